Context: an optimization exercise on an open-source flow, tuned for small area and a short achievable clock period. The choices shown serve that exercise and are no tape-out recipe. At most, simulation tests tie the RTL to the original design; equivalence was not proved. Order is by start time. A run may have started before the one above it ended, and the first run may already hold edits. Some runs may be left out. An edit can pass the tests and still lose a function that they never use. For runs 5 to 7, only the layout was checked, not whether the RTL still works. Power is estimated from default activity; no workload was simulated.

==> design.v <==
module RegFile #(parameter WIDTH = 8, DEPTH = 16, ADDR = 4 )
(
input    wire                CLK,
input    wire                RST,
input    wire                WrEn,
input    wire                RdEn,
input    wire   [ADDR-1:0]   Address,
input    wire   [WIDTH-1:0]  WrData,
output   reg    [WIDTH-1:0]  RdData,
output   wire   [WIDTH-1:0]  REG0,
output   wire   [WIDTH-1:0]  REG1,
output   wire   [WIDTH-1:0]  REG2,
output   wire   [WIDTH-1:0]  REG3,
output   wire   [WIDTH-1:0]  REG4,
output   wire   [WIDTH-1:0]  REG5
);
integer I ; 
reg [WIDTH-1:0] regArr [DEPTH-1:0] ;    
always @(posedge CLK or negedge RST)
 begin
   if(!RST)   
    begin
      for (I=0 ; I < DEPTH ; I = I +1)
        begin
          regArr[I] <= 0 ;
        end
     end
   else if (WrEn && !RdEn)  
     begin
      regArr[Address] <= WrData ;
     end
  end
always @(posedge CLK)
 begin
   if (RST && RdEn && !WrEn)  
     begin    
       RdData <= regArr[Address] ;
     end        
  end
assign REG0 = regArr[0] ;
assign REG1 = regArr[1] ;
assign REG2 = regArr[2] ;
assign REG3 = regArr[3] ;
assign REG4 = regArr[4] ;
assign REG5 = regArr[5] ;
endmodule
module FSM_Controller #(parameter WIDTH = 8 , ALU_FUN_WD = 4)(
input    wire                  CLK,
input    wire                  RST,
input    wire                  Enable,
input    wire [WIDTH-1:0]      ALU_Config0,
input    wire [WIDTH-1:0]      ALU_Config1,
input    wire                  UART_Busy,
output   reg  [ALU_FUN_WD-1:0] ALU_FUN,
output   reg                   ALU_Enable,
output   reg                   CLKG_EN
);
parameter   [4:0]      IDLE       = 5'b00000,
                       CHK_ADD    = 5'b00001,
					   CHK_SUB    = 5'b00010,
					   CHK_MULT   = 5'b00011,
					   CHK_DIV    = 5'b00100,
                       CHK_AND    = 5'b00101,
					   CHK_OR     = 5'b00110,
					   CHK_NAND   = 5'b00111,
					   CHK_NOR    = 5'b01000,
					   CHK_XOR    = 5'b01001,					   
					   CHK_XNOR   = 5'b01010,						   
					   CHK_EQ_CMP = 5'b01011,
					   CHK_GR_CMP = 5'b01100,
					   CHK_LS_CMP = 5'b01101,					   
					   CHK_SFT_R  = 5'b01110,
					   CHK_SFT_L  = 5'b01111,
					   CHK_NO_OP  = 5'b10000,
                       WAIT_BUSY_HIGH = 5'b10001,
                       WAIT_BUSY_LOW  = 5'b10010;					   
reg         [4:0]      current_state , 
                       next_state ;
reg         [4:0]      state_flag ;
always @ (posedge CLK or negedge RST)
 begin
  if(!RST)
   begin
    current_state <= IDLE ;
   end
  else
   begin
    current_state <= next_state ;
   end
 end
always @ (*)
 begin
  CLKG_EN = 1'b1 ;  
  ALU_FUN = 'b0000 ;
  ALU_Enable = 1'b0 ;  
  case(current_state)
  IDLE      : begin
               CLKG_EN = 1'b1 ;  
			   ALU_FUN = 'b0000 ;
			   ALU_Enable = 1'b0 ;    
               if(Enable)
			    next_state = CHK_ADD ;
			   else
			    next_state = IDLE ; 			
              end
  CHK_ADD   : begin
               CLKG_EN = 1'b1 ; 
               if(ALU_Config0[0])
			    begin
				 ALU_FUN = 'd0 ;
				 ALU_Enable = 1'b1 ;
			     next_state = WAIT_BUSY_HIGH ;				 
				end
			   else 
                begin
			     ALU_Enable = 1'b0 ;				
			     next_state = CHK_SUB ;               
                end			   
              end
  CHK_SUB   : begin
               CLKG_EN = 1'b1 ; 
               if(ALU_Config0[1])
			    begin
				 ALU_FUN = 'd1 ;
				 ALU_Enable = 1'b1 ;
			     next_state = WAIT_BUSY_HIGH ;				 
				end
			   else 
                begin
			     ALU_Enable = 1'b0 ;	
			     next_state = CHK_MULT ;               
                end						
              end
  CHK_MULT  : begin
              CLKG_EN = 1'b1 ;  
               if(ALU_Config0[2])
			    begin
				 ALU_FUN = 'd2 ;
				 ALU_Enable = 1'b1 ;
			     next_state = WAIT_BUSY_HIGH ;				 
				end
			   else 
                begin
			     ALU_Enable = 1'b0 ;	
			     next_state = CHK_DIV ;               
                end						
              end
  CHK_DIV   : begin
              CLKG_EN = 1'b1 ;  
               if(ALU_Config0[3])
			    begin
				 ALU_FUN = 'd3 ;
				 ALU_Enable = 1'b1 ;
			     next_state = WAIT_BUSY_HIGH ;				 
				end
			   else 
                begin
			     ALU_Enable = 1'b0 ;	
			     next_state = CHK_AND ;               
                end						
              end
  CHK_AND   : begin
              CLKG_EN = 1'b1 ; 
               if(ALU_Config0[4])
			    begin
				 ALU_FUN = 'd4 ;
				 ALU_Enable = 1'b1 ;
			     next_state = WAIT_BUSY_HIGH ;						 
				end
			   else 
                begin
			     ALU_Enable = 1'b0 ;	
			     next_state = CHK_OR ;               
                end						
              end
  CHK_OR    : begin
              CLKG_EN = 1'b1 ; 
               if(ALU_Config0[5])
			    begin
				 ALU_FUN = 'd5 ;
				 ALU_Enable = 1'b1 ;
			     next_state = WAIT_BUSY_HIGH ;					 
				end
			   else 
                begin
			     ALU_Enable = 1'b0 ;	
			     next_state = CHK_NAND ;               
                end						
              end
  CHK_NAND  : begin
              CLKG_EN = 1'b1 ; 
               if(ALU_Config0[6])
			    begin
				 ALU_FUN = 'd6 ;
				 ALU_Enable = 1'b1 ;
			     next_state = WAIT_BUSY_HIGH ;						 
				end
			   else 
                begin
			     ALU_Enable = 1'b0 ;	
			     next_state = CHK_NOR ;               
                end						
              end					   		  
  CHK_NOR  : begin
              CLKG_EN = 1'b1 ;   
               if(ALU_Config0[7])
			    begin
				 ALU_FUN = 'd7 ;
				 ALU_Enable = 1'b1 ;
			     next_state = WAIT_BUSY_HIGH ;						 
				end
			   else 
                begin
			     ALU_Enable = 1'b0 ;	
			     next_state = CHK_XOR ;               
                end						
              end	
  CHK_XOR  : begin
              CLKG_EN = 1'b1 ;  
               if(ALU_Config1[0])
			    begin
				 ALU_FUN = 'd8 ;
				 ALU_Enable = 1'b1 ;
			     next_state = WAIT_BUSY_HIGH ;					 
				end
			   else 
                begin
			     ALU_Enable = 1'b0 ;	
			     next_state = CHK_XNOR ;               
                end						
              end	
  CHK_XNOR  : begin
              CLKG_EN = 1'b1 ;  
               if(ALU_Config1[1])
			    begin
				 ALU_FUN = 'd9 ;
				 ALU_Enable = 1'b1 ;
			     next_state = WAIT_BUSY_HIGH ;					 
				end
			   else 
                begin
			     next_state = CHK_EQ_CMP ;               
                end						
              end	
  CHK_EQ_CMP : begin
               CLKG_EN = 1'b1 ;   
               if(ALU_Config1[2])
			    begin
				 ALU_FUN = 'd10 ;
				 ALU_Enable = 1'b1 ;
			     next_state = WAIT_BUSY_HIGH ;				 
				end
			   else 
                begin
			     ALU_Enable = 1'b0 ;	
			     next_state = CHK_GR_CMP ;               
                end						
              end	
  CHK_GR_CMP : begin
               CLKG_EN = 1'b1 ;    
               if(ALU_Config1[3])
			    begin
				 ALU_FUN = 'd11 ;
				 ALU_Enable = 1'b1 ;
			     next_state = WAIT_BUSY_HIGH ;					 
				end
			   else 
                begin
			     ALU_Enable = 1'b0 ;	
			     next_state = CHK_LS_CMP ;               
                end						
              end	
  CHK_LS_CMP : begin
               CLKG_EN = 1'b1 ; 
               if(ALU_Config1[4])
			    begin
				 ALU_FUN = 'd12 ;
				 ALU_Enable = 1'b1 ;
			     next_state = WAIT_BUSY_HIGH ;					 
				end
			   else 
                begin
			     ALU_Enable = 1'b0 ;	
			     next_state = CHK_SFT_R ;               
                end						
              end
  CHK_SFT_R  : begin
               CLKG_EN = 1'b1 ;  
               if(ALU_Config1[5])
			    begin
				 ALU_FUN = 'd13 ;
				 ALU_Enable = 1'b1 ;
			     next_state = WAIT_BUSY_HIGH ;					 
				end
			   else 
                begin
			     ALU_Enable = 1'b0 ;	
			     next_state = CHK_SFT_L ;               
                end						
              end
  CHK_SFT_L : begin
              CLKG_EN = 1'b1 ;
               if(ALU_Config1[6])
			    begin
				 ALU_FUN = 'd14 ;
				 ALU_Enable = 1'b1 ;
			     next_state = WAIT_BUSY_HIGH ;					 
				end
			   else 
                begin
			     ALU_Enable = 1'b0 ;	
			     next_state = CHK_NO_OP ;               
                end						
              end
  CHK_NO_OP : begin
              CLKG_EN = 1'b1 ;
               if(ALU_Config1[7])
			    begin
				 ALU_FUN = 'd15 ;
				 ALU_Enable = 1'b1 ;
			     next_state = WAIT_BUSY_HIGH ;					 
				end
			   else 
                begin
			     ALU_Enable = 1'b0 ;	
			     next_state = IDLE ;               
                end						
              end
  WAIT_BUSY_HIGH : begin
              CLKG_EN = 1'b1 ;
			  ALU_Enable = 1'b0 ; 
               if(UART_Busy)
			    begin
			     next_state = WAIT_BUSY_LOW ;					 
				end
			   else 
                begin
			     next_state = WAIT_BUSY_HIGH ;	            
                end						
              end			  
  WAIT_BUSY_LOW  : begin
               CLKG_EN = 1'b0 ;
			   ALU_Enable = 1'b0 ;				   
               if(UART_Busy)        
			    begin
			     next_state = WAIT_BUSY_LOW ;				 
				end
			   else 
                begin
				 case(state_flag)
				  5'd0  :  next_state = IDLE ;   
				  5'd1  :  next_state = CHK_SUB ;  
		 		  5'd2  :  next_state = CHK_MULT ;  
		 		  5'd3  :  next_state = CHK_DIV ;  
		 		  5'd4  :  next_state = CHK_AND ;  
		 		  5'd5  :  next_state = CHK_OR ;  
		 		  5'd6  :  next_state = CHK_NAND ;  
				  5'd7  :  next_state = CHK_NOR ;  
				  5'd8  :  next_state = CHK_XOR ;  
				  5'd9  :  next_state = CHK_XNOR ;  
				  5'd10 :  next_state = CHK_EQ_CMP ;  
				  5'd11 :  next_state = CHK_GR_CMP ;  
				  5'd12 :  next_state = CHK_LS_CMP ;  
				  5'd13 :  next_state = CHK_SFT_R ;  
				  5'd14 :  next_state = CHK_SFT_L ; 
				  5'd15 :  next_state = CHK_NO_OP ;  
				  5'd16 :  next_state = IDLE ;   		   
                  default : next_state = IDLE ; 
                 endcase				 
                end						
              end			  
  default   : begin
			   next_state = IDLE ; 
              end	
  endcase                 	   
 end 
always @ (posedge CLK or negedge RST)
begin
 if(!RST)
  begin
   state_flag <= 5'd0 ;  
  end
 else  
  case(current_state)
  IDLE      : begin	
			   state_flag <= 5'd0 ;    
              end
  CHK_ADD   : begin
			   state_flag <= 5'd1 ;     
              end
  CHK_SUB   : begin
			   state_flag <= 5'd2 ;  			
              end
  CHK_MULT  : begin
			  state_flag <= 5'd3 ;    		
              end
  CHK_DIV   : begin
			  state_flag <= 5'd4 ;    				
              end
  CHK_AND   : begin
			  state_flag <= 5'd5 ;    				
              end
  CHK_OR    : begin
			  state_flag <= 5'd6 ;    					
              end
  CHK_NAND  : begin
			  state_flag <= 5'd7 ;    		
              end					   		  
  CHK_NOR  : begin
			  state_flag <= 5'd8 ;    		
              end	
  CHK_XOR  : begin
			  state_flag <= 5'd9 ;    	
              end	
  CHK_XNOR  : begin
			  state_flag <= 5'd10 ;    		
              end	
  CHK_EQ_CMP : begin
			   state_flag <= 5'd11 ;    			
              end	
  CHK_GR_CMP : begin
			   state_flag <= 5'd12 ;    				
              end	
  CHK_LS_CMP : begin
  			   state_flag <= 5'd13 ;  		
              end
  CHK_SFT_R  : begin
  			   state_flag <= 5'd14 ;  	
              end
  CHK_SFT_L : begin
  			  state_flag <= 5'd15 ;  
              end
  CHK_NO_OP : begin
  			  state_flag <= 5'd16 ;  			
              end
  WAIT_BUSY_HIGH : begin				
                   end			  
  WAIT_BUSY_LOW  : begin
                   end
  default   : begin
			   state_flag <= 5'd0 ;   
              end	
  endcase                 	   
 end 
endmodule
module ALU # ( parameter DATA_WIDTH = 8 , 
               parameter FUN_WIDTH = 4
) 
 (
  input wire [DATA_WIDTH-1:0]  A, B,
  input wire [FUN_WIDTH-1:0]   ALU_FUN,
  input wire                   CLK,
  input wire                   RST,
  input wire                   Enable,
  input wire                   CLK_EN,      
  input wire                   TICK,        
  output reg [DATA_WIDTH-1:0]  ALU_OUT,
  output reg                   OUT_VALID
);
  reg   [DATA_WIDTH-1:0]  ALU_OUT_Comb;
  reg                     OUT_VALID_Comb;
always @(posedge CLK or negedge RST)
 begin
  if(!RST)
   begin
    ALU_OUT <= 'b0 ;
    OUT_VALID <= 'b0 ;
   end
  else if(CLK_EN && (Enable || TICK))   
   begin
    ALU_OUT <= ALU_OUT_Comb;
    OUT_VALID <= OUT_VALID_Comb;
   end
 end  
always @(*)
 begin
  if(Enable)
   begin
     OUT_VALID_Comb = 1'b1 ;
     ALU_OUT_Comb = 1'b0 ;
    case (ALU_FUN) 
    4'b0000: begin
               ALU_OUT_Comb = A+B;
              end
    4'b0001: begin
               ALU_OUT_Comb = A-B;
              end
    4'b0010: begin
               ALU_OUT_Comb = A*B;
              end
    4'b0011: begin
               ALU_OUT_Comb = (B == 'b0) ? {DATA_WIDTH{1'b1}} : A/B;   
              end
    4'b0100: begin
               ALU_OUT_Comb = A & B;
              end
    4'b0101: begin
               ALU_OUT_Comb = A | B;
              end
    4'b0110: begin
               ALU_OUT_Comb = ~ (A & B);
              end
    4'b0111: begin
               ALU_OUT_Comb = ~ (A | B);
              end     
    4'b1000: begin
               ALU_OUT_Comb =  (A ^ B);
              end
    4'b1001: begin
               ALU_OUT_Comb = ~ (A ^ B);
              end           
    4'b1010: begin
              if (A==B)
                 ALU_OUT_Comb = 16'b1;
              else
                 ALU_OUT_Comb = 16'b0;
              end
    4'b1011: begin
               if (A>B)
                 ALU_OUT_Comb = 16'b1;
               else
                 ALU_OUT_Comb = 16'b0;
              end 
    4'b1100: begin
               if (A<B)
                 ALU_OUT_Comb = 16'b11;
               else
                 ALU_OUT_Comb = 16'b0;
              end     
    4'b1101: begin
              ALU_OUT_Comb = A>>1;
             end
    4'b1110: begin 
              ALU_OUT_Comb = A<<1;
             end
    default: begin
	       OUT_VALID_Comb = 1'b1 ;
               ALU_OUT_Comb = 16'b0;
             end
    endcase
   end
  else
   begin
    OUT_VALID_Comb = 1'b0 ;
    ALU_OUT_Comb = 16'b0;
   end
 end
endmodule
module ClkDiv #( 
 parameter RATIO_WD = 8 
)
(
 input  wire                   i_ref_clk ,              
 input  wire                   i_rst ,                  
 input  wire                   i_clk_en,                
 input  wire [RATIO_WD-1 : 0] i_div_ratio,             
 output wire                   o_div_tick               
);
reg  [RATIO_WD-2 : 0]  count ;
wire [RATIO_WD-2 :0]   edge_flip_half ;  
wire [RATIO_WD-2 :0]   edge_flip_full ;                                                                        
reg                    div_clk ;
reg                    odd_edge_tog ;               
wire                   flip ;
wire                   is_one ;
wire                   is_zero;
wire                   clk_en;
wire                   is_odd;
always @(posedge i_ref_clk or negedge i_rst)                
 begin : counter_proc
  if(!i_rst)
   begin
    count <= 0 ;
	div_clk <= 0 ;	
    odd_edge_tog <= 1 ;
   end
    else if(clk_en) 
     begin
      if(!is_odd && (count == edge_flip_half))               
       begin
        count <= 0 ;                                         
        div_clk <= ~div_clk ;                                
       end
      else if((is_odd && (count == edge_flip_half) && odd_edge_tog ) || (is_odd && (count == edge_flip_full) && !odd_edge_tog ))   
       begin  
        count <= 0 ;                                         
        div_clk <= ~div_clk ;		                         
        odd_edge_tog <= ~odd_edge_tog ;                      
       end
    else
     count <= count + 1'b1 ;
   end
 end
assign is_odd = i_div_ratio[0] ;
assign edge_flip_half = ((i_div_ratio >> 1) - 1 ) ;
assign edge_flip_full = (i_div_ratio >> 1) ;
assign is_zero = ~|i_div_ratio ;                                
assign is_one  = (i_div_ratio == 1'b1) ;                        
assign clk_en = i_clk_en & !is_one & !is_zero;                  
assign flip = (!is_odd && (count == edge_flip_half)) || (is_odd && (count == edge_flip_half) && odd_edge_tog ) || (is_odd && (count == edge_flip_full) && !odd_edge_tog ) ;
assign o_div_tick = clk_en ? (flip && !div_clk) : 1'b1 ;        
endmodule
module parity_calc # ( parameter WIDTH = 8 )
(
 input   wire                  CLK,
 input   wire                  TICK,
 input   wire                  RST,
 input   wire                  parity_enable,
 input   wire                  parity_type,
 input   wire   [WIDTH-1:0]    DATA,
 input   wire                  Data_Valid,
 output  reg                   parity 
);
reg  [WIDTH-1:0]    DATA_V ;
always @ (posedge CLK or negedge RST)
 begin
  if(!RST)
   begin
    DATA_V <= 'b0 ;
   end
  else if(TICK && Data_Valid)
   begin
    DATA_V <= DATA ;
   end 
 end
always @ (posedge CLK or negedge RST)
 begin
  if(!RST)
   begin
    parity <= 'b0 ;
   end
  else if(TICK)
   begin
    if (parity_enable)
	 begin
	  case(parity_type)
	  1'b0 : begin                 
	          parity <= ^DATA_V  ;      
	         end
	  1'b1 : begin
	          parity <= ~^DATA_V ;      
	         end		
	  endcase       	 
	 end
   end
 end 
endmodule
module Serializer # ( parameter WIDTH = 8 )
(
 input   wire                  CLK,
 input   wire                  TICK,
 input   wire                  RST,
 input   wire   [WIDTH-1:0]    DATA,
 input   wire                  Enable, 
 input   wire                  Data_Valid, 
 output  wire                  ser_out,
 output  wire                  ser_done
);
reg  [WIDTH-1:0]    DATA_V ;
reg  [2:0]          ser_count ;
always @ (posedge CLK or negedge RST)
 begin
  if(!RST)
   begin
    DATA_V <= 'b0 ;
   end
  else if(TICK && Data_Valid)
   begin
    DATA_V <= DATA ;
   end	
  else if(TICK && Enable)
   begin
    DATA_V <= DATA_V >> 1 ;          
   end
 end
always @ (posedge CLK or negedge RST)
 begin
  if(!RST)
   begin
    ser_count <= 'b0 ;
   end
  else if(TICK)
   begin
    if (Enable)
	 begin
      ser_count <= ser_count + 'b1 ;		 
	 end
	else 
	 begin
      ser_count <= 'b0 ;		 
	 end	
   end
 end 
assign ser_done = (ser_count == 'b111) ? 1'b1 : 1'b0 ;
assign ser_out = DATA_V[0] ;
endmodule
module mux  (
 input   wire                  CLK,
 input   wire                  TICK,
 input   wire                  RST,
 input   wire                  IN_0,
 input   wire                  IN_1,
 input   wire                  IN_2,
 input   wire                  IN_3,
 input   wire     [1:0]        SEL,
 output  reg                   OUT 
 );
reg              mux_out ;
always @ (*)
  begin
   case(SEL)
	2'b00 : begin                 
	         mux_out <= IN_0 ;       
	        end
	2'b01 : begin
	         mux_out <= IN_1 ;      
	        end	
	2'b10 : begin
	         mux_out <= IN_2 ;       
	        end	
	2'b11 : begin
	         mux_out <= IN_3 ;      
	        end		
	endcase        	   
  end
always @ (posedge CLK or negedge RST)
 begin
  if(!RST)
   begin
    OUT <= 'b0 ;
   end
  else if(TICK)
   begin
    OUT <= mux_out ;
   end 
 end  
endmodule
module uart_fsm  (
 input   wire                  CLK,
 input   wire                  TICK,
 input   wire                  RST,
 input   wire                  Data_Valid, 
 input   wire                  ser_done, 
 input   wire                  parity_enable, 
 output  reg                   Ser_enable,
 output  reg     [1:0]         mux_sel, 
 output  reg                   busy
);
parameter   [2:0]      IDLE   = 3'b000,
                       start  = 3'b001,
					   data   = 3'b011,
					   parity = 3'b010,
					   stop   = 3'b110 ;
reg         [2:0]      current_state , next_state ;
reg                    busy_c ;
always @ (posedge CLK or negedge RST)
 begin
  if(!RST)
   begin
    current_state <= IDLE ;
   end
  else if(TICK)
   begin
    current_state <= next_state ;
   end
 end
always @ (*)
 begin
  case(current_state)
  IDLE   : begin
            if(Data_Valid)
			 next_state = start ;
			else
			 next_state = IDLE ; 			
           end
  start  : begin
			 next_state = data ;  
           end
  data   : begin
            if(ser_done)
			 begin
			  if(parity_enable)
			   next_state = parity ;
              else
			   next_state = stop ;			  
			 end
			else
			 next_state = data ; 			
           end
  parity : begin
			 next_state = stop ; 
           end
  stop   : begin
			 next_state = IDLE ; 
           end	
  default: begin
			 next_state = IDLE ; 
           end	
  endcase                 	   
 end 
always @ (*)
 begin
  Ser_enable = 1'b0 ;
  case(current_state)
  IDLE   : begin
			Ser_enable = 1'b0 ;
            mux_sel = 2'b11 ;	
            busy_c = 1'b0 ;									
           end
  start  : begin
			Ser_enable = 1'b0 ;  
            busy_c = 1'b1 ;
            mux_sel = 2'b00 ;	
           end
  data   : begin 
			Ser_enable = 1'b1 ;    
            busy_c = 1'b1 ;
            mux_sel = 2'b01 ;	
            if(ser_done)
			 Ser_enable = 1'b0 ;  
			else
 			 Ser_enable = 1'b1 ;              			 
           end
  parity : begin
            busy_c = 1'b1 ;
            mux_sel = 2'b10 ;	
           end
  stop   : begin
            busy_c = 1'b1 ;
            mux_sel = 2'b11 ;			
           end		
  default: begin
            busy_c = 1'b0 ;
			Ser_enable = 1'b0 ;
            mux_sel = 2'b00 ;		
           end	
  endcase         	              
 end 
always @ (posedge CLK or negedge RST)
 begin
  if(!RST)
   begin
    busy <= 1'b0 ;
   end
  else if(TICK)
   begin
    busy <= busy_c ;
   end
 end
endmodule
module UART_TX  (
 input   wire                  CLK,
 input   wire                  TICK,
 input   wire                  RST,
 input   wire     [7:0]        P_DATA,
 input   wire                  Data_Valid,
 input   wire                  parity_enable,
 input   wire                  parity_type, 
 output  wire                  S_DATA,
 output  wire                  busy
 );
wire          seriz_en    , 
              seriz_done  ,
		 	  ser_data    ,
		 	  parity      ;
wire  [1:0]   mux_sel ;
uart_fsm  U0_fsm (
.CLK(CLK),
.TICK(TICK),
.RST(RST),
.Data_Valid(Data_Valid), 
.parity_enable(parity_enable),
.ser_done(seriz_done), 
.Ser_enable(seriz_en),
.mux_sel(mux_sel), 
.busy(busy)
);
Serializer U0_Serializer (
.CLK(CLK),
.TICK(TICK),
.RST(RST),
.DATA(P_DATA),
.Enable(seriz_en), 
.Data_Valid(Data_Valid), 
.ser_out(ser_data),
.ser_done(seriz_done)
);
mux U0_mux (
.CLK(CLK),
.TICK(TICK),
.RST(RST),
.IN_0(1'b0),
.IN_1(ser_data),
.IN_2(parity),
.IN_3(1'b1),
.SEL(mux_sel),
.OUT(S_DATA) 
);
parity_calc U0_parity_calc (
.CLK(CLK),
.TICK(TICK),
.RST(RST),
.parity_enable(parity_enable),
.parity_type(parity_type),
.DATA(P_DATA),
.Data_Valid(Data_Valid), 
.parity(parity)
); 
endmodule
module System_Top #(parameter WIDTH = 8, ADDR = 4 , ALU_FUN_WD = 4) (
input    wire                CONTROL_EN,
input    wire                CLKDIV_EN,
input    wire                CLK,
input    wire                RST,
input    wire                WrEn,
input    wire                RdEn,
input    wire   [ADDR-1:0]   Address,
input    wire   [WIDTH-1:0]  WrData,
output   wire   [WIDTH-1:0]  RdData,
output   wire                SYS_OUT,
output   wire                SYS_VLD
);
wire    [WIDTH-1:0]      ALU_A,
                         ALU_B,
			 ALU_Config0,
			 ALU_Config1,
			 UART_Config,
			 CLKDIV_Config;
wire                     UART_TICK ;
wire 	                 ALU_Enable,
			 CLKG_EN,
			 ALU_VLD ;
wire   [WIDTH-1:0]       ALU_OUT ;
wire   [ALU_FUN_WD-1:0]  ALU_FUN ;
FSM_Controller U0_FSM_Controller (
.CLK(CLK),
.RST(RST),
.Enable(CONTROL_EN),
.ALU_Config0(ALU_Config0),
.ALU_Config1(ALU_Config1),
.UART_Busy(SYS_VLD),
.ALU_Enable(ALU_Enable),
.ALU_FUN(ALU_FUN),
.CLKG_EN(CLKG_EN)
);
RegFile U0_RegFile (
.CLK(CLK),
.RST(RST),
.WrEn(WrEn),
.RdEn(RdEn),
.Address(Address),
.WrData(WrData),
.RdData(RdData),
.REG0(ALU_A),
.REG1(ALU_B),
.REG2(ALU_Config0),
.REG3(ALU_Config1),
.REG4(UART_Config),
.REG5(CLKDIV_Config)
);
ALU U0_ALU (
.CLK(CLK),
.CLK_EN(CLKG_EN),
.TICK(UART_TICK),
.RST(RST),
.A(ALU_A), 
.B(ALU_B),
.Enable(ALU_Enable),
.ALU_FUN(ALU_FUN),
.ALU_OUT(ALU_OUT),
.OUT_VALID(ALU_VLD)
);
UART_TX  U0_UART_TX (
.CLK(CLK),
.TICK(UART_TICK),
.RST(RST),
.P_DATA(ALU_OUT),
.Data_Valid(ALU_VLD),
.parity_enable(UART_Config[0]),
.parity_type(UART_Config[1]), 
.S_DATA(SYS_OUT),
.busy(SYS_VLD)
);
ClkDiv U0_ClkDiv (
.i_ref_clk(CLK),             
.i_rst(RST),               
.i_clk_en(CLKDIV_EN),               
.i_div_ratio(CLKDIV_Config),            
.o_div_tick(UART_TICK)             
);
endmodule
==> run.sh <==
#!/bin/bash
# synth_recipe.tcl (not shown) runs the flow's synth.tcl, then flattens the netlist and writes it again
# the make line also repeats each setting of config.mk as NAME=value (left out here)
make -C /OpenROAD-flow-scripts/flow DESIGN_CONFIG=/design/flow/config.mk WORK_HOME=/design/flow/orfs CLKGATE_MAP_FILE= SYNTH_SCRIPT=/design/flow/synth_recipe.tcl finish
==> config.mk <==
export PLATFORM = sky130hd
export DESIGN_NAME = System_Top
export DESIGN_NICKNAME = System_Top
export VERILOG_FILES = /design/flow/design.v
export SDC_FILE = /design/flow/constraint.sdc
export NUM_CORES = 4
export LEC_CHECK = 0
export CAP_MARGIN = 20
export CORE_MARGIN = 2
export CORE_UTILIZATION = 40
export SLEW_MARGIN = 20
==> constraint.sdc <==
create_clock -name core_clock -period 11.0 [get_ports {CLK}]
set_input_delay 2.2000 -clock core_clock [delete_from_list [all_inputs] [get_ports {CLK}]]
set_output_delay 2.2000 -clock core_clock [all_outputs]
set_load 0.01 [all_outputs]
==> results of run 1 <==
-- layout make-up --
cell class | count | area share (%)
Clock buffer | 17 | 2.86
Clock inverter | 15 | 1.33
Inverter | 77 | 1.94
Multi-Input combinational cell | 1012 | 53.3
Sequential cell | 189 | 32.1
Tap cell | 442 | 3.72
Timing Repair Buffer | 85 | 4.80
-- cells by family (layout without fill, tap and decap cells) --
| family | count (synthesis) | after routing | share of synthesized area, % |
|---|---|---|---|
| fa+ha+maj | 101 | 101 | 10.4 |
| compound gates | 317 | 317 | 16.5 |
| xor+xnor | 53 | 53 | 3.53 |
| buf+inv | 152 | 194 | 5.16 |
| simple gates | 368 | 368 | 13.3 |
| mux | 173 | 173 | 14.8 |
| flops | 189 | 189 | 36.3 |
-- worst max path at each step --
stage                       startpoint                end  cells after the start
6_report       U0_RegFile.regArr[1][4]  U0_ALU.ALU_OUT[0]                     48
4_1_cts        U0_RegFile.regArr[1][4]  U0_ALU.ALU_OUT[0]                     51
3_5_place_dp   U0_RegFile.regArr[1][4]  U0_ALU.ALU_OUT[0]                     49
3_3_place_gp   U0_RegFile.regArr[1][4]  U0_ALU.ALU_OUT[0]                     49
2_1_floorplan  U0_RegFile.regArr[1][4]  U0_ALU.ALU_OUT[0]                     47
5_1_grt        U0_RegFile.regArr[1][4]  U0_ALU.ALU_OUT[0]                     51
-- registers in the layout (all words and copies together) (netlist names), 5 cells and up --
| name | cells |
|---|---|
| U0_RegFile.regArr | 128 |
| U0_ALU.ALU_OUT | 8 |
| U0_RegFile.RdData | 8 |
| U0_UART_TX.U0_Serializer.DATA_V | 8 |
| U0_UART_TX.U0_parity_calc.DATA_V | 8 |
| U0_ClkDiv.count | 7 |
| U0_FSM_Controller.current_state | 5 |
| U0_FSM_Controller.state_flag | 5 |
-- power groups by stage --
stage | combinational (W) | clock (W) | sequential [W]
2_1_floorplan | 0.00163 | 0 | 0.000976
3_3_place_gp | 0.00214 | 0 | 0.00105
3_5_place_dp | 0.00218 | 0 | 0.00106
4_1_cts | 0.00224 | 0.000643 | 0.00105
5_1_grt | 0.00272 | 0.000675 | 0.00108
6_report | 0.00245 | 0.000637 | 0.00105
-- layer usage --
| layer | share of wire [%] | global-route usage (%) |
|---|---|---|
| met1 | 45 | 31.3 |
| met2 | 46 | 36.3 |
| met3 | 7.0 | 4.52 |
| met4 | 2.0 | 6.92 |
| met5 | 0 | 0 |
-- metrics by stage --
stage / std cells / total power [W] / utilization (%)
final: 1837 / 0.00414 / 45.8
after global routing: 1837 / 0.00447 / 45.8
after CTS: 1831 / 0.00394 / 45.2
after detailed placement: 1797 / 0.00324 / 43.1
after global placement: 1797 / 0.00320 / 43.1
after floorplan: 1353 / 0.00261 / -
-- timing repair --
| item | 4_1_cts | 5_1_grt |
|---|---|---|
| setup buffers | 2 | 6 |
| pin swaps | 3 | 13 |
| resized for setup | 10 | 35 |
| endpoints found under the setup margin | 1 | 1 |
-- cell usage in the layout (no fill, tap or decap), drive strengths merged, types with 9 or more instances in the layout --
cell and n:
nand4 9, mux2i 20, a21o 14, xnor2 36, nand2b 13, clkdlybuf4s50 26
ha 86, clkinv 12, a22oi 10, clkbuf 18, o21ai 78, fa 14
xor2 17, inv 80, buf 58, a221oi 15, o22ai 19, nand3 39
dfrtp 180, nor3 43, a22o 11, and3 15, nand2 96, a21oi 61
a211oi 11, mux2 151, o21a 22, nor2 104
==> qor.yml, run 1 <==
status: "complete, no violations"
cp_max_fo: 5
yosysWarnings: 9
setup_ws_ps: 322
vdd_ir_drop_max_uv: 239
synthCells: 1353
yosys_register_bits: 189
start_util_pct: 40.5
endpoint_kind: "flop"
cts_tree: "done"
clockBufferDepth: 2
min_from: "U0_ClkDiv.div_clk"
die_h_um: 185
syn_to_final_growth_pct: 13.1
min_path_type: "flop to flop"
io_pins: 28
holdBufCountCts: 0
multi_input_area_mm2: 0.00792
fp-row-count: 66
r2r-start: "U0_RegFile.regArr[1][4]"
critical_path_buf_inv_count: 3
htree_levels: 4
p_int_w: 0.00240
core_area_mm2: 0.0325
grt_pass1_vias: 10600
r2r_slack_ps: 320
async_reset_ff_share_pct: 95.8
synth_ff_type: "dfrtp_1"
insertion_delay_ps: 450
pwr-share-comb_pct: 59.2
slowest_stage: "or4_4"
antenna_found_initial: 0
fmax_ghz: 0.0936
place_area_mm2: 0.0140
arrival_ps: 10980
synthesis.nets: 1471
switchingPower_w: 0.00174
yosys.cell_types.count: 84
port_buffers: 27
fin_crit_sh_pct: 97.1
grt_setup_unrepaired: "yes"
drive_gt1_share_pct: 21.4
finalSetupTns_ps: 0
slew_headroom_pct: 29.3
min_path_cells: 1
design_area_mm2: 0.0149
skew_ps: 19.6
grt_pass1_wl_um: 60400
maxCapViolCount: 0
cts_made_buffers: 17
path_clk_slew_ps: 80
dp_slack_ps: -316
vias_per_cell: 5.84
power_leakage_nw: 6.55
synth_area_leader_cell: "dfrtp_1"
diodes: 0
synthTopCellsByCount: "dfrtp_1 (180), mux2_2 (151), nor2_1 (104), nand2_1 (96), ha_1 (86)"
seq_area_frac_synth_pct: 36.3
post_drt_wl_per_cell_um: 20.9
powerDensity_mw_per_mm2: 279
crit_family: "compound AO/OA/AOI/OAI gates"
place_congestion: 0.885
finalHoldWorstSlack_ps: 476
synth_area_mm2: 0.0132
grt_usage_pct: 22.8
cpMostUsedCell: "o21a_1"
synth-edff-count: 8
regArea_mm2: 0.00477
dieArea_mm2: 0.0344
nFillCells: 3028
cts.sinks: 189
drc: 0
avgSynthCellArea_um2: 9.72
wirelength_um: 38300
finalSetupViolCount: 0
path_class: "flop to flop"
clock-root-buffer: "clkbuf_16"
gr-total-overflow: 0
vias: 10700
grt_max_degree: 110
worst_pin_slew_ps: 1050
netSwitchingFraction_pct: 42.1
worst_setup_path_start_kind: "flop"
period_needed_ps: 10680
netlist.area_leader.share_pct: 34.2
hold_path_end: "U0_ClkDiv.div_clk"
first_pass_iters: 7
max_stage_delay_ps: 560
synth_most_common_cell: "dfrtp_1"
ant_nets: 0
required_ps: 11300
synth_area_leaders: "dfrtp_1 (34%), mux2_2 (13%), ha_1 (8.2%)"
clock_power_share_pct: 15.4
finalHoldViolations: 0
power_frac_seq_pct: 25.4
hpwlAfterDp_um: 26800
fp.dieW_um: 185
drtIter0Drc: 995
slew_violations: 0
nets: 1500
ff2ff_path_depth: 48
r2r_end: "U0_ALU.ALU_OUT[0]"
==> run 2: changes to the inputs <==
==> design.v (replaced) <==
module System_Top #(parameter WIDTH = 8, ADDR = 4 , ALU_FUN_WD = 4) (
input    wire                CONTROL_EN,
input    wire                CLKDIV_EN,
input    wire                CLK,
input    wire                RST,
input    wire                WrEn,
input    wire                RdEn,
input    wire   [ADDR-1:0]   Address,
input    wire   [WIDTH-1:0]  WrData,
output   reg    [WIDTH-1:0]  RdData,
output   reg                 SYS_OUT,
output   reg                 SYS_VLD
);
reg [7:0] regArr [0:15];
integer I;
always @(posedge CLK or negedge RST)
 begin
  if (!RST)
   begin
    for (I = 0; I < 16; I = I + 1)
      regArr[I] <= 8'd0;
   end
  else if (WrEn && !RdEn)
    regArr[Address] <= WrData;
 end
always @(posedge CLK)
 begin
  if (RST && RdEn && !WrEn)
    RdData <= regArr[Address];
 end
wire [7:0] A     = regArr[0];
wire [7:0] B     = regArr[1];
wire [15:0] CFG  = {regArr[3], regArr[2]};
wire       PAR_EN  = regArr[4][0];
wire       PAR_TYP = regArr[4][1];
wire [7:0] RATIO = regArr[5];
reg  [6:0] dv_count;
reg        div_clk;
reg        odd_tog;
wire       is_odd   = RATIO[0];
wire [6:0] half     = RATIO[7:1];
wire [6:0] half_m1  = half - 7'd1;
wire       ratio_ok = |RATIO[7:1];
wire       dv_en    = CLKDIV_EN & ratio_ok;
wire       flip     = is_odd ? (odd_tog ? (dv_count == half_m1) : (dv_count == half))
                             : (dv_count == half_m1);
always @(posedge CLK or negedge RST)
 begin
  if (!RST)
   begin
    dv_count <= 7'd0;
    div_clk  <= 1'b0;
    odd_tog  <= 1'b1;
   end
  else if (dv_en)
   begin
    if (flip)
     begin
      dv_count <= 7'd0;
      div_clk  <= ~div_clk;
      if (is_odd)
        odd_tog <= ~odd_tog;
     end
    else
      dv_count <= dv_count + 7'd1;
   end
 end
wire tick = ~dv_en | (flip & ~div_clk);
localparam [1:0] C_IDLE = 2'd0, C_CHK = 2'd1, C_WH = 2'd2, C_WL = 2'd3;
reg  [1:0] cphase;
reg  [3:0] op;
wire       alu_en = (cphase == C_CHK) & CFG[op];
always @(posedge CLK or negedge RST)
 begin
  if (!RST)
   begin
    cphase <= C_IDLE;
    op     <= 4'd0;
   end
  else
   case (cphase)
    C_IDLE: if (CONTROL_EN) cphase <= C_CHK;
    C_CHK:  if (CFG[op]) cphase <= C_WH;
            else begin
              op <= op + 4'd1;
              if (op == 4'd15) cphase <= C_IDLE;
            end
    C_WH:   if (SYS_VLD) cphase <= C_WL;
    C_WL:   if (!SYS_VLD) begin
              op <= op + 4'd1;
              cphase <= (op == 4'd15) ? C_IDLE : C_CHK;
            end
   endcase
 end
reg  [7:0] res;
wire [8:0] diff = {1'b0, A} - {1'b0, B};
wire       a_lt = diff[8];
wire       a_eq = (A == B);
wire [7:0] mul_lo = A * B[3:0];
wire [3:0] mul_hi = A[3:0] * B[7:4];
wire       q7 = ({7'd0, A[7]} >= B);
wire [0:0] r7 = q7 ? (A[7] - B[0]) : A[7];
wire [1:0] t6 = {r7, A[6]};
wire       q6 = ({6'd0, t6} >= B);
wire [1:0] r6 = q6 ? (t6 - B[1:0]) : t6;
wire [2:0] t5 = {r6, A[5]};
wire       q5 = ({5'd0, t5} >= B);
wire [2:0] r5 = q5 ? (t5 - B[2:0]) : t5;
wire [3:0] t4 = {r5, A[4]};
wire       q4 = ({4'd0, t4} >= B);
wire [3:0] r4 = q4 ? (t4 - B[3:0]) : t4;
always @(*)
 begin
  case (op)
   4'd0:  res = A + B;
   4'd1:  res = diff[7:0];
   4'd2:  res = mul_lo;
   4'd3:  res = {A[3:0], q7, q6, q5, q4};
   4'd4:  res = A & B;
   4'd5:  res = A | B;
   4'd6:  res = ~(A & B);
   4'd7:  res = ~(A | B);
   4'd8:  res = A ^ B;
   4'd9:  res = ~(A ^ B);
   4'd10: res = {7'd0, a_eq};
   4'd11: res = {7'd0, ~a_lt & ~a_eq};
   4'd12: res = {6'd0, a_lt, a_lt};
   4'd13: res = {1'b0, A[7:1]};
   4'd14: res = {A[6:0], 1'b0};
   default: res = 8'd0;
  endcase
 end
localparam [1:0] S_NONE = 2'd0, S_MUL = 2'd1, S_DIV1 = 2'd2, S_DIV2 = 2'd3;
reg  [1:0] seq;
reg  [7:0] Q;       
reg  [5:0] R;       
reg  [7:0] Bc;      
wire [4:0] t3 = {R[3:0], Q[7]};
wire       q3 = ({3'd0, t3} >= Bc);
wire [4:0] r3 = q3 ? (t3 - Bc[4:0]) : t3;
wire [5:0] t2 = {r3, Q[6]};
wire       q2 = ({2'd0, t2} >= Bc);
wire [5:0] r2 = q2 ? (t2 - Bc[5:0]) : t2;
wire [6:0] t1 = {R[5:0], Q[7]};
wire       q1 = ({1'd0, t1} >= Bc);
wire [6:0] r1 = q1 ? (t1 - Bc[6:0]) : t1;
wire [7:0] t0 = {r1, Q[6]};
wire       q0 = (t0 >= Bc);
reg  [3:0] ust;
reg        valid;
wire       in_data = ust[3];
always @(posedge CLK or negedge RST)
 begin
  if (!RST)
   begin
    valid   <= 1'b0;
    seq     <= S_NONE;
    ust     <= 4'd0;
    SYS_VLD <= 1'b0;
    SYS_OUT <= 1'b0;
   end
  else
   begin
    if (alu_en)
      valid <= 1'b1;
    else if (tick)
      valid <= 1'b0;
    if (alu_en)
      seq <= (op == 4'd2) ? S_MUL : (op == 4'd3) ? S_DIV1 : S_NONE;
    else
      seq <= (seq == S_DIV1) ? S_DIV2 : S_NONE;
    if (tick)
     begin
      SYS_VLD <= (ust != 4'd0);
      case (ust)
       4'd0:    SYS_OUT <= 1'b1;
       4'd1:    SYS_OUT <= 1'b0;
       4'd3:    SYS_OUT <= 1'b1;
       default: SYS_OUT <= Q[0];
      endcase
      case (ust)
       4'd0:    if (valid) ust <= 4'd1;
       4'd1:    ust <= 4'd8;
       4'd2:    ust <= 4'd3;
       4'd3:    ust <= 4'd0;
       4'd15:   ust <= PAR_EN ? 4'd2 : 4'd3;
       default: ust <= ust + 4'd1;
      endcase
     end
   end
 end
always @(posedge CLK)
 begin
  if (alu_en)
   begin
    Q  <= res;
    R  <= {2'd0, (op == 4'd2) ? mul_hi : r4};
    Bc <= B;
   end
  else if (seq == S_MUL)
    Q[7:4] <= Q[7:4] + R[3:0];
  else if (seq == S_DIV1)
   begin
    Q <= {Q[5:0], q3, q2};
    R <= r2;
   end
  else if (seq == S_DIV2)
    Q <= {Q[5:0], q1, q0};
  else if (tick && in_data)
   begin
    if (ust == 4'd15)
      Q[0] <= Q[7] ^ PAR_TYP;
    else
      Q <= {Q[7] ^ Q[0], Q[7:1]};
   end
 end
endmodule
==> qor.yml, run 2 <==
path_class: "flop to flop"  # unchanged
netlist.area_leader.share_pct: 29.5  # was 34.2%
status: "complete, no violations"  # unchanged
switchingPower_w: 0.00142  # was 0.00174 W
io_pins: 28  # unchanged
mostFrequentLayoutCell: "dfrtp_1"  # unchanged
die_h_um: 183  # was 185 µm
slowest_stage: "or4_1"  # was or4_4
htree_levels: 4  # unchanged
r2r-start: "regArr[1][6]"  # was U0_RegFile.regArr[1][4]
seq_area_frac_synth_pct: 36.6  # was 36.3%
yosys_register_bits: 182  # was 189
period_needed_ps: 6030  # was 10680 ps
path_clk_slew_ps: 80  # about the same
largest_reg_flops: 128  # unchanged
r2r_end: "Q[0]"  # was U0_ALU.ALU_OUT[0]
antenna_found_initial: 0  # unchanged
grt_pass1_vias: 9867  # was 10600
dieArea_mm2: 0.0334  # was 0.0344 mm²
min_from: "div_clk"  # was U0_ClkDiv.div_clk
grt_pass1_wl_um: 58100  # was 60400 µm
vdd_ir_drop_max_uv: 139  # was 239 µV
power_leakage_nw: 6.02  # was 6.55 nW
cts_tree: "done"  # unchanged
synth_ff_type: "dfrtp_1"  # unchanged
nFillCells: 3001  # was 3028
finalSetupViolCount: 0  # unchanged
fp-row-count: 65  # was 66
synth_area_leader_cell: "dfrtp_1"  # unchanged
yosys.cell_types.count: 86  # was 84
yosysWarnings: 2  # was 9
drtIter0Drc: 1085  # was 995
post-cts-setup-buffers: 0  # was 2
cts_repair_resize_count: 0  # was 10
synth_area_mm2: 0.0128  # was 0.0132 mm²
first_pass_iters: 5  # was 7
gr-total-overflow: 0  # unchanged
final_cell_mix: "dfrtp_1 (151), mux2_2 (146), nand2_1 (106)"  # was dfrtp_1 (180), mux2_2 (150), nor2_1 (102)
multi_input_area_mm2: 0.00754  # was 0.00792 mm²
avgSynthCellArea_um2: 10.1  # was 9.72 µm²
required_ps: 11180  # was 11300 ps
synth_most_common_cell: "dfrtp_1"  # unchanged
synthCells: 1271  # was 1353
clock_power_share_pct: 19.0  # was 15.4%
post_drt_wl_per_cell_um: 22.3  # was 20.9 µm
power_frac_seq_pct: 32.5  # was 25.4%
vias_per_cell: 6.00  # was 5.84
dp_slack_ps: 5140  # was -316 ps
clockBufferDepth: 2  # unchanged
insertion_delay_ps: 450  # about the same
powerDensity_mw_per_mm2: 242  # was 279 mW/mm²
worst_setup_path_start_kind: "flop"  # unchanged
synthTopCellsByCount: "dfrtp_1 (151), mux2_2 (146), nand2_1 (106), ha_1 (83), nor2_1 (83)"  # was dfrtp_1 (180), mux2_2 (151), nor2_1 (104), nand2_1 (96), ha_1 (86)
grt_usage_pct: 22.7  # was 22.8%
drc: 0  # unchanged
crit_path_start: "regArr[1][6]"  # was U0_RegFile.regArr[1][4]
vias: 10000  # was 10700
drive_gt1_share_pct: 16.5  # was 21.4%
fin_crit_sh_pct: 54.8  # was 97.1%
grt_max_degree: 87  # was 110
p_int_w: 0.00195  # was 0.00240 W
ff2ff_path_depth: 23  # was 48
diodes: 0  # unchanged
synth_area_leaders: "dfrtp_1 (30%), mux2_2 (13%), ha_1 (8.1%)"  # was dfrtp_1 (34%), mux2_2 (13%), ha_1 (8.2%)
min_path_type: "flop to flop"  # unchanged
synth-edff-count: 28  # was 8
endpoint_kind: "flop"  # unchanged
fp.dieW_um: 183  # was 185 µm
worst_pin_slew_ps: 983  # was 1050 ps
start_util_pct: 40.5  # about the same
fmax_ghz: 0.166  # was 0.0936 GHz
place_congestion: 0.917  # was 0.885
cp_cell_sequence: "or4_1 > nor2_1 > nand2_1 > nor3_1 > nor2_1 > a21oi_1 > ha_1 > a21boi_0 > o21ai_0 > a21oi_1 > a21oi_1 > ha_1 > a21oi_1 > nor3_1 > mux2i_1 > ha_1 > a21oi_1 > o21ai_0 > nand2b_1 > nand2b_1 > a21oi_1 > a221oi_1 > o22ai_1"
finalHoldWorstSlack_ps: 491  # was 476 ps
crit_path_end: "Q[0]"  # was U0_ALU.ALU_OUT[0]
hpwlAfterDp_um: 26400  # was 26800 µm
max_stage_delay_ps: 630  # was 560 ps
pwr-share-comb_pct: 48.5  # was 59.2%
netSwitchingFraction_pct: 42.2  # was 42.1%
largest_register: "regArr"  # was U0_RegFile.regArr
arrival_ps: 6220  # was 10980 ps
syn_to_final_growth_pct: 8.81  # was 13.1%
holdBufCountCts: 0  # unchanged
cts_made_buffers: 17  # unchanged
cts.sinks: 182  # was 189
r2r_slack_ps: 4970  # was 320 ps
nets: 1373  # was 1500
setup_ws_ps: 4970  # was 322 ps
regArea_mm2: 0.00469  # was 0.00477 mm²
finalHoldViolations: 0  # unchanged
core_area_mm2: 0.0316  # was 0.0325 mm²
wirelength_um: 37200  # was 38300 µm
slew_headroom_pct: 34.4  # was 29.3%
grt_setup_unrepaired: "no"  # was yes
finalSetupTns_ps: 0  # unchanged
synthesis.nets: 1389  # was 1471
slew_violations: 0  # unchanged
clock-root-buffer: "clkbuf_16"  # unchanged
skew_ps: 14.8  # was 19.6 ps
ant_nets: 0  # unchanged
cp_max_fo: 8  # was 5
async_reset_ff_share_pct: 83.5  # was 95.8%
maxCapViolCount: 0  # unchanged
cpMostUsedCell: "a21oi_1"  # was o21a_1
port_buffers: 27  # unchanged
## run 2: changes by cell type after synthesis, moves of 8 or more
cell,delta
nand2_1,+10
mux2i_1,+16
dfrtp_1,-29
nand3_1,-17
edfxtp_1,+20
inv_1,-11
a31oi_1,+8
and3_1,-12
nor3_1,-27
o21a_1,-11
nor2_1,-21
## run 2: final cells by class
type,count,share of cell area [%]
multi-input cells,952,54.2
flip-flops and latches,182,33.7
repair buffers,36,2.44
well taps,402,3.61
clock inverters,12,0.890
inverters,66,1.78
clock buffers,20,3.43
## run 2: cells by family after synthesis
| group | count (synthesis) | synth area share (%) |
|---|---|---|
| fa+ha+maj | 100 | 10.8 |
| compound gates | 312 | 16.4 |
| buf+inv | 137 | 4.42 |
| xor+xnor | 49 | 3.57 |
| mux | 189 | 17.0 |
| simple gates | 302 | 11.1 |
| flops | 182 | 36.6 |
## run 2: how the worst min path moves through the flow
stage	slack, ps	depth (start not counted)	to
6_report	490	1	div_clk
5_1_grt	500	1	div_clk
4_1_cts	490	1	div_clk
3_5_place_dp	480	1	div_clk
3_3_place_gp	470	1	div_clk
2_1_floorplan	440	1	div_clk
## run 2: through the flow
| stage | instances | total power [W] | util [%] | area [µm²] |
|---|---|---|---|---|
| 6_report | 1670 | 0.00337 | 44.1 | 13900 |
| 5_1_grt | 1670 | 0.00361 | 44.1 | 13900 |
| 4_1_cts | 1670 | 0.00336 | 44.1 | 13900 |
| 3_5_place_dp | 1638 | 0.00272 | 42.2 | 13300 |
| 3_3_place_gp | 1638 | 0.00269 | 42.2 | 13300 |
| 2_1_floorplan | 1271 | 0.00230 | - | 12800 |
## run 2: per-layer routing
metal / up-vias / wire length, µm / track usage [%]
li1: 4602 / - / -
met1: 4982 / 17000 / 31.4
met2: 360 / 17400 / 37.0
met3: 72 / 1750 / 3.02
met4: 0 / 1080 / 7.52
met5: - / 0 / 0
## run 2: worst max-delay path, delay by kind of cell (launching register included)
family | cells | cell delay (ps)
fa+ha+maj | 3 | 950
compound gates | 11 | 1960
simple gates | 8 | 1980
mux | 1 | 410
flops | 1 | 470
## run 2: power by group through the flow
stage	clock network, W	logic, W	registers, W
finish	0.000639	0.00163	0.00110
global placement	0	0.00159	0.00110
CTS	0.000649	0.00162	0.00109
floorplan	0	0.00130	0.00100
global route	0.000676	0.00181	0.00112
detailed placement	0	0.00161	0.00111
==> run 3: changes to the inputs <==
--- a/config.mk
+++ b/config.mk
@@ -5,7 +5,9 @@
 export SDC_FILE = /design/flow/constraint.sdc
 export NUM_CORES = 4
 export LEC_CHECK = 0
+export ABC_CLOCK_PERIOD_IN_PS = 3500
 export CAP_MARGIN = 20
 export CORE_MARGIN = 2
 export CORE_UTILIZATION = 40
+export SETUP_SLACK_MARGIN = 5
 export SLEW_MARGIN = 20
==> qor.yml, run 3 <==
clock_power_share_pct: 18.8  # was 19.0%
worst_pin_slew_ps: 980  # was 983 ps
nFillCells: 2999  # was 3001
slew_violations: 0  # unchanged
min_from: "div_clk"  # unchanged
vias_per_cell: 5.97  # was 6.00
grt_pass1_vias: 9867  # unchanged
fp-row-count: 65  # unchanged
start_util_pct: 40.5  # unchanged
synth_ff_type: "dfrtp_1"  # unchanged
yosys.cell_types.count: 86  # unchanged
skew_ps: 12.6  # was 14.8 ps
syn_to_final_growth_pct: 9.22  # was 8.81%
htree_levels: 4  # unchanged
synth_fa_ha_area_share_pct: 10.8  # unchanged
yosysWarnings: 2  # unchanged
synthesis.nets: 1389  # unchanged
clockBufferDepth: 2  # unchanged
diodes: 0  # unchanged
insertion_delay_ps: 440  # was 450 ps
grt_usage_pct: 22.7  # unchanged
fmax_ghz: 0.181  # was 0.166 GHz
clock-root-buffer: "clkbuf_16"  # unchanged
worst_setup_path_start_kind: "flop"  # unchanged
pwr-share-comb_pct: 48.8  # was 48.5%
status: "complete, no violations"  # unchanged
arrival_ps: 5730  # was 6220 ps
final_cell_mix: "dfrtp_1 (151), mux2_2 (146), nand2_1 (106)"  # unchanged
switchingPower_w: 0.00143  # was 0.00142 W
path_class: "flop to flop"  # unchanged
wirelength_um: 37200  # about the same
synth_most_common_cell: "dfrtp_1"  # unchanged
synth_compound_area_share_pct: 16.4  # unchanged
synthXorXnorAreaFrac_pct: 3.57  # unchanged
design_area_mm2: 0.0140  # was 0.0139 mm²
synth_area_leaders: "dfrtp_1 (30%), mux2_2 (13%), ha_1 (8.1%)"  # unchanged
async_reset_ff_share_pct: 83.5  # unchanged
period_needed_ps: 5540  # was 6030 ps
synthTopCellsByCount: "dfrtp_1 (151), mux2_2 (146), nand2_1 (106), ha_1 (83), nor2_1 (83)"  # unchanged
synth_top_family_by_area: "multiplexers"  # unchanged
synth_area_mm2: 0.0128  # unchanged
nets: 1376  # was 1373
synth-edff-count: 28  # unchanged
ff2ff_path_depth: 23  # unchanged
setup_ws_ps: 5460  # was 4970 ps
largest_reg_flops: 128  # unchanged
p_int_w: 0.00196  # was 0.00195 W
holdBufCountCts: 0  # unchanged
vias: 9990  # was 10000
drc: 0  # unchanged
post_drt_wl_per_cell_um: 22.2  # was 22.3 µm
seq_area_frac_synth_pct: 36.6  # unchanged
vdd_ir_drop_max_uv: 139  # about the same
dieArea_mm2: 0.0334  # unchanged
finalHoldViolations: 0  # unchanged
required_ps: 11190  # was 11180 ps
slew_headroom_pct: 34.6  # was 34.4%
min_path_type: "flop to flop"  # unchanged
place_area_mm2: 0.0133  # unchanged
synthCells: 1271  # unchanged
antenna_found_initial: 0  # unchanged
avgSynthCellArea_um2: 10.1  # unchanged
netSwitchingFraction_pct: 42.2  # about the same
grt_max_degree: 87  # unchanged
r2r-start: "regArr[1][6]"  # unchanged
gr-total-overflow: 0  # unchanged
fp.dieW_um: 183  # unchanged
ant_nets: 0  # unchanged
min_path_cells: 1  # unchanged
place_congestion: 0.917  # unchanged
maxCapViolCount: 0  # unchanged
hold_path_end: "div_clk"  # unchanged
synthMuxAreaShare_pct: 17.0  # unchanged
drtIter0Drc: 1014  # was 1085
grt_setup_unrepaired: "no"  # unchanged
grt_pass1_wl_um: 58100  # unchanged
cp_max_fo: 7  # was 8
largest_register: "regArr"  # unchanged
first_pass_iters: 6  # was 5
cts.sinks: 182  # unchanged
endpoint_kind: "flop"  # unchanged
synthSimpleGateAreaFrac_pct: 11.1  # unchanged
finalSetupViolCount: 0  # unchanged
die_h_um: 183  # unchanged
r2r_end: "Q[0]"  # unchanged
cts_tree: "done"  # unchanged
power_leakage_nw: 6.04  # was 6.02 nW
finalSetupTns_ps: 0  # unchanged
core_area_mm2: 0.0316  # unchanged
netlist.area_leader.share_pct: 29.5  # unchanged
path_clk_slew_ps: 80  # about the same
r2r_slack_ps: 5460  # was 4970 ps
fin_crit_sh_pct: 50.4  # was 54.8%
drive_gt1_share_pct: 17.0  # was 16.5%
io_pins: 28  # unchanged
dp_slack_ps: 5140  # unchanged
mostFrequentLayoutCell: "dfrtp_1"  # unchanged
power_frac_seq_pct: 32.4  # was 32.5%
powerDensity_mw_per_mm2: 243  # was 242 mW/mm²
cts_made_buffers: 17  # unchanged
synth_area_leader_cell: "dfrtp_1"  # unchanged
port_buffers: 27  # unchanged
hpwlAfterDp_um: 26400  # unchanged
yosys_register_bits: 182  # unchanged
-- run 3: changes by cell type in the layout (fill, tap and decap cells not counted), sizes merged --
cell | previous run | this run
buf | 10 | 13
-- run 3: through the flow --
stage,utilization [%],hold slack [ps],total power (W),std cells
4_1_cts,44.1,489,0.00336,1670
2_1_floorplan,-,445,0.00230,1271
6_report,44.3,491,0.00339,1673
5_1_grt,44.3,499,0.00363,1673
3_5_place_dp,42.2,476,0.00272,1638
3_3_place_gp,42.2,467,0.00269,1638
-- run 3: layer usage --
metal	track usage (%)	part of all wire, %	up-vias
met5	0	0	-
met3	3.02	4.7	83
met4	7.52	3.2	0
li1	-	-	4618
met2	37.0	46	349
met1	31.4	46	4940
-- run 3: kinds of logic (layout without fill, tap and decap cells) --
logic type / count (synthesis) / after routing
buffers and inverters: 137 / 137
adder cells (fa/ha/maj): 100 / 100
multiplexers: 189 / 189
XOR/XNOR: 49 / 49
flip-flops: 182 / 182
AO/OA/AOI/OAI: 312 / 312
AND/OR/NAND/NOR: 302 / 302
-- run 3: area by class of cell --
type | instances | area [µm²] | share of cell area (%)
sequential | 182 | 4690 | 33.5
timing repair buffer | 39 | 362 | 2.59
tap | 402 | 503 | 3.60
inverter | 66 | 248 | 1.77
clock inverter | 12 | 124 | 0.887
multi-input combinational | 952 | 7570 | 54.2
clock buffer | 20 | 478 | 3.42
-- run 3: power by group through the flow --
stage | Clock, W | Combinational [W] | Sequential, W
after detailed placement | 0 | 0.00161 | 0.00111
after floorplan | 0 | 0.00130 | 0.00100
after global routing | 0.000676 | 0.00183 | 0.00112
final | 0.000638 | 0.00165 | 0.00110
after global placement | 0 | 0.00159 | 0.00110
after CTS | 0.000649 | 0.00162 | 0.00109
-- run 3: critical path, cell delays in order (launching register included) --
cell and delay (ps):
dfrtp_1 470, or4_4 610, nor2_1 180, nand2_1 120, nor3_1 150, nor2_1 60, a21oi_1 180, inv_1 80
fa_1 420, a21boi_1 200, a31o_2 280, a21oi_1 230, ha_1 240, a21oi_4 90, nor3_4 200, mux2_2 380
ha_1 320, a21oi_1 150, o21ai_0 110, nand2b_1 200, nand2b_1 140, a21oi_1 60, a221oi_1 260, o22ai_1 130
-- run 3: worst max path at each step --
| stage | from | end |
|---|---|---|
| after floorplan | regArr[1][6] | Q[0] |
| after global placement | regArr[1][6] | Q[0] |
| after detailed placement | regArr[1][6] | Q[0] |
| after CTS | regArr[1][6] | Q[0] |
| after global routing | regArr[1][6] | Q[0] |
| final | regArr[1][6] | Q[0] |
-- run 3: repair_timing --
action	CTS	global route
setup buffers	0	3
resized for setup	0	7
setup endpoints to repair	0	5
==> run 4: changes to the inputs <==
==> flow/run.sh (new file) <==
#!/bin/bash
# Standard ORFS layout (standard.sh) with two changes: the adder-extraction step of
# synthesis is skipped (ADDER_MAP_FILE empty, so abc maps the arithmetic), and the timing
# repair aims for extra setup slack.
set -euo pipefail
KNOBS="ADDER_MAP_FILE= SETUP_SLACK_MARGIN=7.3"
bash standard.sh $KNOBS synth > make_synth.log 2>&1
bash standard.sh $KNOBS finish > make_finish.log 2>&1
==> standard.sh (new file) <==
#!/bin/bash
# synth_recipe.tcl (not shown) runs the flow's synth.tcl, then flattens the netlist and writes it again
# the make line also repeats each setting of config.mk as NAME=value (left out here)
make -C /OpenROAD-flow-scripts/flow DESIGN_CONFIG=/design/flow/config.mk WORK_HOME=/design/flow/orfs CLKGATE_MAP_FILE= SYNTH_SCRIPT=/design/flow/synth_recipe.tcl "${@:-finish}"
--- a/config.mk
+++ b/config.mk
@@ -5,9 +5,7 @@
 export SDC_FILE = /design/flow/constraint.sdc
 export NUM_CORES = 4
 export LEC_CHECK = 0
-export ABC_CLOCK_PERIOD_IN_PS = 3500
 export CAP_MARGIN = 20
 export CORE_MARGIN = 2
 export CORE_UTILIZATION = 40
-export SETUP_SLACK_MARGIN = 5
 export SLEW_MARGIN = 20
removed: run.sh
==> qor.yml, run 4 <==
cts_made_buffers: 17  # unchanged
antenna_found_initial: 0  # unchanged
htree_levels: 4  # unchanged
grt.met2_usage_pct: 40.0  # was 37.0%
diodes: 0  # unchanged
busiest_layer: "met2"  # unchanged
dp_slack_ps: 5910  # was 5140 ps
design_area_mm2: 0.0146  # was 0.0140 mm²
fin_crit_sh_pct: 33.5  # was 50.4%
io_pins: 28  # unchanged
synth_top_family_by_area: "compound AO/OA/AOI/OAI gates"  # was multiplexers
synth_ff_type: "dfrtp_1"  # unchanged
yosys_register_bits: 182  # unchanged
synth-edff-count: 28  # unchanged
power_leakage_nw: 5.64  # was 6.04 nW
hold_path_end: "odd_tog"  # was div_clk
drc: 0  # unchanged
r2r_slack_ps: 7410  # was 5460 ps
slowest_stage: "a222oi_1"  # was or4_4
min_path_type: "flop to flop"  # unchanged
clock-root-buffer: "clkbuf_16"  # unchanged
synth_area_mm2: 0.0128  # about the same
seq_area_frac_synth_pct: 36.7  # was 36.6%
cts_tree: "done"  # unchanged
synthSimpleGateAreaFrac_pct: 15.5  # was 11.1%
largest_register: "regArr"  # unchanged
place_congestion: 0.926  # was 0.917
synthTopCellsByCount: "dfrtp_1 (151), nand2_1 (143), mux2_2 (132), nor2_1 (91), a21oi_1 (88)"  # was dfrtp_1 (151), mux2_2 (146), nand2_1 (106), ha_1 (83), nor2_1 (83)
dieArea_mm2: 0.0334  # about the same
path_clk_slew_ps: 80  # about the same
ff2ff_path_depth: 11  # was 23
synth_area_leader_cell: "dfrtp_1"  # unchanged
clockBufferDepth: 2  # unchanged
post_drt_wl_per_cell_um: 22.7  # was 22.2 µm
synthCells: 1412  # was 1271
final_cell_mix: "dfrtp_1 (139), nand2_1 (133), mux2_2 (132)"  # was dfrtp_1 (151), mux2_2 (146), nand2_1 (106)
first_pass_iters: 5  # was 6
crit_path_start: "Address[2]"  # was regArr[1][6]
cts.sinks: 182  # unchanged
endpoint_kind: "flop"  # unchanged
worst_pin_slew_ps: 1030  # was 980 ps
core_area_mm2: 0.0315  # was 0.0316 mm²
min_path_cells: 1  # unchanged
skew_ps: 13.4  # was 12.6 ps
nets: 1420  # was 1376
yosys.cell_types.count: 83  # was 86
mostFrequentLayoutCell: "dfrtp_1"  # unchanged
port_buffers: 27  # unchanged
finalSetupTns_ps: 0  # unchanged
min_from: "odd_tog"  # was div_clk
yosysWarnings: 2  # unchanged
drtIter0Drc: 1253  # was 1014
synth_most_common_cell: "dfrtp_1"  # unchanged
worst_setup_path_start_kind: "primary input"  # was flop
synth_compound_area_share_pct: 20.4  # was 16.4%
vias_per_cell: 6.25  # was 5.97
utilization_pct: 46.3  # was 44.3%
synthXorXnorAreaFrac_pct: 7.01  # was 3.57%
netlist.area_leader.share_pct: 29.6  # was 29.5%
synthMuxAreaShare_pct: 13.9  # was 17.0%
die_h_um: 183  # about the same
avgSynthCellArea_um2: 9.04  # was 10.1 µm²
vdd_ir_drop_max_uv: 98.1  # was 139 µV
max_stage_delay_ps: 350  # was 610 ps
grt_pass1_wl_um: 63800  # was 58100 µm
cp_cell_sequence: "dlygate4sd2_1 > buf_12 > and2_1 > a22o_1 > a32o_1 > a222oi_1 > a21oi_1"  # was or4_4 > nor2_1 > nand2_1 > nor3_1 > nor2_1 > a21oi_1 > inv_1 > fa_1 > a21boi_1 > a31o_2 > a21oi_1 > ha_1 > a21oi_4 > nor3_4 > mux2_2 > ha_1 > a21oi_1 > o21ai_0 > nand2b_1 > nand2b_1 > a21oi_1 > a221oi_1 > o22ai_1
place_area_mm2: 0.0132  # was 0.0133 mm²
synth_fa_ha_area_share_pct: 2.01  # was 10.8%
drive_gt1_share_pct: 23.0  # was 17.0%
gr-total-overflow: 0  # unchanged
maxCapViolCount: 0  # unchanged
powerDensity_mw_per_mm2: 221  # was 243 mW/mm²
wirelength_um: 41200  # was 37200 µm
r2r_end: "R[2]"  # was Q[0]
slew_headroom_pct: 30.9  # was 34.6%
vias: 11300  # was 9990
fp-row-count: 65  # unchanged
grt_use_met1_pct: 33.6  # was 31.4%
syn_to_final_growth_pct: 14.2  # was 9.22%
required_ps: 11180  # was 11190 ps
fp.dieW_um: 183  # about the same
met3_usage_pct: 3.17  # was 3.02%
ant_nets: 0  # unchanged
grt_pass1_vias: 10700  # was 9867
setup_ws_ps: 7310  # was 5460 ps
slew_violations: 0  # unchanged
arrival_ps: 3870  # was 5730 ps
synthesis.nets: 1430  # was 1389
hpwlAfterDp_um: 26800  # was 26400 µm
cp_max_fo: 19  # was 7
r2r-start: "Q[7]"  # was regArr[1][6]
start_util_pct: 40.6  # was 40.5%
period_needed_ps: 3690  # was 5540 ps
largest_reg_flops: 128  # unchanged
finalHoldViolations: 0  # unchanged
fmax_ghz: 0.271  # was 0.181 GHz
path_class: "primary input to flop"  # was flop to flop
grt_setup_unrepaired: "yes"  # was no
async_reset_ff_share_pct: 83.5  # unchanged
synth_area_leaders: "dfrtp_1 (30%), mux2_2 (12%), edfxtp_1 (6.6%)"  # was dfrtp_1 (30%), mux2_2 (13%), ha_1 (8.1%)
status: "complete, no violations"  # unchanged
finalSetupViolCount: 0  # unchanged
grt_usage_pct: 24.5  # was 22.7%
grt_max_degree: 82  # was 87
insertion_delay_ps: 440  # about the same
finalPower_w: 0.00323  # was 0.00339 W
[run 4: final cells by class]
type                       instances  area [µm²]
fill                            2956       16900
multi-input combinational       1080        7760
sequential                       182        4710
timing repair buffer              82         863
tap                              402         503
clock buffer                      17         425
clock inverter                    15         163
inverter                          38         150
timing repair inverter             1        7.51
[run 4: critical path: cells and delay by family]
family          cells  cell delay [ps]
simple gates        1              200
compound gates      4              960
buf+inv             2              490
[run 4: stage by stage]
step,hold WS (ps),instances
2_1_floorplan,423,1412
3_3_place_gp,477,1746
3_5_place_dp,482,1746
4_1_cts,489,1800
5_1_grt,509,1817
6_report,489,1817
[run 4: routing by layer]
layer  vias up  part of all wire, %
met5         -                    0
met4         0                  3.7
met3       105                  5.7
met2       458                   47
met1      5603                   43
li1       5182                    -
[run 4: kinds of logic after synthesis]
group	Yosys count
buf+inv	150
xor+xnor	97
compound gates	387
mux	154
fa+ha+maj	25
simple gates	417
flops	182
[run 4: repair_timing]
action / in CTS / in global routing
resized for setup: 78 / 35
pin swaps: 5 / 6
gates cloned: 4 / 2
hold buffers: 0 / 0
buffers inserted: 18 / 15
endpoints found under the setup margin: 148 / 35
[run 4: power by group]
group          internal [W]  switching, W  total (W)
registers          0.000876      0.000229    0.00111
logic              0.000642      0.000864    0.00151
clock network      0.000305      0.000312   0.000617
[run 4: worst max path at each step]
stage | to | slack (ps) | depth (start not counted)
after global placement | regArr[3][1] | 6030 | 6
after CTS | Q[0] | 7310 | 12
after floorplan | regArr[3][0] | 7260 | 5
after global routing | R[1] | 7270 | 11
after detailed placement | regArr[3][4] | 5910 | 6
final | RdData[6] | 7310 | 7
==> run 5: changes to the inputs <==
--- a/design.v
+++ b/design.v
@@ -93,9 +93,10 @@
    endcase
  end
 reg  [7:0] res;
-wire [8:0] diff = {1'b0, A} - {1'b0, B};
-wire       a_lt = diff[8];
-wire       a_eq = (A == B);
+wire       is_sub = (op != 4'd0);
+wire [8:0] sum    = {1'b0, A} + {1'b0, B ^ {8{is_sub}}} + {8'd0, is_sub};
+wire       a_lt   = ~sum[8];
+wire       a_eq   = (A == B);
 wire [7:0] mul_lo = A * B[3:0];
 wire [3:0] mul_hi = A[3:0] * B[7:4];
 wire       q7 = ({7'd0, A[7]} >= B);
@@ -103,19 +104,13 @@
 wire [1:0] t6 = {r7, A[6]};
 wire       q6 = ({6'd0, t6} >= B);
 wire [1:0] r6 = q6 ? (t6 - B[1:0]) : t6;
-wire [2:0] t5 = {r6, A[5]};
-wire       q5 = ({5'd0, t5} >= B);
-wire [2:0] r5 = q5 ? (t5 - B[2:0]) : t5;
-wire [3:0] t4 = {r5, A[4]};
-wire       q4 = ({4'd0, t4} >= B);
-wire [3:0] r4 = q4 ? (t4 - B[3:0]) : t4;
 always @(*)
  begin
   case (op)
-   4'd0:  res = A + B;
-   4'd1:  res = diff[7:0];
+   4'd0:  res = sum[7:0];
+   4'd1:  res = sum[7:0];
    4'd2:  res = mul_lo;
-   4'd3:  res = {A[3:0], q7, q6, q5, q4};
+   4'd3:  res = {A[5:0], q7, q6};
    4'd4:  res = A & B;
    4'd5:  res = A | B;
    4'd6:  res = ~(A & B);
@@ -130,22 +125,20 @@
    default: res = 8'd0;
   endcase
  end
-localparam [1:0] S_NONE = 2'd0, S_MUL = 2'd1, S_DIV1 = 2'd2, S_DIV2 = 2'd3;
-reg  [1:0] seq;
+localparam [2:0] S_NONE = 3'd0, S_MUL = 3'd1, S_DIV1 = 3'd2, S_DIV2 = 3'd3, S_DIV3 = 3'd4;
+reg  [2:0] seq;
 reg  [7:0] Q;       
-reg  [5:0] R;       
+reg  [6:0] R;       
 reg  [7:0] Bc;      
-wire [4:0] t3 = {R[3:0], Q[7]};
-wire       q3 = ({3'd0, t3} >= Bc);
-wire [4:0] r3 = q3 ? (t3 - Bc[4:0]) : t3;
-wire [5:0] t2 = {r3, Q[6]};
-wire       q2 = ({2'd0, t2} >= Bc);
-wire [5:0] r2 = q2 ? (t2 - Bc[5:0]) : t2;
-wire [6:0] t1 = {R[5:0], Q[7]};
-wire       q1 = ({1'd0, t1} >= Bc);
-wire [6:0] r1 = q1 ? (t1 - Bc[6:0]) : t1;
-wire [7:0] t0 = {r1, Q[6]};
-wire       q0 = (t0 >= Bc);
+wire [7:0] ta = {R, Q[7]};
+wire       qa = (ta >= Bc);
+wire [7:0] da = ta - Bc;
+wire [6:0] ra = qa ? da[6:0] : ta[6:0];
+wire [7:0] tb = {ra, Q[6]};
+wire       qb = (tb >= Bc);
+wire [7:0] db = tb - Bc;
+wire [6:0] rb = qb ? db[6:0] : tb[6:0];
+wire       div_last = (seq == S_DIV3);
 reg  [3:0] ust;
 reg        valid;
 wire       in_data = ust[3];
@@ -168,7 +161,7 @@
     if (alu_en)
       seq <= (op == 4'd2) ? S_MUL : (op == 4'd3) ? S_DIV1 : S_NONE;
     else
-      seq <= (seq == S_DIV1) ? S_DIV2 : S_NONE;
+      seq <= (seq == S_DIV1) ? S_DIV2 : (seq == S_DIV2) ? S_DIV3 : S_NONE;
     if (tick)
      begin
       SYS_VLD <= (ust != 4'd0);
@@ -176,7 +169,7 @@
        4'd0:    SYS_OUT <= 1'b1;
        4'd1:    SYS_OUT <= 1'b0;
        4'd3:    SYS_OUT <= 1'b1;
-       default: SYS_OUT <= Q[0];
+       default: SYS_OUT <= div_last ? qb : Q[0];
       endcase
       case (ust)
        4'd0:    if (valid) ust <= 4'd1;
@@ -194,18 +187,18 @@
   if (alu_en)
    begin
     Q  <= res;
-    R  <= {2'd0, (op == 4'd2) ? mul_hi : r4};
+    R  <= (op == 4'd2) ? {3'd0, mul_hi} : {5'd0, r6};
     Bc <= B;
    end
   else if (seq == S_MUL)
     Q[7:4] <= Q[7:4] + R[3:0];
-  else if (seq == S_DIV1)
-   begin
-    Q <= {Q[5:0], q3, q2};
-    R <= r2;
-   end
-  else if (seq == S_DIV2)
-    Q <= {Q[5:0], q1, q0};
+  else if (seq == S_DIV1 || seq == S_DIV2 || (div_last && !(tick && in_data)))
+   begin
+    Q <= {Q[5:0], qa, qb};
+    R <= rb;
+   end
+  else if (div_last)           
+    Q <= {Q[5] ^ qb, Q[5:0], qa};
   else if (tick && in_data)
    begin
     if (ust == 4'd15)
==> flow/run.sh (replaced) <==
#!/bin/bash
# The standard ORFS layout (standard.sh) with two changes: synthesis skips the
# adder-extraction step (ADDER_MAP_FILE empty, so abc maps the arithmetic), and timing
# repair aims for extra setup slack. Each make run logs to its own file here; ORFS keeps
# every tool's log under orfs/logs.
set -euo pipefail
KNOBS="ADDER_MAP_FILE= SETUP_SLACK_MARGIN=7.3"
bash standard.sh $KNOBS synth > make_synth.log 2>&1
bash standard.sh $KNOBS finish > make_finish.log 2>&1
--- a/config.mk
+++ b/config.mk
@@ -5,6 +5,7 @@
 export SDC_FILE = /design/flow/constraint.sdc
 export NUM_CORES = 4
 export LEC_CHECK = 0
+export ABC_AREA = 1
 export CAP_MARGIN = 20
 export CORE_MARGIN = 2
 export CORE_UTILIZATION = 40
==> qor.yml, run 5 <==
min_from: "valid"  # was odd_tog
place_congestion: 0.939  # was 0.926
critical_path_buf_inv_count: 1  # was 2
endpoint_kind: "output pin"  # was flop
seq_area_frac_synth_pct: 41.9  # was 36.7%
grt_pass1_vias: 9838  # was 10700
yosys_register_bits: 184  # was 182
cp_max_fo: 1  # was 19
synth_most_common_cell: "nand2_1"  # was dfrtp_1
max_stage_delay_ps: 570  # was 350 ps
min_path_cells: 2  # was 1
hpwlAfterDp_um: 23700  # was 26800 µm
dp_cells: 1944  # was 1746
status: "complete, no violations"  # unchanged
largest_reg_flops: 128  # unchanged
power_leakage_nw: 5.85  # was 5.64 nW
period_needed_ps: 3620  # was 3690 ps
fin_crit_sh_pct: 32.9  # was 33.5%
mostFrequentLayoutCell: "nand2_1"  # was dfrtp_1
cts.sinks: 184  # was 182
ff2ff_path_depth: 10  # was 11
final_cell_mix: "nand2_1 (475), o21ai_0 (187), inv_1 (163)"  # was dfrtp_1 (139), nand2_1 (133), mux2_2 (132)
grt_pass1_wl_um: 53700  # was 63800 µm
ant_nets: 0  # unchanged
fp.dieW_um: 173  # was 183 µm
powerDensity_mw_per_mm2: 256  # was 221 mW/mm²
finalSetupTns_ps: 0  # unchanged
io_pins: 28  # unchanged
nFillCells: 2810  # was 2956
netlist.area_leader.share_pct: 33.5  # was 29.6%
slew_violations: 0  # unchanged
grt_usage_pct: 22.4  # was 24.5%
avgSynthCellArea_um2: 7.17  # was 9.04 µm²
synthCells: 1586  # was 1412
worst_setup_path_start_kind: "flop"  # was primary input
cp_cell_sequence: "clkdlybuf4s50_1"  # was dlygate4sd2_1 > buf_12 > and2_1 > a22o_1 > a32o_1 > a222oi_1 > a21oi_1
cts_made_buffers: 17  # unchanged
wirelength_um: 32900  # was 41200 µm
r2r_end: "Q[2]"  # was R[2]
layout.cells.non_filler: 1982  # was 1817
r2r_slack_ps: 7700  # was 7410 ps
synth_area_leader_cell: "dfrtp_1"  # unchanged
crit_path_start: "RdData[1]"  # was Address[2]
synth_area_leaders: "dfrtp_1 (33%), nand2_1 (16%), o21ai_0 (8.5%)"  # was dfrtp_1 (30%), mux2_2 (12%), edfxtp_1 (6.6%)
vdd_ir_drop_max_uv: 118  # was 98.1 µV
largest_register: "regArr"  # unchanged
grt_max_degree: 82  # unchanged
synthTopCellsByCount: "nand2_1 (484), o21ai_0 (192), inv_1 (171), dfrtp_1 (152), nor2_1 (137)"  # was dfrtp_1 (151), nand2_1 (143), mux2_2 (132), nor2_1 (91), a21oi_1 (88)
path_class: "flop to output pin"  # was primary input to flop
core_area_mm2: 0.0279  # was 0.0315 mm²
grt_setup_unrepaired: "yes"  # unchanged
nets: 1609  # was 1420
min_path_type: "flop to flop"  # unchanged
insertion_delay_ps: 450  # was 440 ps
arrival_ps: 1420  # was 3870 ps
htree_levels: 4  # unchanged
diodes: 0  # unchanged
syn_to_final_growth_pct: 11.7  # was 14.2%
synthesis.nets: 1604  # was 1430
skew_ps: 18.2  # was 13.4 ps
clockBufferDepth: 2  # unchanged
start_util_pct: 40.8  # was 40.6%
drtIter0Drc: 968  # was 1253
slew_headroom_pct: 37.9  # was 30.9%
r2r-start: "op[1]"  # was Q[7]
crit_family: "buffers and inverters"  # was compound AO/OA/AOI/OAI gates
maxCapViolCount: 0  # unchanged
fmax_ghz: 0.276  # was 0.271 GHz
hold_path_end: "valid"  # was odd_tog
slowest_stage: "clkdlybuf4s50_1"  # was a222oi_1
synth-edff-count: 31  # was 28
yosys.cell_types.count: 52  # was 83
vias_per_cell: 5.32  # was 6.25
first_pass_iters: 7  # was 5
synth_area_mm2: 0.0114  # was 0.0128 mm²
worst_pin_slew_ps: 930  # was 1030 ps
required_ps: 8800  # was 11180 ps
cts_tree: "done"  # unchanged
clock-root-buffer: "clkbuf_16"  # unchanged
fp-row-count: 61  # was 65
port_buffers: 27  # unchanged
drive_gt1_share_pct: 8.42  # was 23.0%
utilization_pct: 45.6  # was 46.3%
drc: 0  # unchanged
synth_ff_type: "dfrtp_1"  # unchanged
gr-total-overflow: 0  # unchanged
path_clk_slew_ps: 70  # was 80 ps
antenna_found_initial: 0  # unchanged
async_reset_ff_share_pct: 83.2  # was 83.5%
regArea_mm2: 0.00476  # was 0.00471 mm²
yosysWarnings: 2  # unchanged
multi_input_area_mm2: 0.00584  # was 0.00776 mm²
die_h_um: 173  # was 183 µm
vias: 10500  # was 11300
post_drt_wl_per_cell_um: 16.6  # was 22.7 µm
finalHoldViolations: 0  # unchanged
finalSetupViolCount: 0  # unchanged
dieArea_mm2: 0.0298  # was 0.0334 mm²
==> run 5: cell count changes in the layout (fill, tap and decap cells not counted), moves of 36 or more <==
cell,before,now
xnor2_1,64,14
nand3_1,32,82
buf_4,41,5
a21oi_1,87,41
nand2_1,133,475
o21ai_0,79,187
nor2_1,85,122
mux2_2,132,0
inv_1,32,163
==> run 5: repair_timing <==
item,in CTS,in global routing
endpoints found under the setup margin,150,28
buffers inserted,6,0
cloned,0,0
pin swaps,4,1
hold buffers,0,0
resized for setup,43,15
==> run 5: logic make-up (layout without fill, tap and decap cells) <==
kind of cell / count (synthesis) / in the layout / share of synthesized area [%]
and+or+nand+nor: 799 / 799 / 29.9
AOI/OAI and AO/OA: 338 / 338 / 17.3
DFF: 184 / 184 / 41.9
buffers and inverters: 225 / 243 / 7.89
xor gates and xnor gates: 40 / 40 / 3.08
==> run 5: worst max-delay path by stage <==
stage / slack (ps) / end / cells past startpoint
6_report: 7380 / RdData[1] / 1
5_1_grt: 7280 / regArr[14][0] / 6
4_1_cts: 7300 / RdData[5] / 1
3_5_place_dp: 6330 / regArr[13][1] / 5
3_3_place_gp: 6390 / regArr[13][0] / 8
2_1_floorplan: 7520 / RdData[7] / 8
==> run 5: metal layers <==
metal	GRT usage (%)	routed length, µm	share of wire [%]	up-vias
met4	5.80	535	1.6	0
met5	0	0	0	-
li1	-	-	-	5260
met2	34.4	14700	45	274
met1	32.9	15900	48	4977
met3	3.61	1720	5.2	34
==> run 5: layout make-up <==
type                            instances  share of cell area [%]
Multi-Input combinational cell       1177                    46.0
Sequential cell                       184                    37.5
Inverter                              177                    5.28
Tap cell                              378                    3.72
Clock buffer                           17                    3.35
Timing Repair Buffer                   34                    2.61
Clock inverter                         15                    1.58
==> run 5: metrics by stage <==
stage	hold slack [ps]	cell area (µm²)	power [W]	setup slack, ps
after floorplan	420	11400	0.00223	7520
after global placement	461	11900	0.00255	6390
after detailed placement	470	11900	0.00257	6330
after CTS	486	12600	0.00324	7300
after global routing	509	12700	0.00352	7280
final	486	12700	0.00325	7380
==> run 5: power breakdown <==
part	switching (W)	leakage (nW)	total (W)	internal, W
Clock	0.000315	0.304	0.000646	0.000331
Combinational	0.000981	3.29	0.00150	0.000518
Sequential	0.000185	2.25	0.00110	0.000917
Total	0.00148	5.85	0.00325	0.00177
==> run 6: changes to the inputs <==
==> flow/run.sh (replaced) <==
#!/bin/bash
# The standard ORFS layout (standard.sh) with one change: timing
# repair aims for extra setup slack. Each make run logs to its own file here; ORFS keeps
# every tool's log under orfs/logs.
set -euo pipefail
KNOBS="SETUP_SLACK_MARGIN=7.3"
bash standard.sh $KNOBS synth > make_synth.log 2>&1
bash standard.sh $KNOBS finish > make_finish.log 2>&1
==> qor.yml, run 6 <==
cp_cell_sequence: "clkdlybuf4s50_1"  # unchanged
synth-edff-count: 31  # unchanged
avgSynthCellArea_um2: 7.82  # was 7.17 µm²
finalHoldViolations: 0  # unchanged
grt_max_degree: 82  # unchanged
syn_to_final_growth_pct: 13.4  # was 11.7%
nets: 1632  # was 1609
cp_max_fo: 1  # unchanged
start_util_pct: 40.7  # was 40.8%
dieArea_mm2: 0.0308  # was 0.0298 mm²
final_cell_mix: "nand2_1 (426), o21ai_0 (181), inv_1 (172)"  # was nand2_1 (475), o21ai_0 (187), inv_1 (163)
vias: 10300  # was 10500
yosysWarnings: 2  # unchanged
skew_ps: 20.3  # was 18.2 ps
htree_levels: 4  # unchanged
synth_area_mm2: 0.0118  # was 0.0114 mm²
worst_setup_path_start_kind: "flop"  # unchanged
clock-root-buffer: "clkbuf_16"  # unchanged
path_class: "flop to output pin"  # unchanged
endpoint_kind: "output pin"  # unchanged
hpwlAfterDp_um: 24700  # was 23700 µm
vias_per_cell: 5.34  # was 5.32
r2r_slack_ps: 7400  # was 7700 ps
holdBufCountCts: 0  # unchanged
diodes: 0  # unchanged
nFillCells: 2908  # was 2810
dp_cells: 1879  # was 1944
finalSetupTns_ps: 0  # unchanged
min_path_type: "flop to flop"  # unchanged
fmax_ghz: 0.276  # about the same
synth_area_leader_cell: "dfrtp_1"  # unchanged
layout.cells.non_filler: 1927  # was 1982
netlist.area_leader.share_pct: 32.4  # was 33.5%
vdd_ir_drop_max_uv: 149  # was 118 µV
drc: 0  # unchanged
grt_pass1_vias: 9823  # was 9838
grt_setup_unrepaired: "yes"  # unchanged
fin_crit_sh_pct: 32.9  # about the same
max_stage_delay_ps: 580  # was 570 ps
fp.dieW_um: 175  # was 173 µm
critical_path_buf_inv_count: 1  # unchanged
drive_gt1_share_pct: 8.81  # was 8.42%
grt_pass1_wl_um: 55200  # was 53700 µm
cts_tree: "done"  # unchanged
yosys.cell_types.count: 55  # was 52
status: "complete, no violations"  # unchanged
ant_nets: 0  # unchanged
finalSetupViolCount: 0  # unchanged
worst_pin_slew_ps: 958  # was 930 ps
grt_usage_pct: 22.8  # was 22.4%
gr-total-overflow: 0  # unchanged
synthCells: 1503  # was 1586
period_needed_ps: 3620  # about the same
synthesis.nets: 1605  # was 1604
cts_made_buffers: 17  # unchanged
place_congestion: 0.949  # was 0.939
first_pass_iters: 9  # was 7
utilization_pct: 46.2  # was 45.6%
powerDensity_mw_per_mm2: 274  # was 256 mW/mm²
maxCapViolCount: 0  # unchanged
io_pins: 28  # unchanged
slowest_stage: "clkdlybuf4s50_1"  # unchanged
power_leakage_nw: 6.30  # was 5.85 nW
port_buffers: 27  # unchanged
slew_headroom_pct: 35.5  # was 37.9%
arrival_ps: 1420  # about the same
drtIter0Drc: 871  # was 968
fp-row-count: 62  # was 61
largest_register: "regArr"  # unchanged
synthTopCellsByCount: "nand2_1 (435), o21ai_0 (185), inv_1 (183), dfrtp_1 (152), nor2_1 (88)"  # was nand2_1 (484), o21ai_0 (192), inv_1 (171), dfrtp_1 (152), nor2_1 (137)
yosys_register_bits: 184  # unchanged
post_drt_wl_per_cell_um: 17.7  # was 16.6 µm
async_reset_ff_share_pct: 83.2  # unchanged
die_h_um: 175  # was 173 µm
path_clk_slew_ps: 90  # was 70 ps
largest_reg_flops: 128  # unchanged
clockBufferDepth: 2  # unchanged
wirelength_um: 34100  # was 32900 µm
synth_ff_type: "dfrtp_1"  # unchanged
cts.sinks: 184  # unchanged
core_area_mm2: 0.0289  # was 0.0279 mm²
mostFrequentLayoutCell: "nand2_1"  # unchanged
antenna_found_initial: 0  # unchanged
slew_violations: 0  # unchanged
insertion_delay_ps: 460  # was 450 ps
crit_family: "buffers and inverters"  # unchanged
seq_area_frac_synth_pct: 40.5  # was 41.9%
synth_most_common_cell: "nand2_1"  # unchanged
required_ps: 8800  # about the same
synth_area_leaders: "dfrtp_1 (32%), nand2_1 (14%), edfxtp_1 (7.9%)"  # was dfrtp_1 (33%), nand2_1 (16%), o21ai_0 (8.5%)
[run 6: cell type report]
type	count	area [µm²]	share of cell area, %
inverter	193	733	5.50
sequential	184	4770	35.8
clock buffer	17	425	3.19
timing repair inverter	1	7.51	0.0563
tap	384	480	3.61
clock inverter	15	230	1.73
multi-input combinational	1089	6270	47.1
timing repair buffer	44	409	3.07
[run 6: worst paths after layout]
check                              from            to  cells past startpoint
max                           RdData[7]     RdData[7]                      1
min                             div_clk       div_clk                      1
max reg2reg                regArr[0][0]          Q[3]                      9
min reg2reg                     div_clk       div_clk                      1
max in group asynchronous           RST  regArr[6][0]                      2
min in group asynchronous           RST  regArr[0][5]                      1
[run 6: per-layer routing]
| metal | routed length (µm) | up-vias | global-route usage [%] |
|---|---|---|---|
| met5 | 0 | - | 0 |
| met2 | 15500 | 305 | 35.7 |
| met1 | 16300 | 4929 | 33.9 |
| met3 | 1840 | 29 | 2.62 |
| met4 | 396 | 0 | 5.58 |
| li1 | - | 5019 | - |
[run 6: where the power goes]
part	switching, W	internal, W	total [W]
Clock	0.000347	0.000327	0.000674
Sequential	0.000198	0.000924	0.00112
Combinational	0.00112	0.000729	0.00185
Total	0.00167	0.00198	0.00365
[run 6: cell families (layout without fill, tap and decap cells)]
group | after synthesis | after routing | synth area share, %
compound gates | 329 | 329 | 16.1
simple gates | 631 | 631 | 22.6
buf+inv | 230 | 270 | 7.59
fa+ha+maj | 84 | 84 | 9.84
flops | 184 | 184 | 40.5
xor+xnor | 45 | 45 | 3.35
[run 6: timing repair]
item	in CTS	in global routing
resized for setup	17	47
pin swaps	4	10
setup endpoints to repair	16	111
cloned	1	0
setup buffers	0	15
[run 6: metrics by stage]
step / power, W / setup slack [ps] / instance area (µm²) / hold WS [ps]
floorplan: 0.00232 / 7580 / 11800 / 445
global placement: 0.00273 / 6330 / 12400 / 462
detailed placement: 0.00276 / 6420 / 12400 / 466
CTS: 0.00346 / 7180 / 13100 / 480
global route: 0.00396 / 7190 / 13300 / 492
finish: 0.00365 / 7380 / 13300 / 473
==> run 7: changes to the inputs <==
==> flow/run.sh (replaced) <==
#!/bin/bash
# The standard ORFS layout (standard.sh), run with these make settings on top of
# config.mk: ADDER_MAP_FILE= SETUP_SLACK_MARGIN=7.6
# ADDER_MAP_FILE empty skips synthesis's adder-extraction step, so abc maps the arithmetic;
# SETUP_SLACK_MARGIN makes timing repair aim for extra setup slack. Each make run logs to its
# own file here; ORFS keeps every tool's log under orfs/logs.
set -euo pipefail
KNOBS="ADDER_MAP_FILE= SETUP_SLACK_MARGIN=7.6"
bash standard.sh $KNOBS synth > make_synth.log 2>&1
bash standard.sh $KNOBS finish > make_finish.log 2>&1
--- a/config.mk
+++ b/config.mk
@@ -8,5 +8,5 @@
 export ABC_AREA = 1
 export CAP_MARGIN = 20
 export CORE_MARGIN = 2
-export CORE_UTILIZATION = 40
+export CORE_UTILIZATION = 60
 export SLEW_MARGIN = 20
==> qor.yml, run 7 <==
first_pass_iters: 6  # was 9
path_clk_slew_ps: 80  # was 90 ps
cts_made_buffers: 17  # unchanged
slew_headroom_pct: 36.7  # was 35.5%
grt_pass1_wl_um: 52600  # was 55200 µm
die_h_um: 142  # was 175 µm
fp.dieW_um: 142  # was 175 µm
cp_max_fo: 16  # was 1
largest_reg_flops: 128  # unchanged
synth_area_leaders: "dfrtp_1 (33%), nand2_1 (16%), o21ai_0 (8.5%)"  # was dfrtp_1 (32%), nand2_1 (14%), edfxtp_1 (7.9%)
synthCells: 1586  # was 1503
power_leakage_nw: 5.86  # was 6.30 nW
core_area_mm2: 0.0186  # was 0.0289 mm²
synthTopCellsByCount: "nand2_1 (484), o21ai_0 (192), inv_1 (171), dfrtp_1 (152), nor2_1 (137)"  # was nand2_1 (435), o21ai_0 (185), inv_1 (183), dfrtp_1 (152), nor2_1 (88)
synth-edff-count: 31  # unchanged
period_needed_ps: 3420  # was 3620 ps
cts_tree: "done"  # unchanged
finalSetupViolCount: 0  # unchanged
largest_register: "regArr"  # unchanged
crit_family: "buffers and inverters"  # unchanged
htree_levels: 4  # unchanged
regArea_mm2: 0.00476  # was 0.00477 mm²
post_drt_wl_per_cell_um: 17.7  # about the same
grt_max_degree: 99  # was 82
finalSetupTns_ps: 0  # unchanged
synth_area_leader_cell: "dfrtp_1"  # unchanged
seq_area_frac_synth_pct: 41.9  # was 40.5%
antenna_found_initial: 0  # unchanged
critical_path_buf_inv_count: 3  # was 1
synthesis.nets: 1604  # was 1605
hpwlAfterDp_um: 23100  # was 24700 µm
nFillCells: 1637  # was 2908
skew_ps: 11.2  # was 20.3 ps
vias: 10900  # was 10300
worst_pin_slew_ps: 947  # was 958 ps
place_congestion: 0.960  # was 0.949
syn_to_final_growth_pct: 10.8  # was 13.4%
grt_usage_pct: 33.8  # was 22.8%
diodes: 0  # unchanged
grt_pass1_vias: 9997  # was 9823
yosys_register_bits: 184  # unchanged
drtIter0Drc: 1234  # was 871
drc: 0  # unchanged
status: "complete, no violations"  # unchanged
synth_ff_type: "dfrtp_1"  # unchanged
cp_cell_sequence: "clkdlybuf4s50_1 > inv_1 > nor2_1 > buf_4 > nand2_1 > nand2_1 > o21ai_0"  # was clkdlybuf4s50_1
io_pins: 28  # unchanged
endpoint_kind: "flop"  # was output pin
vias_per_cell: 5.91  # was 5.34
min_path_type: "flop to flop"  # unchanged
vdd_ir_drop_max_uv: 126  # was 149 µV
netlist.area_leader.share_pct: 33.5  # was 32.4%
nets: 1616  # was 1632
maxCapViolCount: 0  # unchanged
insertion_delay_ps: 450  # was 460 ps
required_ps: 11300  # was 8800 ps
arrival_ps: 3720  # was 1420 ps
async_reset_ff_share_pct: 83.2  # unchanged
path_class: "primary input to flop"  # was flop to output pin
powerDensity_mw_per_mm2: 259  # was 274 mW/mm²
gr-total-overflow: 0  # unchanged
drive_gt1_share_pct: 10.1  # was 8.81%
holdBufCountCts: 0  # unchanged
multi_input_area_mm2: 0.00591  # was 0.00627 mm²
synth_area_mm2: 0.0114  # was 0.0118 mm²
met3_usage_pct: 7.32  # was 2.62%
max_stage_delay_ps: 500  # was 580 ps
worst_setup_path_start_kind: "primary input"  # was flop
cpMostUsedCell: "nand2_1"
avgSynthCellArea_um2: 7.17  # was 7.82 µm²
yosysWarnings: 2  # unchanged
clock-root-buffer: "clkbuf_16"  # unchanged
wirelength_um: 32600  # was 34100 µm
slowest_stage: "clkdlybuf4s50_1"  # unchanged
clockBufferDepth: 2  # unchanged
port_buffers: 27  # unchanged
grt_setup_unrepaired: "yes"  # unchanged
ant_nets: 0  # unchanged
fp-row-count: 50  # was 62
mostFrequentLayoutCell: "nand2_1"  # unchanged
cts.sinks: 184  # unchanged
fmax_ghz: 0.293  # was 0.276 GHz
yosys.cell_types.count: 52  # was 55
fin_crit_sh_pct: 31.1  # was 32.9%
design_area_mm2: 0.0126  # was 0.0133 mm²
final_cell_mix: "nand2_1 (469), o21ai_0 (191), inv_1 (160)"  # was nand2_1 (426), o21ai_0 (181), inv_1 (172)
grt_use_met1_pct: 48.6  # was 33.9%
busiest_layer: "met2"  # unchanged
finalHoldViolations: 0  # unchanged
slew_violations: 0  # unchanged
dieArea_mm2: 0.0201  # was 0.0308 mm²
start_util_pct: 61.0  # was 40.7%
grt.met2_usage_pct: 51.3  # was 35.7%
finalPower_w: 0.00326  # was 0.00365 W
place_area_mm2: 0.0117  # was 0.0124 mm²
synth_most_common_cell: "nand2_1"  # unchanged
[run 7: cell types whose count changed after synthesis, sizes merged, moves of 9 or more]
cell	delta
inv	-16
nand2	+68
fa	-14
buf	+9
nand3	+41
nor2	+42
ha	-70
[run 7: cell type report]
cell class              count  share of cell area, %
clock inverters            13                   1.21
flip-flops and latches    184                   37.8
inverters                 177                   5.38
multi-input cells        1177                   47.0
well taps                 234                   2.32
clock buffers              19                   3.52
repair inverters            2                 0.0994
repair buffers             39                   2.69
[run 7: final timing paths]
kind	start	to	slack, ps	depth (start not counted)
max in group asynchronous	RST	regArr[15][3]	8150	2
min reg2reg	valid	valid	470	2
max reg2reg	regArr[0][0]	Q[6]	7870	15
min in group asynchronous	RST	dv_count[4]	1670	1
max	WrEn	regArr[10][4]	7580	7
min	valid	valid	470	2
[run 7: metal layers]
layer | part of all wire (%) | vias to the layer above
met5 | 0 | -
met4 | 2.3 | 0
met3 | 8.5 | 69
met2 | 44 | 492
met1 | 45 | 5057
li1 | - | 5289
[run 7: cell families (layout without fill, tap and decap cells)]
| logic type | after synthesis | count (layout) | synth area share, % |
|---|---|---|---|
| buffers and inverters | 225 | 250 | 7.89 |
| AO/OA/AOI/OAI | 338 | 338 | 17.3 |
| XOR/XNOR | 40 | 40 | 3.08 |
| flip-flops | 184 | 184 | 41.9 |
| AND/OR/NAND/NOR | 799 | 799 | 29.9 |
[run 7: what timing repair did]
action	in CTS	in global routing
pin swaps	1	6
cloned	1	1
gates resized for setup	61	33
setup buffers	6	4
setup endpoints to repair	173	153
[run 7: worst register-to-register path: cells and delay by family, from the launching register on]
family | cells | cell delay, ps
AOI/OAI and AO/OA | 2 | 700
and+or+nand+nor | 11 | 1310
DFF | 1 | 570
buffers and inverters | 2 | 310
[run 7: power breakdown]
part	leakage, nW	switching (W)	total, W	internal (W)
logic	3.32	0.00101	0.00153	0.000520
clock network	0.287	0.000298	0.000629	0.000330
registers	2.25	0.000188	0.00111	0.000917
[run 7: stage by stage]
stage / hold WS [ps] / utilization, % / instances / setup WS, ps
5_1_grt: 492 / 67.6 / 1845 / 7470
4_1_cts: 472 / 67.0 / 1840 / 7600
2_1_floorplan: 420 / - / 1586 / 7540
6_report: 473 / 67.6 / 1845 / 7580
3_5_place_dp: 457 / 62.9 / 1801 / 6550
3_3_place_gp: 456 / 62.9 / 1801 / 6620
==> run 8: changes to the inputs <==
--- a/design.v
+++ b/design.v
@@ -66,10 +66,30 @@
    end
  end
 wire tick = ~dv_en | (flip & ~div_clk);
-localparam [1:0] C_IDLE = 2'd0, C_CHK = 2'd1, C_WH = 2'd2, C_WL = 2'd3;
+localparam [1:0] C_IDLE = 2'd0, C_CHK = 2'd1, C_WH = 2'd3, C_WL = 2'd2;
 reg  [1:0] cphase;
 reg  [3:0] op;
 wire       alu_en = (cphase == C_CHK) & CFG[op];
+reg  [1:0] cphase_nx;
+reg        op_inc;
+always @(*)
+ begin
+  cphase_nx = cphase;
+  op_inc    = 1'b0;
+  case (cphase)
+   C_IDLE: if (CONTROL_EN) cphase_nx = C_CHK;
+   C_CHK:  if (CFG[op]) cphase_nx = C_WH;
+           else begin
+             op_inc = 1'b1;
+             if (op == 4'd15) cphase_nx = C_IDLE;
+           end
+   C_WH:   if (SYS_VLD) cphase_nx = C_WL;
+   C_WL:   if (!SYS_VLD) begin
+             op_inc = 1'b1;
+             cphase_nx = (op == 4'd15) ? C_IDLE : C_CHK;
+           end
+  endcase
+ end
 always @(posedge CLK or negedge RST)
  begin
   if (!RST)
@@ -78,27 +98,22 @@
     op     <= 4'd0;
    end
   else
-   case (cphase)
-    C_IDLE: if (CONTROL_EN) cphase <= C_CHK;
-    C_CHK:  if (CFG[op]) cphase <= C_WH;
-            else begin
-              op <= op + 4'd1;
-              if (op == 4'd15) cphase <= C_IDLE;
-            end
-    C_WH:   if (SYS_VLD) cphase <= C_WL;
-    C_WL:   if (!SYS_VLD) begin
-              op <= op + 4'd1;
-              cphase <= (op == 4'd15) ? C_IDLE : C_CHK;
-            end
-   endcase
+   begin
+    cphase[0] <= cphase_nx[0];
+    cphase[1] <= cphase_nx[1];
+    if (op_inc)
+      op <= op + 4'd1;
+   end
  end
 reg  [7:0] res;
-wire       is_sub = (op != 4'd0);
-wire [8:0] sum    = {1'b0, A} + {1'b0, B ^ {8{is_sub}}} + {8'd0, is_sub};
+wire       is_mul = (op == 4'd2);
+wire       is_div = (op == 4'd3);
+wire       is_sub = ~is_mul & (op != 4'd0);
+wire [7:0] add_x  = is_mul ? ({B[6:0], 1'b0} & {8{A[7]}}) : A;
+wire [7:0] add_y  = is_mul ? (B & {8{A[6]}}) : (B ^ {8{is_sub}});
+wire [8:0] sum    = {1'b0, add_x} + {1'b0, add_y} + {8'd0, is_sub};
 wire       a_lt   = ~sum[8];
 wire       a_eq   = (A == B);
-wire [7:0] mul_lo = A * B[3:0];
-wire [3:0] mul_hi = A[3:0] * B[7:4];
 wire       q7 = ({7'd0, A[7]} >= B);
 wire [0:0] r7 = q7 ? (A[7] - B[0]) : A[7];
 wire [1:0] t6 = {r7, A[6]};
@@ -109,7 +124,7 @@
   case (op)
    4'd0:  res = sum[7:0];
    4'd1:  res = sum[7:0];
-   4'd2:  res = mul_lo;
+   4'd2:  res = {A[5:0], 2'b00};
    4'd3:  res = {A[5:0], q7, q6};
    4'd4:  res = A & B;
    4'd5:  res = A | B;
@@ -125,29 +140,29 @@
    default: res = 8'd0;
   endcase
  end
-localparam [2:0] S_NONE = 3'd0, S_MUL = 3'd1, S_DIV1 = 3'd2, S_DIV2 = 3'd3, S_DIV3 = 3'd4;
-reg  [2:0] seq;
+reg  [2:0] useq;
 reg  [7:0] Q;       
-reg  [6:0] R;       
+reg  [7:0] R;       
 reg  [7:0] Bc;      
-wire [7:0] ta = {R, Q[7]};
-wire       qa = (ta >= Bc);
-wire [7:0] da = ta - Bc;
-wire [6:0] ra = qa ? da[6:0] : ta[6:0];
-wire [7:0] tb = {ra, Q[6]};
-wire       qb = (tb >= Bc);
-wire [7:0] db = tb - Bc;
-wire [6:0] rb = qb ? db[6:0] : tb[6:0];
-wire       div_last = (seq == S_DIV3);
+wire       u_div  = useq[2];
+wire       u_run  = (useq[1:0] != 2'd0);
+wire       u_last = (useq[1:0] == 2'd1);
+wire [7:0] ta  = {R[6:0], u_div & Q[7]};
+wire [8:0] sa  = {1'b0, ta} + {1'b0, Bc} + {8'd0, u_div};
+wire       qa  = u_div ? sa[8] : Q[7];
+wire [7:0] ra  = qa ? sa[7:0] : ta;
+wire [7:0] tb  = {ra[6:0], u_div & Q[6]};
+wire [8:0] sb  = {1'b0, tb} + {1'b0, Bc} + {8'd0, u_div};
+wire       qb  = u_div ? sb[8] : Q[6];
+wire [7:0] rb  = qb ? sb[7:0] : tb;
+wire [7:0] fin = u_div ? {Q[5:0], qa, qb} : rb;    
 reg  [3:0] ust;
-reg        valid;
 wire       in_data = ust[3];
 always @(posedge CLK or negedge RST)
  begin
   if (!RST)
    begin
-    valid   <= 1'b0;
-    seq     <= S_NONE;
+    useq    <= 3'd0;
     ust     <= 4'd0;
     SYS_VLD <= 1'b0;
     SYS_OUT <= 1'b0;
@@ -155,24 +170,27 @@
   else
    begin
     if (alu_en)
-      valid <= 1'b1;
-    else if (tick)
-      valid <= 1'b0;
-    if (alu_en)
-      seq <= (op == 4'd2) ? S_MUL : (op == 4'd3) ? S_DIV1 : S_NONE;
-    else
-      seq <= (seq == S_DIV1) ? S_DIV2 : (seq == S_DIV2) ? S_DIV3 : S_NONE;
+      useq <= {is_div, (is_mul | is_div) ? 2'd3 : 2'd0};
+    else if (u_run)
+      useq <= {u_div, useq[1:0] - 2'd1};
     if (tick)
      begin
-      SYS_VLD <= (ust != 4'd0);
+      SYS_VLD <= (ust != 4'd0) && (ust != 4'd4);
       case (ust)
        4'd0:    SYS_OUT <= 1'b1;
+       4'd4:    SYS_OUT <= 1'b1;
        4'd1:    SYS_OUT <= 1'b0;
        4'd3:    SYS_OUT <= 1'b1;
-       default: SYS_OUT <= div_last ? qb : Q[0];
+       default: SYS_OUT <= (u_run & u_last) ? fin[0] : Q[0];
       endcase
+     end
+    if (alu_en)
+      ust <= 4'd4;
+    else if (tick)
+     begin
       case (ust)
-       4'd0:    if (valid) ust <= 4'd1;
+       4'd0:    ust <= 4'd0;
+       4'd4:    ust <= 4'd1;
        4'd1:    ust <= 4'd8;
        4'd2:    ust <= 4'd3;
        4'd3:    ust <= 4'd0;
@@ -187,18 +205,16 @@
   if (alu_en)
    begin
     Q  <= res;
-    R  <= (op == 4'd2) ? {3'd0, mul_hi} : {5'd0, r6};
-    Bc <= B;
-   end
-  else if (seq == S_MUL)
-    Q[7:4] <= Q[7:4] + R[3:0];
-  else if (seq == S_DIV1 || seq == S_DIV2 || (div_last && !(tick && in_data)))
+    R  <= is_mul ? sum[7:0] : {6'd0, r6};
+    Bc <= B ^ {8{is_div}};
+   end
+  else if (u_run && !u_last)
    begin
     Q <= {Q[5:0], qa, qb};
     R <= rb;
    end
-  else if (div_last)           
-    Q <= {Q[5] ^ qb, Q[5:0], qa};
+  else if (u_run)              
+    Q <= (tick && in_data) ? {fin[7] ^ fin[0], fin[7:1]} : fin;
   else if (tick && in_data)
    begin
     if (ust == 4'd15)
==> run.sh (new file) <==
#!/bin/bash
# synth_recipe.tcl (not shown) runs the flow's synth.tcl, then flattens the netlist and writes it again
# the make line also repeats each setting of config.mk as NAME=value (left out here)
make -C /OpenROAD-flow-scripts/flow DESIGN_CONFIG=/design/flow/config.mk WORK_HOME=/design/flow/orfs CLKGATE_MAP_FILE= SYNTH_SCRIPT=/design/flow/synth_recipe.tcl finish
--- a/config.mk
+++ b/config.mk
@@ -9,4 +9,5 @@
 export CAP_MARGIN = 20
 export CORE_MARGIN = 2
 export CORE_UTILIZATION = 60
+export SETUP_SLACK_MARGIN = 5
 export SLEW_MARGIN = 20
removed: flow/run.sh
removed: standard.sh
==> qor.yml, run 8 <==
status: "complete, no violations"  # unchanged
async_reset_ff_share_pct: 83.1  # was 83.2%
cts_made_buffers: 17  # unchanged
hpwlAfterDp_um: 23400  # was 23100 µm
busiest_layer: "met2"  # unchanged
finalSetupTns_ps: 0  # unchanged
start_util_pct: 61.2  # was 61.0%
mostFrequentLayoutCell: "nand2_1"  # unchanged
fin_crit_sh_pct: 43.5  # was 31.1%
cts_tree: "done"  # unchanged
fp-row-count: 50  # unchanged
synthTopCellsByCount: "nand2_1 (468), o21ai_0 (183), inv_1 (157), dfrtp_1 (151), nor2_1 (93)"  # was nand2_1 (484), o21ai_0 (192), inv_1 (171), dfrtp_1 (152), nor2_1 (137)
endpoint_kind: "flop"  # unchanged
largest_reg_flops: 128  # unchanged
met3_usage_pct: 4.88  # was 7.32%
die_h_um: 142  # about the same
slew_headroom_pct: 37.6  # was 36.7%
power_leakage_nw: 5.95  # was 5.86 nW
largest_register: "regArr"  # unchanged
clockBufferDepth: 2  # unchanged
slew_violations: 0  # unchanged
grt_use_met1_pct: 49.9  # was 48.6%
post-cts-setup-buffers: 0  # was 6
synth_area_mm2: 0.0115  # was 0.0114 mm²
worst_setup_path_start_kind: "flop"  # was primary input
synth_area_leader_cell: "dfrtp_1"  # unchanged
arrival_ps: 4960  # was 3720 ps
worst_pin_slew_ps: 912  # was 947 ps
synth_area_leaders: "dfrtp_1 (33%), nand2_1 (15%), edfxtp_1 (8.1%)"  # was dfrtp_1 (33%), nand2_1 (16%), o21ai_0 (8.5%)
multi_input_area_mm2: 0.00595  # was 0.00591 mm²
finalPower_w: 0.00380  # was 0.00326 W
yosys.cell_types.count: 58  # was 52
fp.dieW_um: 142  # about the same
holdBufCountCts: 0  # unchanged
regArea_mm2: 0.00474  # was 0.00476 mm²
finalSetupViolCount: 0  # unchanged
avgSynthCellArea_um2: 7.67  # was 7.17 µm²
first_pass_iters: 6  # unchanged
period_needed_ps: 4780  # was 3420 ps
place_congestion: 1.01  # was 0.960
grt.met2_usage_pct: 49.9  # was 51.3%
clock-root-buffer: "clkbuf_16"  # unchanged
drc: 0  # unchanged
insertion_delay_ps: 460  # was 450 ps
synthesis.nets: 1578  # was 1604
synth_most_common_cell: "nand2_1"  # unchanged
ff2ff_path_depth: 26  # was 15
required_ps: 11170  # was 11300 ps
dp_cells: 1725  # was 1801
synthCells: 1498  # was 1586
skew_ps: 15.0  # was 11.2 ps
fmax_ghz: 0.209  # was 0.293 GHz
nets: 1590  # was 1616
wirelength_um: 32300  # was 32600 µm
powerDensity_mw_per_mm2: 303  # was 259 mW/mm²
yosysWarnings: 2  # unchanged
switchingPower_w: 0.00186  # was 0.00149 W
drive_gt1_share_pct: 5.45  # was 10.1%
nFillCells: 1616  # was 1637
grt_setup_unrepaired: "no"  # was yes
post_drt_wl_per_cell_um: 18.4  # was 17.7 µm
yosys_register_bits: 183  # was 184
htree_levels: 4  # unchanged
grt_max_degree: 65  # was 99
design_area_mm2: 0.0125  # was 0.0126 mm²
pwr-share-comb_pct: 53.9  # was 46.9%
grt_pass1_vias: 9552  # was 9997
path_clk_slew_ps: 80  # about the same
layout.cells.non_filler: 1757  # was 1845
drtIter0Drc: 1079  # was 1234
grt_pass1_wl_um: 51800  # was 52600 µm
synth-edff-count: 31  # unchanged
antenna_found_initial: 0  # unchanged
seq_area_frac_synth_pct: 41.2  # was 41.9%
final_cell_mix: "nand2_1 (468), o21ai_0 (182), inv_1 (157)"  # was nand2_1 (469), o21ai_0 (191), inv_1 (160)
cts_repair_resize_count: 0  # was 61
dieArea_mm2: 0.0203  # was 0.0201 mm²
vias_per_cell: 5.89  # was 5.91
netlist.area_leader.share_pct: 32.9  # was 33.5%
gr-total-overflow: 0  # unchanged
power_frac_seq_pct: 28.7  # was 33.9%
io_pins: 28  # unchanged
place_area_mm2: 0.0119  # was 0.0117 mm²
synth_ff_type: "dfrtp_1"  # unchanged
utilization_pct: 66.9  # was 67.6%
cts.sinks: 183  # was 184
diodes: 0  # unchanged
finalHoldViolations: 0  # unchanged
min_path_cells: 1  # was 2
clock_power_share_pct: 17.5  # was 19.3%
core_area_mm2: 0.0188  # was 0.0186 mm²
vias: 10300  # was 10900
vdd_ir_drop_max_uv: 213  # was 126 µV
min_path_type: "flop to flop"  # unchanged
maxCapViolCount: 0  # unchanged
ant_nets: 0  # unchanged
netSwitchingFraction_pct: 48.9  # was 45.8%
cp_max_fo: 15  # was 16
path_class: "flop to flop"  # was primary input to flop
port_buffers: 27  # unchanged
syn_to_final_growth_pct: 9.28  # was 10.8%
grt_usage_pct: 33.0  # was 33.8%
p_int_w: 0.00194  # was 0.00177 W
[run 8: cell count changes after synthesis, moves of 7 or more]
cell,change
o21ai_0,-9
nand2_1,-16
nor2_1,-44
inv_1,-14
ha_1,+55
fa_1,+7
nand2_2,-14
nand3_1,-31
[run 8: critical path: stages, from the launching register on]
cell	delay, ps
dfrtp_1	560
inv_1	300
fa_1	500
fa_1	420
inv_1	90
nand2_1	70
nand2_1	80
nand2_1	80
nand3_2	160
nand2_2	140
nand2_1	100
and2_1	160
ha_1	260
a21oi_1	150
nand2_1	120
nand2_1	100
nand3_1	80
nand2_1	310
inv_1	190
nand3_1	150
nand3_1	90
nand2_1	100
nand2_1	60
nand3_1	60
nand2_1	50
nand2_1	50
nand2_1	70
[run 8: worst paths after layout]
check                           startpoint            end  slack, ps
worst max-delay path               useq[2]           Q[4]       6220
worst min register to register     div_clk        div_clk        480
min in group asynchronous              RST  regArr[14][1]       1640
worst max register to register     useq[2]           Q[4]       6220
worst min-delay path               div_clk        div_clk        480
max in group asynchronous              RST   regArr[6][1]       8210
[run 8: cells by family (layout without fill, tap and decap cells)]
family / after synthesis / count (layout) / synth area share [%]
compound gates: 312 / 312 / 15.7
flops: 183 / 183 / 41.2
buf+inv: 205 / 230 / 6.97
mux: 2 / 2 / 0.185
xor+xnor: 40 / 40 / 3.12
fa+ha+maj: 62 / 62 / 7.21
simple gates: 694 / 694 / 25.5
[run 8: routing by layer]
| metal | share of wire [%] | wire length, µm |
|---|---|---|
| met5 | 0 | 0 |
| met3 | 6.8 | 2190 |
| met2 | 44 | 14300 |
| met4 | 1.9 | 620 |
| met1 | 47 | 15200 |
[run 8: power groups by stage]
stage	sequential, W	combinational, W	clock (W)
after floorplan	0.00103	0.00152	0
after detailed placement	0.00109	0.00200	0
after global placement	0.00109	0.00199	0
after CTS	0.00108	0.00202	0.000669
after global routing	0.00111	0.00231	0.000691
final	0.00109	0.00205	0.000665
[run 8: layout make-up]
type                       instances  area share [%]
multi-input combinational       1110            47.4
tap                              234            2.33
clock buffer                      17            3.39
inverter                         168            5.03
sequential                       183            37.7
timing repair buffer              30            2.34
clock inverter                    15            1.78
[run 8: per-stage QoR]
stage	hold slack, ps	setup slack [ps]
finish	478	6220
global route	500	5700
CTS	482	6240
detailed placement	466	6270
global placement	461	6290
floorplan	447	7000
==> run 9: changes to the inputs <==
==> flow/run.sh (new file) <==
#!/bin/bash
# The standard ORFS layout (standard.sh), run with these make settings on top of
# config.mk: ADDER_MAP_FILE= SETUP_SLACK_MARGIN=7.6
# ADDER_MAP_FILE empty skips synthesis's adder-extraction step, so abc maps the arithmetic;
# SETUP_SLACK_MARGIN makes timing repair aim for extra setup slack. Each make run logs to its
# own file here; ORFS keeps every tool's log under orfs/logs.
set -euo pipefail
KNOBS="ADDER_MAP_FILE= SETUP_SLACK_MARGIN=7.6"
bash standard.sh $KNOBS synth > make_synth.log 2>&1
bash standard.sh $KNOBS finish > make_finish.log 2>&1
==> standard.sh (new file) <==
#!/bin/bash
# synth_recipe.tcl (not shown) runs the flow's synth.tcl, then flattens the netlist and writes it again
# the make line also repeats each setting of config.mk as NAME=value (left out here)
make -C /OpenROAD-flow-scripts/flow DESIGN_CONFIG=/design/flow/config.mk WORK_HOME=/design/flow/orfs CLKGATE_MAP_FILE= SYNTH_SCRIPT=/design/flow/synth_recipe.tcl "${@:-finish}"
--- a/config.mk
+++ b/config.mk
@@ -9,5 +9,4 @@
 export CAP_MARGIN = 20
 export CORE_MARGIN = 2
 export CORE_UTILIZATION = 60
-export SETUP_SLACK_MARGIN = 5
 export SLEW_MARGIN = 20
removed: run.sh
==> qor.yml, run 9 <==
highest_layer: "met5"  # was met4
htree_levels: 4  # unchanged
avgSynthCellArea_um2: 7.30  # was 7.67 µm²
diodes: 0  # unchanged
crit_path_start: "WrEn"  # was useq[2]
wl_met1_um: 14200  # was 15200 µm
cts_made_buffers: 17  # unchanged
wl_met3_um: 2810  # was 2190 µm
synthesis.nets: 1527  # was 1578
slew_violations: 0  # unchanged
vias: 10600  # was 10300
synthCells: 1509  # was 1498
insertion_delay_ps: 440  # was 460 ps
finalHoldWorstSlack_ps: 473  # was 478 ps
netSwitchingFraction_pct: 47.9  # was 48.9%
path_class: "primary input to flop"  # was flop to flop
r2r-start: "Bc[5]"  # was useq[2]
arrival_ps: 3700  # was 4960 ps
dieArea_mm2: 0.0194  # was 0.0203 mm²
drive_gt1_share_pct: 12.4  # was 5.45%
clockBufferDepth: 2  # unchanged
synth-edff-count: 31  # unchanged
r2r_slack_ps: 7750  # was 6220 ps
start_util_pct: 61.3  # was 61.2%
period_needed_ps: 3410  # was 4780 ps
first_pass_iters: 8  # was 6
pwr-share-comb_pct: 51.8  # was 53.9%
ant_nets: 0  # unchanged
status: "complete, no violations"  # unchanged
core_area_mm2: 0.0180  # was 0.0188 mm²
vias_per_cell: 5.97  # was 5.89
drc: 0  # unchanged
utilization_pct: 69.3  # was 66.9%
yosys.cell_types.count: 50  # was 58
hpwlAfterDp_um: 23400  # about the same
largest_register: "regArr"  # unchanged
required_ps: 11290  # was 11170 ps
min_path_type: "flop to flop"  # unchanged
drtIter0Drc: 1305  # was 1079
netlist.area_leader.share_pct: 34.3  # was 32.9%
r2r_end: "Q[7]"  # was Q[4]
finalSetupTns_ps: 0  # unchanged
seq_area_frac_synth_pct: 43.0  # was 41.2%
place_congestion: 0.992  # was 1.01
power_frac_seq_pct: 30.9  # was 28.7%
cp_max_fo: 16  # was 15
port_buffers: 27  # unchanged
nets: 1554  # was 1590
async_reset_ff_share_pct: 83.1  # unchanged
slew_headroom_pct: 35.3  # was 37.6%
setup_ws_ps: 7590  # was 6220 ps
mostFrequentLayoutCell: "nand2_1"  # unchanged
powerDensity_mw_per_mm2: 286  # was 303 mW/mm²
final_cell_mix: "nand2_1 (449), o21ai_0 (182), dfrtp_1 (148)"  # was nand2_1 (468), o21ai_0 (182), inv_1 (157)
largest_reg_flops: 128  # unchanged
dp_slack_ps: 6630  # was 6270 ps
finalSetupViolCount: 0  # unchanged
fin_crit_sh_pct: 31.0  # was 43.5%
vdd_ir_drop_max_uv: 228  # was 213 µV
worst_pin_slew_ps: 966  # was 912 ps
clock_power_share_pct: 17.3  # was 17.5%
die_h_um: 139  # was 142 µm
synth_area_leader_cell: "dfrtp_1"  # unchanged
synth_ff_type: "dfrtp_1"  # unchanged
grt_pass1_wl_um: 52000  # was 51800 µm
crit_path_end: "regArr[0][1]"  # was Q[4]
worst_setup_path_start_kind: "primary input"  # was flop
fp.dieW_um: 139  # was 142 µm
antenna_found_initial: 1  # was 0
clock-root-buffer: "clkbuf_16"  # unchanged
wirelength_um: 32600  # was 32300 µm
power_leakage_nw: 5.79  # was 5.95 nW
post_drt_wl_per_cell_um: 18.3  # was 18.4 µm
grt_usage_pct: 34.0  # was 33.0%
yosysWarnings: 2  # unchanged
p_int_w: 0.00186  # was 0.00194 W
gr-total-overflow: 0  # unchanged
maxCapViolCount: 0  # unchanged
switchingPower_w: 0.00170  # was 0.00186 W
ff2ff_path_depth: 24  # was 26
finalHoldViolations: 0  # unchanged
cts.sinks: 183  # unchanged
yosys_register_bits: 183  # unchanged
cts_tree: "done"  # unchanged
wl_met2_um: 14900  # was 14300 µm
synth_most_common_cell: "nand2_1"  # unchanged
grt_max_degree: 63  # was 65
grt_setup_unrepaired: "yes"  # was no
synth_area_leaders: "dfrtp_1 (34%), nand2_1 (16%), o21ai_0 (8.5%)"  # was dfrtp_1 (33%), nand2_1 (15%), edfxtp_1 (8.1%)
path_clk_slew_ps: 80  # about the same
fmax_ghz: 0.293  # was 0.209 GHz
io_pins: 28  # unchanged
synth_area_mm2: 0.0110  # was 0.0115 mm²
grt_pass1_vias: 9654  # was 9552
endpoint_kind: "flop"  # unchanged
synthTopCellsByCount: "nand2_1 (468), o21ai_0 (188), dfrtp_1 (151), inv_1 (148), nor2_1 (129)"  # was nand2_1 (468), o21ai_0 (183), inv_1 (157), dfrtp_1 (151), nor2_1 (93)
skew_ps: 15.5  # was 15.0 ps
syn_to_final_growth_pct: 13.0  # was 9.28%
fp-row-count: 49  # was 50
-- run 9: critical path: stages --
cell	delay, ps
clkdlybuf4s50_1	480
inv_1	40
nor2_1	80
buf_4	290
nand2_1	340
nand2_1	170
o21ai_0	90
-- run 9: cells by family after synthesis --
logic type | synth area share (%)
and+or+nand+nor | 30.6
AOI/OAI and AO/OA | 16.4
buffers and inverters | 7.24
DFF | 43.0
xor gates and xnor gates | 2.70
-- run 9: layout make-up --
type	instances	area (µm²)
tap	229	287
multi-input combinational	1123	5760
clock inverter	15	178
inverter	157	602
clock buffer	17	425
fill	1515	5520
timing repair inverter	1	5.00
timing repair buffer	53	440
sequential	183	4740
-- run 9: through the flow --
step	power (W)	cells	area, µm²
after floorplan	0.00240	1509	11000
after global placement	0.00278	1722	11400
after detailed placement	0.00281	1722	11400
after CTS	0.00345	1763	12200
after global routing	0.00382	1778	12400
final	0.00356	1778	12400
-- run 9: how the worst min path moves through the flow --
stage / startpoint / end / slack [ps] / depth (start not counted)
detailed placement: div_clk / div_clk / 460 / 1
floorplan: div_clk / div_clk / 440 / 1
finish: div_clk / div_clk / 470 / 1
global route: div_clk / div_clk / 510 / 1
CTS: div_clk / div_clk / 480 / 1
global placement: div_clk / div_clk / 460 / 1
-- run 9: power by group through the flow --
stage               registers [W]  clock network (W)  logic (W)
finish                    0.00110           0.000616    0.00185
global route              0.00112           0.000645    0.00206
CTS                       0.00110           0.000619    0.00173
detailed placement        0.00111                  0    0.00170
global placement          0.00111                  0    0.00167
floorplan                 0.00102                  0    0.00138
-- run 9: routing by layer --
metal | global-route usage (%) | vias up
met1 | 49.8 | 4960
met4 | 9.46 | 2
met5 | 0 | -
li1 | - | 5077
met2 | 52.7 | 519
met3 | 5.75 | 64
-- run 9: what timing repair did --
item	CTS	global route
buffers inserted	8	15
gates resized for setup	60	61
hold buffers	0	0
endpoints found under the hold margin	0	0
setup endpoints to repair	185	168
cloned	1	0
pin swaps	5	10
==> run 10: changes to the inputs <==
==> flow/run.sh (replaced) <==
#!/bin/bash
# The standard ORFS layout (standard.sh) with these changes:
#  - synthesis maps with abc using flow/abc_area.script (area-oriented standard-cell
#    mapping) in place of ORFS's abc_area.script; ORFS's scripts are copied to
#    scripts_mod/ and only that file is replaced;
#  - ADDER_MAP_FILE is empty, so synthesis skips the adder-extraction step and abc maps
#    the arithmetic too;
#  - SETUP_SLACK_MARGIN makes timing repair aim for extra setup slack.
# Registers, their names and cell types are those of the standard synthesis.
# Each make run logs to its own file here; ORFS keeps every tool's log under orfs/logs.
set -euo pipefail
rm -rf scripts_mod
cp -r "$FLOW_HOME/scripts" scripts_mod
cp flow/abc_area.script scripts_mod/abc_area.script
KNOBS="SCRIPTS_DIR=$PWD/scripts_mod ADDER_MAP_FILE= SETUP_SLACK_MARGIN=7.6"
bash standard.sh $KNOBS synth > make_synth.log 2>&1
bash standard.sh $KNOBS finish > make_finish.log 2>&1
==> flow/abc_area.script (new file) <==
strash
dch
map -B 0.9
topo
==> qor.yml, run 10 <==
htree_levels: 4  # unchanged
r2r-start: "Bc[1]"  # was Bc[5]
slew_violations: 0  # unchanged
synthCells: 1463  # was 1509
grt_pass1_vias: 9633  # was 9654
slew_headroom_pct: 34.6  # was 35.3%
final_cell_mix: "nand2_1 (447), o21ai_0 (177), dfrtp_1 (147)"  # was nand2_1 (449), o21ai_0 (182), dfrtp_1 (148)
avgSynthCellArea_um2: 7.25  # was 7.30 µm²
holdBufCountCts: 0  # unchanged
core_area_mm2: 0.0173  # was 0.0180 mm²
drtIter0Drc: 1305  # unchanged
async_reset_ff_share_pct: 83.1  # unchanged
worst_pin_slew_ps: 977  # was 966 ps
synth_area_mm2: 0.0106  # was 0.0110 mm²
utilization_pct: 73.7  # was 69.3%
first_pass_iters: 6  # was 8
largest_register: "regArr"  # unchanged
io_pins: 28  # unchanged
worst-path-stages: 1  # was 7
slowest_stage: "edfxtp_1"  # was clkdlybuf4s50_1
place_congestion: 0.998  # was 0.992
synth_area_leaders: "dfrtp_1 (36%), nand2_1 (18%), o21ai_0 (9.0%)"  # was dfrtp_1 (34%), nand2_1 (16%), o21ai_0 (8.5%)
synth-edff-count: 31  # unchanged
synth_ff_type: "dfrtp_1"  # unchanged
max_stage_delay_ps: 440  # was 480 ps
crit_path_end: "RdData[5]"  # was regArr[0][1]
ant_nets: 0  # unchanged
r2r_end: "Q[7]"  # unchanged
arrival_ps: 1180  # was 3700 ps
cts_tree: "done"  # unchanged
vias_per_cell: 6.10  # was 5.97
crit_path_start: "RdData[5]"  # was WrEn
finalPower_w: 0.00363  # was 0.00356 W
fp-row-count: 48  # was 49
finalHoldWorstSlack_ps: 476  # was 473 ps
die_h_um: 137  # was 139 µm
yosys_register_bits: 183  # unchanged
grt_max_degree: 88  # was 63
worst_setup_path_start_kind: "flop"  # was primary input
path_class: "flop to output pin"  # was primary input to flop
dp_cells: 1717  # was 1722
seq_area_frac_synth_pct: 44.7  # was 43.0%
crit_family: "flip-flops"  # was buffers and inverters
status: "complete, no violations"  # unchanged
start_util_pct: 61.3  # about the same
skew_ps: 12.5  # was 15.5 ps
port_buffers: 27  # unchanged
critical_path_buf_inv_count: 1  # was 3
fp.dieW_um: 137  # was 139 µm
endpoint_kind: "output pin"  # was flop
gr-total-overflow: 0  # unchanged
synth_most_common_cell: "nand2_1"  # unchanged
maxCapViolCount: 0  # unchanged
r2r_slack_ps: 7700  # was 7750 ps
vdd_ir_drop_max_uv: 254  # was 228 µV
largest_reg_flops: 128  # unchanged
min_path_type: "flop to flop"  # unchanged
path_clk_slew_ps: 80  # about the same
required_ps: 8800  # was 11290 ps
layout.cells.non_filler: 1798  # was 1778
grt_setup_unrepaired: "yes"  # unchanged
clock-root-buffer: "clkbuf_16"  # unchanged
wirelength_um: 32800  # was 32600 µm
hpwlAfterDp_um: 22200  # was 23400 µm
grt_pass1_wl_um: 50200  # was 52000 µm
yosys.cell_types.count: 34  # was 50
fin_crit_sh_pct: 30.8  # was 31.0%
drc: 0  # unchanged
ff2ff_path_depth: 26  # was 24
cp_max_fo: 1  # was 16
nFillCells: 1344  # was 1515
nets: 1578  # was 1554
fmax_ghz: 0.295  # was 0.293 GHz
finalHoldViolations: 0  # unchanged
synthTopCellsByCount: "nand2_1 (495), o21ai_0 (190), clkinv_1 (157), dfrtp_1 (151), nor2_1 (137)"  # was nand2_1 (468), o21ai_0 (188), dfrtp_1 (151), inv_1 (148), nor2_1 (129)
clockBufferDepth: 2  # unchanged
insertion_delay_ps: 440  # about the same
vias: 11000  # was 10600
syn_to_final_growth_pct: 20.2  # was 13.0%
netlist.area_leader.share_pct: 35.6  # was 34.3%
cp_cell_sequence: "dlygate4sd2_1"  # was clkdlybuf4s50_1 > inv_1 > nor2_1 > buf_4 > nand2_1 > nand2_1 > o21ai_0
cts.sinks: 183  # unchanged
finalSetupViolCount: 0  # unchanged
powerDensity_mw_per_mm2: 284  # was 286 mW/mm²
antenna_found_initial: 0  # was 1
dieArea_mm2: 0.0188  # was 0.0194 mm²
period_needed_ps: 3380  # was 3410 ps
post_drt_wl_per_cell_um: 18.3  # about the same
drive_gt1_share_pct: 14.9  # was 12.4%
cts_made_buffers: 17  # unchanged
synthesis.nets: 1481  # was 1527
diodes: 0  # unchanged
yosysWarnings: 2  # unchanged
finalSetupTns_ps: 0  # unchanged
mostFrequentLayoutCell: "nand2_1"  # unchanged
synth_area_leader_cell: "dfrtp_1"  # unchanged
power_leakage_nw: 5.58  # was 5.79 nW
grt_usage_pct: 35.1  # was 34.0%
[run 10: cells by family after synthesis]
logic type	count (synthesis)	share of synthesized area (%)
AO/OA/AOI/OAI	307	16.9
XOR/XNOR	34	2.81
buffers and inverters	157	5.56
flip-flops	183	44.7
AND/OR/NAND/NOR	782	30.1
[run 10: worst min-delay path by stage]
| stage | startpoint | to | slack, ps | cells after the start |
|---|---|---|---|---|
| 6_report | div_clk | div_clk | 480 | 1 |
| 5_1_grt | div_clk | div_clk | 500 | 1 |
| 4_1_cts | div_clk | div_clk | 480 | 1 |
| 3_5_place_dp | div_clk | div_clk | 470 | 1 |
| 3_3_place_gp | div_clk | div_clk | 460 | 1 |
| 2_1_floorplan | div_clk | div_clk | 450 | 1 |
[run 10: what timing repair did]
action | 4_1_cts | 5_1_grt
buffers inserted | 21 | 24
gates cloned | 1 | 3
setup endpoints to repair | 180 | 205
gates resized for setup | 97 | 109
pin swaps | 14 | 21
[run 10: metrics by stage]
step / worst slack [ps] / cell area (µm²)
after global routing: 7430 / 12800
after CTS: 7570 / 12200
after global placement: 6580 / 11200
final: 7620 / 12800
after floorplan: 7580 / 10700
after detailed placement: 6550 / 11200
[run 10: area by class of cell]
| type | count | area (µm²) | area share, % |
|---|---|---|---|
| Clock buffer | 20 | 468 | 3.67 |
| Clock inverter | 12 | 133 | 1.04 |
| Inverter | 157 | 632 | 4.96 |
| Multi-Input combinational cell | 1127 | 5880 | 46.1 |
| Sequential cell | 183 | 4740 | 37.2 |
| Timing Repair Buffer | 74 | 616 | 4.83 |
| Tap cell | 225 | 282 | 2.21 |
[run 10: per-layer routing]
metal / GRT usage, % / wire (µm) / vias up
li1: - / - / 5157
met1: 48.9 / 13800 / 5071
met2: 55.4 / 15200 / 641
met3: 6.52 / 2880 / 97
met4: 11.9 / 924 / 0
met5: 0 / 0 / -
[run 10: where the power goes]
part	internal (W)	leakage (nW)	switching, W	total (W)
logic	0.000667	3.05	0.00124	0.00191
registers	0.000913	2.24	0.000183	0.00110
clock network	0.000340	0.296	0.000280	0.000620
total	0.00192	5.58	0.00171	0.00363
==> run 11: changes to the inputs <==
==> flow/run.sh (replaced) <==
#!/bin/bash
# The standard ORFS layout (standard.sh), run with these make settings on top of
# config.mk: ADDER_MAP_FILE= SETUP_SLACK_MARGIN=7.6
# ADDER_MAP_FILE empty skips synthesis's adder-extraction step, so abc maps the arithmetic;
# SETUP_SLACK_MARGIN makes timing repair aim for extra setup slack. Each make run logs to its
# own file here; ORFS keeps every tool's log under orfs/logs.
set -euo pipefail
KNOBS="ADDER_MAP_FILE= SETUP_SLACK_MARGIN=7.6"
bash standard.sh $KNOBS synth > make_synth.log 2>&1
bash standard.sh $KNOBS finish > make_finish.log 2>&1
--- a/config.mk
+++ b/config.mk
@@ -9,4 +9,5 @@
 export CAP_MARGIN = 20
 export CORE_MARGIN = 2
 export CORE_UTILIZATION = 60
+export CTS_BUF_LIST = sky130_fd_sc_hd__clkbuf_8
 export SLEW_MARGIN = 20
removed: flow/abc_area.script
==> qor.yml, run 11 <==
synth_compound_area_share_pct: 16.4  # was 16.9%
synth_fa_ha_area_share_pct: 0  # unchanged
maxCapViolCount: 0  # unchanged
hpwlAfterDp_um: 23400  # was 22200 µm
multi_input_area_mm2: 0.00575  # was 0.00588 mm²
vdd_ir_drop_max_uv: 232  # was 254 µV
path_clk_slew_ps: 110  # was 80 ps
vias: 10600  # was 11000
synthCells: 1509  # was 1463
worst_pin_slew_ps: 1010  # was 977 ps
fmax_ghz: 0.292  # was 0.295 GHz
port_buffers: 27  # unchanged
holdBufCountCts: 0  # unchanged
async_reset_ff_share_pct: 83.1  # unchanged
min_path_type: "flop to flop"  # unchanged
min_path_cells: 1  # unchanged
finalSetupTns_ps: 0  # unchanged
grt_pass1_vias: 9522  # was 9633
layout.cells.non_filler: 1777  # was 1798
yosys_register_bits: 183  # unchanged
ff2ff_path_depth: 24  # was 26
largest_reg_flops: 128  # unchanged
grt_pass1_wl_um: 51500  # was 50200 µm
dp_slack_ps: 6630  # was 6550 ps
synthSimpleGateAreaFrac_pct: 30.6  # was 30.1%
path_class: "primary input to flop"  # was flop to output pin
synth_area_mm2: 0.0110  # was 0.0106 mm²
netlist.area_leader.share_pct: 34.3  # was 35.6%
ant_nets: 0  # unchanged
grt_max_degree: 63  # was 88
drtIter0Drc: 1372  # was 1305
period_needed_ps: 3420  # was 3380 ps
start_util_pct: 61.3  # about the same
synthXorXnorAreaFrac_pct: 2.70  # was 2.81%
yosysWarnings: 2  # unchanged
diodes: 0  # unchanged
synthesis.nets: 1527  # was 1481
cts_made_buffers: 17  # unchanged
endpoint_kind: "flop"  # was output pin
seq_area_frac_synth_pct: 43.0  # was 44.7%
worst_setup_path_start_kind: "primary input"  # was flop
first_pass_iters: 9  # was 6
gr-total-overflow: 0  # unchanged
post_drt_wl_per_cell_um: 18.2  # was 18.3 µm
finalPower_w: 0.00340  # was 0.00363 W
antenna_found_initial: 1  # was 0
core_area_mm2: 0.0180  # was 0.0173 mm²
wirelength_um: 32400  # was 32800 µm
io_pins: 28  # unchanged
synth_ff_type: "dfrtp_1"  # unchanged
synthMuxAreaShare_pct: 0  # unchanged
grt_usage_pct: 33.6  # was 35.1%
cts.sinks: 183  # unchanged
place_congestion: 0.992  # was 0.998
synth_most_common_cell: "nand2_1"  # unchanged
fp.dieW_um: 139  # was 137 µm
fp-row-count: 49  # was 48
regArea_mm2: 0.00474  # about the same
yosys.cell_types.count: 50  # was 34
synthTopCellsByCount: "nand2_1 (468), o21ai_0 (188), dfrtp_1 (151), inv_1 (148), nor2_1 (129)"  # was nand2_1 (495), o21ai_0 (190), clkinv_1 (157), dfrtp_1 (151), nor2_1 (137)
cp_max_fo: 9  # was 1
drc: 0  # unchanged
synth_area_leaders: "dfrtp_1 (34%), nand2_1 (16%), o21ai_0 (8.5%)"  # was dfrtp_1 (36%), nand2_1 (18%), o21ai_0 (9.0%)
arrival_ps: 3650  # was 1180 ps
slew_headroom_pct: 32.5  # was 34.6%
nFillCells: 1548  # was 1344
final_cell_mix: "nand2_1 (444), o21ai_0 (184), dfrtp_1 (148)"  # was nand2_1 (447), o21ai_0 (177), dfrtp_1 (147)
cts_tree: "done"  # unchanged
powerDensity_mw_per_mm2: 278  # was 284 mW/mm²
syn_to_final_growth_pct: 11.0  # was 20.2%
nets: 1553  # was 1578
slew_violations: 0  # unchanged
drive_gt1_share_pct: 12.3  # was 14.9%
clock-root-buffer: "clkbuf_8"  # was clkbuf_16
skew_ps: 17.7  # was 12.5 ps
avgSynthCellArea_um2: 7.30  # was 7.25 µm²
setup_ws_ps: 7580  # was 7620 ps
synth_area_leader_cell: "dfrtp_1"  # unchanged
dieArea_mm2: 0.0194  # was 0.0188 mm²
status: "complete, no violations"  # unchanged
vias_per_cell: 5.96  # was 6.10
htree_levels: 4  # unchanged
dp_cells: 1722  # was 1717
finalHoldWorstSlack_ps: 478  # was 476 ps
finalHoldViolations: 0  # unchanged
required_ps: 11230  # was 8800 ps
synth-edff-count: 31  # unchanged
largest_register: "regArr"  # unchanged
mostFrequentLayoutCell: "nand2_1"  # unchanged
power_leakage_nw: 5.70  # was 5.58 nW
fin_crit_sh_pct: 31.1  # was 30.8%
grt_setup_unrepaired: "yes"  # unchanged
insertion_delay_ps: 480  # was 440 ps
finalSetupViolCount: 0  # unchanged
die_h_um: 139  # was 137 µm
synth_top_family_by_area: "simple AND/OR/NAND/NOR gates"  # unchanged
clockBufferDepth: 2  # unchanged
[run 11: critical path: stages]
cell and delay, ps:
dlygate4sd2_1 260, inv_1 80, nor2_1 50, inv_1 230
nor2_2 170, a221oi_2 290, nand4_1 140, nor4_2 150
a21oi_1 70
[run 11: worst paths after layout]
check | startpoint | end | slack [ps]
max | Address[0] | RdData[2] | 7580
min | div_clk | div_clk | 480
max reg2reg | Bc[5] | Q[7] | 7760
min reg2reg | div_clk | div_clk | 480
max in group asynchronous | RST | useq[2] | 8170
min in group asynchronous | RST | dv_count[3] | 1590
[run 11: layout make-up]
cell class	count	share of cell area [%]
multi-input cells	1123	47.0
flip-flops and latches	183	38.8
inverters	157	4.92
repair buffers	52	3.51
well taps	229	2.34
clock buffers	17	1.91
clock inverters	15	1.45
repair inverters	1	0.0409
[run 11: where the power goes]
part / total (W) / internal, W / switching [W]
sequential: 0.00110 / 0.000912 / 0.000187
combinational: 0.00184 / 0.000634 / 0.00121
clock: 0.000461 / 0.000175 / 0.000285
total: 0.00340 / 0.00172 / 0.00168
[run 11: stage by stage]
stage	area [µm²]	util [%]
2_1_floorplan	11000	-
3_3_place_gp	11400	63.6
3_5_place_dp	11400	63.6
4_1_cts	12000	66.7
5_1_grt	12200	68.1
6_report	12200	68.1
[run 11: logic make-up after synthesis]
kind of cell           Yosys count
buffers and inverters          203
flip-flops                     183
XOR/XNOR                        34
AND/OR/NAND/NOR                782
AO/OA/AOI/OAI                  307
[run 11: repair_timing]
item	4_1_cts	5_1_grt
buffers inserted	8	14
setup endpoints to repair	182	72
resized for setup	71	44
pin swaps	4	3
cloned	1	0
[run 11: per-layer routing]
metal	vias up	GRT usage [%]	share of wire (%)	wire length, µm
met3	74	5.54	8.5	2750
met1	4951	50.0	44	14300
met5	-	0	0.043	14
li1	5068	-	-	-
met2	491	51.5	45	14600
met4	2	8.98	2.1	681
==> run 12: changes to the inputs <==
--- a/design.v
+++ b/design.v
@@ -205,14 +205,10 @@
   if (alu_en)
    begin
     Q  <= res;
-    R  <= is_mul ? sum[7:0] : {6'd0, r6};
     Bc <= B ^ {8{is_div}};
    end
   else if (u_run && !u_last)
-   begin
     Q <= {Q[5:0], qa, qb};
-    R <= rb;
-   end
   else if (u_run)              
     Q <= (tick && in_data) ? {fin[7] ^ fin[0], fin[7:1]} : fin;
   else if (tick && in_data)
@@ -223,4 +219,6 @@
       Q <= {Q[7] ^ Q[0], Q[7:1]};
    end
  end
+always @(posedge CLK)
+  R <= alu_en ? (is_mul ? sum[7:0] : {6'd0, r6}) : rb;
 endmodule
--- a/config.mk
+++ b/config.mk
@@ -9,5 +9,4 @@
 export CAP_MARGIN = 20
 export CORE_MARGIN = 2
 export CORE_UTILIZATION = 60
-export CTS_BUF_LIST = sky130_fd_sc_hd__clkbuf_8
 export SLEW_MARGIN = 20
==> qor.yml, run 12 <==
status: "complete, no violations"  # unchanged
gr-total-overflow: 0  # unchanged
maxCapViolCount: 0  # unchanged
largest_register: "regArr"  # unchanged
holdBufCountCts: 0  # unchanged
worst_setup_path_start_kind: "primary input"  # unchanged
fp.dieW_um: 139  # about the same
arrival_ps: 3690  # was 3650 ps
avgSynthCellArea_um2: 7.20  # was 7.30 µm²
htree_levels: 4  # unchanged
synthCells: 1516  # was 1509
vias_per_cell: 5.99  # was 5.96
hpwlAfterDp_um: 23700  # was 23400 µm
diodes: 0  # unchanged
period_needed_ps: 3400  # was 3420 ps
yosys.cell_types.count: 59  # was 50
async_reset_ff_share_pct: 83.1  # unchanged
path_clk_slew_ps: 80  # was 110 ps
antenna_found_initial: 0  # was 1
synth_area_leaders: "dfrtp_1 (35%), nand2_1 (17%), o21ai_0 (8.2%)"  # was dfrtp_1 (34%), nand2_1 (16%), o21ai_0 (8.5%)
clock-root-buffer: "clkbuf_16"  # was clkbuf_8
grt_max_degree: 58  # was 63
synth_most_common_cell: "nand2_1"  # unchanged
syn_to_final_growth_pct: 14.7  # was 11.0%
vias: 10800  # was 10600
drc: 0  # unchanged
fmax_ghz: 0.294  # was 0.292 GHz
synth_ff_type: "dfrtp_1"  # unchanged
insertion_delay_ps: 440  # was 480 ps
cts_made_buffers: 17  # unchanged
clock_power_share_pct: 17.3  # was 13.5%
largest_reg_flops: 128  # unchanged
required_ps: 11290  # was 11230 ps
ant_nets: 0  # unchanged
slew_headroom_pct: 37.3  # was 32.5%
min_path_type: "flop to flop"  # unchanged
grt_usage_pct: 35.0  # was 33.6%
setup_ws_ps: 7600  # was 7580 ps
port_buffers: 27  # unchanged
start_util_pct: 61.0  # was 61.3%
clockBufferDepth: 2  # unchanged
grt_pass1_wl_um: 53500  # was 51500 µm
pwr-share-comb_pct: 52.7  # was 54.1%
dieArea_mm2: 0.0193  # was 0.0194 mm²
synth_area_leader_cell: "dfrtp_1"  # unchanged
yosys_register_bits: 183  # unchanged
dp_slack_ps: 6620  # was 6630 ps
drive_gt1_share_pct: 13.0  # was 12.3%
finalSetupViolCount: 0  # unchanged
synth_area_mm2: 0.0109  # was 0.0110 mm²
grt_setup_unrepaired: "yes"  # unchanged
dp_cells: 1729  # was 1722
mostFrequentLayoutCell: "nand2_1"  # unchanged
synthesis.nets: 1534  # was 1527
switchingPower_w: 0.00175  # was 0.00168 W
yosysWarnings: 2  # unchanged
drtIter0Drc: 1374  # was 1372
power_leakage_nw: 5.93  # was 5.70 nW
wirelength_um: 33800  # was 32400 µm
finalHoldWorstSlack_ps: 491  # was 478 ps
layout.cells.non_filler: 1802  # was 1777
worst_pin_slew_ps: 937  # was 1010 ps
endpoint_kind: "flop"  # unchanged
skew_ps: 13.0  # was 17.7 ps
netlist.area_leader.share_pct: 34.6  # was 34.3%
nets: 1578  # was 1553
slew_violations: 0  # unchanged
grt_pass1_vias: 9717  # was 9522
p_int_w: 0.00185  # was 0.00172 W
place_congestion: 1.04  # was 0.992
path_class: "primary input to flop"  # unchanged
io_pins: 28  # unchanged
finalSetupTns_ps: 0  # unchanged
first_pass_iters: 6  # was 9
cp_max_fo: 16  # was 9
final_cell_mix: "nand2_1 (458), o21ai_0 (174), dfrtp_1 (149), inv_1 (149), nor2_1 (101)"  # was nand2_1 (444), o21ai_0 (184), dfrtp_1 (148)
synth-edff-count: 24  # was 31
fin_crit_sh_pct: 30.9  # was 31.1%
netSwitchingFraction_pct: 48.5  # was 49.4%
cts_tree: "done"  # unchanged
vdd_ir_drop_max_uv: 280  # was 232 µV
synthTopCellsByCount: "nand2_1 (481), o21ai_0 (179), inv_1 (159), dfrtp_1 (151), nor2_1 (120)"  # was nand2_1 (468), o21ai_0 (188), dfrtp_1 (151), inv_1 (148), nor2_1 (129)
core_area_mm2: 0.0179  # was 0.0180 mm²
fp-row-count: 49  # unchanged
cts.sinks: 183  # unchanged
powerDensity_mw_per_mm2: 288  # was 278 mW/mm²
post_drt_wl_per_cell_um: 18.7  # was 18.2 µm
power_frac_seq_pct: 30.0  # was 32.3%
die_h_um: 139  # about the same
finalHoldViolations: 0  # unchanged
seq_area_frac_synth_pct: 42.7  # was 43.0%
==> run 12: cell types whose count changed in the layout (fill, tap and decap cells not counted), moves of 13 or more <==
cell       change
nand2_1       +14
o22ai_1       +13
buf_4         +20
clkbuf_8      -17
clkbuf_16     +17
==> run 12: through the flow <==
step	cell area, µm²	util, %	power, W
finish	12500	70.0	0.00360
global route	12500	70.0	0.00387
CTS	12200	68.4	0.00346
detailed placement	11300	63.2	0.00280
global placement	11300	63.2	0.00276
floorplan	10900	-	0.00235
==> run 12: critical path: stages <==
cell	delay, ps
clkdlybuf4s50_1	480
inv_1	40
nor2_1	90
buf_4	320
nand2_1	340
nand2_1	130
o21ai_0	100
==> run 12: layer usage <==
layer,track usage (%),part of all wire [%]
met1,54.1,46
met2,50.4,43
met3,7.63,9.6
met4,8.98,2.0
met5,0,0
==> run 12: cell type report <==
type	count	area [µm²]
inverters	165	623
fillers	1536	5380
clock buffers	17	425
well taps	229	287
repair buffers	71	597
clock inverters	15	184
multi-input cells	1122	5740
flip-flops and latches	183	4670
==> run 12: final timing paths <==
path,endpoint,depth (start not counted),start,slack [ps]
max,regArr[15][1],7,WrEn,7600
min,regArr[2][4],2,regArr[2][4],490
max reg2reg,R[1],12,op[0],7750
min reg2reg,regArr[2][4],2,regArr[2][4],490
max in group asynchronous,regArr[8][1],2,RST,8220
min in group asynchronous,regArr[7][5],1,RST,1660
==> run 12: repair_timing <==
action	CTS	global route
cloned	0	0
hold endpoints to repair	0	0
pin swaps	10	12
setup endpoints to repair	186	83
buffers inserted	22	19
resized for setup	77	41
==> run 12: cell families (layout without fill, tap and decap cells) <==
logic type,count (synthesis),in the layout,share of synthesized area [%]
buffers and inverters,211,268,7.51
XOR/XNOR,31,31,2.49
AND/OR/NAND/NOR,778,778,30.4
flip-flops,183,183,42.7
AO/OA/AOI/OAI,313,313,16.9
==> run 12: power by group through the flow <==
stage	combinational [W]	clock, W	sequential [W]
2_1_floorplan	0.00134	0	0.00100
3_3_place_gp	0.00167	0	0.00110
3_5_place_dp	0.00170	0	0.00109
4_1_cts	0.00176	0.000624	0.00108
5_1_grt	0.00212	0.000648	0.00110
6_report	0.00190	0.000623	0.00108
==> run 13: changes to the inputs <==
==> flow/run.sh (replaced) <==
#!/bin/bash
# The standard ORFS layout (standard.sh), run with these make settings on top of
# config.mk: ADDER_MAP_FILE= SETUP_SLACK_MARGIN=7.75
# ADDER_MAP_FILE empty skips synthesis's adder-extraction step, so abc maps the arithmetic;
# SETUP_SLACK_MARGIN makes timing repair aim for extra setup slack. Each make run logs to its
# own file here; ORFS keeps every tool's log under orfs/logs.
set -euo pipefail
KNOBS="ADDER_MAP_FILE= SETUP_SLACK_MARGIN=7.75"
bash standard.sh $KNOBS synth > make_synth.log 2>&1
bash standard.sh $KNOBS finish > make_finish.log 2>&1
--- a/config.mk
+++ b/config.mk
@@ -9,4 +9,5 @@
 export CAP_MARGIN = 20
 export CORE_MARGIN = 2
 export CORE_UTILIZATION = 60
+export CTS_BUF_LIST = sky130_fd_sc_hd__clkbuf_8
 export SLEW_MARGIN = 20
==> qor.yml, run 13 <==
status: "complete, no violations"  # unchanged
slew_violations: 0  # unchanged
grt_usage_pct: 33.5  # was 35.0%
antenna_found_initial: 0  # unchanged
ant_nets: 0  # unchanged
largest_reg_flops: 128  # unchanged
wirelength_um: 32800  # was 33800 µm
min_path_type: "flop to flop"  # unchanged
htree_levels: 4  # unchanged
grt_pass1_vias: 9734  # was 9717
crit_path_start: "RdData[1]"  # was WrEn
cts_made_buffers: 17  # unchanged
core_area_mm2: 0.0179  # unchanged
netlist.area_leader.share_pct: 34.6  # unchanged
maxCapViolCount: 0  # unchanged
dieArea_mm2: 0.0193  # unchanged
fin_crit_sh_pct: 30.4  # was 30.9%
powerDensity_mw_per_mm2: 280  # was 288 mW/mm²
finalHoldViolations: 0  # unchanged
vdd_ir_drop_max_uv: 289  # was 280 µV
finalSetupTns_ps: 0  # unchanged
clock_power_share_pct: 13.0  # was 17.3%
dp_slack_ps: 6620  # about the same
largest_register: "regArr"  # unchanged
synth_area_leaders: "dfrtp_1 (35%), nand2_1 (17%), o21ai_0 (8.2%)"  # unchanged
synthTopCellsByCount: "nand2_1 (481), o21ai_0 (179), inv_1 (159), dfrtp_1 (151), nor2_1 (120)"  # unchanged
fp-row-count: 49  # unchanged
fmax_ghz: 0.299  # was 0.294 GHz
seq_area_frac_synth_pct: 42.7  # unchanged
arrival_ps: 1140  # was 3690 ps
worst_pin_slew_ps: 856  # was 937 ps
worst_setup_path_start_kind: "flop"  # was primary input
drtIter0Drc: 1192  # was 1374
path_class: "flop to output pin"  # was primary input to flop
power_leakage_nw: 6.07  # was 5.93 nW
clockBufferDepth: 2  # unchanged
diodes: 0  # unchanged
start_util_pct: 61.0  # unchanged
yosys.cell_types.count: 59  # unchanged
synth-edff-count: 24  # unchanged
grt_pass1_wl_um: 51400  # was 53500 µm
endpoint_kind: "output pin"  # was flop
yosys_register_bits: 183  # unchanged
async_reset_ff_share_pct: 83.1  # unchanged
clock-root-buffer: "clkbuf_8"  # was clkbuf_16
gr-total-overflow: 0  # unchanged
slowest_stage: "edfxtp_1"  # was clkdlybuf4s50_1
power_frac_seq_pct: 30.0  # about the same
cts.sinks: 183  # unchanged
drive_gt1_share_pct: 17.6  # was 13.0%
insertion_delay_ps: 500  # was 440 ps
period_needed_ps: 3340  # was 3400 ps
netSwitchingFraction_pct: 49.7  # was 48.5%
synth_area_leader_cell: "dfrtp_1"  # unchanged
post_drt_wl_per_cell_um: 17.9  # was 18.7 µm
hpwlAfterDp_um: 22800  # was 23700 µm
critical_path_buf_inv_count: 1  # was 3
finalHoldWorstSlack_ps: 494  # was 491 ps
grt_max_degree: 71  # was 58
vias_per_cell: 5.93  # was 5.99
min_from: "regArr[8][6]"  # was regArr[2][4]
setup_ws_ps: 7660  # was 7600 ps
finalSetupViolCount: 0  # unchanged
yosysWarnings: 2  # unchanged
pwr-share-comb_pct: 57.0  # was 52.7%
p_int_w: 0.00179  # was 0.00185 W
final_cell_mix: "nand2_1 (438), o21ai_0 (172), dfrtp_1 (148)"  # was nand2_1 (458), o21ai_0 (174), dfrtp_1 (149), inv_1 (149), nor2_1 (101)
synth_area_mm2: 0.0109  # unchanged
nets: 1603  # was 1578
drc: 0  # unchanged
io_pins: 28  # unchanged
avgSynthCellArea_um2: 7.20  # unchanged
slew_headroom_pct: 42.7  # was 37.3%
mostFrequentLayoutCell: "nand2_1"  # unchanged
syn_to_final_growth_pct: 16.5  # was 14.7%
cts_tree: "done"  # unchanged
switchingPower_w: 0.00177  # was 0.00175 W
cp_max_fo: 1  # was 16
synth_most_common_cell: "nand2_1"  # unchanged
holdBufCountCts: 0  # unchanged
path_clk_slew_ps: 100  # was 80 ps
first_pass_iters: 6  # unchanged
grt_setup_unrepaired: "yes"  # unchanged
die_h_um: 139  # unchanged
required_ps: 8800  # was 11290 ps
crit_family: "flip-flops"  # was buffers and inverters
vias: 10800  # about the same
max_stage_delay_ps: 480  # about the same
synth_ff_type: "dfrtp_1"  # unchanged
fp.dieW_um: 139  # unchanged
skew_ps: 20.1  # was 13.0 ps
place_congestion: 0.957  # was 1.04
r2r-start: "op[3]"  # was op[0]
synthesis.nets: 1534  # unchanged
synthCells: 1516  # unchanged
port_buffers: 27  # unchanged
cp_cell_sequence: "buf_2"  # was clkdlybuf4s50_1 > inv_1 > nor2_1 > buf_4 > nand2_1 > nand2_1 > o21ai_0
run 13: changes by cell type in the layout (fill, tap and decap cells not counted), moves of 4 or more:
cell / previous run / this run
buf_4: 43 / 65
nor2_1: 101 / 93
nand3_1: 88 / 84
dlygate4sd2_1: 6 / 0
nor2_4: 13 / 19
clkdlybuf4s15_1: 7 / 0
nand2_4: 5 / 16
buf_2: 0 / 11
clkbuf_16: 17 / 0
clkbuf_8: 0 / 17
nand2_1: 458 / 438
nand2_2: 43 / 53
run 13: layer usage:
layer / vias up / routed length [µm] / global-route usage [%]
met5: - / 0 / 0
met4: 0 / 895 / 11.1
met3: 76 / 2710 / 6.35
met2: 495 / 14500 / 49.4
met1: 5098 / 14600 / 50.1
li1: 5161 / - / -
run 13: cell families (layout without fill, tap and decap cells):
kind of cell	Yosys count	after routing	share of synthesized area (%)
buffers and inverters	211	290	7.51
and+or+nand+nor	778	781	30.4
AOI/OAI and AO/OA	313	313	16.9
xor gates and xnor gates	31	31	2.49
DFF	183	183	42.7
run 13: layout make-up:
cell class	count	area, µm²
clock buffer	17	234
clock inverter	15	175
fill	1494	5180
inverter	165	637
multi-input combinational	1125	5990
sequential	183	4670
tap	229	287
timing repair buffer	93	728
run 13: path summary, 6_finish.rpt:
| kind | to | slack [ps] | depth (start not counted) |
|---|---|---|---|
| max in group asynchronous | useq[2] | 8190 | 2 |
| worst max-delay path | RdData[1] | 7660 | 1 |
| min in group asynchronous | dv_count[4] | 1560 | 1 |
| worst min register to register | regArr[8][6] | 490 | 2 |
| worst max register to register | Q[1] | 7870 | 21 |
| worst min-delay path | regArr[8][6] | 490 | 2 |
run 13: power by group through the flow:
| stage | clock network [W] | logic (W) | registers, W |
|---|---|---|---|
| 3_3_place_gp | 0 | 0.00166 | 0.00108 |
| 3_5_place_dp | 0 | 0.00169 | 0.00108 |
| 5_1_grt | 0.000487 | 0.00226 | 0.00109 |
| 2_1_floorplan | 0 | 0.00135 | 0.00100 |
| 4_1_cts | 0.000465 | 0.00174 | 0.00106 |
| 6_report | 0.000463 | 0.00203 | 0.00107 |
run 13: through the flow:
stage,total power [W],instances,util [%],area [µm²]
final,0.00356,1827,71.0,12700
after floorplan,0.00235,1516,-,11000
after detailed placement,0.00278,1728,63.7,11400
after CTS,0.00327,1781,67.2,12000
after global routing,0.00384,1827,71.0,12700
after global placement,0.00274,1728,63.7,11400
run 13: what timing repair did:
item                                   4_1_cts  5_1_grt
gates resized for setup                     87      103
gates cloned                                 0        3
endpoints found under the hold margin        0        0
setup buffers                               21       43
setup endpoints to repair                  187      137
pin swaps                                   11       29
==> run 14: changes to the inputs <==
==> flow/run.sh (replaced) <==
#!/bin/bash
# The standard ORFS layout (standard.sh), run with these make settings on top of
# config.mk: ADDER_MAP_FILE= SETUP_SLACK_MARGIN=7.6
# ADDER_MAP_FILE empty skips synthesis's adder-extraction step, so abc maps the arithmetic;
# SETUP_SLACK_MARGIN makes timing repair aim for extra setup slack. Each make run logs to its
# own file here; ORFS keeps every tool's log under orfs/logs.
set -euo pipefail
KNOBS="ADDER_MAP_FILE= SETUP_SLACK_MARGIN=7.6"
bash standard.sh $KNOBS synth > make_synth.log 2>&1
bash standard.sh $KNOBS finish > make_finish.log 2>&1
--- a/config.mk
+++ b/config.mk
@@ -8,6 +8,7 @@
 export ABC_AREA = 1
 export CAP_MARGIN = 20
 export CORE_MARGIN = 2
-export CORE_UTILIZATION = 60
+export CORE_UTILIZATION = 70
 export CTS_BUF_LIST = sky130_fd_sc_hd__clkbuf_8
+export PLACE_DENSITY = 0.8
 export SLEW_MARGIN = 20
==> qor.yml, run 14 <==
status: "complete, no violations"  # unchanged
grt_max_degree: 79  # was 71
grt_pass1_vias: 9885  # was 9734
yosys_register_bits: 183  # unchanged
cpMostUsedCell: "nand2_1"
core_area_mm2: 0.0152  # was 0.0179 mm²
clockBufferDepth: 2  # unchanged
min_path_cells: 2  # unchanged
switchingPower_w: 0.00170  # was 0.00177 W
powerDensity_mw_per_mm2: 279  # was 280 mW/mm²
cp_max_fo: 16  # was 1
max_stage_delay_ps: 500  # was 480 ps
worst_pin_slew_ps: 899  # was 856 ps
vias_per_cell: 6.42  # was 5.93
post_drt_wl_per_cell_um: 19.4  # was 17.9 µm
synthTopCellsByCount: "nand2_1 (481), o21ai_0 (179), inv_1 (159), dfrtp_1 (151), nor2_1 (120)"  # unchanged
synth_area_leaders: "dfrtp_1 (35%), nand2_1 (17%), o21ai_0 (8.2%)"  # unchanged
ant_nets: 0  # unchanged
die_h_um: 129  # was 139 µm
place_area_mm2: 0.0113  # was 0.0114 mm²
netlist.area_leader.share_pct: 34.6  # unchanged
finalHoldWorstSlack_ps: 497  # was 494 ps
place_congestion: 1.03  # was 0.957
syn_to_final_growth_pct: 11.8  # was 16.5%
diodes: 0  # unchanged
synth_area_mm2: 0.0109  # unchanged
fp.dieW_um: 129  # was 139 µm
drive_gt1_share_pct: 12.6  # was 17.6%
nets: 1571  # was 1603
holdBufCountCts: 0  # unchanged
avgSynthCellArea_um2: 7.20  # unchanged
utilization_pct: 80.3  # was 71.0%
slowest_stage: "clkdlybuf4s50_1"  # was edfxtp_1
wirelength_um: 34000  # was 32800 µm
grt_setup_unrepaired: "yes"  # unchanged
path_clk_slew_ps: 100  # about the same
synth_most_common_cell: "nand2_1"  # unchanged
dieArea_mm2: 0.0166  # was 0.0193 mm²
synthCells: 1516  # unchanged
final_cell_mix: "nand2_1 (461), o21ai_0 (175), inv_1 (153)"  # was nand2_1 (438), o21ai_0 (172), dfrtp_1 (148)
required_ps: 11310  # was 8800 ps
synth_ff_type: "dfrtp_1"  # unchanged
finalHoldViolations: 0  # unchanged
clock_power_share_pct: 13.6  # was 13.0%
finalSetupTns_ps: 0  # unchanged
clock-root-buffer: "clkbuf_8"  # unchanged
largest_register: "regArr"  # unchanged
worst_setup_path_start_kind: "primary input"  # was flop
grt_pass1_wl_um: 52900  # was 51400 µm
skew_ps: 15.6  # was 20.1 ps
drtIter0Drc: 1553  # was 1192
insertion_delay_ps: 480  # was 500 ps
grt_usage_pct: 41.3  # was 33.5%
fin_crit_sh_pct: 31.7  # was 30.4%
cts.sinks: 183  # unchanged
yosysWarnings: 2  # unchanged
htree_levels: 4  # unchanged
seq_area_frac_synth_pct: 42.7  # unchanged
vdd_ir_drop_max_uv: 156  # was 289 µV
cp_cell_sequence: "clkdlybuf4s50_1 > inv_1 > nor2_1 > buf_4 > nand2_1 > nand2_1 > o21ai_0"  # was buf_2
p_int_w: 0.00171  # was 0.00179 W
start_util_pct: 71.8  # was 61.0%
maxCapViolCount: 0  # unchanged
crit_family: "buffers and inverters"  # was flip-flops
synth_area_leader_cell: "dfrtp_1"  # unchanged
cts_made_buffers: 17  # unchanged
mostFrequentLayoutCell: "nand2_1"  # unchanged
worst-path-stages: 7  # was 1
async_reset_ff_share_pct: 83.1  # unchanged
arrival_ps: 3800  # was 1140 ps
slew_violations: 0  # unchanged
path_class: "primary input to flop"  # was flop to output pin
yosys.cell_types.count: 59  # unchanged
min_path_type: "flop to flop"  # unchanged
endpoint_kind: "flop"  # was output pin
nFillCells: 1054  # was 1494
synthesis.nets: 1534  # unchanged
synth-edff-count: 24  # unchanged
critical_path_buf_inv_count: 3  # was 1
largest_reg_flops: 128  # unchanged
pwr-share-comb_pct: 54.7  # was 57.0%
hpwlAfterDp_um: 22900  # was 22800 µm
fmax_ghz: 0.287  # was 0.299 GHz
design_area_mm2: 0.0122  # was 0.0127 mm²
fp-row-count: 45  # was 49
period_needed_ps: 3490  # was 3340 ps
first_pass_iters: 6  # unchanged
slew_headroom_pct: 39.9  # was 42.7%
power_leakage_nw: 5.84  # was 6.07 nW
gr-total-overflow: 0  # unchanged
drc: 0  # unchanged
netSwitchingFraction_pct: 49.8  # was 49.7%
antenna_found_initial: 0  # unchanged
io_pins: 28  # unchanged
finalSetupViolCount: 0  # unchanged
ff2ff_path_depth: 20  # was 21
power_frac_seq_pct: 31.7  # was 30.0%
cts_tree: "done"  # unchanged
vias: 11300  # was 10800
port_buffers: 27  # unchanged
==> run 14: cell counts after synthesis <==
No cell type changed its count.
==> run 14: path summary, 6_finish.rpt <==
kind / endpoint / slack (ps) / start
min in group asynchronous: dv_count[4] / 1730 / RST
setup reg to reg: Q[5] / 7770 / op[2]
hold reg to reg: regArr[2][5] / 500 / regArr[2][5]
max in group asynchronous: regArr[1][0] / 8070 / RST
hold / removal: regArr[2][5] / 500 / regArr[2][5]
setup / recovery: regArr[3][5] / 7510 / WrEn
==> run 14: metal layers <==
layer	GRT usage, %	wire, µm	vias to the layer above	part of all wire, %
li1	-	-	5096	-
met1	62.0	13800	5196	41
met2	60.0	14700	850	43
met3	9.27	4370	123	13
met4	13.7	1090	0	3.2
met5	0	0	-	0
==> run 14: what timing repair did <==
action	in CTS	in global routing
pin swaps	12	10
endpoints found under the setup margin	183	167
buffers inserted	22	13
gates cloned	0	0
gates resized for setup	84	47
==> run 14: metrics by stage <==
| step | std cells | total power, W | setup slack (ps) |
|---|---|---|---|
| 6_report | 1754 | 0.00341 | 7510 |
| 3_5_place_dp | 1687 | 0.00277 | 6650 |
| 4_1_cts | 1741 | 0.00327 | 7600 |
| 2_1_floorplan | 1516 | 0.00235 | 7600 |
| 3_3_place_gp | 1687 | 0.00272 | 6750 |
| 5_1_grt | 1754 | 0.00364 | 7360 |
==> run 14: logic make-up after synthesis <==
group | share of synthesized area, %
XOR/XNOR | 2.49
AND/OR/NAND/NOR | 30.4
flip-flops | 42.7
AO/OA/AOI/OAI | 16.9
buffers and inverters | 7.51
==> run 14: final cells by class <==
class / instances / area (µm²) / area share [%]
flip-flops and latches: 183 / 4670 / 38.2
well taps: 188 / 235 / 1.93
repair buffers: 64 / 524 / 4.29
clock inverters: 15 / 168 / 1.37
clock buffers: 17 / 234 / 1.92
multi-input cells: 1122 / 5750 / 47.1
inverters: 165 / 631 / 5.16
==> run 14: power by group through the flow <==
stage | clock [W] | combinational (W) | sequential [W]
floorplan | 0 | 0.00134 | 0.00100
global placement | 0 | 0.00163 | 0.00109
detailed placement | 0 | 0.00168 | 0.00109
CTS | 0.000459 | 0.00174 | 0.00107
global route | 0.000485 | 0.00206 | 0.00110
finish | 0.000463 | 0.00187 | 0.00108
==> run 14: worst register-to-register path: stages (launching register included) <==
cell	delay, ps
dfrtp_1	460
nor2_4	180
nand2_4	140
nor2_4	220
buf_4	170
o21ai_0	80
or2_1	260
nand2_1	110
inv_1	50
nand2_1	70
nand2_1	50
nand3_1	100
nand2_1	60
nand2_1	100
nand2_1	60
nand3_1	120
nand2_1	150
xor2_2	270
o21ai_0	190
nand2_1	90
nand2_1	60
==> run 15: changes to the inputs <==
--- a/config.mk
+++ b/config.mk
@@ -8,7 +8,7 @@
 export ABC_AREA = 1
 export CAP_MARGIN = 20
 export CORE_MARGIN = 2
-export CORE_UTILIZATION = 70
-export CTS_BUF_LIST = sky130_fd_sc_hd__clkbuf_8
-export PLACE_DENSITY = 0.8
+export CORE_UTILIZATION = 60
+export CTS_CLUSTER_DIAMETER = 100
+export CTS_CLUSTER_SIZE = 40
 export SLEW_MARGIN = 20
==> qor.yml, run 15 <==
cts_tree: "done"  # unchanged
synth_area_leaders: "dfrtp_1 (35%), nand2_1 (17%), o21ai_0 (8.2%)"  # unchanged
avgSynthCellArea_um2: 7.20  # unchanged
die_h_um: 139  # was 129 µm
netlist.area_leader.share_pct: 34.6  # unchanged
ant_nets: 0  # unchanged
drc: 0  # unchanged
ff2ff_path_depth: 12  # was 20
largest_reg_flops: 128  # unchanged
synth_area_mm2: 0.0109  # unchanged
synth_area_leader_cell: "dfrtp_1"  # unchanged
min_from: "regArr[2][4]"  # was regArr[2][5]
powerDensity_mw_per_mm2: 288  # was 279 mW/mm²
nets: 1578  # was 1571
hpwlAfterDp_um: 23700  # was 22900 µm
insertion_delay_ps: 440  # was 480 ps
fin_crit_sh_pct: 30.9  # was 31.7%
largest_register: "regArr"  # unchanged
grt.met2_usage_pct: 50.4  # was 60.0%
worst_setup_path_start_kind: "primary input"  # unchanged
status: "complete, no violations"  # unchanged
r2r_slack_ps: 7750  # was 7770 ps
dp_slack_ps: 6620  # was 6650 ps
vias_per_cell: 5.99  # was 6.42
required_ps: 11290  # was 11310 ps
async_reset_ff_share_pct: 83.1  # unchanged
port_buffers: 27  # unchanged
grt_setup_unrepaired: "yes"  # unchanged
finalSetupViolCount: 0  # unchanged
first_pass_iters: 6  # unchanged
r2r-start: "op[0]"  # was op[2]
endpoint_kind: "flop"  # unchanged
yosys.cell_types.count: 59  # unchanged
fp.dieW_um: 139  # was 129 µm
busiest_layer: "met1"  # unchanged
start_util_pct: 61.0  # was 71.8%
maxCapViolCount: 0  # unchanged
final_cell_mix: "nand2_1 (458), o21ai_0 (174), dfrtp_1 (149), inv_1 (149), nor2_1 (101)"  # was nand2_1 (461), o21ai_0 (175), inv_1 (153)
wirelength_um: 33800  # was 34000 µm
cts.sinks: 183  # unchanged
post_drt_wl_per_cell_um: 18.7  # was 19.4 µm
finalSetupTns_ps: 0  # unchanged
drive_gt1_share_pct: 13.0  # was 12.6%
grt_use_met1_pct: 54.1  # was 62.0%
clock-root-buffer: "clkbuf_16"  # was clkbuf_8
period_needed_ps: 3400  # was 3490 ps
syn_to_final_growth_pct: 14.7  # was 11.8%
core_area_mm2: 0.0179  # was 0.0152 mm²
grt_usage_pct: 35.0  # was 41.3%
arrival_ps: 3690  # was 3800 ps
seq_area_frac_synth_pct: 42.7  # unchanged
hold_path_end: "regArr[2][4]"  # was regArr[2][5]
slew_violations: 0  # unchanged
slew_headroom_pct: 37.3  # was 39.9%
grt_max_degree: 58  # was 79
finalPower_w: 0.00360  # was 0.00341 W
holdBufCountCts: 0  # unchanged
met3_usage_pct: 7.63  # was 9.27%
setup_ws_ps: 7600  # was 7510 ps
dieArea_mm2: 0.0193  # was 0.0166 mm²
io_pins: 28  # unchanged
finalHoldViolations: 0  # unchanged
fmax_ghz: 0.294  # was 0.287 GHz
yosys_register_bits: 183  # unchanged
vdd_ir_drop_max_uv: 280  # was 156 µV
mostFrequentLayoutCell: "nand2_1"  # unchanged
synth_most_common_cell: "nand2_1"  # unchanged
htree_levels: 4  # unchanged
skew_ps: 13.0  # was 15.6 ps
vias: 10800  # was 11300
synthTopCellsByCount: "nand2_1 (481), o21ai_0 (179), inv_1 (159), dfrtp_1 (151), nor2_1 (120)"  # unchanged
grt_pass1_vias: 9717  # was 9885
worst_pin_slew_ps: 937  # was 899 ps
min_path_type: "flop to flop"  # unchanged
path_clk_slew_ps: 80  # was 100 ps
cts_made_buffers: 17  # unchanged
drtIter0Drc: 1374  # was 1553
yosysWarnings: 2  # unchanged
gr-total-overflow: 0  # unchanged
path_class: "primary input to flop"  # unchanged
fp-row-count: 49  # was 45
synthCells: 1516  # unchanged
min_path_cells: 2  # unchanged
synth-edff-count: 24  # unchanged
diodes: 0  # unchanged
antenna_found_initial: 0  # unchanged
clockBufferDepth: 2  # unchanged
synthesis.nets: 1534  # unchanged
r2r_end: "R[1]"  # was Q[5]
crit_path_start: "WrEn"  # unchanged
cp_max_fo: 16  # unchanged
power_leakage_nw: 5.93  # was 5.84 nW
grt_pass1_wl_um: 53500  # was 52900 µm
synth_ff_type: "dfrtp_1"  # unchanged
place_congestion: 1.04  # was 1.03
==> run 15: repair_timing <==
| action | CTS | global route |
|---|---|---|
| setup buffers | 22 | 19 |
| resized for setup | 77 | 41 |
| pin swaps | 10 | 12 |
| setup endpoints to repair | 186 | 83 |
==> run 15: kinds of logic (layout without fill, tap and decap cells) <==
kind of cell,after synthesis,after routing,share of synthesized area (%)
AO/OA/AOI/OAI,313,313,16.9
XOR/XNOR,31,31,2.49
buffers and inverters,211,268,7.51
flip-flops,183,183,42.7
AND/OR/NAND/NOR,778,778,30.4
==> run 15: worst max-delay path by stage <==
stage,cells after the start,endpoint
floorplan,8,regArr[13][6]
detailed placement,8,regArr[9][6]
finish,7,regArr[15][1]
global route,22,Q[1]
global placement,8,regArr[9][3]
CTS,9,RdData[1]
==> run 15: area by class of cell <==
cell class                      instances  area, µm²
Timing Repair Buffer                   71        597
Clock inverter                         15        184
Fill cell                            1536       5380
Multi-Input combinational cell       1122       5740
Sequential cell                       183       4670
Inverter                              165        623
Clock buffer                           17        425
Tap cell                              229        287
==> run 15: power by group <==
group | internal, W | leakage [nW] | total [W] | switching (W)
sequential | 0.000894 | 2.23 | 0.00108 | 0.000188
combinational | 0.000652 | 3.40 | 0.00190 | 0.00125
clock | 0.000308 | 0.292 | 0.000623 | 0.000315
total | 0.00185 | 5.93 | 0.00360 | 0.00175
==> run 15: worst max-delay path, cell delays in order <==
cell and delay [ps]:
clkdlybuf4s50_1 480, inv_1 40, nor2_1 90, buf_4 320, nand2_1 340, nand2_1 130, o21ai_0 100
==> run 15: routing by layer <==
| layer | wire (µm) | part of all wire [%] | vias up |
|---|---|---|---|
| li1 | - | - | 5102 |
| met1 | 15400 | 46 | 5052 |
| met2 | 14400 | 43 | 581 |
| met3 | 3250 | 9.6 | 65 |
| met4 | 687 | 2.0 | 0 |
| met5 | 0 | 0 | - |
==> run 15: stage by stage <==
| step | utilization [%] | cells | hold slack [ps] | cell area (µm²) |
|---|---|---|---|---|
| 3_5_place_dp | 63.2 | 1729 | 475 | 11300 |
| 5_1_grt | 70.0 | 1802 | 518 | 12500 |
| 4_1_cts | 68.4 | 1783 | 491 | 12200 |
| 6_report | 70.0 | 1802 | 491 | 12500 |
| 3_3_place_gp | 63.2 | 1729 | 467 | 11300 |
| 2_1_floorplan | - | 1516 | 449 | 10900 |
==> run 16: changes to the inputs <==
--- a/config.mk
+++ b/config.mk
@@ -9,6 +9,7 @@
 export CAP_MARGIN = 20
 export CORE_MARGIN = 2
 export CORE_UTILIZATION = 60
+export CTS_BUF_LIST = sky130_fd_sc_hd__clkbuf_8
 export CTS_CLUSTER_DIAMETER = 100
-export CTS_CLUSTER_SIZE = 40
+export CTS_CLUSTER_SIZE = 25
 export SLEW_MARGIN = 20
==> qor.yml, run 16 <==
vias_per_cell: 5.93  # was 5.99
gr-total-overflow: 0  # unchanged
largest_reg_flops: 128  # unchanged
yosysWarnings: 2  # unchanged
finalSetupTns_ps: 0  # unchanged
min_path_type: "flop to flop"  # unchanged
switchingPower_w: 0.00172  # was 0.00175 W
synthCells: 1516  # unchanged
clock-root-buffer: "clkbuf_8"  # was clkbuf_16
power_frac_seq_pct: 31.4  # was 30.0%
io_pins: 28  # unchanged
min_path_cells: 2  # unchanged
first_pass_iters: 6  # unchanged
drive_gt1_share_pct: 13.4  # was 13.0%
mostFrequentLayoutCell: "nand2_1"  # unchanged
synth_area_leaders: "dfrtp_1 (35%), nand2_1 (17%), o21ai_0 (8.2%)"  # unchanged
r2r_end: "Q[6]"  # was R[1]
synth_most_common_cell: "nand2_1"  # unchanged
synth_fa_ha_area_share_pct: 0  # unchanged
finalHoldViolations: 0  # unchanged
synthMuxAreaShare_pct: 0  # unchanged
synth_area_leader_cell: "dfrtp_1"  # unchanged
synthXorXnorAreaFrac_pct: 2.49  # unchanged
maxCapViolCount: 0  # unchanged
synth-edff-count: 24  # unchanged
clockBufferDepth: 2  # unchanged
dp_cells: 1729  # unchanged
fmax_ghz: 0.298  # was 0.294 GHz
grt_pass1_vias: 9760  # was 9717
yosys_register_bits: 183  # unchanged
drc: 0  # unchanged
place_congestion: 1.04  # unchanged
diodes: 0  # unchanged
powerDensity_mw_per_mm2: 280  # was 288 mW/mm²
antenna_found_initial: 0  # unchanged
post_drt_wl_per_cell_um: 18.4  # was 18.7 µm
status: "complete, no violations"  # unchanged
finalPower_w: 0.00344  # was 0.00360 W
largest_register: "regArr"  # unchanged
fp-row-count: 49  # unchanged
fp.dieW_um: 139  # unchanged
skew_ps: 26.1  # was 13.0 ps
path_clk_slew_ps: 100  # was 80 ps
seq_area_frac_synth_pct: 42.7  # unchanged
cp_max_fo: 9  # was 16
hpwlAfterDp_um: 23700  # unchanged
ant_nets: 0  # unchanged
synth_compound_area_share_pct: 16.9  # unchanged
synth_top_family_by_area: "simple AND/OR/NAND/NOR gates"  # unchanged
cts_made_buffers: 17  # unchanged
die_h_um: 139  # unchanged
nets: 1581  # was 1578
r2r-start: "Bc[4]"  # was op[0]
path_class: "primary input to flop"  # unchanged
pwr-share-comb_pct: 55.1  # was 52.7%
synth_area_mm2: 0.0109  # unchanged
yosys.cell_types.count: 59  # unchanged
drtIter0Drc: 1267  # was 1374
grt_setup_unrepaired: "yes"  # unchanged
core_area_mm2: 0.0179  # unchanged
ff2ff_path_depth: 25  # was 12
endpoint_kind: "flop"  # unchanged
r2r_slack_ps: 7770  # was 7750 ps
grt_pass1_wl_um: 53200  # was 53500 µm
crit_path_start: "Address[2]"  # was WrEn
avgSynthCellArea_um2: 7.20  # unchanged
clock_power_share_pct: 13.6  # was 17.3%
period_needed_ps: 3350  # was 3400 ps
slew_headroom_pct: 39.1  # was 37.3%
worst_setup_path_start_kind: "primary input"  # unchanged
synthesis.nets: 1534  # unchanged
finalSetupViolCount: 0  # unchanged
vias: 10700  # was 10800
cts_tree: "done"  # unchanged
holdBufCountCts: 0  # unchanged
utilization_pct: 68.7  # was 70.0%
start_util_pct: 61.0  # unchanged
nFillCells: 1556  # was 1536
async_reset_ff_share_pct: 83.1  # unchanged
layout.cells.non_filler: 1805  # was 1802
place_area_mm2: 0.0113  # unchanged
p_int_w: 0.00172  # was 0.00185 W
crit_path_end: "RdData[2]"  # was regArr[15][1]
grt_max_degree: 58  # unchanged
grt_usage_pct: 34.7  # was 35.0%
insertion_delay_ps: 480  # was 440 ps
synth_ff_type: "dfrtp_1"  # unchanged
netSwitchingFraction_pct: 50.0  # was 48.5%
slew_violations: 0  # unchanged
required_ps: 11200  # was 11290 ps
htree_levels: 4  # unchanged
fin_crit_sh_pct: 30.5  # was 30.9%
final_cell_mix: "nand2_1 (457), o21ai_0 (173), inv_1 (151)"  # was nand2_1 (458), o21ai_0 (174), dfrtp_1 (149), inv_1 (149), nor2_1 (101)
dieArea_mm2: 0.0193  # unchanged
design_area_mm2: 0.0123  # was 0.0125 mm²
arrival_ps: 3560  # was 3690 ps
synthTopCellsByCount: "nand2_1 (481), o21ai_0 (179), inv_1 (159), dfrtp_1 (151), nor2_1 (120)"  # unchanged
vdd_ir_drop_max_uv: 281  # was 280 µV
syn_to_final_growth_pct: 12.7  # was 14.7%
synthSimpleGateAreaFrac_pct: 30.4  # unchanged
cts.sinks: 183  # unchanged
port_buffers: 27  # unchanged
worst_pin_slew_ps: 909  # was 937 ps
wirelength_um: 33300  # was 33800 µm
power_leakage_nw: 5.87  # was 5.93 nW
netlist.area_leader.share_pct: 34.6  # unchanged
run 16: how the worst min path moves through the flow:
stage,startpoint,to,slack (ps)
3_3_place_gp,regArr[4][0],regArr[4][0],470
3_5_place_dp,regArr[2][6],regArr[2][6],480
5_1_grt,regArr[14][3],regArr[14][3],530
6_report,regArr[2][5],regArr[2][5],500
4_1_cts,regArr[2][6],regArr[2][6],500
2_1_floorplan,regArr[9][0],regArr[9][0],450
run 16: cells by family (layout without fill, tap and decap cells):
family                 count (synthesis)  count (layout)
flip-flops                           183             183
buffers and inverters                211             271
XOR/XNOR                              31              31
AND/OR/NAND/NOR                      778             778
AO/OA/AOI/OAI                        313             313
run 16: final cells by class:
type | instances | area [µm²] | share of cell area (%)
Inverter | 165 | 623 | 5.06
Sequential cell | 183 | 4670 | 37.9
Multi-Input combinational cell | 1122 | 5720 | 46.5
Clock inverter | 15 | 184 | 1.49
Clock buffer | 17 | 234 | 1.90
Tap cell | 229 | 287 | 2.33
Timing Repair Buffer | 74 | 587 | 4.77
run 16: power by group through the flow:
| stage | clock (W) | sequential (W) | combinational, W |
|---|---|---|---|
| after floorplan | 0 | 0.00100 | 0.00134 |
| after CTS | 0.000471 | 0.00108 | 0.00176 |
| after detailed placement | 0 | 0.00109 | 0.00170 |
| after global routing | 0.000494 | 0.00110 | 0.00211 |
| after global placement | 0 | 0.00110 | 0.00167 |
| final | 0.000467 | 0.00108 | 0.00190 |
run 16: through the flow:
step | setup slack (ps) | hold WS [ps]
finish | 7650 | 498
global route | 7560 | 527
CTS | 7600 | 498
detailed placement | 6620 | 475
global placement | 6630 | 467
floorplan | 7600 | 449
run 16: metal layers:
layer / track usage (%) / part of all wire [%] / up-vias
li1: - / - / 5108
met1: 54.0 / 46 / 4982
met2: 50.5 / 42 / 541
met3: 6.56 / 9.9 / 71
met4: 8.61 / 2.1 / 0
met5: 0 / 0 / -
run 16: repair_timing:
item | CTS | global route
gates cloned | 0 | 0
endpoints found under the setup margin | 179 | 87
pin swaps | 8 | 7
gates resized for setup | 82 | 46
buffers inserted | 25 | 19
run 16: critical path, stage by stage:
cell           delay [ps]
dlygate4sd2_1         280
inv_2                  90
nor2_1                 60
inv_2                 180
nor2_4                 90
nand2_1                80
nand4_1               140
nor3_1                250
a41oi_1               180
==> run 17: changes to the inputs <==
==> flow/run.sh (replaced) <==
#!/bin/bash
# The standard ORFS layout (standard.sh) with these changes:
#  - synthesis maps with abc using flow/abc_area.script (area-oriented standard-cell
#    mapping) in place of ORFS's abc_area.script; ORFS's scripts are copied to
#    scripts_mod/ and only that file is replaced;
#  - ADDER_MAP_FILE is empty, so synthesis skips the adder-extraction step and abc maps
#    the arithmetic too;
#  - SETUP_SLACK_MARGIN makes timing repair aim for extra setup slack.
# Registers, their names and cell types are those of the standard synthesis.
# Each make run logs to its own file here; ORFS keeps every tool's log under orfs/logs.
set -euo pipefail
rm -rf scripts_mod
cp -r "$FLOW_HOME/scripts" scripts_mod
cp flow/abc_area.script scripts_mod/abc_area.script
KNOBS="SCRIPTS_DIR=$PWD/scripts_mod ADDER_MAP_FILE= SETUP_SLACK_MARGIN=7.6"
bash standard.sh $KNOBS synth > make_synth.log 2>&1
bash standard.sh $KNOBS finish > make_finish.log 2>&1
==> flow/abc_area.script (new file) <==
strash
dch
map -a -B 0.9
topo
stime -c
buffer -c
upsize -c
dnsize -c
==> qor.yml, run 17 <==
fp.dieW_um: 135  # was 139 µm
r2r_end: "Q[5]"  # was Q[6]
ff2ff_path_depth: 30  # was 25
start_util_pct: 61.8  # was 61.0%
dieArea_mm2: 0.0183  # was 0.0193 mm²
core_area_mm2: 0.0167  # was 0.0179 mm²
diodes: 0  # unchanged
vias_per_cell: 6.06  # was 5.93
clock-root-buffer: "clkbuf_8"  # unchanged
vdd_ir_drop_max_uv: 346  # was 281 µV
hpwlAfterDp_um: 21000  # was 23700 µm
cts_made_buffers: 17  # unchanged
fmax_ghz: 0.239  # was 0.298 GHz
cpMostUsedCell: "nand2_1"  # was inv_2
io_pins: 28  # unchanged
r2r-start: "Bc[0]"  # was Bc[4]
drtIter0Drc: 1074  # was 1267
nFillCells: 1359  # was 1556
netlist.area_leader.share_pct: 36.6  # was 34.6%
yosys.cell_types.count: 61  # was 59
multi_input_area_mm2: 0.00545  # was 0.00572 mm²
largest_register: "regArr"  # unchanged
synth_area_leaders: "dfrtp_1 (37%), nand2_1 (11%), o21ai_0 (8.4%)"  # was dfrtp_1 (35%), nand2_1 (17%), o21ai_0 (8.2%)
arrival_ps: 4430  # was 3560 ps
worst_setup_path_start_kind: "flop"  # was primary input
syn_to_final_growth_pct: 17.4  # was 12.7%
min_path_cells: 1  # was 2
synth_area_leader_cell: "dfrtp_1"  # unchanged
r2r_slack_ps: 6820  # was 7770 ps
synthCells: 1328  # was 1516
max_stage_delay_ps: 440  # was 280 ps
hold_path_end: "div_clk"  # was regArr[2][5]
synth_area_mm2: 0.0103  # was 0.0109 mm²
first_pass_iters: 8  # was 6
min_from: "div_clk"  # was regArr[2][5]
power_leakage_nw: 5.44  # was 5.87 nW
port_buffers: 27  # unchanged
antenna_found_initial: 0  # unchanged
final_cell_mix: "nand2_1 (279), o21ai_0 (161), dfrtp_1 (149)"  # was nand2_1 (457), o21ai_0 (173), inv_1 (151)
cts.sinks: 183  # unchanged
regArea_mm2: 0.00467  # about the same
period_needed_ps: 4180  # was 3350 ps
finalPower_w: 0.00347  # was 0.00344 W
post_drt_wl_per_cell_um: 19.1  # was 18.4 µm
drc: 0  # unchanged
mostFrequentLayoutCell: "nand2_1"  # unchanged
drive_gt1_share_pct: 16.9  # was 13.4%
gr-total-overflow: 0  # unchanged
ant_nets: 0  # unchanged
slew_headroom_pct: 36.4  # was 39.1%
vias: 9852  # was 10700
fin_crit_sh_pct: 38.0  # was 30.5%
cts_tree: "done"  # unchanged
die_h_um: 135  # was 139 µm
finalSetupTns_ps: 0  # unchanged
htree_levels: 4  # unchanged
min_path_type: "flop to flop"  # unchanged
synth_most_common_cell: "nand2_1"  # unchanged
slew_violations: 0  # unchanged
synth-edff-count: 24  # unchanged
async_reset_ff_share_pct: 83.1  # unchanged
finalSetupViolCount: 0  # unchanged
utilization_pct: 72.5  # was 68.7%
endpoint_kind: "flop"  # unchanged
cp_max_fo: 6  # was 9
grt_pass1_vias: 9113  # was 9760
grt_usage_pct: 34.1  # was 34.7%
skew_ps: 16.3  # was 26.1 ps
fp-row-count: 47  # was 49
largest_reg_flops: 128  # unchanged
avgSynthCellArea_um2: 7.77  # was 7.20 µm²
synth_ff_type: "dfrtp_1"  # unchanged
grt_max_degree: 80  # was 58
wirelength_um: 31100  # was 33300 µm
yosysWarnings: 2  # unchanged
seq_area_frac_synth_pct: 45.2  # was 42.7%
maxCapViolCount: 0  # unchanged
required_ps: 11250  # was 11200 ps
insertion_delay_ps: 490  # was 480 ps
worst_pin_slew_ps: 930  # was 909 ps
finalHoldWorstSlack_ps: 474  # was 498 ps
place_congestion: 1.03  # was 1.04
crit_path_start: "Bc[0]"  # was Address[2]
path_class: "flop to flop"  # was primary input to flop
status: "complete, no violations"  # unchanged
yosys_register_bits: 183  # unchanged
synthesis.nets: 1346  # was 1534
nets: 1412  # was 1581
clockBufferDepth: 2  # unchanged
path_clk_slew_ps: 100  # about the same
grt_setup_unrepaired: "yes"  # unchanged
slowest_stage: "edfxtp_1"  # was dlygate4sd2_1
grt_pass1_wl_um: 47900  # was 53200 µm
powerDensity_mw_per_mm2: 287  # was 280 mW/mm²
synthTopCellsByCount: "nand2_1 (298), o21ai_0 (174), nor2_1 (172), dfrtp_1 (151), inv_1 (138)"  # was nand2_1 (481), o21ai_0 (179), inv_1 (159), dfrtp_1 (151), nor2_1 (120)
finalHoldViolations: 0  # unchanged
-- run 17: where the power goes --
part           switching [W]  internal (W)
registers           0.000165      0.000892
logic                0.00121      0.000722
clock network       0.000276      0.000211
-- run 17: how the worst max path moves through the flow --
stage,to,slack [ps],cells after the start
2_1_floorplan,Q[2],7360,31
4_1_cts,Q[5],7010,29
5_1_grt,Q[7],6670,30
3_5_place_dp,Q[7],6380,27
3_3_place_gp,Q[7],6390,27
6_report,Q[5],6820,30
-- run 17: metal layers --
metal	global-route usage [%]	vias to the layer above	routed length, µm
li1	-	4645	-
met1	44.6	4597	12200
met2	56.0	504	15100
met3	6.31	106	2550
met4	14.5	0	1230
met5	0	-	0
-- run 17: repair_timing --
action,in CTS,in global routing
endpoints found under the setup margin,164,235
hold buffers,0,0
resized for setup,82,73
pin swaps,16,45
setup buffers,26,26
cloned,0,2
-- run 17: critical path: cells and delay by family (launching register included) --
family	cells	cell delay [ps]
buffers and inverters	5	470
AND/OR/NAND/NOR	13	1160
flip-flops	1	440
adder cells (fa/ha/maj)	1	370
AO/OA/AOI/OAI	11	1500
-- run 17: logic make-up (layout without fill, tap and decap cells) --
kind of cell               after synthesis  after routing  synth area share [%]
AOI/OAI and AO/OA                      367            367                  22.3
and+or+nand+nor                        554            555                  21.9
buffers and inverters                  184            262                  7.00
adders and majority gates                2              2                 0.243
DFF                                    183            183                  45.2
xor gates and xnor gates                38             38                  3.30
-- run 17: cell type report --
cell class / count / share of cell area (%)
Sequential cell: 183 / 38.6
Multi-Input combinational cell: 962 / 45.0
Timing Repair Buffer: 81 / 5.69
Tap cell: 220 / 2.27
Timing Repair inverter: 1 / 0.0517
Inverter: 148 / 4.86
Clock buffer: 17 / 1.93
Clock inverter: 15 / 1.58
-- run 17: stage by stage --
stage | area, µm² | cells | setup WS (ps)
floorplan | 10400 | 1328 | 7360
global placement | 10800 | 1541 | 6390
detailed placement | 10800 | 1541 | 6380
CTS | 11600 | 1599 | 7010
global route | 12100 | 1627 | 6670
finish | 12100 | 1627 | 6820
==> run 18: changes to the inputs <==
==> flow/abc_area.script (replaced) <==
strash
dc2
dch
map -B 0.9
topo
stime -c
buffer -c
upsize -c
dnsize -c
==> qor.yml, run 18 <==
status: "complete, no violations"  # unchanged
synth_area_leader_cell: "dfrtp_1"  # unchanged
hpwlAfterDp_um: 23100  # was 21000 µm
io_pins: 28  # unchanged
worst_setup_path_start_kind: "flop"  # unchanged
arrival_ps: 4140  # was 4430 ps
synth_fa_ha_area_share_pct: 0.0954  # was 0.243%
seq_area_frac_synth_pct: 44.5  # was 45.2%
switchingPower_w: 0.00175  # was 0.00165 W
vdd_ir_drop_max_uv: 341  # was 346 µV
drtIter0Drc: 940  # was 1074
grt_max_degree: 80  # unchanged
synth_most_common_cell: "nand2_1"  # unchanged
wirelength_um: 34100  # was 31100 µm
mostFrequentLayoutCell: "nand2_1"  # unchanged
synthMuxAreaShare_pct: 0  # unchanged
period_needed_ps: 3920  # was 4180 ps
cp_max_fo: 7  # was 6
first_pass_iters: 8  # unchanged
core_area_mm2: 0.0172  # was 0.0167 mm²
drive_gt1_share_pct: 19.9  # was 16.9%
grt_usage_pct: 36.5  # was 34.1%
slew_headroom_pct: 46.2  # was 36.4%
synth_area_mm2: 0.0105  # was 0.0103 mm²
synth_ff_type: "dfrtp_1"  # unchanged
synthSimpleGateAreaFrac_pct: 26.2  # was 21.9%
ant_nets: 0  # unchanged
nets: 1472  # was 1412
powerDensity_mw_per_mm2: 286  # was 287 mW/mm²
cts.sinks: 183  # unchanged
gr-total-overflow: 0  # unchanged
clock-root-buffer: "clkbuf_8"  # unchanged
synthCells: 1377  # was 1328
post_drt_wl_per_cell_um: 20.2  # was 19.1 µm
yosys.cell_types.count: 56  # was 61
yosysWarnings: 2  # unchanged
setup_ws_ps: 7080  # was 6820 ps
path_class: "flop to flop"  # unchanged
htree_levels: 4  # unchanged
insertion_delay_ps: 480  # was 490 ps
min_from: "regArr[15][6]"  # was div_clk
fin_crit_sh_pct: 35.6  # was 38.0%
finalHoldViolations: 0  # unchanged
finalPower_w: 0.00360  # was 0.00347 W
slowest_stage: "edfxtp_1"  # unchanged
clockBufferDepth: 2  # unchanged
synthXorXnorAreaFrac_pct: 3.26  # was 3.30%
drc: 0  # unchanged
dp_slack_ps: 6220  # was 6380 ps
endpoint_kind: "flop"  # unchanged
vias: 10300  # was 9852
antenna_found_initial: 0  # unchanged
slew_violations: 0  # unchanged
finalSetupTns_ps: 0  # unchanged
nFillCells: 1304  # was 1359
port_buffers: 27  # unchanged
netlist.area_leader.share_pct: 36.0  # was 36.6%
synth_top_family_by_area: "simple AND/OR/NAND/NOR gates"  # was compound AO/OA/AOI/OAI gates
synth-edff-count: 24  # unchanged
power_frac_seq_pct: 30.1  # was 30.5%
max_stage_delay_ps: 460  # was 440 ps
maxCapViolCount: 0  # unchanged
clock_power_share_pct: 13.2  # was 14.0%
cts_made_buffers: 17  # unchanged
r2r-start: "Bc[1]"  # was Bc[0]
start_util_pct: 61.1  # was 61.8%
finalHoldWorstSlack_ps: 498  # was 474 ps
required_ps: 11230  # was 11250 ps
vias_per_cell: 6.07  # was 6.06
synthTopCellsByCount: "nand2_1 (375), o21ai_0 (179), dfrtp_1 (151), inv_1 (146), nor2_1 (108)"  # was nand2_1 (298), o21ai_0 (174), nor2_1 (172), dfrtp_1 (151), inv_1 (138)
netSwitchingFraction_pct: 48.6  # was 47.4%
cpMostUsedCell: "nand2_2"  # was nand2_1
skew_ps: 12.1  # was 16.3 ps
fp.dieW_um: 136  # was 135 µm
path_clk_slew_ps: 110  # was 100 ps
worst_pin_slew_ps: 806  # was 930 ps
syn_to_final_growth_pct: 19.8  # was 17.4%
holdBufCountCts: 0  # unchanged
die_h_um: 136  # was 135 µm
synth_area_leaders: "dfrtp_1 (36%), nand2_1 (13%), o21ai_0 (8.5%)"  # was dfrtp_1 (37%), nand2_1 (11%), o21ai_0 (8.4%)
fp-row-count: 48  # was 47
dieArea_mm2: 0.0186  # was 0.0183 mm²
min_path_type: "flop to flop"  # unchanged
synthesis.nets: 1395  # was 1346
final_cell_mix: "nand2_1 (344), o21ai_0 (170), dfrtp_1 (149)"  # was nand2_1 (279), o21ai_0 (161), dfrtp_1 (149)
grt_pass1_wl_um: 51000  # was 47900 µm
largest_register: "regArr"  # unchanged
largest_reg_flops: 128  # unchanged
async_reset_ff_share_pct: 83.1  # unchanged
synth_compound_area_share_pct: 18.8  # was 22.3%
grt_pass1_vias: 9370  # was 9113
avgSynthCellArea_um2: 7.62  # was 7.77 µm²
grt_setup_unrepaired: "yes"  # unchanged
power_leakage_nw: 5.85  # was 5.44 nW
pwr-share-comb_pct: 56.7  # was 55.5%
crit_path_start: "Bc[1]"  # was Bc[0]
diodes: 0  # unchanged
fmax_ghz: 0.255  # was 0.239 GHz
yosys_register_bits: 183  # unchanged
cts_tree: "done"  # unchanged
finalSetupViolCount: 0  # unchanged
place_congestion: 0.972  # was 1.03
p_int_w: 0.00185  # was 0.00183 W
run 18: area by class of cell:
type	count	area, µm²	area share [%]
clock inverter	15	188	1.49
inverter	153	632	5.03
sequential	183	4670	37.1
multi-input combinational	1002	5720	45.5
timing repair buffer	97	848	6.75
tap	225	282	2.24
clock buffer	17	234	1.86
run 18: per-stage QoR:
| stage | cell area, µm² | instances | util [%] |
|---|---|---|---|
| floorplan | 10600 | 1377 | - |
| global placement | 11000 | 1593 | 64.1 |
| detailed placement | 11000 | 1593 | 64.1 |
| CTS | 12000 | 1668 | 70.0 |
| global route | 12600 | 1692 | 73.2 |
| finish | 12600 | 1692 | 73.2 |
run 18: path summary, 6_finish.rpt:
kind	end	slack (ps)	cells after the start
worst max-delay path	Q[4]	7080	35
worst min-delay path	regArr[15][6]	500	2
worst max register to register	Q[4]	7080	35
worst min register to register	regArr[15][6]	500	2
max in group asynchronous	regArr[14][0]	8440	2
min in group asynchronous	ust[0]	1560	1
run 18: kinds of logic (layout without fill, tap and decap cells):
kind of cell    count (synthesis)  count (layout)
simple gates                  631             632
compound gates                330             330
buf+inv                       193             282
flops                         183             183
xor+xnor                       39              39
fa+ha+maj                       1               1
run 18: routing by layer:
layer / routed length (µm) / global-route usage [%] / up-vias
met1: 13300 / 44.8 / 4880
met5: 0 / 0 / -
li1: - / - / 4775
met2: 16800 / 61.9 / 459
met3: 1880 / 5.67 / 149
met4: 2130 / 20.0 / 0
run 18: worst max-delay path: cells and delay by family, from the launching register on:
family / cells / cell delay (ps)
buffers and inverters: 9 / 990
AOI/OAI and AO/OA: 1 / 90
DFF: 1 / 460
and+or+nand+nor: 24 / 1880
xor gates and xnor gates: 1 / 210
run 18: power groups by stage:
| stage | clock (W) | combinational, W | sequential (W) |
|---|---|---|---|
| 3_3_place_gp | 0 | 0.00155 | 0.00108 |
| 5_1_grt | 0.000502 | 0.00222 | 0.00110 |
| 4_1_cts | 0.000478 | 0.00182 | 0.00107 |
| 2_1_floorplan | 0 | 0.00126 | 0.00100 |
| 6_report | 0.000477 | 0.00204 | 0.00108 |
| 3_5_place_dp | 0 | 0.00159 | 0.00108 |
run 18: timing repair:
item | 4_1_cts | 5_1_grt
gates cloned | 1 | 0
buffers inserted | 42 | 24
pin swaps | 38 | 43
gates resized for setup | 102 | 94
endpoints found under the setup margin | 170 | 74
==> run 19: changes to the inputs <==
==> flow/run.sh (replaced) <==
#!/bin/bash
# The standard ORFS layout (standard.sh), run with these make settings on top of
# config.mk: ADDER_MAP_FILE= SETUP_SLACK_MARGIN=7.6
# ADDER_MAP_FILE empty skips synthesis's adder-extraction step, so abc maps the arithmetic;
# SETUP_SLACK_MARGIN makes timing repair aim for extra setup slack. Each make run logs to its
# own file here; ORFS keeps every tool's log under orfs/logs.
set -euo pipefail
KNOBS="ADDER_MAP_FILE= SETUP_SLACK_MARGIN=7.6"
bash standard.sh $KNOBS synth > make_synth.log 2>&1
bash standard.sh $KNOBS finish > make_finish.log 2>&1
--- a/config.mk
+++ b/config.mk
@@ -6,10 +6,10 @@
 export NUM_CORES = 4
 export LEC_CHECK = 0
 export ABC_AREA = 1
-export CAP_MARGIN = 20
+export CAP_MARGIN = 5
 export CORE_MARGIN = 2
 export CORE_UTILIZATION = 60
 export CTS_BUF_LIST = sky130_fd_sc_hd__clkbuf_8
 export CTS_CLUSTER_DIAMETER = 100
 export CTS_CLUSTER_SIZE = 25
-export SLEW_MARGIN = 20
+export SLEW_MARGIN = 5
removed: flow/abc_area.script
==> qor.yml, run 19 <==
cts_made_buffers: 17  # unchanged
finalSetupViolCount: 0  # unchanged
layout.cells.non_filler: 1805  # was 1692
ff2ff_path_depth: 25  # was 35
grt_max_degree: 58  # was 80
r2r_slack_ps: 7770  # was 7080 ps
drc: 0  # unchanged
hold_path_end: "regArr[2][5]"  # was regArr[15][6]
insertion_delay_ps: 480  # about the same
min_path_type: "flop to flop"  # unchanged
path_class: "primary input to flop"  # was flop to flop
final_cell_mix: "nand2_1 (457), o21ai_0 (173), inv_1 (151)"  # was nand2_1 (344), o21ai_0 (170), dfrtp_1 (149)
utilization_pct: 68.7  # was 73.2%
endpoint_kind: "flop"  # unchanged
finalPower_w: 0.00344  # was 0.00360 W
htree_levels: 4  # unchanged
synth_area_mm2: 0.0109  # was 0.0105 mm²
async_reset_ff_share_pct: 83.1  # unchanged
fmax_ghz: 0.298  # was 0.255 GHz
worst_pin_slew_ps: 909  # was 806 ps
clock-root-buffer: "clkbuf_8"  # unchanged
r2r-start: "Bc[4]"  # was Bc[1]
grt_usage_pct: 34.7  # was 36.5%
cp_max_fo: 9  # was 7
largest_reg_flops: 128  # unchanged
worst_setup_path_start_kind: "primary input"  # was flop
synth_area_leaders: "dfrtp_1 (35%), nand2_1 (17%), o21ai_0 (8.2%)"  # was dfrtp_1 (36%), nand2_1 (13%), o21ai_0 (8.5%)
skew_ps: 26.1  # was 12.1 ps
diodes: 0  # unchanged
mostFrequentLayoutCell: "nand2_1"  # unchanged
fp-row-count: 49  # was 48
antenna_found_initial: 0  # unchanged
place_congestion: 1.04  # was 0.972
yosys.cell_types.count: 59  # was 56
port_buffers: 27  # unchanged
vias: 10700  # was 10300
first_pass_iters: 6  # was 8
synth_most_common_cell: "nand2_1"  # unchanged
ant_nets: 0  # unchanged
synth_ff_type: "dfrtp_1"  # unchanged
maxCapViolCount: 0  # unchanged
core_area_mm2: 0.0179  # was 0.0172 mm²
io_pins: 28  # unchanged
yosys_register_bits: 183  # unchanged
largest_register: "regArr"  # unchanged
path_clk_slew_ps: 100  # was 110 ps
seq_area_frac_synth_pct: 42.7  # was 44.5%
slew_headroom_pct: 39.1  # was 46.2%
r2r_end: "Q[6]"  # was Q[4]
cts.sinks: 183  # unchanged
gr-total-overflow: 0  # unchanged
min_path_cells: 2  # unchanged
drtIter0Drc: 1267  # was 940
netlist.area_leader.share_pct: 34.6  # was 36.0%
multi_input_area_mm2: 0.00572  # about the same
clockBufferDepth: 2  # unchanged
synth_area_leader_cell: "dfrtp_1"  # unchanged
power_leakage_nw: 5.87  # was 5.85 nW
cts_tree: "done"  # unchanged
post_drt_wl_per_cell_um: 18.4  # was 20.2 µm
finalSetupTns_ps: 0  # unchanged
start_util_pct: 61.0  # was 61.1%
powerDensity_mw_per_mm2: 280  # was 286 mW/mm²
dieArea_mm2: 0.0193  # was 0.0186 mm²
period_needed_ps: 3350  # was 3920 ps
synthesis.nets: 1534  # was 1395
required_ps: 11200  # was 11230 ps
status: "complete, no violations"  # unchanged
nets: 1581  # was 1472
synthTopCellsByCount: "nand2_1 (481), o21ai_0 (179), inv_1 (159), dfrtp_1 (151), nor2_1 (120)"  # was nand2_1 (375), o21ai_0 (179), dfrtp_1 (151), inv_1 (146), nor2_1 (108)
drive_gt1_share_pct: 13.4  # was 19.9%
slew_violations: 0  # unchanged
grt_pass1_wl_um: 53200  # was 51000 µm
wirelength_um: 33300  # was 34100 µm
dp_cells: 1729  # was 1593
regArea_mm2: 0.00467  # about the same
synth-edff-count: 24  # unchanged
avgSynthCellArea_um2: 7.20  # was 7.62 µm²
vias_per_cell: 5.93  # was 6.07
yosysWarnings: 2  # unchanged
syn_to_final_growth_pct: 12.7  # was 19.8%
grt_pass1_vias: 9760  # was 9370
arrival_ps: 3560  # was 4140 ps
fp.dieW_um: 139  # was 136 µm
min_from: "regArr[2][5]"  # was regArr[15][6]
holdBufCountCts: 0  # unchanged
hpwlAfterDp_um: 23700  # was 23100 µm
grt_setup_unrepaired: "yes"  # unchanged
vdd_ir_drop_max_uv: 281  # was 341 µV
die_h_um: 139  # was 136 µm
fin_crit_sh_pct: 30.5  # was 35.6%
finalHoldViolations: 0  # unchanged
nFillCells: 1556  # was 1304
synthCells: 1516  # was 1377
## run 19: cell count changes after synthesis, sizes merged, moves of 11 or more
cell    before  now
nand3       74   96
nor2       116  127
a221oi      25    7
inv        149  162
nand4        6   19
nand2      408  509
## run 19: per-layer routing
layer	vias up	wire, µm	GRT usage, %	share of wire, %
met2	541	14000	50.5	42
met4	0	712	8.61	2.1
li1	5108	-	-	-
met1	4982	15200	54.0	46
met5	-	0	0	0
met3	71	3300	6.56	9.9
## run 19: stage by stage
step	area, µm²	hold slack, ps	setup WS, ps
2_1_floorplan	10900	449	7600
5_1_grt	12300	527	7560
4_1_cts	12000	498	7600
3_3_place_gp	11300	467	6630
3_5_place_dp	11300	475	6620
6_report	12300	498	7650
## run 19: logic make-up (layout without fill, tap and decap cells)
family | count (synthesis) | in the layout | share of synthesized area [%]
AOI/OAI and AO/OA | 313 | 313 | 16.9
xor gates and xnor gates | 31 | 31 | 2.49
buffers and inverters | 211 | 271 | 7.51
DFF | 183 | 183 | 42.7
and+or+nand+nor | 778 | 778 | 30.4
## run 19: critical path, cell delays in order
cell	delay, ps
dlygate4sd2_1	280
inv_2	90
nor2_1	60
inv_2	180
nor2_4	90
nand2_1	80
nand4_1	140
nor3_1	250
a41oi_1	180
## run 19: how the worst max path moves through the flow
stage	startpoint	to	slack, ps	depth (start not counted)
floorplan	Address[0]	regArr[13][6]	7600	8
global placement	Address[0]	regArr[9][3]	6630	8
detailed placement	Address[0]	regArr[9][6]	6620	8
CTS	RdData[3]	RdData[3]	7600	1
global route	op[3]	Q[1]	7560	21
finish	Address[2]	RdData[2]	7650	9
## run 19: what timing repair did
item	in CTS	in global routing
gates resized for setup	82	46
buffers inserted	25	19
pin swaps	8	7
setup endpoints to repair	179	87
## run 19: where the power goes
part	internal [W]	total [W]	switching (W)	leakage, nW
clock	0.000174	0.000467	0.000293	0.205
sequential	0.000894	0.00108	0.000185	2.23
combinational	0.000651	0.00190	0.00124	3.43
## run 19: final cells by class
cell class	count	share of cell area, %
flip-flops and latches	183	37.9
inverters	165	5.06
well taps	229	2.33
multi-input cells	1122	46.5
clock inverters	15	1.49
clock buffers	17	1.90
repair buffers	74	4.77
==> run 20: changes to the inputs <==
--- a/design.v
+++ b/design.v
@@ -114,6 +114,24 @@
 wire [8:0] sum    = {1'b0, add_x} + {1'b0, add_y} + {8'd0, is_sub};
 wire       a_lt   = ~sum[8];
 wire       a_eq   = (A == B);
+reg  [3:0] ltab;
+always @(*)
+ begin
+  case (op)
+   4'd4:    ltab = 4'b1000;    
+   4'd5:    ltab = 4'b1110;    
+   4'd6:    ltab = 4'b0111;    
+   4'd7:    ltab = 4'b0001;    
+   4'd8:    ltab = 4'b0110;    
+   4'd9:    ltab = 4'b1001;    
+   default: ltab = 4'b0000;
+  endcase
+ end
+wire [7:0] lres;
+genvar gi;
+generate for (gi = 0; gi < 8; gi = gi + 1) begin : g_lut
+  assign lres[gi] = ltab[{A[gi], B[gi]}];
+end endgenerate
 wire       q7 = ({7'd0, A[7]} >= B);
 wire [0:0] r7 = q7 ? (A[7] - B[0]) : A[7];
 wire [1:0] t6 = {r7, A[6]};
@@ -126,12 +144,12 @@
    4'd1:  res = sum[7:0];
    4'd2:  res = {A[5:0], 2'b00};
    4'd3:  res = {A[5:0], q7, q6};
-   4'd4:  res = A & B;
-   4'd5:  res = A | B;
-   4'd6:  res = ~(A & B);
-   4'd7:  res = ~(A | B);
-   4'd8:  res = A ^ B;
-   4'd9:  res = ~(A ^ B);
+   4'd4:  res = lres;
+   4'd5:  res = lres;
+   4'd6:  res = lres;
+   4'd7:  res = lres;
+   4'd8:  res = lres;
+   4'd9:  res = lres;
    4'd10: res = {7'd0, a_eq};
    4'd11: res = {7'd0, ~a_lt & ~a_eq};
    4'd12: res = {6'd0, a_lt, a_lt};
--- a/config.mk
+++ b/config.mk
@@ -6,10 +6,10 @@
 export NUM_CORES = 4
 export LEC_CHECK = 0
 export ABC_AREA = 1
-export CAP_MARGIN = 5
+export CAP_MARGIN = 20
 export CORE_MARGIN = 2
 export CORE_UTILIZATION = 60
 export CTS_BUF_LIST = sky130_fd_sc_hd__clkbuf_8
 export CTS_CLUSTER_DIAMETER = 100
 export CTS_CLUSTER_SIZE = 25
-export SLEW_MARGIN = 5
+export SLEW_MARGIN = 20
==> qor.yml, run 20 <==
status: "complete, no violations"  # unchanged
fin_crit_sh_pct: 31.1  # was 30.5%
crit_family: "buffers and inverters"  # was simple AND/OR/NAND/NOR gates
synthTopCellsByCount: "nand2_1 (432), o21ai_0 (178), dfrtp_1 (151), inv_1 (147), nor2_1 (113)"  # was nand2_1 (481), o21ai_0 (179), inv_1 (159), dfrtp_1 (151), nor2_1 (120)
required_ps: 11330  # was 11200 ps
place_congestion: 0.986  # was 1.04
mostFrequentLayoutCell: "nand2_1"  # unchanged
period_needed_ps: 3420  # was 3350 ps
seq_area_frac_synth_pct: 43.0  # was 42.7%
start_util_pct: 60.8  # was 61.0%
grt_usage_pct: 33.5  # was 34.7%
fmax_ghz: 0.292  # was 0.298 GHz
synth_ff_type: "dfrtp_1"  # unchanged
finalHoldViolations: 0  # unchanged
drc: 0  # unchanged
netlist.area_leader.share_pct: 34.8  # was 34.6%
grt_max_degree: 84  # was 58
largest_register: "regArr"  # unchanged
fp-row-count: 49  # unchanged
clockBufferDepth: 2  # unchanged
cp_cell_sequence: "clkdlybuf4s50_1 > inv_1 > nor2_1 > buf_4 > nand2_1 > nand2_1 > o21ai_0"  # was dlygate4sd2_1 > inv_2 > nor2_1 > inv_2 > nor2_4 > nand2_1 > nand4_1 > nor3_1 > a41oi_1
gr-total-overflow: 0  # unchanged
skew_ps: 22.2  # was 26.1 ps
insertion_delay_ps: 470  # was 480 ps
ff2ff_path_depth: 11  # was 25
synth_most_common_cell: "nand2_1"  # unchanged
cp_max_fo: 16  # was 9
clock_power_share_pct: 13.5  # was 13.6%
cts_made_buffers: 17  # unchanged
hpwlAfterDp_um: 22900  # was 23700 µm
finalSetupTns_ps: 0  # unchanged
endpoint_kind: "flop"  # unchanged
vias_per_cell: 5.95  # was 5.93
synthSimpleGateAreaFrac_pct: 28.5  # was 30.4%
arrival_ps: 3750  # was 3560 ps
grt_pass1_wl_um: 50600  # was 53200 µm
final_cell_mix: "nand2_1 (414), o21ai_0 (172), dfrtp_1 (149)"  # was nand2_1 (457), o21ai_0 (173), inv_1 (151)
maxCapViolCount: 0  # unchanged
die_h_um: 138  # was 139 µm
synth_area_mm2: 0.0109  # about the same
min_path_type: "flop to flop"  # unchanged
async_reset_ff_share_pct: 83.1  # unchanged
pwr-share-comb_pct: 55.6  # was 55.1%
synth-edff-count: 24  # unchanged
io_pins: 28  # unchanged
cts.sinks: 183  # unchanged
grt_pass1_vias: 9303  # was 9760
power_frac_seq_pct: 30.9  # was 31.4%
drive_gt1_share_pct: 12.9  # was 13.4%
yosysWarnings: 2  # unchanged
dp_cells: 1689  # was 1729
worst_setup_path_start_kind: "primary input"  # unchanged
switchingPower_w: 0.00173  # was 0.00172 W
multi_input_area_mm2: 0.00564  # was 0.00572 mm²
slew_headroom_pct: 47.4  # was 39.1%
min_path_cells: 1  # was 2
avgSynthCellArea_um2: 7.36  # was 7.20 µm²
synthXorXnorAreaFrac_pct: 3.39  # was 2.49%
core_area_mm2: 0.0178  # was 0.0179 mm²
fp.dieW_um: 138  # was 139 µm
slowest_stage: "clkdlybuf4s50_1"  # was dlygate4sd2_1
wirelength_um: 32200  # was 33300 µm
htree_levels: 4  # unchanged
ant_nets: 0  # unchanged
cpMostUsedCell: "nand2_1"  # was inv_2
synth_fa_ha_area_share_pct: 0  # unchanged
nets: 1522  # was 1581
powerDensity_mw_per_mm2: 287  # was 280 mW/mm²
clock-root-buffer: "clkbuf_8"  # unchanged
vdd_ir_drop_max_uv: 264  # was 281 µV
worst-path-stages: 7  # was 9
synthesis.nets: 1493  # was 1534
synth_top_family_by_area: "simple AND/OR/NAND/NOR gates"  # unchanged
post_drt_wl_per_cell_um: 18.4  # about the same
cts_tree: "done"  # unchanged
regArea_mm2: 0.00467  # about the same
antenna_found_initial: 0  # unchanged
grt_setup_unrepaired: "yes"  # unchanged
path_class: "primary input to flop"  # unchanged
slew_violations: 0  # unchanged
port_buffers: 27  # unchanged
synth_area_leader_cell: "dfrtp_1"  # unchanged
finalHoldWorstSlack_ps: 478  # was 498 ps
nFillCells: 1546  # was 1556
worst_pin_slew_ps: 789  # was 909 ps
finalSetupViolCount: 0  # unchanged
path_clk_slew_ps: 110  # was 100 ps
first_pass_iters: 5  # was 6
netSwitchingFraction_pct: 49.9  # was 50.0%
critical_path_buf_inv_count: 3  # unchanged
drtIter0Drc: 1086  # was 1267
synth_compound_area_share_pct: 17.7  # was 16.9%
dieArea_mm2: 0.0192  # was 0.0193 mm²
synthMuxAreaShare_pct: 0  # unchanged
largest_reg_flops: 128  # unchanged
synth_area_leaders: "dfrtp_1 (35%), nand2_1 (15%), o21ai_0 (8.2%)"  # was dfrtp_1 (35%), nand2_1 (17%), o21ai_0 (8.2%)
holdBufCountCts: 0  # unchanged
p_int_w: 0.00174  # was 0.00172 W
power_leakage_nw: 5.63  # was 5.87 nW
syn_to_final_growth_pct: 11.6  # was 12.7%
vias: 10400  # was 10700
yosys.cell_types.count: 61  # was 59
yosys_register_bits: 183  # unchanged
synthCells: 1475  # was 1516
layout.cells.non_filler: 1747  # was 1805
max_stage_delay_ps: 500  # was 280 ps
-- run 20: cell types whose count changed in the layout (fill, tap and decap cells not counted), sizes merged, moves of 5 or more --
cell    before  now
nand2      509  458
buf         52   28
xnor2        6   13
inv        169  164
nor2       127  122
o221ai       1    6
o22ai       23   18
-- run 20: worst register-to-register path, cell delays in order, from the launching register on --
cell,delay (ps)
dfrtp_1,470
inv_1,220
nor2_1,130
inv_1,150
o22ai_1,80
o21ai_0,160
nand2_1,70
a221oi_1,510
nand3_1,260
clkinvlp_4,430
nor2_1,120
o21ai_2,190
-- run 20: metal layers --
metal / vias up / share of wire (%) / GRT usage [%]
met5: - / 0 / 0
met3: 59 / 8.9 / 8.07
met2: 475 / 44 / 50.9
met1: 4881 / 45 / 48.7
li1: 4971 / - / -
met4: 0 / 2.3 / 8.54
-- run 20: stage by stage --
step / area (µm²) / setup WS, ps / utilization [%] / power (W)
final: 12100 / 7580 / 67.9 / 0.00347
after detailed placement: 11300 / 6430 / 63.2 / 0.00288
after global routing: 12100 / 7510 / 67.9 / 0.00376
after floorplan: 10900 / 7610 / - / 0.00242
after global placement: 11300 / 6390 / 63.2 / 0.00285
after CTS: 11900 / 7600 / 66.8 / 0.00338
-- run 20: area by class of cell --
type	count	area share, %
multi-input combinational	1082	46.6
sequential	183	38.5
inverter	166	5.25
timing repair buffer	54	3.78
tap	229	2.37
clock buffer	18	2.05
clock inverter	14	1.46
antenna	1	0.0207
-- run 20: timing repair --
item	CTS	global route
cloned	0	1
pin swaps	10	10
gates resized for setup	66	48
setup endpoints to repair	156	202
buffers inserted	13	11
-- run 20: cells by family after synthesis --
group / count (synthesis)
buf+inv: 211
simple gates: 717
flops: 183
xor+xnor: 42
compound gates: 322
-- run 20: power groups by stage --
stage / registers (W) / clock network, W / logic [W]
finish: 0.00107 / 0.000469 / 0.00193
global route: 0.00110 / 0.000496 / 0.00217
CTS: 0.00107 / 0.000473 / 0.00183
detailed placement: 0.00108 / 0 / 0.00179
global placement: 0.00109 / 0 / 0.00176
floorplan: 0.00101 / 0 / 0.00141
-- run 20: worst paths after layout --
path	from	endpoint	slack, ps
max	WrEn	regArr[6][5]	7580
min	div_clk	div_clk	480
max reg2reg	op[1]	Q[3]	7880
min reg2reg	div_clk	div_clk	480
max in group asynchronous	RST	regArr[0][7]	8130
min in group asynchronous	RST	dv_count[2]	1740
==> run 21: changes to the inputs <==
--- a/design.v
+++ b/design.v
@@ -114,24 +114,6 @@
 wire [8:0] sum    = {1'b0, add_x} + {1'b0, add_y} + {8'd0, is_sub};
 wire       a_lt   = ~sum[8];
 wire       a_eq   = (A == B);
-reg  [3:0] ltab;
-always @(*)
- begin
-  case (op)
-   4'd4:    ltab = 4'b1000;    
-   4'd5:    ltab = 4'b1110;    
-   4'd6:    ltab = 4'b0111;    
-   4'd7:    ltab = 4'b0001;    
-   4'd8:    ltab = 4'b0110;    
-   4'd9:    ltab = 4'b1001;    
-   default: ltab = 4'b0000;
-  endcase
- end
-wire [7:0] lres;
-genvar gi;
-generate for (gi = 0; gi < 8; gi = gi + 1) begin : g_lut
-  assign lres[gi] = ltab[{A[gi], B[gi]}];
-end endgenerate
 wire       q7 = ({7'd0, A[7]} >= B);
 wire [0:0] r7 = q7 ? (A[7] - B[0]) : A[7];
 wire [1:0] t6 = {r7, A[6]};
@@ -144,12 +126,12 @@
    4'd1:  res = sum[7:0];
    4'd2:  res = {A[5:0], 2'b00};
    4'd3:  res = {A[5:0], q7, q6};
-   4'd4:  res = lres;
-   4'd5:  res = lres;
-   4'd6:  res = lres;
-   4'd7:  res = lres;
-   4'd8:  res = lres;
-   4'd9:  res = lres;
+   4'd4:  res = A & B;
+   4'd5:  res = A | B;
+   4'd6:  res = ~(A & B);
+   4'd7:  res = ~(A | B);
+   4'd8:  res = A ^ B;
+   4'd9:  res = ~(A ^ B);
    4'd10: res = {7'd0, a_eq};
    4'd11: res = {7'd0, ~a_lt & ~a_eq};
    4'd12: res = {6'd0, a_lt, a_lt};
==> flow/run.sh (replaced) <==
#!/bin/bash
# The standard ORFS layout (standard.sh), run with these make settings on top of
# config.mk: ADDER_MAP_FILE= SETUP_SLACK_MARGIN=7.67
# ADDER_MAP_FILE empty skips synthesis's adder-extraction step, so abc maps the arithmetic;
# SETUP_SLACK_MARGIN makes timing repair aim for extra setup slack. Each make run logs to its
# own file here; ORFS keeps every tool's log under orfs/logs.
set -euo pipefail
KNOBS="ADDER_MAP_FILE= SETUP_SLACK_MARGIN=7.67"
bash standard.sh $KNOBS synth > make_synth.log 2>&1
bash standard.sh $KNOBS finish > make_finish.log 2>&1
==> qor.yml, run 21 <==
synthCells: 1516  # was 1475
finalSetupViolCount: 0  # unchanged
syn_to_final_growth_pct: 14.7  # was 11.6%
powerDensity_mw_per_mm2: 279  # was 287 mW/mm²
arrival_ps: 1140  # was 3750 ps
hpwlAfterDp_um: 23400  # was 22900 µm
htree_levels: 4  # unchanged
r2r_slack_ps: 7830  # was 7880 ps
cts_made_buffers: 17  # unchanged
grt_pass1_vias: 9634  # was 9303
vias: 10800  # was 10400
path_clk_slew_ps: 110  # about the same
skew_ps: 19.7  # was 22.2 ps
netSwitchingFraction_pct: 49.9  # about the same
crit_family: "flip-flops"  # was buffers and inverters
grt_pass1_wl_um: 52500  # was 50600 µm
largest_reg_flops: 128  # unchanged
synth-edff-count: 24  # unchanged
min_from: "useq[0]"  # was div_clk
min_path_cells: 1  # unchanged
holdBufCountCts: 0  # unchanged
avgSynthCellArea_um2: 7.20  # was 7.36 µm²
core_area_mm2: 0.0179  # was 0.0178 mm²
place_congestion: 1.03  # was 0.986
insertion_delay_ps: 500  # was 470 ps
utilization_pct: 69.9  # was 67.9%
power_leakage_nw: 5.93  # was 5.63 nW
max_stage_delay_ps: 480  # was 500 ps
p_int_w: 0.00175  # was 0.00174 W
min_path_type: "flop to flop"  # unchanged
critical_path_buf_inv_count: 1  # was 3
io_pins: 28  # unchanged
grt_use_met1_pct: 52.5  # was 48.7%
synthesis.nets: 1534  # was 1493
synth_area_leader_cell: "dfrtp_1"  # unchanged
fin_crit_sh_pct: 30.4  # was 31.1%
largest_register: "regArr"  # unchanged
yosys.cell_types.count: 59  # was 61
busiest_layer: "met1"  # was met2
multi_input_area_mm2: 0.00585  # was 0.00564 mm²
netlist.area_leader.share_pct: 34.6  # was 34.8%
hold_path_end: "useq[0]"  # was div_clk
synth_compound_area_share_pct: 16.9  # was 17.7%
fmax_ghz: 0.299  # was 0.292 GHz
finalSetupTns_ps: 0  # unchanged
r2r-start: "op[3]"  # was op[1]
async_reset_ff_share_pct: 83.1  # unchanged
synthSimpleGateAreaFrac_pct: 30.4  # was 28.5%
grt_usage_pct: 34.5  # was 33.5%
die_h_um: 139  # was 138 µm
switchingPower_w: 0.00174  # was 0.00173 W
wirelength_um: 33500  # was 32200 µm
vdd_ir_drop_max_uv: 274  # was 264 µV
pwr-share-comb_pct: 55.6  # about the same
worst_setup_path_start_kind: "flop"  # was primary input
port_buffers: 27  # unchanged
dieArea_mm2: 0.0193  # was 0.0192 mm²
grt.met2_usage_pct: 50.3  # was 50.9%
cp_max_fo: 1  # was 16
drc: 0  # unchanged
grt_max_degree: 73  # was 84
grt_setup_unrepaired: "yes"  # unchanged
clock-root-buffer: "clkbuf_8"  # unchanged
antenna_found_initial: 1  # was 0
fp-row-count: 49  # unchanged
vias_per_cell: 5.97  # was 5.95
slew_headroom_pct: 35.1  # was 47.4%
ff2ff_path_depth: 20  # was 11
clock_power_share_pct: 13.6  # was 13.5%
worst_pin_slew_ps: 970  # was 789 ps
nFillCells: 1546  # unchanged
final_cell_mix: "nand2_1 (448), o21ai_0 (173), dfrtp_1 (148)"  # was nand2_1 (414), o21ai_0 (172), dfrtp_1 (149)
synth_most_common_cell: "nand2_1"  # unchanged
slew_violations: 0  # unchanged
fp.dieW_um: 139  # was 138 µm
seq_area_frac_synth_pct: 42.7  # was 43.0%
mostFrequentLayoutCell: "nand2_1"  # unchanged
synth_fa_ha_area_share_pct: 0  # unchanged
synth_area_leaders: "dfrtp_1 (35%), nand2_1 (17%), o21ai_0 (8.2%)"  # was dfrtp_1 (35%), nand2_1 (15%), o21ai_0 (8.2%)
yosys_register_bits: 183  # unchanged
cp_cell_sequence: "buf_2"  # was clkdlybuf4s50_1 > inv_1 > nor2_1 > buf_4 > nand2_1 > nand2_1 > o21ai_0
r2r_end: "Q[1]"  # was Q[3]
maxCapViolCount: 0  # unchanged
synth_top_family_by_area: "simple AND/OR/NAND/NOR gates"  # unchanged
slowest_stage: "edfxtp_1"  # was clkdlybuf4s50_1
drtIter0Drc: 1288  # was 1086
first_pass_iters: 7  # was 5
required_ps: 8800  # was 11330 ps
power_frac_seq_pct: 30.7  # was 30.9%
yosysWarnings: 2  # unchanged
regArea_mm2: 0.00467  # about the same
clockBufferDepth: 2  # unchanged
endpoint_kind: "output pin"  # was flop
cts.sinks: 183  # unchanged
post_drt_wl_per_cell_um: 18.5  # was 18.4 µm
synthXorXnorAreaFrac_pct: 2.49  # was 3.39%
synth_ff_type: "dfrtp_1"  # unchanged
status: "complete, no violations"  # unchanged
finalHoldViolations: 0  # unchanged
drive_gt1_share_pct: 15.8  # was 12.9%
crit_path_start: "RdData[6]"  # was WrEn
synthTopCellsByCount: "nand2_1 (481), o21ai_0 (179), inv_1 (159), dfrtp_1 (151), nor2_1 (120)"  # was nand2_1 (432), o21ai_0 (178), dfrtp_1 (151), inv_1 (147), nor2_1 (113)
ant_nets: 0  # unchanged
gr-total-overflow: 0  # unchanged
nets: 1592  # was 1522
met3_usage_pct: 7.63  # was 8.07%
start_util_pct: 61.0  # was 60.8%
synthMuxAreaShare_pct: 0  # unchanged
cts_tree: "done"  # unchanged
synth_area_mm2: 0.0109  # about the same
diodes: 0  # was 1
period_needed_ps: 3340  # was 3420 ps
path_class: "flop to output pin"  # was primary input to flop
## run 21: cell count changes in the layout (fill, tap and decap cells not counted), moves of 7 or more
| cell | change |
|---|---|
| buf_4 | +31 |
| inv_1 | +7 |
| nor2_4 | +8 |
| xnor2_1 | -7 |
| nand2_1 | +34 |
| buf_2 | +9 |
| nor2_2 | -9 |
| nand2_2 | +18 |
## run 21: logic make-up after synthesis
family / Yosys count
AOI/OAI and AO/OA: 313
xor gates and xnor gates: 31
buffers and inverters: 211
DFF: 183
and+or+nand+nor: 778
## run 21: through the flow
step / cells / cell area [µm²] / hold slack [ps] / power [W] / setup WS, ps
CTS: 1788 / 12100 / 493 / 0.00331 / 7660
floorplan: 1516 / 11000 / 449 / 0.00235 / 7610
global route: 1816 / 12500 / 510 / 0.00376 / 7590
detailed placement: 1729 / 11300 / 473 / 0.00279 / 6710
finish: 1816 / 12500 / 494 / 0.00350 / 7660
global placement: 1729 / 11300 / 468 / 0.00276 / 6710
## run 21: final cells by class
cell class	count	share of cell area (%)
multi-input cells	1122	46.7
flip-flops and latches	183	37.3
repair buffers	85	5.18
inverters	165	5.03
well taps	229	2.29
clock buffers	17	1.87
clock inverters	15	1.58
## run 21: repair_timing
item,4_1_cts,5_1_grt
setup buffers,27,28
gates resized for setup,100,73
endpoints found under the hold margin,0,0
pin swaps,10,22
endpoints found under the setup margin,194,94
## run 21: power groups by stage
stage,Combinational [W],Clock [W],Sequential [W]
after floorplan,0.00135,0,0.00100
after global placement,0.00166,0,0.00109
after detailed placement,0.00169,0,0.00109
after CTS,0.00176,0.000478,0.00107
after global routing,0.00216,0.000505,0.00109
final,0.00195,0.000477,0.00108
## run 21: how the worst max path moves through the flow
stage	endpoint	slack [ps]	cells after the start
final	RdData[6]	7660	1
after global routing	Q[1]	7590	21
after CTS	regArr[8][3]	7660	7
after detailed placement	regArr[15][6]	6710	6
after global placement	regArr[5][1]	6710	8
after floorplan	regArr[6][7]	7610	8
## run 21: metal layers
layer	routed length (µm)	vias to the layer above	share of wire, %
li1	-	5144	-
met1	14900	5084	44
met2	14700	540	44
met3	3220	71	9.6
met4	721	2	2.2
met5	8	-	0.024
==> run 22: changes to the inputs <==
--- a/design.v
+++ b/design.v
@@ -114,6 +114,24 @@
 wire [8:0] sum    = {1'b0, add_x} + {1'b0, add_y} + {8'd0, is_sub};
 wire       a_lt   = ~sum[8];
 wire       a_eq   = (A == B);
+reg  [3:0] ltab;
+always @(*)
+ begin
+  case (op)
+   4'd4:    ltab = 4'b1000;    
+   4'd5:    ltab = 4'b1110;    
+   4'd6:    ltab = 4'b0111;    
+   4'd7:    ltab = 4'b0001;    
+   4'd8:    ltab = 4'b0110;    
+   4'd9:    ltab = 4'b1001;    
+   default: ltab = 4'b0000;
+  endcase
+ end
+wire [7:0] lres;
+genvar gi;
+generate for (gi = 0; gi < 8; gi = gi + 1) begin : g_lut
+  assign lres[gi] = ltab[{A[gi], B[gi]}];
+end endgenerate
 wire       q7 = ({7'd0, A[7]} >= B);
 wire [0:0] r7 = q7 ? (A[7] - B[0]) : A[7];
 wire [1:0] t6 = {r7, A[6]};
@@ -126,12 +144,12 @@
    4'd1:  res = sum[7:0];
    4'd2:  res = {A[5:0], 2'b00};
    4'd3:  res = {A[5:0], q7, q6};
-   4'd4:  res = A & B;
-   4'd5:  res = A | B;
-   4'd6:  res = ~(A & B);
-   4'd7:  res = ~(A | B);
-   4'd8:  res = A ^ B;
-   4'd9:  res = ~(A ^ B);
+   4'd4:  res = lres;
+   4'd5:  res = lres;
+   4'd6:  res = lres;
+   4'd7:  res = lres;
+   4'd8:  res = lres;
+   4'd9:  res = lres;
    4'd10: res = {7'd0, a_eq};
    4'd11: res = {7'd0, ~a_lt & ~a_eq};
    4'd12: res = {6'd0, a_lt, a_lt};
==> qor.yml, run 22 <==
synth-edff-count: 24  # unchanged
io_pins: 28  # unchanged
synthTopCellsByCount: "nand2_1 (432), o21ai_0 (178), dfrtp_1 (151), inv_1 (147), nor2_1 (113)"  # was nand2_1 (481), o21ai_0 (179), inv_1 (159), dfrtp_1 (151), nor2_1 (120)
path_class: "flop to output pin"  # unchanged
max_stage_delay_ps: 470  # was 480 ps
fp-row-count: 49  # unchanged
slew_headroom_pct: 44.4  # was 35.1%
synth_area_leaders: "dfrtp_1 (35%), nand2_1 (15%), o21ai_0 (8.2%)"  # was dfrtp_1 (35%), nand2_1 (17%), o21ai_0 (8.2%)
mostFrequentLayoutCell: "nand2_1"  # unchanged
hold_path_end: "div_clk"  # was useq[0]
fin_crit_sh_pct: 30.3  # was 30.4%
power_leakage_nw: 5.81  # was 5.93 nW
grt_max_degree: 83  # was 73
r2r_slack_ps: 7810  # was 7830 ps
p_int_w: 0.00180  # was 0.00175 W
grt_usage_pct: 33.7  # was 34.5%
largest_reg_flops: 128  # unchanged
highest_layer: "met4"  # was met5
cts_tree: "done"  # unchanged
synth_most_common_cell: "nand2_1"  # unchanged
powerDensity_mw_per_mm2: 290  # was 279 mW/mm²
finalSetupTns_ps: 0  # unchanged
critical_path_buf_inv_count: 1  # unchanged
worst_pin_slew_ps: 835  # was 970 ps
synthesis.nets: 1493  # was 1534
utilization_pct: 69.8  # was 69.9%
insertion_delay_ps: 490  # was 500 ps
synth_area_leader_cell: "dfrtp_1"  # unchanged
gr-total-overflow: 0  # unchanged
switchingPower_w: 0.00181  # was 0.00174 W
clock-root-buffer: "clkbuf_8"  # unchanged
yosys.cell_types.count: 61  # was 59
wirelength_um: 32600  # was 33500 µm
wl_met1_um: 14700  # was 14900 µm
r2r-start: "Bc[6]"  # was op[3]
ant_nets: 0  # unchanged
fmax_ghz: 0.300  # was 0.299 GHz
fp.dieW_um: 138  # was 139 µm
drive_gt1_share_pct: 16.3  # was 15.8%
wl_met3_um: 3130  # was 3220 µm
dieArea_mm2: 0.0192  # was 0.0193 mm²
cp_cell_sequence: "buf_2"  # unchanged
min_path_type: "flop to flop"  # unchanged
pwr-share-comb_pct: 57.5  # was 55.6%
status: "complete, no violations"  # unchanged
period_needed_ps: 3330  # was 3340 ps
largest_register: "regArr"  # unchanged
min_path_cells: 1  # unchanged
maxCapViolCount: 0  # unchanged
diodes: 0  # unchanged
first_pass_iters: 6  # was 7
syn_to_final_growth_pct: 14.7  # about the same
die_h_um: 138  # was 139 µm
port_buffers: 27  # unchanged
holdBufCountCts: 0  # unchanged
endpoint_kind: "output pin"  # unchanged
cp_max_fo: 1  # unchanged
finalHoldViolations: 0  # unchanged
grt_pass1_wl_um: 51000  # was 52500 µm
vdd_ir_drop_max_uv: 291  # was 274 µV
hpwlAfterDp_um: 23000  # was 23400 µm
synth_ff_type: "dfrtp_1"  # unchanged
clockBufferDepth: 2  # unchanged
place_congestion: 1.02  # was 1.03
clock_power_share_pct: 12.7  # was 13.6%
netSwitchingFraction_pct: 50.2  # was 49.9%
slew_violations: 0  # unchanged
wl_met2_um: 13900  # was 14700 µm
synth_area_mm2: 0.0109  # about the same
seq_area_frac_synth_pct: 43.0  # was 42.7%
min_from: "div_clk"  # was useq[0]
vias_per_cell: 5.98  # was 5.97
synthCells: 1475  # was 1516
grt_setup_unrepaired: "yes"  # unchanged
drtIter0Drc: 1427  # was 1288
netlist.area_leader.share_pct: 34.8  # was 34.6%
slowest_stage: "edfxtp_1"  # unchanged
ff2ff_path_depth: 23  # was 20
htree_levels: 4  # unchanged
arrival_ps: 1130  # was 1140 ps
yosys_register_bits: 183  # unchanged
nets: 1540  # was 1592
yosysWarnings: 2  # unchanged
drc: 0  # unchanged
avgSynthCellArea_um2: 7.36  # was 7.20 µm²
finalSetupViolCount: 0  # unchanged
skew_ps: 21.9  # was 19.7 ps
cts.sinks: 183  # unchanged
grt_pass1_vias: 9278  # was 9634
crit_family: "flip-flops"  # unchanged
start_util_pct: 60.8  # was 61.0%
power_frac_seq_pct: 29.8  # was 30.7%
post_drt_wl_per_cell_um: 18.5  # about the same
r2r_end: "Q[0]"  # was Q[1]
vias: 10600  # was 10800
async_reset_ff_share_pct: 83.1  # unchanged
core_area_mm2: 0.0178  # was 0.0179 mm²
final_cell_mix: "nand2_1 (401), o21ai_0 (172), dfrtp_1 (150)"  # was nand2_1 (448), o21ai_0 (173), dfrtp_1 (148)
path_clk_slew_ps: 110  # about the same
required_ps: 8800  # about the same
antenna_found_initial: 0  # was 1
cts_made_buffers: 17  # unchanged
worst_setup_path_start_kind: "flop"  # unchanged
run 22: cell types whose count changed after synthesis, moves of 5 or more:
cell / change
nand2_2: -6
inv_1: -12
nor2_1: -7
o221ai_1: +5
o22ai_1: -5
xnor2_1: +7
inv_2: +8
nand2_1: -49
nand2_4: +5
run 22: worst max path at each step:
stage	from	endpoint	cells after the start
floorplan	Address[2]	RdData[1]	7
global placement	Address[2]	regArr[10][4]	7
detailed placement	Address[2]	regArr[10][7]	7
CTS	Address[0]	RdData[6]	9
global route	op[3]	Q[0]	19
finish	RdData[2]	RdData[2]	1
run 22: repair_timing:
action	CTS	global route
endpoints found under the setup margin	183	196
setup buffers	14	29
pin swaps	8	20
gates cloned	0	1
resized for setup	92	79
run 22: stage by stage:
stage          instance area (µm²)  power, W  hold slack, ps  instances  worst slack (ps)
6_report                     12400   0.00361             471       1764              7670
5_1_grt                      12400   0.00388             493       1764              7560
4_1_cts                      12000   0.00342             477       1734              7630
3_5_place_dp                 11300   0.00290             458       1688              6670
3_3_place_gp                 11300   0.00287             457       1688              6690
2_1_floorplan                11000   0.00243             442       1475              7640
run 22: metal layers:
metal / vias up / GRT usage (%)
met1: 4904 / 52.4
met2: 568 / 48.5
met5: - / 0
met3: 71 / 5.54
met4: 0 / 10.0
li1: 5010 / -
run 22: final cells by class:
class                   count  area [µm²]
clock inverters            14         158
inverters                 166         653
multi-input cells        1082        5870
flip-flops and latches    183        4670
well taps                 229         287
clock buffers              18         248
repair buffers             72         567
fillers                  1505        5400
run 22: power by group through the flow:
stage | sequential [W] | clock [W] | combinational [W]
after detailed placement | 0.00109 | 0 | 0.00181
after global placement | 0.00109 | 0 | 0.00178
final | 0.00108 | 0.000457 | 0.00207
after floorplan | 0.00101 | 0 | 0.00142
after global routing | 0.00110 | 0.000487 | 0.00230
after CTS | 0.00107 | 0.000462 | 0.00188
run 22: worst reg2reg max path, stage by stage (launching register included):
cell      delay, ps
edfxtp_1        460
nand2_1         140
nand2_2         110
nor2_4          160
and2_1          200
nand2_4         110
nand2_8         110
nand2_8         100
nand2_1         150
nand3_4         130
nand2_4         110
nor2_2           50
nand2_1         100
nand2_2          70
nand2_2          80
nand2_2          60
nand2_4         120
nand3b_1        160
nand3_1         130
nand2_1          70
nor2_1           90
o21bai_1         80
nand2_1          60
nand2_1          80
run 22: logic make-up after synthesis:
group	synth area share [%]
AO/OA/AOI/OAI	17.7
XOR/XNOR	3.39
buffers and inverters	7.48
flip-flops	43.0
AND/OR/NAND/NOR	28.5
==> run 23: changes to the inputs <==
--- a/config.mk
+++ b/config.mk
@@ -8,7 +8,7 @@
 export ABC_AREA = 1
 export CAP_MARGIN = 20
 export CORE_MARGIN = 2
-export CORE_UTILIZATION = 60
+export CORE_UTILIZATION = 55
 export CTS_BUF_LIST = sky130_fd_sc_hd__clkbuf_8
 export CTS_CLUSTER_DIAMETER = 100
 export CTS_CLUSTER_SIZE = 25
==> qor.yml, run 23 <==
status: "complete, no violations"  # unchanged
seq_area_frac_synth_pct: 43.0  # unchanged
slowest_stage: "edfxtp_1"  # unchanged
critical_path_buf_inv_count: 1  # unchanged
core_area_mm2: 0.0194  # was 0.0178 mm²
worst_setup_path_start_kind: "flop"  # unchanged
period_needed_ps: 3350  # was 3330 ps
power_frac_seq_pct: 30.4  # was 29.8%
fp-row-count: 51  # was 49
start_util_pct: 55.9  # was 60.8%
slew_violations: 0  # unchanged
fp.dieW_um: 144  # was 138 µm
min_from: "div_clk"  # unchanged
p_int_w: 0.00176  # was 0.00180 W
largest_reg_flops: 128  # unchanged
yosys_register_bits: 183  # unchanged
wirelength_um: 33000  # was 32600 µm
nets: 1523  # was 1540
antenna_found_initial: 0  # unchanged
io_pins: 28  # unchanged
drive_gt1_share_pct: 15.0  # was 16.3%
htree_levels: 4  # unchanged
async_reset_ff_share_pct: 83.1  # unchanged
power_leakage_nw: 5.67  # was 5.81 nW
synth_area_mm2: 0.0109  # unchanged
netlist.area_leader.share_pct: 34.8  # unchanged
dp_cells: 1726  # was 1688
holdBufCountCts: 0  # unchanged
max_stage_delay_ps: 480  # was 470 ps
synth-edff-count: 24  # unchanged
syn_to_final_growth_pct: 13.2  # was 14.7%
maxCapViolCount: 0  # unchanged
diodes: 0  # unchanged
vias_per_cell: 5.80  # was 5.98
finalSetupViolCount: 0  # unchanged
vdd_ir_drop_max_uv: 128  # was 291 µV
place_congestion: 0.980  # was 1.02
hpwlAfterDp_um: 23900  # was 23000 µm
synth_area_leader_cell: "dfrtp_1"  # unchanged
required_ps: 8800  # about the same
avgSynthCellArea_um2: 7.36  # unchanged
hold_path_end: "div_clk"  # unchanged
synth_ff_type: "dfrtp_1"  # unchanged
grt_pass1_vias: 9129  # was 9278
first_pass_iters: 6  # unchanged
worst_pin_slew_ps: 840  # was 835 ps
yosysWarnings: 2  # unchanged
path_class: "flop to output pin"  # unchanged
fmax_ghz: 0.298  # was 0.300 GHz
ff2ff_path_depth: 26  # was 23
nFillCells: 1773  # was 1505
synthTopCellsByCount: "nand2_1 (432), o21ai_0 (178), dfrtp_1 (151), inv_1 (147), nor2_1 (113)"  # unchanged
clock-root-buffer: "clkbuf_8"  # unchanged
drc: 0  # unchanged
port_buffers: 27  # unchanged
pwr-share-comb_pct: 56.1  # was 57.5%
min_path_type: "flop to flop"  # unchanged
synthesis.nets: 1493  # unchanged
cts_tree: "done"  # unchanged
endpoint_kind: "output pin"  # unchanged
skew_ps: 20.5  # was 21.9 ps
finalHoldViolations: 0  # unchanged
min_path_cells: 1  # unchanged
synth_area_leaders: "dfrtp_1 (35%), nand2_1 (15%), o21ai_0 (8.2%)"  # unchanged
mostFrequentLayoutCell: "nand2_1"  # unchanged
cp_cell_sequence: "buf_2"  # unchanged
grt_setup_unrepaired: "yes"  # unchanged
finalSetupTns_ps: 0  # unchanged
r2r-start: "Bc[0]"  # was Bc[6]
cts.sinks: 183  # unchanged
powerDensity_mw_per_mm2: 290  # about the same
dieArea_mm2: 0.0209  # was 0.0192 mm²
clock_power_share_pct: 13.5  # was 12.7%
clockBufferDepth: 2  # unchanged
switchingPower_w: 0.00180  # was 0.00181 W
drtIter0Drc: 1154  # was 1427
fin_crit_sh_pct: 30.5  # was 30.3%
crit_family: "flip-flops"  # unchanged
grt_max_degree: 70  # was 83
arrival_ps: 1150  # was 1130 ps
synth_most_common_cell: "nand2_1"  # unchanged
layout.cells.non_filler: 1783  # was 1764
post_drt_wl_per_cell_um: 18.5  # about the same
vias: 10300  # was 10600
largest_register: "regArr"  # unchanged
cts_made_buffers: 17  # unchanged
path_clk_slew_ps: 110  # about the same
grt_pass1_wl_um: 51200  # was 51000 µm
die_h_um: 144  # was 138 µm
final_cell_mix: "nand2_1 (404), o21ai_0 (171), dfrtp_1 (149)"  # was nand2_1 (401), o21ai_0 (172), dfrtp_1 (150)
slew_headroom_pct: 43.8  # was 44.4%
r2r_slack_ps: 7860  # was 7810 ps
synthCells: 1475  # unchanged
cp_max_fo: 1  # unchanged
r2r_end: "Q[7]"  # was Q[0]
ant_nets: 0  # unchanged
insertion_delay_ps: 490  # about the same
netSwitchingFraction_pct: 50.6  # was 50.2%
grt_usage_pct: 32.3  # was 33.7%
yosys.cell_types.count: 61  # unchanged
gr-total-overflow: 0  # unchanged
[run 23: cell types whose count changed in the layout (fill, tap and decap cells not counted), moves of 3 or more]
cell / before / now
inv_4: 4 / 0
buf_4: 41 / 25
o21ai_2: 2 / 6
nand2_4: 15 / 11
nand2_1: 401 / 404
a21oi_1: 28 / 31
a21oi_2: 5 / 2
[run 23: how the worst max path moves through the flow]
stage               startpoint             to  slack [ps]  cells after the start
floorplan           Address[2]      RdData[1]        7640                      7
global placement    Address[2]  regArr[10][1]        6650                      7
detailed placement  Address[2]  regArr[10][6]        6640                      7
CTS                  RdData[2]      RdData[2]        7640                      1
global route              RdEn      RdData[3]        7610                      3
finish               RdData[2]      RdData[2]        7650                      1
[run 23: area by class of cell]
type | instances | area (µm²) | share of cell area [%]
multi-input cells | 1082 | 5800 | 47.2
well taps | 265 | 332 | 2.70
flip-flops and latches | 183 | 4670 | 38.0
clock inverters | 15 | 196 | 1.60
clock buffers | 17 | 234 | 1.90
inverters | 166 | 637 | 5.18
repair buffers | 55 | 422 | 3.43
[run 23: metrics by stage]
stage	instance area, µm²	total power (W)	hold WS (ps)	setup slack (ps)	util [%]
after global routing	12300	0.00383	500	7610	63.4
after global placement	11400	0.00288	457	6650	58.8
after CTS	12000	0.00342	481	7640	61.8
after detailed placement	11400	0.00291	463	6640	58.8
final	12300	0.00356	478	7650	63.4
after floorplan	11000	0.00243	442	7640	-
[run 23: kinds of logic after synthesis]
group,share of synthesized area (%)
XOR/XNOR,3.39
flip-flops,43.0
AO/OA/AOI/OAI,17.7
buffers and inverters,7.48
AND/OR/NAND/NOR,28.5
[run 23: power groups by stage]
stage               clock network [W]  registers [W]  logic [W]
finish                       0.000479        0.00108    0.00200
global route                 0.000510        0.00110    0.00222
CTS                          0.000485        0.00108    0.00186
detailed placement                  0        0.00109    0.00182
global placement                    0        0.00109    0.00179
floorplan                           0        0.00101    0.00142
[run 23: timing repair]
action / CTS / global route
setup buffers: 10 / 14
cloned: 0 / 1
hold endpoints to repair: 0 / 0
resized for setup: 81 / 71
pin swaps: 7 / 11
endpoints found under the setup margin: 226 / 177
[run 23: per-layer routing]
metal  GRT usage (%)  routed length (µm)
met1            51.1               15600
met2            46.5               14200
met3            4.90                2610
met4            7.15                 539
met5               0                   0
==> run 24: changes to the inputs <==
--- a/config.mk
+++ b/config.mk
@@ -8,7 +8,7 @@
 export ABC_AREA = 1
 export CAP_MARGIN = 20
 export CORE_MARGIN = 2
-export CORE_UTILIZATION = 55
+export CORE_UTILIZATION = 65
 export CTS_BUF_LIST = sky130_fd_sc_hd__clkbuf_8
 export CTS_CLUSTER_DIAMETER = 100
 export CTS_CLUSTER_SIZE = 25
==> qor.yml, run 24 <==
htree_levels: 4  # unchanged
yosys.cell_types.count: 61  # unchanged
synthCells: 1475  # unchanged
cts_made_buffers: 17  # unchanged
max_stage_delay_ps: 490  # was 480 ps
grt_usage_pct: 35.9  # was 32.3%
largest_register: "regArr"  # unchanged
arrival_ps: 3710  # was 1150 ps
nFillCells: 1317  # was 1773
dieArea_mm2: 0.0177  # was 0.0209 mm²
drc: 0  # unchanged
synthMuxAreaShare_pct: 0  # unchanged
cts_tree: "done"  # unchanged
seq_area_frac_synth_pct: 43.0  # unchanged
grt_setup_unrepaired: "yes"  # unchanged
drtIter0Drc: 1435  # was 1154
die_h_um: 133  # was 144 µm
busiest_layer: "met1"  # unchanged
fp.dieW_um: 133  # was 144 µm
holdBufCountCts: 0  # unchanged
maxCapViolCount: 0  # unchanged
utilization_pct: 73.8  # was 63.4%
finalSetupViolCount: 0  # unchanged
powerDensity_mw_per_mm2: 290  # about the same
vias_per_cell: 6.09  # was 5.80
met3_usage_pct: 7.99  # was 4.90%
required_ps: 11340  # was 8800 ps
worst_setup_path_start_kind: "primary input"  # was flop
cp_max_fo: 16  # was 1
clockBufferDepth: 2  # unchanged
place_congestion: 0.977  # was 0.980
gr-total-overflow: 0  # unchanged
grt_pass1_wl_um: 49500  # was 51200 µm
grt_pass1_vias: 9223  # was 9129
multi_input_area_mm2: 0.00572  # was 0.00580 mm²
core_area_mm2: 0.0165  # was 0.0194 mm²
start_util_pct: 65.9  # was 55.9%
io_pins: 28  # unchanged
slew_violations: 0  # unchanged
crit_family: "buffers and inverters"  # was flip-flops
period_needed_ps: 3370  # was 3350 ps
synth-edff-count: 24  # unchanged
diodes: 0  # unchanged
finalSetupTns_ps: 0  # unchanged
synth_ff_type: "dfrtp_1"  # unchanged
insertion_delay_ps: 480  # was 490 ps
regArea_mm2: 0.00467  # about the same
fmax_ghz: 0.297  # was 0.298 GHz
post_drt_wl_per_cell_um: 18.2  # was 18.5 µm
status: "complete, no violations"  # unchanged
slowest_stage: "clkdlybuf4s50_1"  # was edfxtp_1
synth_area_mm2: 0.0109  # unchanged
skew_ps: 19.9  # was 20.5 ps
drive_gt1_share_pct: 14.4  # was 15.0%
worst_pin_slew_ps: 783  # was 840 ps
fin_crit_sh_pct: 30.6  # was 30.5%
yosysWarnings: 2  # unchanged
grt_max_degree: 81  # was 70
ant_nets: 0  # unchanged
vias: 10600  # was 10300
vdd_ir_drop_max_uv: 209  # was 128 µV
cpMostUsedCell: "nand2_1"
cts.sinks: 183  # unchanged
synthesis.nets: 1493  # unchanged
antenna_found_initial: 0  # unchanged
yosys_register_bits: 183  # unchanged
avgSynthCellArea_um2: 7.36  # unchanged
largest_reg_flops: 128  # unchanged
grt_use_met1_pct: 55.8  # was 51.1%
netlist.area_leader.share_pct: 34.8  # unchanged
min_path_type: "flop to flop"  # unchanged
hpwlAfterDp_um: 22500  # was 23900 µm
cp_cell_sequence: "clkdlybuf4s50_1 > inv_1 > nor2_1 > buf_4 > nand2_1 > nand2_1 > o21ai_0"  # was buf_2
synth_area_leader_cell: "dfrtp_1"  # unchanged
synthXorXnorAreaFrac_pct: 3.39  # unchanged
slew_headroom_pct: 47.7  # was 43.8%
async_reset_ff_share_pct: 83.1  # unchanged
synth_area_leaders: "dfrtp_1 (35%), nand2_1 (15%), o21ai_0 (8.2%)"  # unchanged
fp-row-count: 47  # was 51
power_leakage_nw: 5.64  # was 5.67 nW
synth_most_common_cell: "nand2_1"  # unchanged
grt.met2_usage_pct: 51.4  # was 46.5%
wirelength_um: 31700  # was 33000 µm
nets: 1528  # was 1523
final_cell_mix: "nand2_1 (409), o21ai_0 (172), dfrtp_1 (149)"  # was nand2_1 (404), o21ai_0 (171), dfrtp_1 (149)
mostFrequentLayoutCell: "nand2_1"  # unchanged
critical_path_buf_inv_count: 3  # was 1
finalHoldViolations: 0  # unchanged
endpoint_kind: "flop"  # was output pin
clock-root-buffer: "clkbuf_8"  # unchanged
path_class: "primary input to flop"  # was flop to output pin
synth_compound_area_share_pct: 17.7  # unchanged
syn_to_final_growth_pct: 11.9  # was 13.2%
synth_top_family_by_area: "simple AND/OR/NAND/NOR gates"  # unchanged
port_buffers: 27  # unchanged
synthTopCellsByCount: "nand2_1 (432), o21ai_0 (178), dfrtp_1 (151), inv_1 (147), nor2_1 (113)"  # unchanged
first_pass_iters: 6  # unchanged
synth_fa_ha_area_share_pct: 0  # unchanged
path_clk_slew_ps: 100  # was 110 ps
synthSimpleGateAreaFrac_pct: 28.5  # unchanged
[run 24: cell type report]
cell class,instances,share of cell area (%)
multi-input cells,1081,47.1
flip-flops and latches,183,38.4
inverters,166,5.36
repair buffers,61,3.92
well taps,220,2.27
clock buffers,18,2.04
clock inverters,14,0.927
[run 24: kinds of logic (layout without fill, tap and decap cells)]
family,Yosys count,after routing
xor gates and xnor gates,42,42
AOI/OAI and AO/OA,322,322
and+or+nand+nor,717,717
buffers and inverters,211,259
DFF,183,183
[run 24: what timing repair did]
action,CTS,global route
pin swaps,8,13
gates resized for setup,78,59
gates cloned,0,0
hold endpoints to repair,0,0
buffers inserted,11,20
endpoints found under the setup margin,166,202
[run 24: report_power, final]
group	total [W]	internal, W	leakage, nW	switching [W]
sequential	0.00107	0.000894	2.24	0.000176
clock	0.000427	0.000169	0.197	0.000259
combinational	0.00203	0.000696	3.21	0.00133
[run 24: path summary, 6_finish.rpt]
| path | start | end | slack [ps] | cells after the start |
|---|---|---|---|---|
| hold reg to reg | div_clk | div_clk | 480 | 1 |
| max in group asynchronous | RST | op[3] | 8190 | 2 |
| setup reg to reg | op[3] | Q[0] | 7860 | 19 |
| min in group asynchronous | RST | dv_count[2] | 1680 | 1 |
| hold / removal | div_clk | div_clk | 480 | 1 |
| setup / recovery | WrEn | regArr[7][4] | 7630 | 7 |
[run 24: metrics by stage]
step | hold WS, ps | setup slack [ps] | total power [W] | cells | cell area [µm²]
6_report | 484 | 7630 | 0.00352 | 1743 | 12100
5_1_grt | 504 | 7510 | 0.00378 | 1743 | 12100
4_1_cts | 483 | 7650 | 0.00336 | 1723 | 11900
3_5_place_dp | 466 | 6730 | 0.00289 | 1680 | 11300
3_3_place_gp | 458 | 6740 | 0.00285 | 1680 | 11300
2_1_floorplan | 442 | 7640 | 0.00243 | 1475 | 11000
[run 24: routing by layer]
layer	part of all wire (%)	vias up
met5	0	-
met4	2.2	0
met3	11	73
met2	43	642
met1	45	4916
li1	-	4992
[run 24: worst reg2reg max path: stages, from the launching register on]
cell and delay, ps:
dfrtp_2 450, nor2_4 200, nand2_8 130, nor2_4 200, nand2_1 110, inv_2 130, buf_4 140, nor3_1 40
inv_1 60, nand2_1 50, inv_1 50, nor2_1 40, inv_1 80, nor2_1 60, a221oi_1 530, a21oi_1 170
nand3_1 100, nand4_1 120, nand2_1 140, nand2_1 90
==> run 25: changes to the inputs <==
==> flow/run.sh (replaced) <==
#!/bin/bash
# The standard ORFS layout (standard.sh), run with these make settings on top of
# config.mk: ADDER_MAP_FILE= SETUP_SLACK_MARGIN=7.72
# ADDER_MAP_FILE empty skips synthesis's adder-extraction step, so abc maps the arithmetic;
# SETUP_SLACK_MARGIN makes timing repair aim for extra setup slack. Each make run logs to its
# own file here; ORFS keeps every tool's log under orfs/logs.
set -euo pipefail
KNOBS="ADDER_MAP_FILE= SETUP_SLACK_MARGIN=7.72"
bash standard.sh $KNOBS synth > make_synth.log 2>&1
bash standard.sh $KNOBS finish > make_finish.log 2>&1
==> qor.yml, run 25 <==
antenna_found_initial: 0  # unchanged
io_pins: 28  # unchanged
maxCapViolCount: 0  # unchanged
syn_to_final_growth_pct: 18.9  # was 11.9%
worst_pin_slew_ps: 808  # was 783 ps
ant_nets: 0  # unchanged
vdd_ir_drop_max_uv: 220  # was 209 µV
mostFrequentLayoutCell: "nand2_1"  # unchanged
fp.dieW_um: 133  # unchanged
synth_top_family_by_area: "simple AND/OR/NAND/NOR gates"  # unchanged
cp_max_fo: 5  # was 16
synthTopCellsByCount: "nand2_1 (432), o21ai_0 (178), dfrtp_1 (151), inv_1 (147), nor2_1 (113)"  # unchanged
arrival_ps: 3730  # was 3710 ps
synth_area_leader_cell: "dfrtp_1"  # unchanged
path_clk_slew_ps: 110  # was 100 ps
place_congestion: 1.01  # was 0.977
fin_crit_sh_pct: 31.7  # was 30.6%
largest_reg_flops: 128  # unchanged
synth-edff-count: 24  # unchanged
seq_area_frac_synth_pct: 43.0  # unchanged
gr-total-overflow: 0  # unchanged
netlist.area_leader.share_pct: 34.8  # unchanged
cts.sinks: 183  # unchanged
finalSetupViolCount: 0  # unchanged
status: "complete, no violations"  # unchanged
diodes: 0  # unchanged
wirelength_um: 35200  # was 31700 µm
port_buffers: 27  # unchanged
synth_most_common_cell: "nand2_1"  # unchanged
finalSetupTns_ps: 0  # unchanged
power_leakage_nw: 5.97  # was 5.64 nW
synth_area_leaders: "dfrtp_1 (35%), nand2_1 (15%), o21ai_0 (8.2%)"  # unchanged
grt_setup_unrepaired: "yes"  # unchanged
synthCells: 1475  # unchanged
synthXorXnorAreaFrac_pct: 3.39  # unchanged
fp-row-count: 47  # unchanged
skew_ps: 13.5  # was 19.9 ps
grt_max_degree: 59  # was 81
avgSynthCellArea_um2: 7.36  # unchanged
slew_headroom_pct: 46.1  # was 47.7%
drive_gt1_share_pct: 19.7  # was 14.4%
yosys.cell_types.count: 61  # unchanged
first_pass_iters: 7  # was 6
final_cell_mix: "nand2_1 (392), o21ai_0 (170), dfrtp_1 (146)"  # was nand2_1 (409), o21ai_0 (172), dfrtp_1 (149)
cts_tree: "done"  # unchanged
synthSimpleGateAreaFrac_pct: 28.5  # unchanged
clock-root-buffer: "clkbuf_8"  # unchanged
synthesis.nets: 1493  # unchanged
nets: 1559  # was 1528
finalHoldViolations: 0  # unchanged
synth_compound_area_share_pct: 17.7  # unchanged
htree_levels: 4  # unchanged
endpoint_kind: "flop"  # unchanged
start_util_pct: 65.9  # unchanged
path_class: "flop to flop"  # was primary input to flop
core_area_mm2: 0.0165  # unchanged
synth_fa_ha_area_share_pct: 0  # unchanged
period_needed_ps: 3490  # was 3370 ps
synthMuxAreaShare_pct: 0  # unchanged
grt_pass1_vias: 9790  # was 9223
insertion_delay_ps: 490  # was 480 ps
dieArea_mm2: 0.0177  # unchanged
vias: 11200  # was 10600
required_ps: 11240  # was 11340 ps
yosysWarnings: 2  # unchanged
vias_per_cell: 6.29  # was 6.09
holdBufCountCts: 0  # unchanged
finalHoldWorstSlack_ps: 484  # about the same
cts_made_buffers: 17  # unchanged
dp_cells: 1679  # was 1680
layout.cells.non_filler: 1774  # was 1743
slew_violations: 0  # unchanged
post_drt_wl_per_cell_um: 19.8  # was 18.2 µm
worst_setup_path_start_kind: "flop"  # was primary input
drc: 0  # unchanged
utilization_pct: 78.4  # was 73.8%
grt_pass1_wl_um: 52100  # was 49500 µm
hpwlAfterDp_um: 23300  # was 22500 µm
largest_register: "regArr"  # unchanged
clockBufferDepth: 2  # unchanged
drtIter0Drc: 1500  # was 1435
synth_ff_type: "dfrtp_1"  # unchanged
grt_usage_pct: 37.7  # was 35.9%
die_h_um: 133  # unchanged
powerDensity_mw_per_mm2: 302  # was 290 mW/mm²
min_path_type: "flop to flop"  # unchanged
fmax_ghz: 0.287  # was 0.297 GHz
synth_area_mm2: 0.0109  # unchanged
yosys_register_bits: 183  # unchanged
async_reset_ff_share_pct: 83.1  # unchanged
## run 25: cell counts after synthesis
Identical to the previous run, type by type.
## run 25: kinds of logic (layout without fill, tap and decap cells)
kind of cell / Yosys count / count (layout)
flip-flops: 183 / 183
AND/OR/NAND/NOR: 717 / 720
XOR/XNOR: 42 / 42
buffers and inverters: 211 / 287
AO/OA/AOI/OAI: 322 / 322
## run 25: layer usage
layer  vias up  share of wire [%]  global-route usage [%]
met5         -                  0                       0
met4         0                4.0                    13.3
met3       146                9.6                    7.19
met2       712                 46                    58.8
met1      5238                 41                    53.4
li1       5055                  -                       -
## run 25: power by group
group	switching (W)	internal [W]	total, W	leakage (nW)
registers	0.000198	0.000896	0.00109	2.23
clock network	0.000285	0.000216	0.000501	0.219
logic	0.00150	0.000812	0.00231	3.52
## run 25: path summary, 6_finish.rpt
kind                         start           to  slack (ps)  cells after the start
setup / recovery             Bc[4]         Q[7]        7510                     24
hold / removal             div_clk      div_clk         480                      1
setup reg to reg             Bc[4]         Q[7]        7510                     24
hold reg to reg            div_clk      div_clk         480                      1
max in group asynchronous      RST        op[0]        8210                      2
min in group asynchronous      RST  dv_count[2]        1660                      1
## run 25: critical path, cell delays in order (launching register included)
cell and delay (ps):
edfxtp_1 510, nor2_1 280, inv_2 50, nand2_1 140, nor2_1 90, a21oi_2 180
nand3_1 270, nand2_1 170, nand2_1 130, nand3_4 120, nand2_4 80, inv_2 70
nand2_1 70, nor2_2 160, nand2_4 90, nand2_4 130, nand2_8 80, nand2_8 90
nand3_2 120, nand2_2 110, nand3_1 70, nand3_1 80, nand2_1 50, nand2_1 50
nand2_1 50
## run 25: cell type report
class                   instances  area, µm²
clock buffers                  17        234
clock inverters                15        211
fillers                      1204       3560
inverters                     166        658
multi-input cells            1084       6130
flip-flops and latches        183       4670
well taps                     220        275
repair buffers                 89        731
## run 25: timing repair
action                     in CTS  in global routing
cloned                          0                  3
pin swaps                      12                 46
hold endpoints to repair        0                  0
resized for setup              93                125
setup buffers                  17                 43
setup endpoints to repair     182                134
## run 25: metrics by stage
step           setup slack (ps)  power (W)  cell area (µm²)
5_1_grt                    7340    0.00414            12900
4_1_cts                    7730    0.00341            12000
2_1_floorplan              7650    0.00243            11000
3_5_place_dp               6440    0.00288            11400
3_3_place_gp               6430    0.00282            11400
6_report                   7510    0.00390            12900
==> run 26: changes to the inputs <==
--- a/config.mk
+++ b/config.mk
@@ -8,7 +8,7 @@
 export ABC_AREA = 1
 export CAP_MARGIN = 20
 export CORE_MARGIN = 2
-export CORE_UTILIZATION = 65
+export CORE_UTILIZATION = 60
 export CTS_BUF_LIST = sky130_fd_sc_hd__clkbuf_8
 export CTS_CLUSTER_DIAMETER = 100
 export CTS_CLUSTER_SIZE = 25
==> qor.yml, run 26 <==
clock_power_share_pct: 12.8  # about the same
period_needed_ps: 3280  # was 3490 ps
nFillCells: 1526  # was 1204
power_frac_seq_pct: 29.4  # was 28.0%
syn_to_final_growth_pct: 16.6  # was 18.9%
slew_headroom_pct: 45.8  # was 46.1%
dp_cells: 1688  # was 1679
port_buffers: 27  # unchanged
path_class: "primary input to flop"  # was flop to flop
required_ps: 11200  # was 11240 ps
synthTopCellsByCount: "nand2_1 (432), o21ai_0 (178), dfrtp_1 (151), inv_1 (147), nor2_1 (113)"  # unchanged
maxCapViolCount: 0  # unchanged
post_drt_wl_per_cell_um: 18.5  # was 19.8 µm
cts_tree: "done"  # unchanged
yosysWarnings: 2  # unchanged
finalHoldViolations: 0  # unchanged
seq_area_frac_synth_pct: 43.0  # unchanged
yosys.cell_types.count: 61  # unchanged
async_reset_ff_share_pct: 83.1  # unchanged
antenna_found_initial: 0  # unchanged
vias: 10600  # was 11200
finalSetupTns_ps: 0  # unchanged
powerDensity_mw_per_mm2: 292  # was 302 mW/mm²
grt_max_degree: 65  # was 59
mostFrequentLayoutCell: "nand2_1"  # unchanged
synthCells: 1475  # unchanged
ff2ff_path_depth: 26  # was 24
cp_max_fo: 8  # was 5
clockBufferDepth: 2  # unchanged
final_cell_mix: "nand2_1 (392), o21ai_0 (171), dfrtp_1 (147)"  # was nand2_1 (392), o21ai_0 (170), dfrtp_1 (146)
utilization_pct: 71.0  # was 78.4%
nets: 1545  # was 1559
diodes: 0  # unchanged
vdd_ir_drop_max_uv: 252  # was 220 µV
first_pass_iters: 6  # was 7
synth_area_mm2: 0.0109  # unchanged
wl_met3_um: 2430  # was 3380 µm
synth_area_leader_cell: "dfrtp_1"  # unchanged
start_util_pct: 60.8  # was 65.9%
ant_nets: 0  # unchanged
regArea_mm2: 0.00467  # about the same
crit_path_end: "RdData[4]"  # was Q[7]
synth_ff_type: "dfrtp_1"  # unchanged
grt_setup_unrepaired: "yes"  # unchanged
cts_made_buffers: 17  # unchanged
netSwitchingFraction_pct: 49.2  # was 50.7%
fmax_ghz: 0.304  # was 0.287 GHz
synth-edff-count: 24  # unchanged
yosys_register_bits: 183  # unchanged
worst_setup_path_start_kind: "primary input"  # was flop
gr-total-overflow: 0  # unchanged
r2r_end: "Q[0]"  # was Q[7]
htree_levels: 4  # unchanged
path_clk_slew_ps: 90  # was 110 ps
status: "complete, no violations"  # unchanged
crit_path_start: "Address[1]"  # was Bc[4]
dieArea_mm2: 0.0192  # was 0.0177 mm²
io_pins: 28  # unchanged
pwr-share-comb_pct: 57.9  # was 59.2%
largest_register: "regArr"  # unchanged
synth_area_leaders: "dfrtp_1 (35%), nand2_1 (15%), o21ai_0 (8.2%)"  # unchanged
multi_input_area_mm2: 0.00600  # was 0.00613 mm²
arrival_ps: 3480  # was 3730 ps
finalSetupViolCount: 0  # unchanged
min_path_type: "flop to flop"  # unchanged
netlist.area_leader.share_pct: 34.8  # unchanged
min_path_cells: 1  # unchanged
r2r_slack_ps: 7800  # was 7510 ps
grt_pass1_wl_um: 52000  # was 52100 µm
insertion_delay_ps: 470  # was 490 ps
worst_pin_slew_ps: 812  # was 808 ps
p_int_w: 0.00188  # was 0.00192 W
power_leakage_nw: 5.88  # was 5.97 nW
cts.sinks: 183  # unchanged
wirelength_um: 32700  # was 35200 µm
die_h_um: 138  # was 133 µm
drc: 0  # unchanged
hpwlAfterDp_um: 23500  # was 23300 µm
skew_ps: 18.1  # was 13.5 ps
highest_layer: "met4"  # unchanged
synth_most_common_cell: "nand2_1"  # unchanged
switchingPower_w: 0.00182  # was 0.00198 W
holdBufCountCts: 0  # unchanged
finalPower_w: 0.00370  # was 0.00390 W
layout.cells.non_filler: 1769  # was 1774
vias_per_cell: 5.99  # was 6.29
grt_pass1_vias: 9621  # was 9790
endpoint_kind: "flop"  # unchanged
drtIter0Drc: 1166  # was 1500
r2r-start: "Bc[3]"  # was Bc[4]
wl_met1_um: 14400  # was 14200 µm
largest_reg_flops: 128  # unchanged
fin_crit_sh_pct: 29.9  # was 31.7%
synthesis.nets: 1493  # unchanged
clock-root-buffer: "clkbuf_8"  # unchanged
fp.dieW_um: 138  # was 133 µm
grt_usage_pct: 34.0  # was 37.7%
drive_gt1_share_pct: 18.1  # was 19.7%
place_congestion: 0.965  # was 1.01
core_area_mm2: 0.0178  # was 0.0165 mm²
avgSynthCellArea_um2: 7.36  # unchanged
slew_violations: 0  # unchanged
wl_met2_um: 15100  # was 16100 µm
fp-row-count: 49  # was 47
-- run 26: metal layers --
metal,global-route usage [%],vias up
met3,5.02,62
met4,10.1,0
met5,0,-
li1,-,5021
met2,52.4,449
met1,50.3,5056
-- run 26: logic make-up after synthesis --
kind of cell	synth area share, %
AO/OA/AOI/OAI	17.7
XOR/XNOR	3.39
buffers and inverters	7.48
flip-flops	43.0
AND/OR/NAND/NOR	28.5
-- run 26: worst min-delay path by stage --
stage,start,end,slack [ps]
floorplan,div_clk,div_clk,440
global placement,div_clk,div_clk,460
detailed placement,div_clk,div_clk,460
CTS,div_clk,div_clk,480
global route,div_clk,div_clk,490
finish,div_clk,div_clk,480
-- run 26: timing repair --
action	in CTS	in global routing
cloned	0	2
pin swaps	11	42
buffers inserted	16	31
endpoints found under the setup margin	182	145
hold endpoints to repair	0	0
resized for setup	86	125
-- run 26: metrics by stage --
step | hold slack (ps) | setup WS (ps) | area [µm²]
floorplan | 442 | 7650 | 11000
CTS | 479 | 7710 | 12000
global route | 495 | 7600 | 12700
finish | 479 | 7720 | 12700
global placement | 457 | 6440 | 11400
detailed placement | 464 | 6430 | 11400
-- run 26: final cells by class --
type,count,share of cell area (%)
clock inverter,13,1.14
clock buffer,19,2.07
multi-input combinational,1082,47.4
tap,229,2.26
timing repair buffer,76,4.96
timing repair inverter,1,0.0494
sequential,183,36.9
inverter,166,5.23
-- run 26: worst max-delay path: stages --
cell	delay [ps]
buf_2	140
nor2_1	70
inv_2	180
nor2_4	120
nand2_1	90
o2111ai_1	290
a211oi_2	250
o211ai_1	150
-- run 26: power by group through the flow --
stage	sequential, W	clock [W]	combinational (W)
floorplan	0.00101	0	0.00142
global placement	0.00109	0	0.00175
detailed placement	0.00109	0	0.00178
CTS	0.00107	0.000476	0.00183
global route	0.00111	0.000502	0.00237
finish	0.00109	0.000473	0.00214

-- what the ideal ports hide --
The results above use ideal ports. As a check the final layouts listed here were re-extracted and re-timed, cells and wires unchanged.
Step 1 sets driving cells, clkbuf_16 on the clock port and buf_2 on the other inputs (assumed; they add their load-dependent delay and slew).
Step 2 times the ports against the registers' clock, not the clock port: input delays grow and output delays shrink by t, the midpoint of the rising clock arrivals with the driver on.
Three values: ideal, step 1, step 2; two values: the first two.
run	t, ns	slack for setup (ns)	hold slack, ns
run 1	0.488	0.322 / 0.322 / 0.322	0.476 / 0.476 / 0.476
run 2	0.488	4.969 / 4.969 / 4.969	0.491 / 0.491 / 0.491
run 3	0.487	5.461 / 5.461 / 5.461	0.491 / 0.491 / 0.491
run 4	0.485	7.313 / 7.344 / 6.860	0.489 / 0.489 / 0.489
run 5	0.486	7.383 / 7.335 / 6.929	0.486 / 0.486 / 0.486
run 6	0.489	7.376 / 7.328 / 6.968	0.473 / 0.473 / 0.473
run 7	0.491	7.583 / 7.588 / 7.115	0.473 / 0.473 / 0.473
run 8	0.497	6.216 / 6.216 / 6.154	0.478 / 0.478 / 0.478
run 9	0.485	7.592 / 7.571 / 7.132	0.473 / 0.473 / 0.473
run 10	0.480	7.615 / 7.568 / 7.192	0.476 / 0.476 / 0.476
run 11	0.518	7.577 / 7.574 / 7.086	0.478 / 0.478 / 0.478
run 12	0.485	7.601 / 7.572 / 7.139	0.491 / 0.491 / 0.491
run 13	0.530	7.657 / 7.613 / 7.229	0.494 / 0.494 / 0.494
run 14	0.512	7.515 / 7.534 / 7.021	0.497 / 0.497 / 0.497
run 15	0.485	7.601 / 7.572 / 7.139	0.491 / 0.491 / 0.491
run 16	0.519	7.648 / 7.607 / 7.155	0.498 / 0.498 / 0.498
run 17	0.527	6.824 / 6.824 / 6.824	0.474 / 0.474 / 0.474
run 18	0.518	7.084 / 7.084 / 7.057	0.498 / 0.498 / 0.498
run 19	0.519	7.648 / 7.607 / 7.155	0.498 / 0.498 / 0.498
run 20	0.506	7.578 / 7.593 / 7.091	0.478 / 0.478 / 0.478
run 21	0.530	7.656 / 7.611 / 7.166	0.494 / 0.494 / 0.494
run 22	0.522	7.666 / 7.623 / 7.235	0.471 / 0.471 / 0.471
run 23	0.524	7.646 / 7.603 / 7.187	0.478 / 0.478 / 0.478
run 24	0.513	7.629 / 7.646 / 7.133	0.484 / 0.484 / 0.484
run 25	0.528	7.512 / 7.512 / 7.185	0.484 / 0.484 / 0.484
run 26	0.506	7.716 / 7.679 / 7.173	0.479 / 0.479 / 0.479
After both steps every run listed still meets setup and hold. For run 26, which loses most, drivers alone change the setup slack by -0.037 ns; drivers and shift together by -0.543 ns.
